What follows belongs to an exercise in optimizing a design on an open flow for small area and a short achievable clock period; a production flow would make more cautious choices. Where RTL was checked, it was by simulation tests only, not by an equivalence proof against the original. Order is by start time. A run may have started before the one above it ended, and the first run may already hold edits. The series may have gaps, and a smaller design here may also do less where the tests do not look. The RTL of runs 1, 2, 5, 7, 9, 16 to 20, 23, 24 and 26 to 28 was laid out without a check of its function. Power and IR drop assume default switching activity.

<file path="design/flow/design.v">
`timescale 1ns / 1ps
module lab4_2(
  input [1:0] mode,
  input [2:0] n_gasoline_pumps,
  input [2:0] n_diesel_pumps,
  input [3:0] fuel_amount,
  input fuel_type,
  input CLK,
  input rst,
  output [0:5] pump_status,
  output is_gasoline_queue_not_full,
  output is_diesel_queue_not_full,
  output [3:0] n_cars_in_gasoline_queue,
  output [3:0] n_cars_in_diesel_queue,
  output [7:0] total_gasoline_needed,
  output [7:0] total_diesel_needed,
  output reg invalid_gasoline_car,
  output reg invalid_diesel_car,
  output reg invalid_setup_params
);
reg [2:0] gc, ac;
wire [5:0] gm = {gc[2] & gc[1], gc[2] & (gc[1] | gc[0]), gc[2], gc[2] | (gc[1] & gc[0]), gc[2] | gc[1], |gc};
wire [5:0] am = {ac[2] & ac[1], ac[2] & (ac[1] | ac[0]), ac[2], ac[2] | (ac[1] & ac[0]), ac[2] | ac[1], |ac};
reg [3:0] r  [0:5];
reg [3:0] gq [0:7];
reg [3:0] dq [0:7];
reg [3:0] ncg, ncd;
reg [6:0] tg, td;
wire nog = ncg[3] & ncg[2];      
wire nod = ncd[3] & ncd[2];
genvar gi;
generate
  for (gi = 0; gi < 6; gi = gi + 1) begin : g_ps
    assign pump_status[gi] = am[gi] & (r[gi] == 4'd0);
  end
endgenerate
assign is_gasoline_queue_not_full = ~ncg[3];
assign is_diesel_queue_not_full   = ~ncd[3];
assign n_cars_in_gasoline_queue   = ncg;
assign n_cars_in_diesel_queue     = ncd;
assign total_gasoline_needed      = {nog, tg | {7{nog}}};
assign total_diesel_needed        = {nod, td | {7{nod}}};
wire setup  = mode[1];
wire addcmd = ~mode[1] & mode[0];
wire fa_ok  = ~fuel_amount[3] | (fuel_amount[2:0] == 3'd0);
reg [3:0] enc;
always @* begin
  case (fuel_amount)
    4'd0: enc = 4'b0000;
    4'd1: enc = 4'b1000;
    4'd2: enc = 4'b0100;
    4'd3: enc = 4'b0010;
    4'd4: enc = 4'b1001;
    4'd5: enc = 4'b1100;
    4'd6: enc = 4'b0110;
    4'd7: enc = 4'b1011;
    4'd8: enc = 4'b1101;
    default: enc = 4'bxxxx;
  endcase
end
wire add_g  = addcmd & ~fuel_type & fa_ok & ~ncg[3];
wire add_d  = addcmd &  fuel_type & fa_ok & ~ncd[3];
wire flag   = am[0];
wire [2:0] sum3 = n_gasoline_pumps + n_diesel_pumps;
wire [3:0] sum4 = {1'b0, n_gasoline_pumps} + {1'b0, n_diesel_pumps};
wire valid = (sum3 != 3'd0) && (sum3 != 3'd7);
wire g_on  = valid && (n_gasoline_pumps != 3'd0);
wire d_on  = valid && (n_diesel_pumps != 3'd0);
wire [5:0] dm = am & ~gm;
reg  [5:0] free, fg, fd;
reg  [6:0] ohg, ohd;
reg  [5:0] tkg [0:5];      
reg  [5:0] tkd [0:5];
reg  [6:0] pfg, pfd;       
reg  [7:0] eqg, eqd;       
integer a;
always @* begin
  for (a = 0; a < 6; a = a + 1) begin
    free[a] = (r[a] == 4'd0);
    fg[a] = gm[a] & free[a] & ~setup;
    fd[a] = dm[a] & free[a] & ~setup;
  end
  ohg = 7'd1;
  ohd = 7'd1;
  for (a = 0; a < 6; a = a + 1) begin
    tkg[a] = fg[a] ? ohg[5:0] : 6'd0;
    tkd[a] = fd[a] ? ohd[5:0] : 6'd0;
    if (fg[a]) ohg = {ohg[5:0], 1'b0};
    if (fd[a]) ohd = {ohd[5:0], 1'b0};
  end
  pfg = ohg;
  pfd = ohd;
  for (a = 0; a < 8; a = a + 1) begin
    eqg[a] = (ncg == a);
    eqd[a] = (ncd == a);
  end
end
wire [5:0] bg = gm & ~free;
wire [5:0] bd = dm & ~free;
wire [2:0] nbg = bg[0] + bg[1] + bg[2] + bg[3] + bg[4] + bg[5];
wire [2:0] nbd = bd[0] + bd[1] + bd[2] + bd[3] + bd[4] + bd[5];
reg [3:0] gqa [0:7];
reg [3:0] dqa [0:7];
reg [3:0] r_nx  [0:5];
reg [3:0] gq_nx [0:7];
reg [3:0] dq_nx [0:7];
integer b, k;
always @* begin
  for (b = 0; b < 8; b = b + 1) begin
    gqa[b] = gq[b] | ((add_g & eqg[b]) ? enc : 4'd0);
    dqa[b] = dq[b] | ((add_d & eqd[b]) ? enc : 4'd0);
  end
  for (b = 0; b < 6; b = b + 1) begin
    r_nx[b] = setup ? 4'd0 : {r[b][2:0], r[b][3] & r[b][2]};
    for (k = 0; k <= b; k = k + 1) begin
      if (tkg[b][k]) r_nx[b] = r_nx[b] | gqa[k];
      if (tkd[b][k]) r_nx[b] = r_nx[b] | dqa[k];
    end
  end
  for (b = 0; b < 8; b = b + 1) begin
    gq_nx[b] = 4'd0;
    dq_nx[b] = 4'd0;
    for (k = 0; k <= 6; k = k + 1) begin
      if (b + k <= 7) begin
        if (pfg[k] & ~setup) gq_nx[b] = gq_nx[b] | gqa[b + k];
        if (pfd[k] & ~setup) dq_nx[b] = dq_nx[b] | dqa[b + k];
      end
    end
  end
end
reg [2:0] pfg_b, pfd_b;
integer c;
always @* begin
  pfg_b = 3'd0;
  pfd_b = 3'd0;
  for (c = 0; c < 7; c = c + 1) begin
    if (pfg[c]) pfg_b = pfg_b | c;
    if (pfd[c]) pfd_b = pfd_b | c;
  end
end
wire [3:0] ncg_sub = ncg - {1'b0, pfg_b};
wire [3:0] ncd_sub = ncd - {1'b0, pfd_b};
wire neg_g = ncg_sub[3] & ~ncg[3];
wire neg_d = ncd_sub[3] & ~ncd[3];
wire [3:0] ncg_nx = neg_g ? 4'd0 : ncg_sub + add_g;
wire [3:0] ncd_nx = neg_d ? 4'd0 : ncd_sub + add_d;
wire [6:0] tg_nx = tg + {4'b1111, ~nbg} + 7'd1 + (add_g ? fuel_amount : 4'd0);
wire [6:0] td_nx = td + {4'b1111, ~nbd} + 7'd1 + (add_d ? fuel_amount : 4'd0);
integer i;
always @(posedge CLK) begin
  if (rst) begin
    gc <= 3'd0;
    ac <= 3'd0;
    ncg <= 4'hf;
    ncd <= 4'hf;
    tg <= 7'd0;
    td <= 7'd0;
    invalid_gasoline_car <= 1'b0;
    invalid_diesel_car <= 1'b0;
    invalid_setup_params <= 1'b0;
  end else if (setup) begin
    gc <= ~valid ? 3'd0 : (n_gasoline_pumps == 3'd7) ? 3'd6 : n_gasoline_pumps;
    ac <= ~valid ? 3'd0 : (sum4 > 4'd6) ? 3'd6 : sum4[2:0];
    ncg <= g_on ? 4'd0 : 4'hf;
    ncd <= d_on ? 4'd0 : 4'hf;
    tg <= 7'd0;
    td <= 7'd0;
    invalid_gasoline_car <= 1'b0;
    invalid_diesel_car <= 1'b0;
    invalid_setup_params <= ~valid;
  end else begin
    ncg <= ncg_nx;
    ncd <= ncd_nx;
    tg <= tg_nx;
    td <= td_nx;
    invalid_gasoline_car <= flag & addcmd & ~fuel_type & (~fa_ok | ncg[3]);
    invalid_diesel_car   <= flag & addcmd &  fuel_type & (~fa_ok | ncd[3]);
  end
end
always @(posedge CLK) begin
  for (i = 0; i < 6; i = i + 1)
    r[i] <= r_nx[i];
  for (i = 0; i < 8; i = i + 1) begin
    gq[i] <= gq_nx[i];
    dq[i] <= dq_nx[i];
  end
end
endmodule
</file>
<file path="design/flow/flow/run.sh">
#!/bin/bash
# Own layout flow: the standard layout (standard.sh) with two changes:
#  1. synthesis maps the logic with Yosys's default ABC script and without
#     the full-adder extraction (flow/synth.tcl; registers are the same as
#     the standard synthesis's);
#  2. ORFS's timing repair aims for a setup slack margin (SETUP_SLACK_MARGIN),
#     so the gates on the input-to-register paths get sized for a short period.
# Each tool's output goes to a log file of its own in this folder.
set -euo pipefail
W=$PWD
MARGIN=$(cat "$W/flow/margin.txt")
make -C "$FLOW_HOME" DESIGN_CONFIG="$W/config.mk" WORK_HOME="$W/orfs" CLKGATE_MAP_FILE= \
  SYNTH_SCRIPT="$W/flow/synth.tcl" ADDER_MAP_FILE= synth > "$W/synth.log" 2>&1
SETUP_SLACK_MARGIN=$MARGIN bash "$W/standard.sh" > "$W/layout.log" 2>&1
</file>
<file path="design/flow/flow/margin.txt">
26
</file>
<file path="design/flow/flow/synth.tcl">
# The standard synthesis (synth_recipe.tcl), except that ABC maps the logic
# with Yosys's default ABC script instead of ORFS's speed script.
proc synth {args} { yosys synth -nofsm -noshare {*}$args }

proc abc {args} {
  set keep {}
  set skip 0
  foreach a $args {
    if { $skip } { set skip 0; continue }
    if { $a in {-script -constr -D} } { set skip 1; continue }
    lappend keep $a
  }
  puts "abc (default script) $keep"
  yosys abc {*}$keep
}
source $::env(SCRIPTS_DIR)/synth.tcl
# left out here: clear keep_hierarchy, flatten, clean up, hide names made inside functions, write 1_2_yosys.v
</file>
<file path="design/flow/standard.sh">
#!/bin/bash
# synth_recipe.tcl (not shown) runs the flow's synth.tcl, then flattens the netlist and writes it again
# the make line also repeats each setting of config.mk as NAME=value (left out here)
make -C /OpenROAD-flow-scripts/flow DESIGN_CONFIG=/design/flow/config.mk WORK_HOME=/design/flow/orfs CLKGATE_MAP_FILE= SYNTH_SCRIPT=/design/flow/synth_recipe.tcl "${@:-finish}"
</file>
<file path="design/flow/config.mk">
export PLATFORM = sky130hd
export DESIGN_NAME = lab4_2
export DESIGN_NICKNAME = lab4_2
export VERILOG_FILES = /design/flow/design.v
export SDC_FILE = /design/flow/constraint.sdc
export NUM_CORES = 4
export LEC_CHECK = 0
export CAP_MARGIN = 20
export CORE_MARGIN = 2
export CORE_UTILIZATION = 25
export SLEW_MARGIN = 20
</file>
<file path="design/flow/constraint.sdc">
create_clock -name core_clock -period 36.0 [get_ports {CLK}]
set_input_delay 7.2000 -clock core_clock [delete_from_list [all_inputs] [get_ports {CLK}]]
set_output_delay 7.2000 -clock core_clock [all_outputs]
set_load 0.01 [all_outputs]
</file>
==> results.json, run 1 <==
{
  "status": "complete, no violations",
  "area_delta_synth_final_pct": 34.7,
  "crit_type": "input port to register",
  "nets": 1107,
  "fin_util_pct": 34.5,
  "seq_area_frac_synth_pct": 32.3,
  "core_area_um2": 28900,
  "avgSynthCellArea_um2": 7.58,
  "drt_wl_total_um": 31600,
  "synth_ff_type": "dfxtp_1",
  "ir_drop_mv": 0.0241,
  "path_buf_inv": 2,
  "ys_ff_latch": 119,
  "multi_input_area_um2": 5490,
  "layout_min_cycle_time_ns": 9.92,
  "grt_pass1_vias": 8203,
  "track_usage_pct": 19.8,
  "critPathMaxFanout": 6,
  "worstSetupStartpointType": "input port",
  "num_vias": 8894,
  "fillCellCount": 3011,
  "drt-initial-drc-count": 1000,
  "ctsHoldBuffers": 0,
  "arrival_ns": 10.25,
  "start_util_pct": 25.6,
  "final_area_um2": 9950,
  "cp_top_family": "compound AO/OA/AOI/OAI gates",
  "startpoint": "mode[1]",
  "finClkSkew_ns": 0.0150,
  "hold_violations": 0,
  "pre_cts_slack_ns": 24.38,
  "drv_slew": 0,
  "synth_top_area_share_pct": 32.3,
  "grt_max_degree": 33,
  "power_leakage_nw": 3.46,
  "synth_top_cell_by_area": "dfxtp_1",
  "rr_startpoint": "gc[2]",
  "hp-class": "register to register",
  "ant_nets": 0,
  "wl_per_cell_um": 21.2,
  "overflow": 0,
  "setup_viol": 0,
  "drive_above_1_share_pct": 15.2,
  "num_rows": 62,
  "synth_nets": 989,
  "cts_tree": "yes",
  "grt_pass1_wl_um": 47700,
  "ff_latch_area_um2": 2380,
  "maxCapViolations": 0,
  "place_inst": 1414,
  "place_congestion": 0.979,
  "die_y_um": 176,
  "slowest_delay_ns": 0.43,
  "clockBufferDepth": 2,
  "insertion_delay_ns": 0.43,
  "ios": 50,
  "min_period_over_period_pct": 27.5,
  "die_area_um2": 30900,
  "setup_ws_ns": 26.08,
  "rsz0062_at_grt": "yes",
  "yosys_warnings": 11,
  "antenna_found_initial": 0,
  "cts_root_buf": "clkbuf_16",
  "crit_path_top_delay_cell": "maj3_1",
  "diodes": 0,
  "syn_area_um2": 7380,
  "worstMarginPinSlew_ns": 1.16,
  "holdCritStartpoint": "tg[6]",
  "synth_cell_type_count": 46,
  "cp_cell_sequence": "clkbuf_2 > clkbuf_16 > nor4_4 > maj3_2 > or3_1 > nand2_2 > a21boi_4 > nand2b_4 > a21boi_4 > nand3_2 > maj3_1 > a21oi_1 > o21ai_1 > o31ai_1",
  "cts_sinks": 119,
  "syn_inst": 974,
  "cpMostUsedCell": "a21boi_4",
  "drc": 0,
  "cellPowerDensity_nw_per_um2": 43.9,
  "finalNonFillerCells": 1488,
  "dpl_cell_area_um2": 8540,
  "die_x_um": 176,
  "synth_enable_flop_cells": 0,
  "synth_area_leaders": "dfxtp_1 (32%), o22ai_1 (11%), a21oi_1 (7.5%)",
  "async_reset_ff_share_pct": 0,
  "finalSetupTns_ns": 0,
  "worstPathRequired_ns": 36.34,
  "fmax_mhz": 101,
  "cts.reportedPaths.clkPinSlew_ns": 0.06,
  "worstSetupEndpointType": "register",
  "io_buffers": 49,
  "htree_levels": 4,
  "viasPerCell": 5.98,
  "numCtsBuffers": 17,
  "place_hpwl_um": 21100,
  "slew_headroom_pct": 23.0,
  "firstDrtPassIters": 8
}
## logic make-up after synthesis
kind of cell             after synthesis  share of synthesized area, %
XOR/XNOR                              35                          5.30
adder cells (fa/ha/maj)               14                          1.90
buffers and inverters                 13                         0.763
AO/OA/AOI/OAI                        402                          33.9
flip-flops                           119                          32.3
AND/OR/NAND/NOR                      390                          25.7
multiplexers                           1                         0.136
## final cells by class
cell class / count / area share, %
Timing Repair Buffer: 95 / 8.87
Inverter: 11 / 0.541
Sequential cell: 119 / 24.0
Multi-Input combinational cell: 848 / 55.2
Tap cell: 384 / 4.83
Clock buffer: 18 / 4.42
Clock inverter: 13 / 2.19
## layer usage
layer	up-vias	global-route usage [%]	routed length, um
li1	4061	-	-
met1	4127	25.7	12800
met2	567	30.7	14100
met3	139	3.90	2920
met4	0	11.3	1760
met5	-	0	0
## cells in the final DEF (no fill, tap or decap), drive strengths merged, types with 4 or more instances in the layout
cell type,n
a31oi,4
nor2b,7
clkbuf,24
bufinv,5
o21a,7
or4,14
a21oi,110
a2111oi,8
clkinv,12
xor2,9
o22a,14
o21ai,60
a21o,14
o22ai,130
and3,7
clkdlybuf4s50,44
inv,5
o221ai,22
xnor2,20
dfxtp,119
nand2b,31
a22o,4
o211ai,7
nor3,41
xnor3,4
maj3,14
or3,29
buf,44
nand4,6
nor4,16
nand3,29
nand2,69
and2,11
a21boi,10
nor2,124
or2,4
## metrics by stage
stage	total power [W]	hold slack [ns]
finish	0.000437	0.457
global route	0.000454	0.506
CTS	0.000432	0.467
detailed placement	0.000233	0.455
global placement	0.000232	0.433
floorplan	0.000197	0.414
## cell usage after synthesis (14+ instances only)
cell type	number
o22ai_1	130
o21ai_0	60
dfxtp_1	119
or3_1	29
nand2_1	69
nor2_1	124
a21oi_1	110
o22a_1	14
nor4_1	16
maj3_1	14
o221ai_1	22
nand2b_1	31
xnor2_1	20
nand3_1	29
a21o_1	14
nor3_1	41
or4_1	14
## power breakdown
part	switching, W	leakage (nW)	internal, W	total, W
registers	0.00000847	0.963	0.000136	0.000145
logic	0.0000567	2.18	0.0000427	0.0000994
clock network	0.0000673	0.314	0.000125	0.000193
total	0.000132	3.46	0.000304	0.000437
## path summary, 6_finish.rpt
check / endpoint / slack [ns] / cells past startpoint
max: ncd[0] / 26.08 / 14
max reg2reg: td[5] / 31.28 / 15
min: tg[6] / 0.46 / 1
min reg2reg: tg[6] / 0.46 / 1
## state kept, by name (all words and copies together) (netlist names), 3 cells and up
name and flops:
r 24, tg 7, gq 32, dq 32
gc 3, ncg 4, ac 3, td 7
ncd 4
## timing repair
item                                   CTS  global route
resized for setup                       62            49
pin swaps                                9            18
setup endpoints to repair               81            52
endpoints found under the hold margin    0             0
gates cloned                             5             3
setup buffers                           24            11
==> inputs of run 2 (changes only) <==
==> design/flow/flow/margin.txt (replaced) <==
20
==> results.json, run 2 <==
{
  "grt_pass1_vias": 7899,
  "ant_nets": 0,
  "min_period_over_period_pct": 32.0,
  "hold_violations": 0,
  "ys_ff_latch": 119,
  "worstRegToRegCells": 13,
  "rsz0062_at_grt": "no",
  "die_area_um2": 30900,
  "syn_area_um2": 7380,
  "cts.reportedPaths.clkPinSlew_ns": 0.06,
  "cellPowerDensity_nw_per_um2": 43.4,
  "grt_max_degree": 33,
  "drt-initial-drc-count": 908,
  "synth_top_area_share_pct": 32.3,
  "cts_sinks": 119,
  "setup_viol": 0,
  "area_delta_synth_final_pct": 23.1,
  "maxCapViolations": 0,
  "firstDrtPassIters": 6,
  "dpl_cell_area_um2": 8520,
  "ir_drop_mv": 0.0225,
  "cts_root_buf": "clkbuf_16",
  "async_reset_ff_share_pct": 0,
  "status": "complete, no violations",
  "pre_cts_slack_ns": 24.17,
  "crit_type": "input port to register",
  "seq_area_frac_synth_pct": 32.3,
  "drt_wl_total_um": 28700,
  "arrival_ns": 11.86,
  "synth_area_leaders": "dfxtp_1 (32%), o22ai_1 (11%), a21oi_1 (7.5%)",
  "diodes": 0,
  "ctsHoldBuffers": 0,
  "multi_input_area_um2": 4960,
  "overflow": 0,
  "worstMarginPinSlew_ns": 1.08,
  "drv_slew": 0,
  "core_area_um2": 28900,
  "critPathMaxFanout": 28,
  "viasPerCell": 5.83,
  "worstSetupStartpointType": "input port",
  "yosys_warnings": 11,
  "slew_headroom_pct": 27.7,
  "worstSetupEndpointType": "register",
  "synth_ff_type": "dfxtp_1",
  "mostFrequentLayoutCells": "o22ai_1 (130), nor2_1 (122), dfxtp_1 (119)",
  "fin_util_pct": 31.5,
  "synth_enable_flop_cells": 0,
  "numCtsBuffers": 17,
  "num_rows": 62,
  "track_usage_pct": 18.3,
  "final_area_um2": 9090,
  "synth_nets": 989,
  "place_hpwl_um": 20800,
  "grt_pass1_wl_um": 44700,
  "ios": 50,
  "wl_per_cell_um": 19.6,
  "final_common_cell": "o22ai_1",
  "yosysMostFrequentCell": "o22ai_1",
  "antenna_found_initial": 0,
  "finClkSkew_ns": 0.0129,
  "hp-class": "register to register",
  "layout_min_cycle_time_ns": 11.52,
  "power_leakage_nw": 3.10,
  "total_power_w": 0.000395,
  "worstPathRequired_ns": 36.34,
  "synth_top_cell_by_area": "dfxtp_1",
  "ff_latch_area_um2": 2380,
  "fmax_mhz": 86.8,
  "synth_cell_type_count": 46,
  "die_y_um": 176,
  "clockBufferDepth": 2,
  "htree_levels": 4,
  "drive_above_1_share_pct": 5.48,
  "place_congestion": 1.02,
  "insertion_delay_ns": 0.43,
  "nets": 1078,
  "cts_tree": "yes",
  "fillCellCount": 3070,
  "avgSynthCellArea_um2": 7.58,
  "syn_inst": 974,
  "die_x_um": 176,
  "drc": 0,
  "synthTopCellsByCount": "o22ai_1 (130), nor2_1 (124), dfxtp_1 (119)",
  "cts_setup_buffers": 0,
  "reg_top3": "dq (32), gq (32), r (24)",
  "io_buffers": 49,
  "num_vias": 8513,
  "finalSetupTns_ns": 0,
  "setup_ws_ns": 24.48,
  "min_path_cells": 1,
  "start_util_pct": 25.6,
  "post_cts_resized": 0
}
[run 2: changes by cell type in the layout (fill, tap and decap cells not counted), sizes merged]
| cell | change |
|---|---|
| clkdlybuf4s50 | +5 |
| and3 | -1 |
| clkbuf | -7 |
| inv | +1 |
| clkinv | +3 |
| bufinv | -4 |
| bufbuf | -1 |
| o21a | -2 |
| buf | -21 |
| a21boi | -3 |
| clkinvlp | +2 |
[run 2: final timing paths]
path / startpoint / end / slack (ns)
hold / removal: tg[6] / tg[6] / 0.45
setup reg to reg: r[0][1] / ncd[0] / 30.86
hold reg to reg: tg[6] / tg[6] / 0.45
setup / recovery: mode[1] / ncd[0] / 24.48
[run 2: cell families after synthesis]
group | Yosys count | synth area share (%)
fa+ha+maj | 14 | 1.90
flops | 119 | 32.3
compound gates | 402 | 33.9
buf+inv | 13 | 0.763
simple gates | 390 | 25.7
mux | 1 | 0.136
xor+xnor | 35 | 5.30
[run 2: final cells by class]
class	instances	share of cell area (%)
Clock buffer	17	4.68
Tap cell	384	5.28
Clock inverter	15	1.54
Inverter	11	0.454
Multi-Input combinational cell	842	54.6
Sequential cell	119	26.2
Timing Repair Buffer	72	7.27
[run 2: stage by stage]
| stage | hold slack (ns) | instances |
|---|---|---|
| after global placement | 0.438 | 1427 |
| after global routing | 0.473 | 1460 |
| after floorplan | 0.414 | 974 |
| final | 0.451 | 1460 |
| after detailed placement | 0.450 | 1428 |
| after CTS | 0.460 | 1460 |
[run 2: per-layer routing]
layer	vias to the layer above	track usage, %	part of all wire, %
li1	3995	-	-
met5	-	0	0
met1	4000	23.4	42
met3	87	3.74	7.6
met4	0	10.5	4.5
met2	431	28.7	46
[run 2: power by group]
group	total (W)	leakage (nW)	internal [W]	switching, W
clock	0.000165	0.267	0.0000959	0.0000688
combinational	0.0000858	1.87	0.0000363	0.0000495
sequential	0.000144	0.963	0.000136	0.00000786
total	0.000395	3.10	0.000269	0.000126
[run 2: worst max-delay path, stage by stage]
cell	delay [ns]
clkdlybuf4s50_1	0.40
buf_4	0.22
nor4_1	0.88
maj3_1	0.41
or3_1	0.21
nand2_1	0.12
nand2_1	0.11
a21o_1	0.22
o21a_1	0.73
a31oi_1	0.27
maj3_1	0.44
a21oi_1	0.20
o21ai_0	0.18
o31ai_1	0.27
==> inputs of run 3 (changes only) <==
==> design/flow/design.v (replaced) <==
`timescale 1ns / 1ps
module lab4_2(
  input [1:0] mode,
  input [2:0] n_gasoline_pumps,
  input [2:0] n_diesel_pumps,
  input [3:0] fuel_amount,
  input fuel_type,
  input CLK,
  input rst,
  output [0:5] pump_status,
  output is_gasoline_queue_not_full,
  output is_diesel_queue_not_full,
  output [3:0] n_cars_in_gasoline_queue,
  output [3:0] n_cars_in_diesel_queue,
  output [7:0] total_gasoline_needed,
  output [7:0] total_diesel_needed,
  output reg invalid_gasoline_car,
  output reg invalid_diesel_car,
  output reg invalid_setup_params
);
reg [2:0] gc, ac;
reg [23:0] r;      
reg [31:0] gq;     
reg [31:0] dq;
reg [3:0] ncg, ncd;
reg [6:0] tg, td;
wire [23:0] r_keep;
wire [5:0]  newg, newd;
wire [31:0] gq_sh, dq_sh;
wire [7:0]  insg, insd;
wire [3:0]  ncg0, ncg1, ncd0, ncd1;
wire [6:0]  tg0, td0;
lab4_2_core core (
  .gc(gc), .ac(ac), .r(r), .gq(gq), .dq(dq), .ncg(ncg), .ncd(ncd), .tg(tg), .td(td),
  .pump_status(pump_status),
  .r_keep(r_keep), .newg(newg), .newd(newd),
  .gq_sh(gq_sh), .dq_sh(dq_sh), .insg(insg), .insd(insd),
  .ncg0(ncg0), .ncg1(ncg1), .ncd0(ncd0), .ncd1(ncd1),
  .tg0(tg0), .td0(td0));
wire nog = ncg[3] & ncg[2];      
wire nod = ncd[3] & ncd[2];
assign is_gasoline_queue_not_full = ~ncg[3];
assign is_diesel_queue_not_full   = ~ncd[3];
assign n_cars_in_gasoline_queue   = ncg;
assign n_cars_in_diesel_queue     = ncd;
assign total_gasoline_needed      = {nog, tg | {7{nog}}};
assign total_diesel_needed        = {nod, td | {7{nod}}};
wire setup  = mode[1];
wire addcmd = ~mode[1] & mode[0];
wire fa_ok  = ~fuel_amount[3] | (fuel_amount[2:0] == 3'd0);
wire add_g  = addcmd & ~fuel_type & fa_ok & ~ncg[3];
wire add_d  = addcmd &  fuel_type & fa_ok & ~ncd[3];
wire flag   = ac != 3'd0;
reg [3:0] enc;
always @* begin
  case (fuel_amount)
    4'd0: enc = 4'b0000;
    4'd1: enc = 4'b1000;
    4'd2: enc = 4'b0100;
    4'd3: enc = 4'b0010;
    4'd4: enc = 4'b1001;
    4'd5: enc = 4'b1100;
    4'd6: enc = 4'b0110;
    4'd7: enc = 4'b1011;
    4'd8: enc = 4'b1101;
    default: enc = 4'bxxxx;
  endcase
end
wire [3:0] lo_g = {1'b0, tg0[2:0]} + {1'b0, fuel_amount[2:0]};
wire [3:0] lo_d = {1'b0, td0[2:0]} + {1'b0, fuel_amount[2:0]};
wire [6:0] tga = fuel_amount[3] ? tg0 + 7'd8 : {tg0[6:3] + lo_g[3], lo_g[2:0]};
wire [6:0] tda = fuel_amount[3] ? td0 + 7'd8 : {td0[6:3] + lo_d[3], lo_d[2:0]};
wire [2:0] sum3 = n_gasoline_pumps + n_diesel_pumps;
wire [3:0] sum4 = {1'b0, n_gasoline_pumps} + {1'b0, n_diesel_pumps};
wire valid = (sum3 != 3'd0) && (sum3 != 3'd7);
wire g_on  = valid && (n_gasoline_pumps != 3'd0);
wire d_on  = valid && (n_diesel_pumps != 3'd0);
always @(posedge CLK) begin
  if (rst) begin
    gc <= 3'd0;
    ac <= 3'd0;
    ncg <= 4'hf;
    ncd <= 4'hf;
    tg <= 7'd0;
    td <= 7'd0;
    invalid_gasoline_car <= 1'b0;
    invalid_diesel_car <= 1'b0;
    invalid_setup_params <= 1'b0;
  end else if (setup) begin
    gc <= ~valid ? 3'd0 : (n_gasoline_pumps == 3'd7) ? 3'd6 : n_gasoline_pumps;
    ac <= ~valid ? 3'd0 : (sum4 > 4'd6) ? 3'd6 : sum4[2:0];
    ncg <= g_on ? 4'd0 : 4'hf;
    ncd <= d_on ? 4'd0 : 4'hf;
    tg <= 7'd0;
    td <= 7'd0;
    invalid_gasoline_car <= 1'b0;
    invalid_diesel_car <= 1'b0;
    invalid_setup_params <= ~valid;
  end else begin
    ncg <= add_g ? ncg1 : ncg0;
    ncd <= add_d ? ncd1 : ncd0;
    tg <= add_g ? tga : tg0;
    td <= add_d ? tda : td0;
    invalid_gasoline_car <= flag & addcmd & ~fuel_type & (~fa_ok | ncg[3]);
    invalid_diesel_car   <= flag & addcmd &  fuel_type & (~fa_ok | ncd[3]);
  end
end
integer i;
always @(posedge CLK) begin
  for (i = 0; i < 6; i = i + 1)
    r[4*i +: 4] <= (setup ? 4'd0 : r_keep[4*i +: 4]) |
                   (((add_g & newg[i]) | (add_d & newd[i])) ? enc : 4'd0);
  for (i = 0; i < 8; i = i + 1) begin
    gq[4*i +: 4] <= (setup ? 4'd0 : gq_sh[4*i +: 4]) | ((add_g & insg[i]) ? enc : 4'd0);
    dq[4*i +: 4] <= (setup ? 4'd0 : dq_sh[4*i +: 4]) | ((add_d & insd[i]) ? enc : 4'd0);
  end
end
endmodule
module lab4_2_core(
  input  [2:0]  gc, ac,
  input  [23:0] r,
  input  [31:0] gq, dq,
  input  [3:0]  ncg, ncd,
  input  [6:0]  tg, td,
  output [0:5]  pump_status,
  output reg [23:0] r_keep,      
  output reg [5:0]  newg, newd,  
  output reg [31:0] gq_sh, dq_sh,  
  output [7:0]  insg, insd,      
  output [3:0]  ncg0, ncg1, ncd0, ncd1,  
  output [6:0]  tg0, td0         
);
wire [5:0] gm = {gc[2] & gc[1], gc[2] & (gc[1] | gc[0]), gc[2], gc[2] | (gc[1] & gc[0]), gc[2] | gc[1], |gc};
wire [5:0] am = {ac[2] & ac[1], ac[2] & (ac[1] | ac[0]), ac[2], ac[2] | (ac[1] & ac[0]), ac[2] | ac[1], |ac};
wire [5:0] dm = am & ~gm;
reg  [5:0] free;
reg  [6:0] ohg, ohd;
reg  [5:0] tkg [0:5];      
reg  [5:0] tkd [0:5];
reg  [7:0] eqg, eqd;       
reg  [2:0] pfg, pfd;       
integer a, b, k;
genvar gi;
generate
  for (gi = 0; gi < 6; gi = gi + 1) begin : g_ps
    assign pump_status[gi] = am[gi] & free[gi];
  end
endgenerate
always @* begin
  for (a = 0; a < 6; a = a + 1)
    free[a] = (r[4*a +: 4] == 4'd0);
  ohg = 7'd1;
  ohd = 7'd1;
  for (a = 0; a < 6; a = a + 1) begin
    tkg[a] = (gm[a] & free[a]) ? ohg[5:0] : 6'd0;
    tkd[a] = (dm[a] & free[a]) ? ohd[5:0] : 6'd0;
    if (gm[a] & free[a]) ohg = {ohg[5:0], 1'b0};
    if (dm[a] & free[a]) ohd = {ohd[5:0], 1'b0};
  end
  pfg = 3'd0;
  pfd = 3'd0;
  for (a = 0; a < 7; a = a + 1) begin
    if (ohg[a]) pfg = pfg | a;
    if (ohd[a]) pfd = pfd | a;
  end
  for (a = 0; a < 8; a = a + 1) begin
    eqg[a] = (ncg == a);
    eqd[a] = (ncd == a);
  end
  for (b = 0; b < 6; b = b + 1) begin
    r_keep[4*b +: 4] = {r[4*b +: 3], r[4*b+3] & r[4*b+2]};
    newg[b] = 1'b0;
    newd[b] = 1'b0;
    for (k = 0; k <= b; k = k + 1) begin
      if (tkg[b][k]) r_keep[4*b +: 4] = r_keep[4*b +: 4] | gq[4*k +: 4];
      if (tkd[b][k]) r_keep[4*b +: 4] = r_keep[4*b +: 4] | dq[4*k +: 4];
      newg[b] = newg[b] | (tkg[b][k] & eqg[k]);
      newd[b] = newd[b] | (tkd[b][k] & eqd[k]);
    end
  end
  for (b = 0; b < 8; b = b + 1) begin
    gq_sh[4*b +: 4] = 4'd0;
    dq_sh[4*b +: 4] = 4'd0;
    for (k = 0; k <= 6; k = k + 1) begin
      if (b + k <= 7) begin
        if (ohg[k]) gq_sh[4*b +: 4] = gq_sh[4*b +: 4] | gq[4*(b+k) +: 4];
        if (ohd[k]) dq_sh[4*b +: 4] = dq_sh[4*b +: 4] | dq[4*(b+k) +: 4];
      end
    end
  end
end
wire [3:0] ncg_sub = ncg - {1'b0, pfg};
wire [3:0] ncd_sub = ncd - {1'b0, pfd};
wire neg_g = ncg_sub[3] & ~ncg[3];
wire neg_d = ncd_sub[3] & ~ncd[3];
assign ncg0 = neg_g ? 4'd0 : ncg_sub;
assign ncd0 = neg_d ? 4'd0 : ncd_sub;
assign ncg1 = neg_g ? 4'd0 : ncg_sub + 4'd1;
assign ncd1 = neg_d ? 4'd0 : ncd_sub + 4'd1;
genvar gb;
generate
  for (gb = 0; gb < 8; gb = gb + 1) begin : g_ins
    assign insg[gb] = ~neg_g & (ncg_sub[2:0] == gb);
    assign insd[gb] = ~neg_d & (ncd_sub[2:0] == gb);
  end
endgenerate
wire [5:0] bg = gm & ~free;
wire [5:0] bd = dm & ~free;
wire [2:0] nbg = bg[0] + bg[1] + bg[2] + bg[3] + bg[4] + bg[5];
wire [2:0] nbd = bd[0] + bd[1] + bd[2] + bd[3] + bd[4] + bd[5];
assign tg0 = tg + {4'b1111, ~nbg} + 7'd1;
assign td0 = td + {4'b1111, ~nbd} + 7'd1;
endmodule
==> design/flow/flow/run.sh (replaced) <==
#!/bin/bash
# Own layout flow: the standard layout (standard.sh) with these changes:
#  1. synthesis keeps lab4_2_core (pure combinational logic) apart from the
#     top module, so the command inputs only pass through the top's final
#     logic, and maps the logic with Yosys's default ABC script and without
#     the full-adder extraction (flow/synth.tcl); the registers are the same
#     as the standard synthesis's, all in the top module;
#  2. ORFS's timing repair aims for a setup slack margin (flow/margin.txt),
#     so the gates get sized for a short period.
# Each tool's output goes to a log file of its own in this folder.
set -euo pipefail
W=$PWD
MARGIN=$(cat "$W/flow/margin.txt")
make -C "$FLOW_HOME" DESIGN_CONFIG="$W/config.mk" WORK_HOME="$W/orfs" CLKGATE_MAP_FILE= \
  SYNTH_SCRIPT="$W/flow/synth.tcl" ADDER_MAP_FILE= SYNTH_HIERARCHICAL=1 SYNTH_MINIMUM_KEEP_SIZE=0 \
  synth > "$W/synth.log" 2>&1
SETUP_SLACK_MARGIN=$MARGIN bash "$W/standard.sh" > "$W/layout.log" 2>&1
==> design/flow/flow/margin.txt (replaced) <==
27
==> results.json, run 3 <==
{
  "overflow": 0,
  "cp_cell_sequence": "clkdlybuf4s50_1 > o31a_1 > nor2_2 > and3_4 > buf_12 > a22oi_1 > o2bb2ai_1",
  "numCtsBuffers": 17,
  "synth_top_cell_by_area": "dfxtp_1",
  "setup_viol": 0,
  "drt-initial-drc-count": 1774,
  "cts_tree": "yes",
  "area_delta_synth_final_pct": 24.4,
  "crit_type": "input port to register",
  "die_x_um": 185,
  "fmax_mhz": 112,
  "track_usage_pct": 18.6,
  "avgSynthCellArea_um2": 8.01,
  "final_common_cell": "nand2_1",
  "mostFrequentLayoutCells": "nand2_1 (134), dfxtp_1 (114), a222oi_1 (92)",
  "drc": 0,
  "maxCapViolations": 0,
  "slew_headroom_pct": 29.5,
  "yosysMostFrequentCell": "nand2_1",
  "layout_min_cycle_time_ns": 8.96,
  "finalNonFillerCells": 1574,
  "hp-class": "register to register",
  "finalSetupTns_ns": 0,
  "worstPathRequired_ns": 36.30,
  "slowest_delay_ns": 0.73,
  "syn_inst": 1028,
  "reg_top3": "dq (32), gq (32), r (24)",
  "cts_sinks": 119,
  "die_area_um2": 34400,
  "wl_per_cell_um": 20.7,
  "ant_nets": 0,
  "worstSetupEndpointType": "register",
  "worstMarginPinSlew_ns": 1.06,
  "io_buffers": 49,
  "yosys_warnings": 10,
  "ios": 50,
  "seq_area_frac_synth_pct": 28.9,
  "ys_ff_latch": 119,
  "hold_violations": 0,
  "synth_ff_type": "dfxtp_1",
  "grt_max_degree": 51,
  "drt_wl_total_um": 32600,
  "num_vias": 9728,
  "arrival_ns": 9.26,
  "min_period_over_period_pct": 24.9,
  "insertion_delay_ns": 0.44,
  "finClkSkew_ns": 0.0142,
  "synthTopCellsByCount": "nand2_1 (136), dfxtp_1 (119), nor2_1 (94)",
  "synth_nets": 1043,
  "ctsHoldBuffers": 0,
  "synth_cell_type_count": 49,
  "power_leakage_nw": 3.54,
  "synth_top_area_share_pct": 28.9,
  "rsz0062_at_grt": "yes",
  "nets": 1134,
  "status": "complete, no violations",
  "drv_slew": 0,
  "core_area_um2": 32500,
  "async_reset_ff_share_pct": 0,
  "place_inst": 1530,
  "synth_area_leaders": "dfxtp_1 (29%), a222oi_1 (11%), o2bb2ai_1 (9.5%)",
  "critPathMaxFanout": 11,
  "cts.reportedPaths.clkPinSlew_ns": 0.06,
  "worstSetupStartpointType": "input port",
  "crit_path_top_delay_cell": "clkdlybuf4s50_1",
  "syn_area_um2": 8230,
  "clockBufferDepth": 2,
  "grt_pass1_vias": 8853,
  "place_congestion": 0.919,
  "synth_enable_flop_cells": 0,
  "num_rows": 66,
  "antenna_found_initial": 0,
  "die_y_um": 185,
  "grt_pass1_wl_um": 50200,
  "ir_drop_mv": 0.0307,
  "place_hpwl_um": 22000,
  "firstDrtPassIters": 9,
  "start_util_pct": 25.4,
  "htree_levels": 4,
  "diodes": 0,
  "viasPerCell": 6.18,
  "cts_root_buf": "clkbuf_16",
  "cellPowerDensity_nw_per_um2": 47.1,
  "drive_above_1_share_pct": 8.48
}
run 3: routing by layer:
metal,wire [um],track usage [%]
met4,1130,7.81
met1,14100,24.6
met3,2670,3.58
met2,14700,29.3
met5,0,0
run 3: cell families (layout without fill, tap and decap cells):
kind of cell / after synthesis / count (layout) / synth area share (%)
compound gates: 416 / 416 / 40.2
xor+xnor: 44 / 44 / 5.03
fa+ha+maj: 6 / 6 / 0.730
buf+inv: 30 / 133 / 1.46
flops: 119 / 119 / 28.9
mux: 3 / 3 / 0.380
simple gates: 410 / 411 / 23.2
run 3: what timing repair did:
item,in CTS,in global routing
resized for setup,42,16
cloned,1,1
buffers inserted,6,4
pin swaps,3,3
setup endpoints to repair,133,36
run 3: final cells by class:
class,count,area [um^2]
Sequential cell,119,2390
Timing Repair Buffer,72,669
Tap cell,442,553
Multi-Input combinational cell,880,5920
Clock buffer,18,429
Timing Repair inverter,1,8.76
Clock inverter,14,150
Inverter,28,118
Fill cell,3435,22200
run 3: critical path, delay by kind of cell:
kind | cells | cell delay (ns)
AOI/OAI and AO/OA | 3 | 0.86
and+or+nand+nor | 2 | 0.31
buffers and inverters | 2 | 0.88
run 3: metrics by stage:
step | cell area [um^2] | utilization (%) | hold WS, ns | total power [W] | setup WS (ns)
final | 10200 | 31.6 | 0.488 | 0.000482 | 27.04
after CTS | 10100 | 31.2 | 0.497 | 0.000480 | 26.95
after detailed placement | 9390 | 28.9 | 0.481 | 0.000306 | 25.94
after global routing | 10200 | 31.6 | 0.537 | 0.000507 | 26.99
after floorplan | 8250 | - | 0.467 | 0.000249 | 27.05
after global placement | 9390 | 28.9 | 0.470 | 0.000305 | 26.03
run 3: worst paths after layout:
kind | end | from | slack, ns | depth (start not counted)
worst max-delay path | r[23] | fuel_amount[3] | 27.04 | 7
worst min-delay path | invalid_setup_params | invalid_setup_params | 0.49 | 2
worst max register to register | dq[21] | r[3] | 29.32 | 15
worst min register to register | invalid_setup_params | invalid_setup_params | 0.49 | 2
run 3: modules after synthesis, one instance, submodules excluded:
module / cells inside / times used / flops+latches
lab4_2: 392 / 1 / 119
lab4_2_core: 636 / 1 / 0
run 3: power by group:
| group | internal [W] | switching, W | leakage, nW |
|---|---|---|---|
| clock | 0.000102 | 0.0000687 | 0.288 |
| sequential | 0.000138 | 0.0000142 | 0.963 |
| combinational | 0.0000582 | 0.000101 | 2.29 |
==> inputs of run 4 (changes only) <==
--- a/design/flow/flow/run.sh
+++ b/design/flow/flow/run.sh
@@ -15,3 +15,3 @@
   SYNTH_SCRIPT="$W/flow/synth.tcl" ADDER_MAP_FILE= SYNTH_HIERARCHICAL=1 SYNTH_MINIMUM_KEEP_SIZE=0 \
   synth > "$W/synth.log" 2>&1
-SETUP_SLACK_MARGIN=$MARGIN bash "$W/standard.sh" > "$W/layout.log" 2>&1
+BUFFER_PORTS_ARGS="-buffer_cell sky130_fd_sc_hd__buf_2" SETUP_SLACK_MARGIN=$MARGIN bash "$W/standard.sh" > "$W/layout.log" 2>&1
==> design/flow/flow/margin.txt (replaced) <==
27.5
==> results.json, run 4 <==
{
  "status": "complete, no violations",
  "track_usage_pct": 18.8,
  "ys_ff_latch": 119,
  "drt-initial-drc-count": 1714,
  "grt_pass1_wl_um": 50900,
  "grt_max_degree": 101,
  "syn_inst": 1028,
  "ant_nets": 0,
  "num_vias": 9832,
  "insertion_delay_ns": 0.43,
  "place_inst": 1529,
  "finalNonFillerCells": 1587,
  "cts_sinks": 119,
  "worstRegToRegCells": 15,
  "fillCellCount": 3402,
  "wl_met1_um": 13900,
  "cts.reportedPaths.clkPinSlew_ns": 0.05,
  "drc": 0,
  "ir_drop_mv": 0.0258,
  "routed-wl-met3_um": 3040,
  "power_leakage_nw": 3.62,
  "place_congestion": 0.927,
  "htree_levels": 4,
  "layout_min_cycle_time_ns": 8.77,
  "diodes": 0,
  "start_util_pct": 25.4,
  "critPathMaxFanout": 2,
  "cts_tree": "yes",
  "final_common_cell": "nand2_1",
  "area_delta_synth_final_pct": 25.1,
  "drt_wl_total_um": 32800,
  "yosysMostFrequentCell": "nand2_1",
  "viasPerCell": 6.20,
  "synth_nets": 1043,
  "worstSetupStartpointType": "register",
  "drv_slew": 0,
  "crit_type": "register to primary output",
  "antenna_found_initial": 0,
  "firstDrtPassIters": 14,
  "numCtsBuffers": 17,
  "mostFrequentLayoutCells": "nand2_1 (133), dfxtp_1 (106), a222oi_1 (92)",
  "io_buffers": 49,
  "cts_root_buf": "clkbuf_16",
  "drive_above_1_share_pct": 15.2,
  "clockBufferDepth": 2,
  "synth_cell_type_count": 49,
  "hp-class": "register to register",
  "wl_met2_um": 14800,
  "synth_top_area_share_pct": 28.9,
  "finalSetupTns_ns": 0,
  "cellPowerDensity_nw_per_um2": 46.4,
  "arrival_ns": 1.57,
  "reg_top3": "dq (32), gq (32), r (24)",
  "die_area_um2": 34400,
  "num_rows": 66,
  "async_reset_ff_share_pct": 0,
  "setup_viol": 0,
  "worstMarginPinSlew_ns": 1.15,
  "r2r_slack_ns": 29.25,
  "worstSetupEndpointType": "primary output",
  "synth_area_leaders": "dfxtp_1 (29%), a222oi_1 (11%), o2bb2ai_1 (9.5%)",
  "syn_area_um2": 8230,
  "core_area_um2": 32500,
  "finClkSkew_ns": 0.00870,
  "slew_headroom_pct": 22.3,
  "fmax_mhz": 114,
  "die_x_um": 185,
  "die_y_um": 185,
  "top_layer": "met4",
  "overflow": 0,
  "wl_per_cell_um": 20.7,
  "avgSynthCellArea_um2": 8.01,
  "nets": 1149,
  "min_period_over_period_pct": 24.3,
  "synth_enable_flop_cells": 0,
  "synthTopCellsByCount": "nand2_1 (136), dfxtp_1 (119), nor2_1 (94)",
  "grt_pass1_vias": 9107,
  "synth_top_cell_by_area": "dfxtp_1",
  "rsz0062_at_grt": "yes",
  "place_hpwl_um": 22000,
  "ios": 50,
  "hold_violations": 0,
  "seq_area_frac_synth_pct": 28.9,
  "total_power_w": 0.000478,
  "ctsHoldBuffers": 0,
  "synth_ff_type": "dfxtp_1",
  "min_path_cells": 2,
  "worstPathRequired_ns": 28.80,
  "yosys_warnings": 10,
  "maxCapViolations": 0
}
[run 4: cell counts after synthesis]
No cell type changed its count.
[run 4: where the power goes]
group	total [W]	internal, W	leakage, nW	switching (W)
clock	0.000169	0.000106	0.278	0.0000632
combinational	0.000158	0.0000525	2.38	0.000106
sequential	0.000150	0.000138	0.967	0.0000123
[run 4: worst paths after layout]
kind	start	to
max reg2reg	r[3]	dq[23]
min reg2reg	invalid_setup_params	invalid_setup_params
min	invalid_setup_params	invalid_setup_params
max	r[19]	pump_status[4]
[run 4: repair_timing]
item,CTS,global route
setup buffers,14,13
setup endpoints to repair,32,39
gates cloned,1,0
resized for setup,45,29
pin swaps,9,11
[run 4: per-module statistics from Yosys (local to each module, per instance)]
| module | cells | flip-flops and latches |
|---|---|---|
| lab4_2 | 392 | 119 |
| lab4_2_core | 636 | 0 |
[run 4: metrics by stage]
stage / hold slack [ns] / worst slack, ns / instance area, um^2 / util (%)
2_1_floorplan: 0.467 / 27.41 / 8360 / -
3_3_place_gp: 0.465 / 26.97 / 9240 / 28.5
3_5_place_dp: 0.467 / 26.94 / 9250 / 28.5
4_1_cts: 0.478 / 27.23 / 10100 / 31.1
5_1_grt: 0.547 / 27.20 / 10300 / 31.7
6_report: 0.484 / 27.23 / 10300 / 31.7
[run 4: logic make-up after synthesis]
family / after synthesis / synth area share [%]
flip-flops: 119 / 28.9
XOR/XNOR: 44 / 5.03
AND/OR/NAND/NOR: 410 / 23.2
AO/OA/AOI/OAI: 416 / 40.2
adder cells (fa/ha/maj): 6 / 0.730
buffers and inverters: 30 / 1.46
multiplexers: 3 / 0.380
[run 4: final cells by class]
cell class | instances | area [um^2] | share of cell area (%)
clock buffers | 22 | 474 | 4.61
inverters | 28 | 131 | 1.28
well taps | 442 | 553 | 5.37
flip-flops and latches | 119 | 2400 | 23.3
repair buffers | 88 | 619 | 6.01
multi-input cells | 880 | 6020 | 58.4
clock inverters | 8 | 98.8 | 0.960
[run 4: per-layer routing]
metal  vias up  global-route usage, %
li1       4447                      -
met3        88                   3.72
met5         -                      0
met2       582                   29.3
met4         0                   8.29
met1      4715                   25.0
[run 4: worst max-delay path: stages, from the launching register on]
cell and delay, ns:
dfxtp_2 0.32, or4_4 0.56, nor2_4 0.14, buf_6 0.12
==> inputs of run 5 (changes only) <==
--- a/design/flow/design.v
+++ b/design/flow/design.v
@@ -8,7 +8,7 @@
   input CLK,
   input rst,
-  output [0:5] pump_status,
-  output is_gasoline_queue_not_full,
-  output is_diesel_queue_not_full,
+  output reg [0:5] pump_status,
+  output reg is_gasoline_queue_not_full,
+  output reg is_diesel_queue_not_full,
   output [3:0] n_cars_in_gasoline_queue,
   output [3:0] n_cars_in_diesel_queue,
@@ -24,5 +24,5 @@
 reg [31:0] dq;
 reg [3:0] ncg, ncd;
-reg [6:0] tg, td;
+reg [7:0] tg, td;
 wire [23:0] r_keep;
 wire [5:0]  newg, newd;
@@ -30,20 +30,17 @@
 wire [7:0]  insg, insd;
 wire [3:0]  ncg0, ncg1, ncd0, ncd1;
-wire [6:0]  tg0, td0;
+wire [7:0]  tg0, td0;
+wire [5:0]  zkeep;
 lab4_2_core core (
   .gc(gc), .ac(ac), .r(r), .gq(gq), .dq(dq), .ncg(ncg), .ncd(ncd), .tg(tg), .td(td),
-  .pump_status(pump_status),
+  .zkeep(zkeep),
   .r_keep(r_keep), .newg(newg), .newd(newd),
   .gq_sh(gq_sh), .dq_sh(dq_sh), .insg(insg), .insd(insd),
   .ncg0(ncg0), .ncg1(ncg1), .ncd0(ncd0), .ncd1(ncd1),
   .tg0(tg0), .td0(td0));
-wire nog = ncg[3] & ncg[2];      
-wire nod = ncd[3] & ncd[2];
-assign is_gasoline_queue_not_full = ~ncg[3];
-assign is_diesel_queue_not_full   = ~ncd[3];
 assign n_cars_in_gasoline_queue   = ncg;
 assign n_cars_in_diesel_queue     = ncd;
-assign total_gasoline_needed      = {nog, tg | {7{nog}}};
-assign total_diesel_needed        = {nod, td | {7{nod}}};
+assign total_gasoline_needed      = tg;
+assign total_diesel_needed        = td;
 wire setup  = mode[1];
 wire addcmd = ~mode[1] & mode[0];
@@ -69,6 +66,6 @@
 wire [3:0] lo_g = {1'b0, tg0[2:0]} + {1'b0, fuel_amount[2:0]};
 wire [3:0] lo_d = {1'b0, td0[2:0]} + {1'b0, fuel_amount[2:0]};
-wire [6:0] tga = fuel_amount[3] ? tg0 + 7'd8 : {tg0[6:3] + lo_g[3], lo_g[2:0]};
-wire [6:0] tda = fuel_amount[3] ? td0 + 7'd8 : {td0[6:3] + lo_d[3], lo_d[2:0]};
+wire [7:0] tga = fuel_amount[3] ? tg0 + 8'd8 : {tg0[7:3] + lo_g[3], lo_g[2:0]};
+wire [7:0] tda = fuel_amount[3] ? td0 + 8'd8 : {td0[7:3] + lo_d[3], lo_d[2:0]};
 wire [2:0] sum3 = n_gasoline_pumps + n_diesel_pumps;
 wire [3:0] sum4 = {1'b0, n_gasoline_pumps} + {1'b0, n_diesel_pumps};
@@ -76,4 +73,20 @@
 wire g_on  = valid && (n_gasoline_pumps != 3'd0);
 wire d_on  = valid && (n_diesel_pumps != 3'd0);
+wire [5:0] am_set;
+genvar gs;
+generate
+  for (gs = 0; gs < 6; gs = gs + 1) begin : g_amset
+    assign am_set[gs] = valid && (sum4 > gs);
+  end
+endgenerate
+wire [3:0] ncg_nx = add_g ? ncg1 : ncg0;
+wire [3:0] ncd_nx = add_d ? ncd1 : ncd0;
+wire fa_nz = fuel_amount != 4'd0;
+reg [5:0] ps_nx;
+integer p;
+always @* begin
+  for (p = 0; p < 6; p = p + 1)
+    ps_nx[p] = zkeep[p] & ~(fa_nz & ((add_g & newg[p]) | (add_d & newd[p])));
+end
 always @(posedge CLK) begin
   if (rst) begin
@@ -82,6 +95,9 @@
     ncg <= 4'hf;
     ncd <= 4'hf;
-    tg <= 7'd0;
-    td <= 7'd0;
+    tg <= 8'hff;
+    td <= 8'hff;
+    pump_status <= 6'd0;
+    is_gasoline_queue_not_full <= 1'b0;
+    is_diesel_queue_not_full <= 1'b0;
     invalid_gasoline_car <= 1'b0;
     invalid_diesel_car <= 1'b0;
@@ -92,12 +108,18 @@
     ncg <= g_on ? 4'd0 : 4'hf;
     ncd <= d_on ? 4'd0 : 4'hf;
-    tg <= 7'd0;
-    td <= 7'd0;
+    tg <= g_on ? 8'd0 : 8'hff;
+    td <= d_on ? 8'd0 : 8'hff;
+    pump_status <= {am_set[0], am_set[1], am_set[2], am_set[3], am_set[4], am_set[5]};
+    is_gasoline_queue_not_full <= g_on;
+    is_diesel_queue_not_full <= d_on;
     invalid_gasoline_car <= 1'b0;
     invalid_diesel_car <= 1'b0;
     invalid_setup_params <= ~valid;
   end else begin
-    ncg <= add_g ? ncg1 : ncg0;
-    ncd <= add_d ? ncd1 : ncd0;
+    ncg <= ncg_nx;
+    ncd <= ncd_nx;
+    pump_status <= {ps_nx[0], ps_nx[1], ps_nx[2], ps_nx[3], ps_nx[4], ps_nx[5]};
+    is_gasoline_queue_not_full <= ~ncg_nx[3];
+    is_diesel_queue_not_full <= ~ncd_nx[3];
     tg <= add_g ? tga : tg0;
     td <= add_d ? tda : td0;
@@ -122,6 +144,6 @@
   input  [31:0] gq, dq,
   input  [3:0]  ncg, ncd,
-  input  [6:0]  tg, td,
-  output [0:5]  pump_status,
+  input  [7:0]  tg, td,
+  output [5:0]  zkeep,           
   output reg [23:0] r_keep,      
   output reg [5:0]  newg, newd,  
@@ -129,5 +151,5 @@
   output [7:0]  insg, insd,      
   output [3:0]  ncg0, ncg1, ncd0, ncd1,  
-  output [6:0]  tg0, td0         
+  output [7:0]  tg0, td0         
 );
 wire [5:0] gm = {gc[2] & gc[1], gc[2] & (gc[1] | gc[0]), gc[2], gc[2] | (gc[1] & gc[0]), gc[2] | gc[1], |gc};
@@ -143,6 +165,6 @@
 genvar gi;
 generate
-  for (gi = 0; gi < 6; gi = gi + 1) begin : g_ps
-    assign pump_status[gi] = am[gi] & free[gi];
+  for (gi = 0; gi < 6; gi = gi + 1) begin : g_z
+    assign zkeep[gi] = am[gi] & (r_keep[4*gi +: 4] == 4'd0);
   end
 endgenerate
@@ -209,5 +231,5 @@
 wire [2:0] nbg = bg[0] + bg[1] + bg[2] + bg[3] + bg[4] + bg[5];
 wire [2:0] nbd = bd[0] + bd[1] + bd[2] + bd[3] + bd[4] + bd[5];
-assign tg0 = tg + {4'b1111, ~nbg} + 7'd1;
-assign td0 = td + {4'b1111, ~nbd} + 7'd1;
+assign tg0 = tg + {5'b11111, ~nbg} + 8'd1;
+assign td0 = td + {5'b11111, ~nbd} + 8'd1;
 endmodule
==> design/flow/flow/margin.txt (replaced) <==
27.8
==> results.json, run 5 <==
{
  "track_usage_pct": 19.4,
  "place_hpwl_um": 24200,
  "antenna_found_initial": 0,
  "dpl_cell_area_um2": 9730,
  "crit_type": "input port to register",
  "yosys_warnings": 10,
  "insertion_delay_ns": 0.43,
  "cts_tree": "yes",
  "avgSynthCellArea_um2": 8.14,
  "synth_nets": 1075,
  "drive_above_1_share_pct": 26.1,
  "worstPathRequired_ns": 36.29,
  "critPathCapture": "pump_status[4]",
  "finalSetupTns_ns": 0,
  "wl_per_cell_um": 22.1,
  "grt_pass1_wl_um": 55900,
  "finClkSkew_ns": 0.00989,
  "async_reset_ff_share_pct": 0,
  "critPathMaxFanout": 8,
  "worstSetupEndpointType": "register",
  "final_area_um2": 12200,
  "seq_area_frac_synth_pct": 29.9,
  "grt_pass1_vias": 9860,
  "synth_top_cell_by_area": "dfxtp_1",
  "ff_latch_area_um2": 2620,
  "die_area_um2": 36000,
  "r2r_end": "gq[21]",
  "finalNonFillerCells": 1673,
  "grtUsageMet1_pct": 25.7,
  "hold_violations": 0,
  "viasPerCell": 6.40,
  "firstDrtPassIters": 11,
  "cts_root_buf": "clkbuf_16",
  "io_buffers": 49,
  "slew_headroom_pct": 23.5,
  "die_y_um": 190,
  "rr_startpoint": "gc[2]",
  "synthTopCellsByCount": "nand2_1 (131), dfxtp_1 (129), a222oi_1 (93)",
  "grtUsageMet3_pct": 3.89,
  "numCtsBuffers": 17,
  "path_buf_inv": 5,
  "die_x_um": 190,
  "power_leakage_nw": 4.37,
  "ys_ff_latch": 129,
  "diodes": 0,
  "core_area_um2": 34300,
  "grt_busiest_layer": "met2",
  "worstSetupStartpointType": "input port",
  "place_congestion": 0.967,
  "multi_input_area_um2": 7180,
  "mostFrequentLayoutCells": "dfxtp_1 (114), nand2_1 (110), a222oi_1 (93)",
  "worstRegToRegCells": 14,
  "synth_ff_type": "dfxtp_1",
  "htree_levels": 4,
  "r2r_slack_ns": 29.87,
  "cellPowerDensity_nw_per_um2": 44.1,
  "synth_top_area_share_pct": 29.9,
  "syn_area_um2": 8630,
  "layout_min_cycle_time_ns": 8.48,
  "cp_top_family": "compound AO/OA/AOI/OAI gates",
  "synth_cell_type_count": 49,
  "grt_max_degree": 97,
  "place_inst": 1580,
  "startpoint": "fuel_amount[2]",
  "hp-class": "register to register",
  "cts_sinks": 129,
  "ant_nets": 0,
  "cts.reportedPaths.clkPinSlew_ns": 0.06,
  "cp_cell_sequence": "buf_12 > o31a_1 > buf_4 > buf_6 > nor4_4 > buf_4 > buf_8 > a22oi_2 > o211ai_1 > a21oi_1",
  "ctsHoldBuffers": 0,
  "overflow": 0,
  "slowest_delay_ns": 0.33,
  "synth_enable_flop_cells": 0,
  "start_util_pct": 25.2,
  "synth_area_leaders": "dfxtp_1 (30%), a222oi_1 (11%), o2bb2ai_1 (8.9%)",
  "status": "complete, no violations",
  "fmax_mhz": 118,
  "min_period_over_period_pct": 23.6,
  "num_vias": 10699,
  "drt-initial-drc-count": 1940,
  "cpMostUsedCell": "buf_4",
  "nets": 1221,
  "cp_num_cells": 10,
  "crit_path_top_delay_cell": "o31a_1",
  "ios": 50,
  "fillCellCount": 3458,
  "reg_top3": "dq (32), gq (32), r (24)",
  "yosysMostFrequentCell": "nand2_1",
  "rsz0062_at_grt": "yes",
  "clockBufferDepth": 2,
  "setup_viol": 0,
  "grtUsageMet2_pct": 30.3,
  "drt_wl_total_um": 37000,
  "final_common_cell": "dfxtp_1",
  "num_rows": 68,
  "syn_inst": 1060,
  "area_delta_synth_final_pct": 41.2,
  "drc": 0,
  "ir_drop_mv": 0.0269,
  "worstMarginPinSlew_ns": 1.14,
  "drv_slew": 0,
  "maxCapViolations": 0,
  "arrival_ns": 8.77
}
run 5: cell count changes after synthesis, sizes merged, moves of 5 or more:
cell | before | now
a221oi | 20 | 14
a31oi | 0 | 5
dfxtp | 119 | 129
nand2 | 136 | 131
nand2b | 17 | 9
nand3 | 37 | 50
nand4 | 0 | 5
nor2 | 94 | 83
o211ai | 3 | 10
o21ai | 49 | 54
or3 | 5 | 13
xnor2 | 32 | 27
xor2 | 10 | 18
run 5: kinds of logic (layout without fill, tap and decap cells):
group	count (synthesis)	in the layout	synth area share (%)
XOR/XNOR	47	47	5.10
flip-flops	129	129	29.9
AO/OA/AOI/OAI	428	430	39.2
AND/OR/NAND/NOR	419	419	23.3
buffers and inverters	25	180	1.09
multiplexers	6	7	0.696
adder cells (fa/ha/maj)	6	6	0.696
run 5: worst min path at each step:
stage                               from                   end  slack (ns)  cells after the start
floorplan                          ac[0]                 ac[0]        0.47                      2
global placement    invalid_setup_params  invalid_setup_params        0.46                      1
detailed placement  invalid_setup_params  invalid_setup_params        0.48                      1
CTS                 invalid_setup_params  invalid_setup_params        0.49                      1
global route        invalid_setup_params  invalid_setup_params        0.51                      1
finish              invalid_setup_params  invalid_setup_params        0.48                      1
run 5: area by class of cell:
cell class	count	area share (%)
repair buffers	124	9.25
well taps	455	4.67
multi-input cells	909	58.9
inverters	25	0.780
flip-flops and latches	129	21.5
clock buffers	22	3.81
clock inverters	9	1.09
run 5: timing repair:
| item | in CTS | in global routing |
|---|---|---|
| pin swaps | 29 | 46 |
| setup buffers | 36 | 21 |
| gates resized for setup | 126 | 142 |
| setup endpoints to repair | 139 | 131 |
| gates cloned | 5 | 0 |
run 5: where the power goes:
| group | switching (W) | internal [W] | leakage [nW] |
|---|---|---|---|
| Combinational | 0.000127 | 0.0000629 | 3.03 |
| Clock | 0.0000675 | 0.000112 | 0.286 |
| Sequential | 0.0000150 | 0.000154 | 1.05 |
run 5: worst register-to-register path: stages, from the launching register on:
cell,delay (ns)
dfxtp_1,0.47
a21oi_1,0.59
or2_0,0.47
nand3_1,0.16
a21oi_1,0.59
o21ai_0,0.24
a21oi_1,0.50
or2_0,0.93
nor3_1,0.23
xnor2_1,0.21
xnor2_1,0.56
o21ai_0,0.40
nor2_1,0.43
nand2_8,0.12
o2bb2ai_2,0.14
run 5: modules after synthesis (local to each module, per instance):
module	times used	flip-flops and latches	area, um^2	cells inside
lab4_2	1	129	4490	408
lab4_2_core	1	0	4140	652
run 5: per-layer routing:
metal,vias to the layer above,routed length (um)
li1,4704,-
met1,5113,14800
met2,752,17000
met3,130,3600
met4,0,1560
met5,-,0
run 5: per-stage QoR:
| stage | util, % | setup WS, ns | total power (W) | hold slack (ns) |
|---|---|---|---|---|
| floorplan | - | 27.11 | 0.000270 | 0.473 |
| global placement | 28.3 | 26.39 | 0.000318 | 0.461 |
| detailed placement | 28.4 | 26.37 | 0.000319 | 0.475 |
| CTS | 32.5 | 27.45 | 0.000515 | 0.486 |
| global route | 35.5 | 27.47 | 0.000563 | 0.507 |
| finish | 35.5 | 27.52 | 0.000538 | 0.484 |
==> inputs of run 6 (changes only) <==
==> design/flow/design.v: back to that of run 3 <==
--- a/design/flow/flow/run.sh
+++ b/design/flow/flow/run.sh
@@ -15,3 +15,3 @@
   SYNTH_SCRIPT="$W/flow/synth.tcl" ADDER_MAP_FILE= SYNTH_HIERARCHICAL=1 SYNTH_MINIMUM_KEEP_SIZE=0 \
   synth > "$W/synth.log" 2>&1
-BUFFER_PORTS_ARGS="-buffer_cell sky130_fd_sc_hd__buf_2" SETUP_SLACK_MARGIN=$MARGIN bash "$W/standard.sh" > "$W/layout.log" 2>&1
+BUFFER_PORTS_ARGS="-buffer_cell sky130_fd_sc_hd__buf_1" SETUP_SLACK_MARGIN=$MARGIN bash "$W/standard.sh" > "$W/layout.log" 2>&1
==> design/flow/flow/margin.txt (replaced) <==
27.5
--- a/design/flow/config.mk
+++ b/design/flow/config.mk
@@ -9,3 +9,4 @@
 export CORE_MARGIN = 2
 export CORE_UTILIZATION = 25
+export CTS_BUF_LIST = sky130_fd_sc_hd__clkbuf_4
 export SLEW_MARGIN = 20
==> results.json, run 6 <==
{
  "mostFrequentLayoutCells": "nand2_1 (134), dfxtp_1 (93), a222oi_1 (92)",
  "wl_met1_um": 13400,
  "synth_ff_type": "dfxtp_1",
  "ios": 50,
  "fin_util_pct": 30.8,
  "die_y_um": 185,
  "num_vias": 9725,
  "synth_nets": 1043,
  "crit_type": "register to primary output",
  "synth_enable_flop_cells": 0,
  "yosys_warnings": 10,
  "seq_area_frac_synth_pct": 28.9,
  "routed-wl-met3_um": 3060,
  "holdCritStartpoint": "invalid_setup_params",
  "reg_top3": "dq (32), gq (32), r (24)",
  "clockBufferDepth": 2,
  "grt_pass1_wl_um": 49900,
  "overflow": 0,
  "nets": 1150,
  "num_rows": 66,
  "syn_inst": 1028,
  "min_to": "invalid_setup_params",
  "io_buffers": 49,
  "cellPowerDensity_nw_per_um2": 40.1,
  "finalSetupTns_ns": 0,
  "synth_area_leaders": "dfxtp_1 (29%), a222oi_1 (11%), o2bb2ai_1 (9.5%)",
  "setup_viol": 0,
  "ir_drop_mv": 0.0204,
  "hp-class": "register to register",
  "layout_min_cycle_time_ns": 8.90,
  "arrival_ns": 1.70,
  "synth_top_area_share_pct": 28.9,
  "top_layer": "met4",
  "final_area_um2": 10000,
  "drc": 0,
  "worstMarginPinSlew_ns": 1.07,
  "r2r_end": "dq[19]",
  "place_hpwl_um": 22000,
  "wl_met2_um": 14500,
  "power_leakage_nw": 3.46,
  "wl_per_cell_um": 20.3,
  "grt_max_degree": 101,
  "die_x_um": 185,
  "maxCapViolations": 0,
  "area_delta_synth_final_pct": 21.6,
  "track_usage_pct": 18.4,
  "dpl_cell_area_um2": 9190,
  "total_power_w": 0.000401,
  "synth_top_cell_by_area": "dfxtp_1",
  "firstDrtPassIters": 14,
  "drt-initial-drc-count": 1669,
  "cts_root_buf": "clkbuf_4",
  "core_area_um2": 32500,
  "die_area_um2": 34400,
  "grt_pass1_vias": 8963,
  "rr_startpoint": "r[1]",
  "avgSynthCellArea_um2": 8.01,
  "min_path_cells": 2,
  "worstPathRequired_ns": 28.80,
  "drt_wl_total_um": 32300,
  "numCtsBuffers": 17,
  "hold_violations": 0,
  "min_period_over_period_pct": 24.7,
  "place_congestion": 0.943,
  "syn_area_um2": 8230,
  "cts.reportedPaths.clkPinSlew_ns": 0.12,
  "fillCellCount": 3499,
  "fmax_mhz": 112,
  "final_common_cell": "nand2_1",
  "status": "complete, no violations",
  "slew_headroom_pct": 28.3,
  "synth_cell_type_count": 49,
  "synthTopCellsByCount": "nand2_1 (136), dfxtp_1 (119), nor2_1 (94)",
  "worstRegToRegCells": 15,
  "worstSetupStartpointType": "register",
  "insertion_delay_ns": 0.57,
  "htree_levels": 4,
  "critPathMaxFanout": 2,
  "drv_slew": 0,
  "cts_tree": "yes",
  "viasPerCell": 6.12,
  "antenna_found_initial": 1,
  "r2r_slack_ns": 29.33,
  "rsz0062_at_grt": "yes",
  "cts_sinks": 119,
  "drive_above_1_share_pct": 14.6,
  "yosysMostFrequentCell": "nand2_1",
  "worstSetupEndpointType": "primary output",
  "ys_ff_latch": 119,
  "finClkSkew_ns": 0.0246,
  "hold_slack_ns": 0.490,
  "start_util_pct": 25.4,
  "ant_nets": 0,
  "async_reset_ff_share_pct": 0
}
## run 6: changes by cell type after synthesis, moves of 6 or more
| cell | previous run | this run |
|---|---|---|
| o211ai_1 | 10 | 3 |
| nand3_1 | 50 | 37 |
| a221oi_1 | 14 | 20 |
| or3_1 | 13 | 5 |
| dfxtp_1 | 129 | 119 |
| nor2_1 | 83 | 94 |
| xor2_1 | 18 | 10 |
| nand2b_1 | 9 | 17 |
## run 6: report_power, final
part / switching [W] / internal, W / leakage (nW)
Clock: 0.0000534 / 0.0000328 / 0.129
Combinational: 0.000108 / 0.0000572 / 2.36
Sequential: 0.0000123 / 0.000138 / 0.972
Total: 0.000173 / 0.000228 / 3.46
## run 6: stage by stage
step | worst slack, ns | instances
after CTS | 27.09 | 1581
final | 27.10 | 1590
after floorplan | 27.41 | 1028
after detailed placement | 26.74 | 1530
after global routing | 27.03 | 1590
after global placement | 26.84 | 1530
## run 6: layer usage
metal  up-vias  global-route usage (%)
met5         -                       0
met4         0                    8.54
met3        97                    3.81
met2       606                    28.9
met1      4586                    24.1
li1       4436                       -
## run 6: cell families after synthesis
family	synth area share [%]
AO/OA/AOI/OAI	40.2
XOR/XNOR	5.03
adder cells (fa/ha/maj)	0.730
buffers and inverters	1.46
flip-flops	28.9
multiplexers	0.380
AND/OR/NAND/NOR	23.2
## run 6: worst max-delay path by stage
stage              startpoint  slack, ns  depth (start not counted)        endpoint
3_3_place_gp          mode[1]      26.84                          8           tg[2]
6_report                 r[1]      27.10                          3  pump_status[0]
5_1_grt                  r[5]      27.03                          3  pump_status[1]
4_1_cts                  r[1]      27.09                          3  pump_status[0]
2_1_floorplan  fuel_amount[1]      27.41                          5           tg[2]
3_5_place_dp          mode[1]      26.74                          7           r[23]
## run 6: layout make-up
type	count	area, um^2	share of cell area [%]
antenna	1	2.50	0.0250
clock buffer	18	135	1.35
clock inverter	13	90.1	0.901
inverter	28	131	1.31
multi-input combinational	880	6040	60.4
sequential	119	2420	24.2
tap	442	553	5.53
timing repair buffer	89	629	6.29
## run 6: timing repair
action                     in CTS  in global routing
hold buffers                    0                  0
pin swaps                       7                  5
setup buffers                  20                  7
gates cloned                    0                  1
gates resized for setup        58                 72
setup endpoints to repair      35                 47
## run 6: critical path, cell delays in order, from the launching register on
cell and delay [ns]:
dfxtp_2 0.35, or4_4 0.54, nor2_2 0.10, buf_2 0.15
## run 6: per-module statistics from Yosys (local to each module, per instance)
module | flops+latches | cells inside | cell area, um^2 | copies in the design
lab4_2 | 119 | 392 | 4180 | 1
lab4_2_core | 0 | 636 | 4050 | 1
==> inputs of run 7 (changes only) <==
--- a/design/flow/design.v
+++ b/design/flow/design.v
@@ -9,6 +9,6 @@
   input rst,
   output [0:5] pump_status,
-  output is_gasoline_queue_not_full,
-  output is_diesel_queue_not_full,
+  output reg is_gasoline_queue_not_full,
+  output reg is_diesel_queue_not_full,
   output [3:0] n_cars_in_gasoline_queue,
   output [3:0] n_cars_in_diesel_queue,
@@ -19,10 +19,11 @@
   output reg invalid_setup_params
 );
-reg [2:0] gc, ac;
+reg [2:0] gc;
+reg [5:0] am;
 reg [23:0] r;      
 reg [31:0] gq;     
 reg [31:0] dq;
 reg [3:0] ncg, ncd;
-reg [6:0] tg, td;
+reg [7:0] tg, td;
 wire [23:0] r_keep;
 wire [5:0]  newg, newd;
@@ -30,7 +31,7 @@
 wire [7:0]  insg, insd;
 wire [3:0]  ncg0, ncg1, ncd0, ncd1;
-wire [6:0]  tg0, td0;
+wire [7:0]  tg0, td0;
 lab4_2_core core (
-  .gc(gc), .ac(ac), .r(r), .gq(gq), .dq(dq), .ncg(ncg), .ncd(ncd), .tg(tg), .td(td),
+  .gc(gc), .am(am), .r(r), .gq(gq), .dq(dq), .ncg(ncg), .ncd(ncd), .tg(tg), .td(td),
   .pump_status(pump_status),
   .r_keep(r_keep), .newg(newg), .newd(newd),
@@ -38,12 +39,8 @@
   .ncg0(ncg0), .ncg1(ncg1), .ncd0(ncd0), .ncd1(ncd1),
   .tg0(tg0), .td0(td0));
-wire nog = ncg[3] & ncg[2];      
-wire nod = ncd[3] & ncd[2];
-assign is_gasoline_queue_not_full = ~ncg[3];
-assign is_diesel_queue_not_full   = ~ncd[3];
 assign n_cars_in_gasoline_queue   = ncg;
 assign n_cars_in_diesel_queue     = ncd;
-assign total_gasoline_needed      = {nog, tg | {7{nog}}};
-assign total_diesel_needed        = {nod, td | {7{nod}}};
+assign total_gasoline_needed      = tg;
+assign total_diesel_needed        = td;
 wire setup  = mode[1];
 wire addcmd = ~mode[1] & mode[0];
@@ -51,5 +48,5 @@
 wire add_g  = addcmd & ~fuel_type & fa_ok & ~ncg[3];
 wire add_d  = addcmd &  fuel_type & fa_ok & ~ncd[3];
-wire flag   = ac != 3'd0;
+wire flag   = am[0];
 reg [3:0] enc;
 always @* begin
@@ -57,11 +54,11 @@
     4'd0: enc = 4'b0000;
     4'd1: enc = 4'b1000;
-    4'd2: enc = 4'b0100;
-    4'd3: enc = 4'b0010;
-    4'd4: enc = 4'b1001;
-    4'd5: enc = 4'b1100;
-    4'd6: enc = 4'b0110;
-    4'd7: enc = 4'b1011;
-    4'd8: enc = 4'b1101;
+    4'd2: enc = 4'b1100;
+    4'd3: enc = 4'b0110;
+    4'd4: enc = 4'b1011;
+    4'd5: enc = 4'b0101;
+    4'd6: enc = 4'b1010;
+    4'd7: enc = 4'b1101;
+    4'd8: enc = 4'b1110;
     default: enc = 4'bxxxx;
   endcase
@@ -69,6 +66,6 @@
 wire [3:0] lo_g = {1'b0, tg0[2:0]} + {1'b0, fuel_amount[2:0]};
 wire [3:0] lo_d = {1'b0, td0[2:0]} + {1'b0, fuel_amount[2:0]};
-wire [6:0] tga = fuel_amount[3] ? tg0 + 7'd8 : {tg0[6:3] + lo_g[3], lo_g[2:0]};
-wire [6:0] tda = fuel_amount[3] ? td0 + 7'd8 : {td0[6:3] + lo_d[3], lo_d[2:0]};
+wire [7:0] tga = fuel_amount[3] ? tg0 + 8'd8 : {tg0[7:3] + lo_g[3], lo_g[2:0]};
+wire [7:0] tda = fuel_amount[3] ? td0 + 8'd8 : {td0[7:3] + lo_d[3], lo_d[2:0]};
 wire [2:0] sum3 = n_gasoline_pumps + n_diesel_pumps;
 wire [3:0] sum4 = {1'b0, n_gasoline_pumps} + {1'b0, n_diesel_pumps};
@@ -76,12 +73,17 @@
 wire g_on  = valid && (n_gasoline_pumps != 3'd0);
 wire d_on  = valid && (n_diesel_pumps != 3'd0);
+wire [3:0] ncg_nx = add_g ? ncg1 : ncg0;
+wire [3:0] ncd_nx = add_d ? ncd1 : ncd0;
+integer i;
 always @(posedge CLK) begin
   if (rst) begin
     gc <= 3'd0;
-    ac <= 3'd0;
+    am <= 6'd0;
     ncg <= 4'hf;
     ncd <= 4'hf;
-    tg <= 7'd0;
-    td <= 7'd0;
+    tg <= 8'hff;
+    td <= 8'hff;
+    is_gasoline_queue_not_full <= 1'b0;
+    is_diesel_queue_not_full <= 1'b0;
     invalid_gasoline_car <= 1'b0;
     invalid_diesel_car <= 1'b0;
@@ -89,15 +91,20 @@
   end else if (setup) begin
     gc <= ~valid ? 3'd0 : (n_gasoline_pumps == 3'd7) ? 3'd6 : n_gasoline_pumps;
-    ac <= ~valid ? 3'd0 : (sum4 > 4'd6) ? 3'd6 : sum4[2:0];
+    for (i = 0; i < 6; i = i + 1)
+      am[i] <= valid && (sum4 > i);
     ncg <= g_on ? 4'd0 : 4'hf;
     ncd <= d_on ? 4'd0 : 4'hf;
-    tg <= 7'd0;
-    td <= 7'd0;
+    tg <= g_on ? 8'd0 : 8'hff;
+    td <= d_on ? 8'd0 : 8'hff;
+    is_gasoline_queue_not_full <= g_on;
+    is_diesel_queue_not_full <= d_on;
     invalid_gasoline_car <= 1'b0;
     invalid_diesel_car <= 1'b0;
     invalid_setup_params <= ~valid;
   end else begin
-    ncg <= add_g ? ncg1 : ncg0;
-    ncd <= add_d ? ncd1 : ncd0;
+    ncg <= ncg_nx;
+    ncd <= ncd_nx;
+    is_gasoline_queue_not_full <= ~ncg_nx[3];
+    is_diesel_queue_not_full <= ~ncd_nx[3];
     tg <= add_g ? tga : tg0;
     td <= add_d ? tda : td0;
@@ -106,5 +113,4 @@
   end
 end
-integer i;
 always @(posedge CLK) begin
   for (i = 0; i < 6; i = i + 1)
@@ -118,9 +124,10 @@
 endmodule
 module lab4_2_core(
-  input  [2:0]  gc, ac,
+  input  [2:0]  gc,
+  input  [5:0]  am,
   input  [23:0] r,
   input  [31:0] gq, dq,
   input  [3:0]  ncg, ncd,
-  input  [6:0]  tg, td,
+  input  [7:0]  tg, td,
   output [0:5]  pump_status,
   output reg [23:0] r_keep,      
@@ -129,8 +136,7 @@
   output [7:0]  insg, insd,      
   output [3:0]  ncg0, ncg1, ncd0, ncd1,  
-  output [6:0]  tg0, td0         
+  output [7:0]  tg0, td0         
 );
 wire [5:0] gm = {gc[2] & gc[1], gc[2] & (gc[1] | gc[0]), gc[2], gc[2] | (gc[1] & gc[0]), gc[2] | gc[1], |gc};
-wire [5:0] am = {ac[2] & ac[1], ac[2] & (ac[1] | ac[0]), ac[2], ac[2] | (ac[1] & ac[0]), ac[2] | ac[1], |ac};
 wire [5:0] dm = am & ~gm;
 reg  [5:0] free;
@@ -149,5 +155,5 @@
 always @* begin
   for (a = 0; a < 6; a = a + 1)
-    free[a] = (r[4*a +: 4] == 4'd0);
+    free[a] = ~(r[4*a+3] | r[4*a+2]);
   ohg = 7'd1;
   ohd = 7'd1;
@@ -169,5 +175,5 @@
   end
   for (b = 0; b < 6; b = b + 1) begin
-    r_keep[4*b +: 4] = {r[4*b +: 3], r[4*b+3] & r[4*b+2]};
+    r_keep[4*b +: 4] = {r[4*b +: 3], (~r[4*b] & r[4*b+1] & r[4*b+3]) | (r[4*b] & ~r[4*b+1] & ~r[4*b+3])};
     newg[b] = 1'b0;
     newd[b] = 1'b0;
@@ -209,5 +215,5 @@
 wire [2:0] nbg = bg[0] + bg[1] + bg[2] + bg[3] + bg[4] + bg[5];
 wire [2:0] nbd = bd[0] + bd[1] + bd[2] + bd[3] + bd[4] + bd[5];
-assign tg0 = tg + {4'b1111, ~nbg} + 7'd1;
-assign td0 = td + {4'b1111, ~nbd} + 7'd1;
+assign tg0 = tg + {5'b11111, ~nbg} + 8'd1;
+assign td0 = td + {5'b11111, ~nbd} + 8'd1;
 endmodule
==> design/flow/flow/run.sh (replaced) <==
#!/bin/bash
# Own layout flow: the standard layout (standard.sh) with these changes:
#  1. synthesis keeps lab4_2_core (pure combinational logic) apart from the
#     top module, so the command inputs only pass through the top's final
#     logic, and maps the logic with an area-minded ABC script (flow/abc.script)
#     and without the full-adder extraction (flow/synth.tcl); the registers
#     are the same as the standard synthesis's, all in the top module;
#  2. ports get sky130_fd_sc_hd__buf_1 buffers (the resizer sizes them up
#     where timing needs it);
#  3. ORFS's timing repair aims for a setup slack margin (flow/margin.txt),
#     so the gates get sized for a short period.
# Each tool's output goes to a log file of its own in this folder.
set -euo pipefail
W=$PWD
MARGIN=$(cat "$W/flow/margin.txt")
make -C "$FLOW_HOME" DESIGN_CONFIG="$W/config.mk" WORK_HOME="$W/orfs" CLKGATE_MAP_FILE= \
  SYNTH_SCRIPT="$W/flow/synth.tcl" MY_ABC_SCRIPT="$W/flow/abc.script" ADDER_MAP_FILE= \
  SYNTH_HIERARCHICAL=1 SYNTH_MINIMUM_KEEP_SIZE=0 \
  synth > "$W/synth.log" 2>&1
BUFFER_PORTS_ARGS="-buffer_cell sky130_fd_sc_hd__buf_1" SETUP_SLACK_MARGIN=$MARGIN \
  bash "$W/standard.sh" > "$W/layout.log" 2>&1
==> design/flow/flow/abc.script (new file) <==
strash
&get -n
&st
&dch -x
&nf -R 200
&st
&dch -x
&nf -R 200
&st
&dch -x
&nf -R 200
&put
==> design/flow/flow/margin.txt (replaced) <==
27
==> design/flow/flow/synth.tcl (replaced) <==
proc synth {args} { yosys synth -nofsm -noshare {*}$args }
proc abc {args} {
  set keep {}
  set skip 0
  foreach a $args {
    if { $skip } { set skip 0; continue }
    if { $a in {-script -constr -D} } { set skip 1; continue }
    lappend keep $a
  }
  if { [info exists ::env(MY_ABC_SCRIPT)] } { lappend keep -script $::env(MY_ABC_SCRIPT) }
  puts "abc (custom) $keep"
  yosys abc {*}$keep
}
source $::env(SCRIPTS_DIR)/synth.tcl
# left out here: clear keep_hierarchy, flatten, clean up, hide names made inside functions, write 1_2_yosys.v
--- a/design/flow/config.mk
+++ b/design/flow/config.mk
@@ -9,4 +9,5 @@
 export CORE_MARGIN = 2
 export CORE_UTILIZATION = 25
-export CTS_BUF_LIST = sky130_fd_sc_hd__clkbuf_4
+export CTS_BUF_LIST = sky130_fd_sc_hd__clkbuf_8
+export PLACE_DENSITY = 0.4
 export SLEW_MARGIN = 20
==> results.json, run 7 <==
{
  "status": "complete, no violations",
  "reg_top3": "dq (32), gq (32), r (24)",
  "overflow": 0,
  "drv_slew": 0,
  "cts_tree": "yes",
  "avgSynthCellArea_um2": 8.06,
  "synth_cell_type_count": 45,
  "syn_area_um2": 8220,
  "track_usage_pct": 20.7,
  "syn_inst": 1020,
  "worstPathRequired_ns": 28.80,
  "total_power_w": 0.000469,
  "place_congestion": 0.892,
  "power_leakage_nw": 3.24,
  "hold_slack_ns": 0.489,
  "die_x_um": 185,
  "io_buffers": 49,
  "synth_top_area_share_pct": 30.7,
  "cts_sinks": 126,
  "rr_startpoint": "gc[2]",
  "startpoint": "r[15]",
  "cp_top_family": "simple AND/OR/NAND/NOR gates",
  "num_vias": 9258,
  "ctsHoldBuffers": 0,
  "power.switching_w": 0.000191,
  "die_y_um": 185,
  "antenna_found_initial": 0,
  "clockBufferDepth": 2,
  "ios": 50,
  "holdCritStartpoint": "am[4]",
  "grt_pass1_vias": 8884,
  "die_area_um2": 34400,
  "insertion_delay_ns": 0.46,
  "maxCapViolations": 0,
  "combPwrFrac_pct": 32.9,
  "layout_min_cycle_time_ns": 8.90,
  "fmax_mhz": 112,
  "diodes": 0,
  "worstMarginPinSlew_ns": 1.13,
  "ir_drop_mv": 0.0270,
  "cellPowerDensity_nw_per_um2": 47.8,
  "htree_levels": 4,
  "slowest_delay_ns": 0.36,
  "place_inst": 1530,
  "path_buf_inv": 1,
  "drive_above_1_share_pct": 7.22,
  "numCtsBuffers": 17,
  "grt_max_degree": 98,
  "internal_power_w": 0.000278,
  "slew_headroom_pct": 24.9,
  "finalSetupTns_ns": 0,
  "worstSetupStartpointType": "register",
  "finalNonFillerCells": 1564,
  "drc": 0,
  "crit_path_top_delay_cell": "dfxtp_1",
  "critPathMaxFanout": 4,
  "yosys_warnings": 10,
  "cp_cell_sequence": "nor2_1 > and2_0 > buf_1",
  "firstDrtPassIters": 9,
  "core_area_um2": 32500,
  "ys_ff_latch": 126,
  "p_seq_share_pct": 36.2,
  "cts_root_buf": "clkbuf_8",
  "hp-class": "register to register",
  "synth_enable_flop_cells": 0,
  "async_reset_ff_share_pct": 0,
  "swShare_pct": 40.7,
  "finClkSkew_ns": 0.0210,
  "rsz0062_at_grt": "yes",
  "drt-initial-drc-count": 1209,
  "seq_area_frac_synth_pct": 30.7,
  "arrival_ns": 1.70,
  "final_area_um2": 9800,
  "start_util_pct": 25.3,
  "grt_pass1_wl_um": 54600,
  "dpl_cell_area_um2": 9210,
  "mostFrequentLayoutCells": "nand2_1 (145), dfxtp_1 (126), nor2_1 (106)",
  "clockPowerShare_pct": 30.9,
  "synth_nets": 1035,
  "worstSetupEndpointType": "primary output",
  "fillCellCount": 3521,
  "min_period_over_period_pct": 24.7,
  "wl_per_cell_um": 22.9,
  "synthTopCellsByCount": "nand2_1 (146), dfxtp_1 (126), nor2_1 (111)",
  "setup_viol": 0,
  "final_common_cell": "nand2_1",
  "viasPerCell": 5.92,
  "crit_type": "register to primary output",
  "place_hpwl_um": 24800,
  "drt_wl_total_um": 35800,
  "cts.reportedPaths.clkPinSlew_ns": 0.08,
  "area_delta_synth_final_pct": 19.1,
  "synth_area_leaders": "dfxtp_1 (31%), a222oi_1 (11%), o2bb2ai_1 (9.4%)",
  "hold_violations": 0,
  "ant_nets": 0,
  "num_rows": 66,
  "synth_ff_type": "dfxtp_1",
  "yosysMostFrequentCell": "nand2_1",
  "nets": 1125,
  "synth_top_cell_by_area": "dfxtp_1"
}
-- run 7: power groups by stage --
| stage | logic [W] | clock network [W] | registers, W |
|---|---|---|---|
| floorplan | 0.000103 | 0 | 0.000167 |
| global placement | 0.000152 | 0 | 0.000173 |
| detailed placement | 0.000150 | 0 | 0.000172 |
| CTS | 0.000151 | 0.000149 | 0.000169 |
| global route | 0.000172 | 0.000155 | 0.000171 |
| finish | 0.000154 | 0.000145 | 0.000170 |
-- run 7: kinds of logic after synthesis --
family,Yosys count,share of synthesized area (%)
simple gates,416,22.9
compound gates,388,37.9
flops,126,30.7
xor+xnor,57,6.07
buf+inv,21,0.959
fa+ha+maj,8,0.974
mux,4,0.502
-- run 7: per-module statistics from Yosys (local to each module, per instance) --
module / copies in the design / flip-flops and latches / area [um^2] / cells
lab4_2_core: 1 / 0 / 3930 / 631
lab4_2: 1 / 126 / 4290 / 389
-- run 7: worst paths after layout --
path              depth (start not counted)  slack [ns]        endpoint
setup / recovery                          3       27.10  pump_status[3]
hold / removal                            2        0.49           am[4]
setup reg to reg                         21       29.53          dq[19]
hold reg to reg                           2        0.49           am[4]
-- run 7: tightest hold or removal path: stages (launching register included) --
cell and delay, ns:
dfxtp_1 0.34, nand2_1 0.06, nand2_1 0.04
-- run 7: routing by layer --
| layer | wire length, um | track usage (%) | share of wire, % | vias up |
|---|---|---|---|---|
| li1 | - | - | - | 4309 |
| met1 | 16200 | 28.1 | 45 | 4508 |
| met2 | 16100 | 32.7 | 45 | 374 |
| met3 | 2620 | 3.48 | 7.3 | 67 |
| met4 | 882 | 7.78 | 2.5 | 0 |
| met5 | 0 | 0 | 0 | - |
-- run 7: through the flow --
step	util (%)	setup slack, ns
final	30.2	27.10
after global placement	28.4	26.20
after CTS	29.8	27.01
after detailed placement	28.4	26.15
after floorplan	-	26.95
after global routing	30.2	26.97
-- run 7: area by class of cell --
type | count | area [um^2] | share of cell area [%]
clock inverter | 12 | 185 | 1.89
clock buffer | 19 | 262 | 2.67
multi-input combinational | 873 | 5790 | 59.1
sequential | 126 | 2520 | 25.8
tap | 442 | 553 | 5.65
inverter | 21 | 105 | 1.07
timing repair buffer | 71 | 382 | 3.90
-- run 7: repair_timing --
| action | in CTS | in global routing |
|---|---|---|
| setup buffers | 0 | 2 |
| pin swaps | 0 | 2 |
| gates resized for setup | 2 | 13 |
| gates cloned | 0 | 0 |
| endpoints found under the setup margin | 26 | 46 |
==> inputs of run 8 (changes only) <==
==> design/flow/design.v: back to that of run 3 <==
==> design/flow/flow/run.sh (replaced) <==
#!/bin/bash
# Own layout flow: the standard layout (standard.sh) with these changes:
#  1. synthesis keeps lab4_2_core (pure combinational logic) apart from the
#     top module, so the command inputs only pass through the top's final
#     logic, and maps the logic with Yosys's default ABC script and without
#     the full-adder extraction (flow/synth.tcl); the registers are the same
#     as the standard synthesis's, all in the top module;
#  2. ORFS's timing repair aims for a setup slack margin (flow/margin.txt),
#     so the gates get sized for a short period.
# Each tool's output goes to a log file of its own in this folder.
set -euo pipefail
W=$PWD
MARGIN=$(cat "$W/flow/margin.txt")
make -C "$FLOW_HOME" DESIGN_CONFIG="$W/config.mk" WORK_HOME="$W/orfs" CLKGATE_MAP_FILE= \
  SYNTH_SCRIPT="$W/flow/synth.tcl" ADDER_MAP_FILE= SYNTH_HIERARCHICAL=1 SYNTH_MINIMUM_KEEP_SIZE=0 \
  synth > "$W/synth.log" 2>&1
BUFFER_PORTS_ARGS="-buffer_cell sky130_fd_sc_hd__buf_1" SETUP_SLACK_MARGIN=$MARGIN bash "$W/standard.sh" > "$W/layout.log" 2>&1
--- a/design/flow/flow/synth.tcl
+++ b/design/flow/flow/synth.tcl
@@ -1,3 +1,6 @@
+# The standard synthesis (synth_recipe.tcl), except that ABC maps the logic
+# with Yosys's default ABC script instead of ORFS's speed script.
 proc synth {args} { yosys synth -nofsm -noshare {*}$args }
+
 proc abc {args} {
   set keep {}
@@ -8,6 +11,5 @@
     lappend keep $a
   }
-  if { [info exists ::env(MY_ABC_SCRIPT)] } { lappend keep -script $::env(MY_ABC_SCRIPT) }
-  puts "abc (custom) $keep"
+  puts "abc (default script) $keep"
   yosys abc {*}$keep
 }
--- a/design/flow/config.mk
+++ b/design/flow/config.mk
@@ -9,5 +9,5 @@
 export CORE_MARGIN = 2
 export CORE_UTILIZATION = 25
-export CTS_BUF_LIST = sky130_fd_sc_hd__clkbuf_8
+export CTS_BUF_LIST = sky130_fd_sc_hd__clkbuf_4 sky130_fd_sc_hd__clkbuf_8
 export PLACE_DENSITY = 0.4
 export SLEW_MARGIN = 20
removed: design/flow/flow/abc.script
==> results.json, run 8 <==
{
  "cts_root_buf": "clkbuf_8",
  "drive_above_1_share_pct": 7.26,
  "hold_violations": 0,
  "synth-xor-area-share_pct": 5.03,
  "holdCritStartpoint": "invalid_setup_params",
  "grtUsageMet2_pct": 32.6,
  "drt_wl_total_um": 35000,
  "cellPowerDensity_nw_per_um2": 44.7,
  "yosysMostFrequentCell": "nand2_1",
  "cp_cell_sequence": "or4_4 > nor2_2 > buf_1",
  "cts_sinks": 119,
  "ys_ff_latch": 119,
  "place_hpwl_um": 24500,
  "ant_nets": 0,
  "io_buffers": 49,
  "cts_tree": "yes",
  "viasPerCell": 5.94,
  "final_common_cell": "nand2_1",
  "place_inst": 1537,
  "fmax_mhz": 112,
  "crit_path_top_delay_cell": "or4_4",
  "yosys_warnings": 10,
  "grt_pass1_vias": 8901,
  "setup_viol": 0,
  "synthAdderAreaFrac_pct": 0.730,
  "grt_busiest_layer": "met2",
  "synth_area_leaders": "dfxtp_1 (29%), a222oi_1 (11%), o2bb2ai_1 (9.5%)",
  "worstRegToRegCells": 14,
  "fillCellCount": 3543,
  "syn_area_um2": 8230,
  "area_delta_synth_final_pct": 17.5,
  "status": "complete, no violations",
  "grtUsageMet3_pct": 3.87,
  "wl_per_cell_um": 22.3,
  "drt-initial-drc-count": 1332,
  "clockBufferDepth": 2,
  "start_util_pct": 25.4,
  "synth_enable_flop_cells": 0,
  "synthMuxAreaShare_pct": 0.380,
  "fin_util_pct": 29.8,
  "finalSetupTns_ns": 0,
  "yosys.area_share.simple_pct": 23.2,
  "ios": 50,
  "drc": 0,
  "ctsHoldBuffers": 0,
  "hp-class": "register to register",
  "insertion_delay_ns": 0.48,
  "min_period_over_period_pct": 24.8,
  "synthTopCellsByCount": "nand2_1 (136), dfxtp_1 (119), nor2_1 (94)",
  "finalNonFillerCells": 1571,
  "overflow": 0,
  "avgSynthCellArea_um2": 8.01,
  "layout_min_cycle_time_ns": 8.93,
  "synth_compound_area_share_pct": 40.2,
  "num_rows": 66,
  "antenna_found_initial": 0,
  "critPathMaxFanout": 8,
  "cp_top_family": "simple AND/OR/NAND/NOR gates",
  "synth_top_family_by_area": "compound AO/OA/AOI/OAI gates",
  "rr_startpoint": "r[4]",
  "r2r_end": "dq[23]",
  "place_congestion": 0.889,
  "diodes": 0,
  "synth_cell_type_count": 49,
  "cp_num_cells": 3,
  "cts.reportedPaths.clkPinSlew_ns": 0.08,
  "synth_nets": 1043,
  "core_area_um2": 32500,
  "r2r_slack_ns": 29.53,
  "synth_top_cell_by_area": "dfxtp_1",
  "drv_slew": 0,
  "worstMarginPinSlew_ns": 1.16,
  "worstSetupEndpointType": "primary output",
  "htree_levels": 4,
  "firstDrtPassIters": 10,
  "maxCapViolations": 0,
  "seq_area_frac_synth_pct": 28.9,
  "grt_max_degree": 101,
  "ir_drop_mv": 0.0205,
  "slew_headroom_pct": 22.7,
  "die_y_um": 185,
  "grtUsageMet1_pct": 27.5,
  "num_vias": 9324,
  "synth_top_area_share_pct": 28.9,
  "track_usage_pct": 20.4,
  "die_x_um": 185,
  "reg_top3": "dq (32), gq (32), r (24)",
  "power_leakage_nw": 3.27,
  "numCtsBuffers": 17,
  "path_buf_inv": 1,
  "nets": 1131,
  "async_reset_ff_share_pct": 0,
  "slowest_delay_ns": 0.60,
  "rsz0062_at_grt": "yes",
  "min_path_cells": 2,
  "syn_inst": 1028,
  "crit_type": "register to primary output",
  "die_area_um2": 34400,
  "min_to": "invalid_setup_params",
  "mostFrequentLayoutCells": "nand2_1 (136), dfxtp_1 (116), a222oi_1 (92)",
  "worstPathRequired_ns": 28.80,
  "arrival_ns": 1.73,
  "grt_pass1_wl_um": 53800,
  "synth_ff_type": "dfxtp_1",
  "worstSetupStartpointType": "register",
  "finClkSkew_ns": 0.0144
}
run 8: changes by cell type in the layout (fill, tap and decap cells not counted), moves of 6 or more:
cell	change
nand2_1	-9
a22oi_1	+12
nand2b_1	+6
xor2_1	-6
clkinv_1	+7
a21oi_1	+8
dfxtp_1	-10
nand4_1	-6
nor2_1	-18
nor4_1	+8
xnor2_1	-8
o21ai_0	+6
or2_0	+8
run 8: power by group:
part	switching [W]	leakage [nW]	internal (W)
Combinational	0.000102	2.12	0.0000454
Clock	0.0000654	0.187	0.0000684
Sequential	0.0000134	0.963	0.000137
Total	0.000181	3.27	0.000251
run 8: metal layers:
| metal | routed length, um | part of all wire, % | vias to the layer above |
|---|---|---|---|
| li1 | - | - | 4385 |
| met1 | 16000 | 46 | 4504 |
| met2 | 16000 | 46 | 383 |
| met3 | 2100 | 6.0 | 52 |
| met4 | 843 | 2.4 | 0 |
| met5 | 0 | 0 | - |
run 8: Yosys stat by module (local to each module, per instance):
module / area, um^2 / cells inside / flops+latches / times used
lab4_2: 4180 / 392 / 119 / 1
lab4_2_core: 4050 / 636 / 0 / 1
run 8: layout make-up:
cell class                      count  area, um^2  share of cell area [%]
Sequential cell                   119        2390                    24.7
Inverter                           28         119                    1.23
Timing Repair Buffer               71         353                    3.65
Clock inverter                     15         179                    1.85
Tap cell                          442         553                    5.72
Clock buffer                       17         234                    2.42
Multi-Input combinational cell    879        5850                    60.5
run 8: worst max path at each step:
stage	startpoint	slack, ns	end
after CTS	r[4]	27.01	pump_status[1]
after global routing	n_gasoline_pumps[1]	26.99	gc[0]
after detailed placement	n_gasoline_pumps[1]	26.26	ncd[0]
after floorplan	fuel_amount[0]	27.05	dq[10]
final	r[4]	27.07	pump_status[1]
after global placement	n_gasoline_pumps[1]	26.33	ncd[3]
run 8: kinds of logic (layout without fill, tap and decap cells):
| group | Yosys count | after routing |
|---|---|---|
| compound gates | 416 | 416 |
| simple gates | 410 | 410 |
| flops | 119 | 119 |
| xor+xnor | 44 | 44 |
| buf+inv | 30 | 131 |
| fa+ha+maj | 6 | 6 |
| mux | 3 | 3 |
run 8: stage by stage:
| step | cell area (um^2) | setup WS, ns | power, W | hold slack, ns |
|---|---|---|---|---|
| floorplan | 8250 | 27.05 | 0.000249 | 0.467 |
| global placement | 9150 | 26.33 | 0.000300 | 0.475 |
| detailed placement | 9150 | 26.26 | 0.000298 | 0.479 |
| CTS | 9620 | 27.01 | 0.000434 | 0.495 |
| global route | 9670 | 26.99 | 0.000462 | 0.571 |
| finish | 9670 | 27.07 | 0.000432 | 0.491 |
run 8: repair_timing:
action | CTS | global route
pin swaps | 1 | 0
setup endpoints to repair | 23 | 44
resized for setup | 13 | 12
buffers inserted | 2 | 0
run 8: worst register-to-register path: stages (launching register included):
cell	delay, ns
dfxtp_1	0.34
or4_4	0.60
nor3_1	0.44
o21ai_0	0.25
a211oi_1	0.91
o21ai_0	0.31
a21oi_1	0.55
or2_0	0.91
nor3_1	0.25
xor2_1	0.31
xor2_1	0.49
o21ai_0	0.35
nor2_1	0.23
nand2_1	0.23
o2bb2ai_1	0.21
==> inputs of run 9 (changes only) <==
==> design/flow/design.v: back to that of run 7 <==
==> design/flow/flow/run.sh (replaced) <==
#!/bin/bash
# Own layout flow: the standard layout (standard.sh) with these changes:
#  1. synthesis keeps lab4_2_core (pure combinational logic) apart from the
#     top module, so the command inputs only pass through the top's final
#     logic, and maps the logic with an area-minded ABC script (flow/abc.script)
#     and without the full-adder extraction (flow/synth.tcl); the registers
#     are the same as the standard synthesis's, all in the top module;
#  2. ports get sky130_fd_sc_hd__buf_1 buffers (the resizer sizes them up
#     where timing needs it);
#  3. ORFS's timing repair aims for a setup slack margin (flow/margin.txt),
#     so the gates get sized for a short period.
# Each tool's output goes to a log file of its own in this folder.
set -euo pipefail
W=$PWD
MARGIN=$(cat "$W/flow/margin.txt")
make -C "$FLOW_HOME" DESIGN_CONFIG="$W/config.mk" WORK_HOME="$W/orfs" CLKGATE_MAP_FILE= \
  SYNTH_SCRIPT="$W/flow/synth.tcl" MY_ABC_SCRIPT="$W/flow/abc.script" ADDER_MAP_FILE= \
  SYNTH_HIERARCHICAL=1 SYNTH_MINIMUM_KEEP_SIZE=0 \
  synth > "$W/synth.log" 2>&1
BUFFER_PORTS_ARGS="-buffer_cell sky130_fd_sc_hd__buf_1" SETUP_SLACK_MARGIN=$MARGIN \
  bash "$W/standard.sh" > "$W/layout.log" 2>&1
==> design/flow/flow/abc.script (new file) <==
strash
&get -n
&st
&dch -x
&nf -R 200
&st
&dch -x
&nf -R 200
&st
&dch -x
&nf -R 200
&put
==> design/flow/flow/margin.txt (replaced) <==
27.5
==> design/flow/flow/synth.tcl (replaced) <==
proc synth {args} { yosys synth -nofsm -noshare {*}$args }
proc abc {args} {
  set keep {}
  set skip 0
  foreach a $args {
    if { $skip } { set skip 0; continue }
    if { $a in {-script -constr -D} } { set skip 1; continue }
    lappend keep $a
  }
  if { [info exists ::env(MY_ABC_SCRIPT)] } { lappend keep -script $::env(MY_ABC_SCRIPT) }
  puts "abc (custom) $keep"
  yosys abc {*}$keep
}
source $::env(SCRIPTS_DIR)/synth.tcl
# left out here: clear keep_hierarchy, flatten, clean up, hide names made inside functions, write 1_2_yosys.v
--- a/design/flow/config.mk
+++ b/design/flow/config.mk
@@ -9,5 +9,5 @@
 export CORE_MARGIN = 2
 export CORE_UTILIZATION = 25
-export CTS_BUF_LIST = sky130_fd_sc_hd__clkbuf_4 sky130_fd_sc_hd__clkbuf_8
+export CTS_BUF_LIST = sky130_fd_sc_hd__clkbuf_8
 export PLACE_DENSITY = 0.4
 export SLEW_MARGIN = 20
==> results.json, run 9 <==
{
  "cellPowerDensity_nw_per_um2": 44.8,
  "synth_area_leaders": "dfxtp_1 (31%), a222oi_1 (11%), o2bb2ai_1 (9.4%)",
  "worstMarginPinSlew_ns": 1.08,
  "area_delta_synth_final_pct": 24.1,
  "diodes": 0,
  "worstPathRequired_ns": 28.80,
  "cts_tree": "yes",
  "wl_per_cell_um": 23.6,
  "critPathCapture": "pump_status[5]",
  "drive_above_1_share_pct": 13.7,
  "power.switching_w": 0.000197,
  "maxCapViolations": 0,
  "slowest_delay_ns": 0.37,
  "min_path_cells": 2,
  "swShare_pct": 43.1,
  "mostFrequentLayoutCells": "nand2_1 (145), dfxtp_1 (111), nor2_1 (100)",
  "overflow": 0,
  "status": "complete, no violations",
  "ir_drop_mv": 0.0192,
  "cts_sinks": 126,
  "avgSynthCellArea_um2": 8.06,
  "place_congestion": 0.902,
  "insertion_delay_ns": 0.47,
  "grt_max_degree": 49,
  "syn_inst": 1020,
  "final_area_um2": 10200,
  "die_y_um": 185,
  "final_common_cell": "nand2_1",
  "synth_enable_flop_cells": 0,
  "grt_pass1_wl_um": 57200,
  "viasPerCell": 6.01,
  "ios": 50,
  "num_vias": 9572,
  "cp_cell_sequence": "nor2_4 > and2_4 > buf_6",
  "rr_startpoint": "gc[2]",
  "r2r_slack_ns": 29.47,
  "slew_headroom_pct": 28.2,
  "ctsHoldBuffers": 0,
  "crit_path_top_delay_cell": "dfxtp_4",
  "worstSetupStartpointType": "register",
  "async_reset_ff_share_pct": 0,
  "numCtsBuffers": 17,
  "synth_nets": 1035,
  "antenna_found_initial": 0,
  "synth_top_cell_by_area": "dfxtp_1",
  "htree_levels": 4,
  "die_x_um": 185,
  "drt-initial-drc-count": 1237,
  "synth_top_area_share_pct": 30.7,
  "num_rows": 66,
  "place_hpwl_um": 25200,
  "reg_top3": "dq (32), gq (32), r (24)",
  "dpl_cell_area_um2": 9300,
  "critPathMaxFanout": 4,
  "hp-class": "register to register",
  "finClkSkew_ns": 0.0202,
  "hold_violations": 0,
  "die_area_um2": 34400,
  "ys_ff_latch": 126,
  "seq_area_frac_synth_pct": 30.7,
  "ant_nets": 0,
  "firstDrtPassIters": 8,
  "drv_slew": 0,
  "combPwrFrac_pct": 35.8,
  "synthTopCellsByCount": "nand2_1 (146), dfxtp_1 (126), nor2_1 (111)",
  "layout_min_cycle_time_ns": 8.51,
  "min_period_over_period_pct": 23.6,
  "clockPowerShare_pct": 27.1,
  "synth_cell_type_count": 45,
  "arrival_ns": 1.31,
  "setup_viol": 0,
  "startpoint": "r[22]",
  "power_leakage_nw": 3.48,
  "internal_power_w": 0.000260,
  "core_area_um2": 32500,
  "nets": 1155,
  "ff_latch_area_um2": 2550,
  "yosysMostFrequentCell": "nand2_1",
  "worstSetupEndpointType": "primary output",
  "drt_wl_total_um": 37700,
  "grt_pass1_vias": 9215,
  "start_util_pct": 25.3,
  "drc": 0,
  "track_usage_pct": 21.8,
  "crit_type": "register to primary output",
  "p_seq_share_pct": 37.0,
  "worstRegToRegCells": 21,
  "io_buffers": 49,
  "yosys_warnings": 10,
  "cts.reportedPaths.clkPinSlew_ns": 0.08,
  "clockBufferDepth": 2,
  "multi_input_area_um2": 5910,
  "syn_area_um2": 8220,
  "r2r_end": "is_gasoline_queue_not_full",
  "fmax_mhz": 118,
  "cts_root_buf": "clkbuf_8",
  "synth_ff_type": "dfxtp_1",
  "fillCellCount": 3477,
  "rsz0062_at_grt": "yes",
  "finalSetupTns_ns": 0
}
==> run 9: timing repair <==
action                                  in CTS  in global routing
endpoints found under the setup margin      99                 96
resized for setup                           60                 20
pin swaps                                   10                  8
hold endpoints to repair                     0                  0
setup buffers                               16                  8
gates cloned                                 4                  2
==> run 9: critical path, delay by kind of cell, from the launching register on <==
family                 cells  cell delay [ns]
flip-flops                 1             0.37
AND/OR/NAND/NOR            2             0.38
buffers and inverters      1             0.10
==> run 9: cells by family (layout without fill, tap and decap cells) <==
| kind of cell | Yosys count | after routing | synth area share, % |
|---|---|---|---|
| AO/OA/AOI/OAI | 388 | 388 | 37.9 |
| XOR/XNOR | 57 | 57 | 6.07 |
| adder cells (fa/ha/maj) | 8 | 8 | 0.974 |
| buffers and inverters | 21 | 153 | 0.959 |
| flip-flops | 126 | 126 | 30.7 |
| multiplexers | 4 | 4 | 0.502 |
| AND/OR/NAND/NOR | 416 | 416 | 22.9 |
==> run 9: power groups by stage <==
stage	Clock, W	Combinational [W]	Sequential, W
floorplan	0	0.000104	0.000167
global placement	0	0.000156	0.000172
detailed placement	0	0.000152	0.000172
CTS	0.000128	0.000159	0.000169
global route	0.000133	0.000182	0.000171
finish	0.000124	0.000164	0.000169
==> run 9: layout make-up <==
class	instances	share of cell area [%]
Clock buffer	18	2.43
Clock inverter	13	1.14
Inverter	21	1.04
Multi-Input combinational cell	873	58.0
Sequential cell	126	25.0
Tap cell	442	5.42
Timing Repair Buffer	98	6.50
Timing Repair inverter	3	0.478
==> run 9: through the flow <==
stage	util, %	instances	power (W)	hold slack (ns)	setup WS, ns
after floorplan	-	1020	0.000271	0.428	26.97
after global placement	28.6	1532	0.000327	0.473	26.57
after detailed placement	28.7	1533	0.000324	0.483	26.55
after CTS	30.9	1584	0.000456	0.496	27.44
after global routing	31.4	1594	0.000486	0.539	27.43
final	31.4	1594	0.000457	0.492	27.49
==> run 9: per-module statistics from Yosys (local to each module, per instance) <==
module,cell area [um^2],copies in the design,flops+latches,cells inside
lab4_2_core,3930,1,0,631
lab4_2,4290,1,126,389
==> run 9: per-layer routing <==
metal	vias up	share of wire, %	track usage (%)
met5	-	0	0
met4	0	2.4	6.89
met3	69	8.2	4.86
met2	493	46	35.3
met1	4643	43	28.7
li1	4367	-	-
==> run 9: how the worst min path moves through the flow <==
stage,start,slack (ns),to
4_1_cts,invalid_setup_params,0.50,invalid_setup_params
6_report,invalid_setup_params,0.49,invalid_setup_params
3_5_place_dp,invalid_setup_params,0.48,invalid_setup_params
2_1_floorplan,am[4],0.43,am[4]
3_3_place_gp,am[4],0.47,am[4]
5_1_grt,am[4],0.54,am[4]
==> inputs of run 10 (changes only) <==
==> design/flow/design.v: back to that of run 3 <==
==> design/flow/flow/run.sh (replaced) <==
#!/bin/bash
# Own layout flow: the standard layout (standard.sh) with these changes:
#  1. synthesis keeps lab4_2_core (pure combinational logic) apart from the
#     top module, so the command inputs only pass through the top's final
#     logic, and maps the logic with Yosys's default ABC script and without
#     the full-adder extraction (flow/synth.tcl); the registers are the same
#     as the standard synthesis's, all in the top module;
#  2. ORFS's timing repair aims for a setup slack margin (flow/margin.txt),
#     so the gates get sized for a short period.
# Each tool's output goes to a log file of its own in this folder.
set -euo pipefail
W=$PWD
MARGIN=$(cat "$W/flow/margin.txt")
make -C "$FLOW_HOME" DESIGN_CONFIG="$W/config.mk" WORK_HOME="$W/orfs" CLKGATE_MAP_FILE= \
  SYNTH_SCRIPT="$W/flow/synth.tcl" ADDER_MAP_FILE= SYNTH_HIERARCHICAL=1 SYNTH_MINIMUM_KEEP_SIZE=0 \
  synth > "$W/synth.log" 2>&1
BUFFER_PORTS_ARGS="-buffer_cell sky130_fd_sc_hd__buf_1" SETUP_SLACK_MARGIN=$MARGIN bash "$W/standard.sh" > "$W/layout.log" 2>&1
==> design/flow/flow/margin.txt (replaced) <==
27
--- a/design/flow/flow/synth.tcl
+++ b/design/flow/flow/synth.tcl
@@ -1,3 +1,6 @@
+# The standard synthesis (synth_recipe.tcl), except that ABC maps the logic
+# with Yosys's default ABC script instead of ORFS's speed script.
 proc synth {args} { yosys synth -nofsm -noshare {*}$args }
+
 proc abc {args} {
   set keep {}
@@ -8,6 +11,5 @@
     lappend keep $a
   }
-  if { [info exists ::env(MY_ABC_SCRIPT)] } { lappend keep -script $::env(MY_ABC_SCRIPT) }
-  puts "abc (custom) $keep"
+  puts "abc (default script) $keep"
   yosys abc {*}$keep
 }
--- a/design/flow/config.mk
+++ b/design/flow/config.mk
@@ -8,6 +8,6 @@
 export CAP_MARGIN = 20
 export CORE_MARGIN = 2
-export CORE_UTILIZATION = 25
+export CORE_UTILIZATION = 35
 export CTS_BUF_LIST = sky130_fd_sc_hd__clkbuf_8
-export PLACE_DENSITY = 0.4
+export PLACE_DENSITY = 0.45
 export SLEW_MARGIN = 20
removed: design/flow/flow/abc.script
==> results.json, run 10 <==
{
  "synth_enable_flop_cells": 0,
  "rsz0062_at_grt": "yes",
  "track_usage_pct": 27.6,
  "grt_max_degree": 101,
  "drive_above_1_share_pct": 6.83,
  "final_common_cell": "nand2_1",
  "slew_headroom_pct": 21.7,
  "finalSetupTns_ns": 0,
  "htree_levels": 4,
  "worstSetupStartpointType": "register",
  "firstDrtPassIters": 13,
  "num_vias": 9393,
  "synth_top_area_share_pct": 28.9,
  "ys_ff_latch": 119,
  "overflow": 0,
  "synthTopCellsByCount": "nand2_1 (136), dfxtp_1 (119), nor2_1 (94)",
  "setup_viol": 0,
  "core_area_um2": 23300,
  "cts_root_buf": "clkbuf_8",
  "multi_input_area_um2": 5820,
  "die_x_um": 157,
  "layout_min_cycle_time_ns": 8.93,
  "ios": 50,
  "insertion_delay_ns": 0.47,
  "synth_nets": 1043,
  "ff_latch_area_um2": 2380,
  "critPathMaxFanout": 8,
  "drt-initial-drc-count": 1386,
  "finClkSkew_ns": 0.0251,
  "total_power_w": 0.000429,
  "place_inst": 1414,
  "drt_wl_total_um": 34500,
  "synth_cell_type_count": 49,
  "antenna_found_initial": 0,
  "hold_violations": 0,
  "crit_type": "register to primary output",
  "maxCapViolations": 0,
  "viasPerCell": 6.49,
  "nets": 1130,
  "area_delta_synth_final_pct": 15.0,
  "power_leakage_nw": 3.27,
  "syn_inst": 1028,
  "die_area_um2": 24800,
  "cellPowerDensity_nw_per_um2": 45.3,
  "fmax_mhz": 112,
  "diodes": 0,
  "num_rows": 56,
  "numCtsBuffers": 17,
  "grt_pass1_wl_um": 52700,
  "grt_busiest_layer": "met2",
  "place_hpwl_um": 24100,
  "ir_drop_mv": 0.0159,
  "cts_tree": "yes",
  "status": "complete, no violations",
  "cts.reportedPaths.clkPinSlew_ns": 0.09,
  "io_buffers": 49,
  "grtUsageMet3_pct": 5.51,
  "yosys_warnings": 10,
  "ctsHoldBuffers": 0,
  "fillCellCount": 2518,
  "grtUsageMet1_pct": 37.2,
  "grtUsageMet2_pct": 44.5,
  "async_reset_ff_share_pct": 0,
  "synth_top_cell_by_area": "dfxtp_1",
  "drc": 0,
  "worstSetupEndpointType": "primary output",
  "worstMarginPinSlew_ns": 1.17,
  "drv_slew": 0,
  "hp-class": "register to register",
  "grt_pass1_vias": 8681,
  "cts_sinks": 119,
  "avgSynthCellArea_um2": 8.01,
  "start_util_pct": 35.4,
  "place_congestion": 0.866,
  "mostFrequentLayoutCells": "nand2_1 (136), dfxtp_1 (117), a222oi_1 (92)",
  "ant_nets": 0,
  "wl_per_cell_um": 23.9,
  "syn_area_um2": 8230,
  "die_y_um": 157,
  "min_period_over_period_pct": 24.8,
  "clockBufferDepth": 2,
  "synth_ff_type": "dfxtp_1",
  "seq_area_frac_synth_pct": 28.9,
  "finalNonFillerCells": 1447,
  "worstPathRequired_ns": 28.80,
  "yosysMostFrequentCell": "nand2_1",
  "reg_top3": "dq (32), gq (32), r (24)",
  "synth_area_leaders": "dfxtp_1 (29%), a222oi_1 (11%), o2bb2ai_1 (9.5%)",
  "arrival_ns": 1.73
}
==> run 10: cell count changes after synthesis, moves of 9 or more <==
cell     delta
xnor2_1     -9
nand2_1    -10
a22oi_1     +9
nor2_1     -17
==> run 10: worst paths after layout <==
check / slack (ns) / end / from / cells after the start
max: 27.07 / pump_status[0] / r[0] / 3
min: 0.56 / ac[0] / ac[0] / 2
max reg2reg: 29.64 / dq[19] / r[4] / 14
min reg2reg: 0.56 / ac[0] / ac[0] / 2
==> run 10: metal layers <==
layer	share of wire, %	vias up
met3	6.8	61
met4	2.1	0
met1	45	4527
met2	46	419
li1	-	4386
met5	0	-
==> run 10: logic make-up after synthesis <==
logic type               Yosys count  synth area share [%]
AND/OR/NAND/NOR                  410                  23.2
buffers and inverters             30                  1.46
AO/OA/AOI/OAI                    416                  40.2
XOR/XNOR                          44                  5.03
adder cells (fa/ha/maj)            6                 0.730
flip-flops                       119                  28.9
multiplexers                       3                 0.380
==> run 10: Yosys stat by module, one instance, submodules excluded <==
module,cells,times used,area [um^2]
lab4_2_core,636,1,4050
lab4_2,392,1,4180
==> run 10: timing repair <==
item / in CTS / in global routing
buffers inserted: 0 / 1
resized for setup: 7 / 12
gates cloned: 0 / 0
pin swaps: 0 / 0
setup endpoints to repair: 17 / 23
==> run 10: area by class of cell <==
type,count,share of cell area [%]
repair buffers,70,3.64
flip-flops and latches,119,25.2
clock inverters,15,1.75
well taps,319,4.22
inverters,28,1.26
clock buffers,17,2.47
multi-input cells,879,61.5
==> run 10: worst max-delay path, stage by stage (launching register included) <==
cell and delay, ns:
dfxtp_1 0.34, or4_4 0.60, nor2_1 0.16, clkbuf_2 0.16
==> run 10: where the power goes <==
part	internal [W]	switching (W)	total [W]
Clock	0.0000630	0.0000687	0.000132
Sequential	0.000137	0.0000137	0.000151
Combinational	0.0000451	0.000101	0.000146
Total	0.000245	0.000184	0.000429
==> run 10: metrics by stage <==
step                util [%]  area (um^2)  setup slack [ns]  hold WS (ns)
floorplan                  -         8250             27.05         0.467
global placement        38.6         8980             26.44         0.546
detailed placement      38.6         8980             26.37         0.553
CTS                     40.4         9400             27.01         0.569
global route            40.7         9460             27.00         0.596
finish                  40.7         9460             27.07         0.561
==> inputs of run 11 (changes only) <==
==> design/flow/flow/margin.txt (replaced) <==
27.5
==> results.json, run 11 <==
{
  "firstDrtPassIters": 13,
  "drive_above_1_share_pct": 12.5,
  "synth_enable_flop_cells": 0,
  "grt_pass1_wl_um": 54000,
  "place_congestion": 0.903,
  "wl_per_cell_um": 24.1,
  "avgSynthCellArea_um2": 8.01,
  "power_leakage_nw": 3.47,
  "synth_nets": 1043,
  "drc": 0,
  "htree_levels": 4,
  "worstSetupStartpointType": "register",
  "grt_pass1_vias": 9006,
  "fmax_mhz": 114,
  "grt_max_degree": 101,
  "worstMarginPinSlew_ns": 1.10,
  "nets": 1150,
  "slew_headroom_pct": 26.4,
  "cts_tree": "yes",
  "slowest_delay_ns": 0.54,
  "overflow": 0,
  "synthTopCellsByCount": "nand2_1 (136), dfxtp_1 (119), nor2_1 (94)",
  "pre_cts_slack_ns": 26.76,
  "status": "complete, no violations",
  "area_delta_synth_final_pct": 21.1,
  "reg_top3": "dq (32), gq (32), r (24)",
  "rsz0062_at_grt": "yes",
  "setup_ws_ns": 27.21,
  "ctsHoldBuffers": 0,
  "io_buffers": 49,
  "num_rows": 56,
  "die_y_um": 157,
  "total_power_w": 0.000444,
  "synth_area_leaders": "dfxtp_1 (29%), a222oi_1 (11%), o2bb2ai_1 (9.5%)",
  "start_util_pct": 35.4,
  "cellPowerDensity_nw_per_um2": 44.6,
  "synth_top_cell_by_area": "dfxtp_1",
  "dpl_cell_area_um2": 9070,
  "cts_sinks": 119,
  "mostFrequentLayoutCells": "nand2_1 (134), dfxtp_1 (105), a222oi_1 (92)",
  "die_area_um2": 24800,
  "yosys_warnings": 10,
  "layout_min_cycle_time_ns": 8.79,
  "drt_wl_total_um": 35300,
  "arrival_ns": 1.59,
  "synth_cell_type_count": 49,
  "viasPerCell": 6.53,
  "yosysMostFrequentCell": "nand2_1",
  "drv_slew": 0,
  "core_area_um2": 23300,
  "place_inst": 1412,
  "cp_top_family": "simple AND/OR/NAND/NOR gates",
  "worstSetupEndpointType": "primary output",
  "final_common_cell": "nand2_1",
  "cts_root_buf": "clkbuf_8",
  "numCtsBuffers": 17,
  "hold_violations": 0,
  "critPathMaxFanout": 3,
  "finalNonFillerCells": 1467,
  "finClkSkew_ns": 0.0165,
  "insertion_delay_ns": 0.45,
  "async_reset_ff_share_pct": 0,
  "finalSetupTns_ns": 0,
  "antenna_found_initial": 0,
  "place_hpwl_um": 24000,
  "ys_ff_latch": 119,
  "ios": 50,
  "syn_area_um2": 8230,
  "crit_type": "register to primary output",
  "path_buf_inv": 1,
  "seq_area_frac_synth_pct": 28.9,
  "worstPathRequired_ns": 28.80,
  "setup_viol": 0,
  "track_usage_pct": 28.4,
  "cts.reportedPaths.clkPinSlew_ns": 0.09,
  "final_area_um2": 9970,
  "die_x_um": 157,
  "num_vias": 9573,
  "clockBufferDepth": 2,
  "drt-initial-drc-count": 1316,
  "hp-class": "register to register",
  "cp_cell_sequence": "or4_4 > nor2_4 > buf_6",
  "maxCapViolations": 0,
  "min_period_over_period_pct": 24.4,
  "syn_inst": 1028,
  "ant_nets": 0,
  "synth_top_area_share_pct": 28.9,
  "diodes": 0,
  "ir_drop_mv": 0.0219,
  "crit_path_top_delay_cell": "or4_4",
  "synth_ff_type": "dfxtp_1"
}
## run 11: cell counts after synthesis
No cell type changed its count.
## run 11: cell families after synthesis
group	Yosys count	synth area share (%)
adders and majority gates	6	0.730
AOI/OAI and AO/OA	416	40.2
muxes	3	0.380
xor gates and xnor gates	44	5.03
and+or+nand+nor	410	23.2
buffers and inverters	30	1.46
DFF	119	28.9
## run 11: through the flow
step                      hold slack (ns)  util (%)
final                               0.478      42.8
after global routing                0.499      42.8
after CTS                           0.482      42.3
after detailed placement            0.465      39.0
after global placement              0.480      39.0
after floorplan                     0.467         -
## run 11: where the power goes
group,switching (W),internal [W]
sequential,0.0000125,0.000138
clock,0.0000642,0.0000729
combinational,0.000106,0.0000507
## run 11: final cells by class
cell class,instances,area [um^2]
Clock buffer,19,262
Clock inverter,13,169
Fill cell,2442,13300
Inverter,28,131
Multi-Input combinational cell,880,6020
Sequential cell,119,2410
Tap cell,319,399
Timing Repair Buffer,89,581
## run 11: worst paths after layout
kind                                             end  cells past startpoint  slack (ns)                 start
worst max-delay path                  pump_status[4]                      3       27.21                 r[17]
worst min-delay path            invalid_setup_params                      2        0.48  invalid_setup_params
worst max register to register                dq[16]                     15       29.12                  r[3]
worst min register to register  invalid_setup_params                      2        0.48  invalid_setup_params
## run 11: routing by layer
metal | vias up | routed length, um | GRT usage, %
met5 | - | 0 | 0
met4 | 0 | 1010 | 9.74
met1 | 4620 | 15600 | 38.8
met2 | 462 | 16200 | 45.6
met3 | 68 | 2530 | 4.19
li1 | 4423 | - | -
## run 11: worst reg2reg max path, delay by kind of cell (launching register included)
| kind | cells | cell delay [ns] |
|---|---|---|
| buffers and inverters | 1 | 0.18 |
| XOR/XNOR | 2 | 0.83 |
| AND/OR/NAND/NOR | 6 | 2.85 |
| flip-flops | 1 | 0.33 |
| AO/OA/AOI/OAI | 6 | 2.62 |
## run 11: Yosys stat by module, one instance, submodules excluded
module	cell area, um^2	copies in the design	cells
lab4_2	4180	1	392
lab4_2_core	4050	1	636
## run 11: what timing repair did
| action | in CTS | in global routing |
|---|---|---|
| pin swaps | 9 | 7 |
| resized for setup | 55 | 32 |
| endpoints found under the setup margin | 99 | 91 |
| buffers inserted | 19 | 3 |
| gates cloned | 1 | 0 |
==> inputs of run 12 (changes only) <==
==> design/flow/flow/run.sh (replaced) <==
#!/bin/bash
# Own layout flow: the standard layout (standard.sh) with these changes:
#  1. synthesis keeps lab4_2_core (pure combinational logic) apart from the
#     top module, so the command inputs only pass through the top's final
#     logic, and maps the logic with an area-minded ABC script (flow/abc.script)
#     and without the full-adder extraction (flow/synth.tcl); the registers
#     are the same as the standard synthesis's, all in the top module;
#  2. ports get sky130_fd_sc_hd__buf_1 buffers (the resizer sizes them up
#     where timing needs it);
#  3. ORFS's timing repair aims for a setup slack margin (flow/margin.txt),
#     so the gates get sized for a short period.
# Each tool's output goes to a log file of its own in this folder.
set -euo pipefail
W=$PWD
MARGIN=$(cat "$W/flow/margin.txt")
make -C "$FLOW_HOME" DESIGN_CONFIG="$W/config.mk" WORK_HOME="$W/orfs" CLKGATE_MAP_FILE= \
  SYNTH_SCRIPT="$W/flow/synth.tcl" MY_ABC_SCRIPT="$W/flow/abc.script" ADDER_MAP_FILE= \
  SYNTH_HIERARCHICAL=1 SYNTH_MINIMUM_KEEP_SIZE=0 \
  synth > "$W/synth.log" 2>&1
BUFFER_PORTS_ARGS="-buffer_cell sky130_fd_sc_hd__buf_1" SETUP_SLACK_MARGIN=$MARGIN \
  bash "$W/standard.sh" > "$W/layout.log" 2>&1
==> design/flow/flow/abc.script (new file) <==
strash
&get -n
&st
&dch -x
&nf -R 200
&st
&dch -x
&nf -R 200
&st
&dch -x
&nf -R 200
&put
==> design/flow/flow/margin.txt (replaced) <==
27
==> design/flow/flow/synth.tcl (replaced) <==
proc synth {args} { yosys synth -nofsm -noshare {*}$args }
proc abc {args} {
  set keep {}
  set skip 0
  foreach a $args {
    if { $skip } { set skip 0; continue }
    if { $a in {-script -constr -D} } { set skip 1; continue }
    lappend keep $a
  }
  if { [info exists ::env(MY_ABC_SCRIPT)] } { lappend keep -script $::env(MY_ABC_SCRIPT) }
  puts "abc (custom) $keep"
  yosys abc {*}$keep
}
source $::env(SCRIPTS_DIR)/synth.tcl
# left out here: clear keep_hierarchy, flatten, clean up, hide names made inside functions, write 1_2_yosys.v
--- a/design/flow/config.mk
+++ b/design/flow/config.mk
@@ -6,8 +6,8 @@
 export NUM_CORES = 4
 export LEC_CHECK = 0
-export CAP_MARGIN = 20
+export CAP_MARGIN = 0
 export CORE_MARGIN = 2
 export CORE_UTILIZATION = 35
 export CTS_BUF_LIST = sky130_fd_sc_hd__clkbuf_8
 export PLACE_DENSITY = 0.45
-export SLEW_MARGIN = 20
+export SLEW_MARGIN = 0
==> results.json, run 12 <==
{
  "die_y_um": 155,
  "grt_pass1_wl_um": 50400,
  "synthTopCellsByCount": "nand2_1 (124), dfxtp_1 (119), nor2_1 (114)",
  "diodes": 0,
  "viasPerCell": 6.52,
  "cts.reportedPaths.clkPinSlew_ns": 0.08,
  "num_vias": 9041,
  "cp_cell_sequence": "nor4_2 > buf_4 > o211a_1 > buf_1",
  "synth_area_leaders": "dfxtp_1 (30%), a222oi_1 (11%), o2bb2ai_1 (9.6%)",
  "synth_nets": 1011,
  "avgSynthCellArea_um2": 8.04,
  "cellPowerDensity_nw_per_um2": 45.2,
  "slowest_delay_ns": 0.33,
  "start_util_pct": 35.5,
  "critPathMaxFanout": 7,
  "die_x_um": 155,
  "cts_sinks": 119,
  "maxCapViolations": 0,
  "overflow": 0,
  "fillCellCount": 2371,
  "arrival_ns": 1.72,
  "reg_top3": "dq (32), gq (32), r (24)",
  "synth_top_cell_by_area": "dfxtp_1",
  "rsz0062_at_grt": "yes",
  "worstSetupStartpointType": "register",
  "num_rows": 55,
  "core_area_um2": 22600,
  "ios": 50,
  "hold_violations": 0,
  "rr_startpoint": "gc[2]",
  "finalSetupTns_ns": 0,
  "wl_per_cell_um": 23.3,
  "hp-class": "register to register",
  "io_buffers": 49,
  "synth_top_area_share_pct": 29.7,
  "worstRegToRegCells": 21,
  "drv_slew": 0,
  "htree_levels": 4,
  "drc": 0,
  "antenna_found_initial": 0,
  "track_usage_pct": 26.6,
  "syn_area_um2": 8010,
  "clockBufferDepth": 2,
  "min_period_over_period_pct": 24.8,
  "syn_inst": 996,
  "fmax_mhz": 112,
  "startpoint": "r[16]",
  "drt_wl_total_um": 32300,
  "status": "complete, no violations",
  "finClkSkew_ns": 0.0162,
  "firstDrtPassIters": 9,
  "insertion_delay_ns": 0.46,
  "synth_enable_flop_cells": 0,
  "drt-initial-drc-count": 1621,
  "setup_viol": 0,
  "finalNonFillerCells": 1386,
  "cts_tree": "yes",
  "layout_min_cycle_time_ns": 8.92,
  "slew_headroom_pct": 21.6,
  "nets": 1103,
  "place_hpwl_um": 22700,
  "yosys_warnings": 10,
  "cts_root_buf": "clkbuf_8",
  "power_leakage_nw": 3.23,
  "grt_max_degree": 99,
  "synth_ff_type": "dfxtp_1",
  "yosysMostFrequentCell": "nand2_1",
  "numCtsBuffers": 17,
  "grt_pass1_vias": 8502,
  "die_area_um2": 24100,
  "worstMarginPinSlew_ns": 1.17,
  "ir_drop_mv": 0.0206,
  "worstSetupEndpointType": "primary output",
  "place_congestion": 0.911,
  "async_reset_ff_share_pct": 0,
  "area_delta_synth_final_pct": 15.8,
  "place_inst": 1352,
  "crit_path_top_delay_cell": "dfxtp_1",
  "final_common_cell": "nand2_1",
  "min_to": "invalid_setup_params",
  "total_power_w": 0.000420,
  "r2r_slack_ns": 29.60,
  "seq_area_frac_synth_pct": 29.7,
  "min_path_cells": 1,
  "ant_nets": 0,
  "r2r_end": "dq[11]",
  "drive_above_1_share_pct": 7.18,
  "synth_cell_type_count": 45,
  "mostFrequentLayoutCells": "nand2_1 (124), dfxtp_1 (117), nor2_1 (109)",
  "ys_ff_latch": 119,
  "worstPathRequired_ns": 28.80,
  "holdCritStartpoint": "invalid_setup_params",
  "crit_type": "register to primary output"
}
[run 12: worst max path at each step]
stage                endpoint  cells after the start
4_1_cts                 td[6]                      9
3_3_place_gp            tg[6]                      9
6_report       pump_status[4]                      4
5_1_grt        pump_status[4]                      4
2_1_floorplan          dq[10]                      3
3_5_place_dp            tg[6]                      9
[run 12: cell type report]
class / instances / area (um^2) / share of cell area [%]
timing repair buffer: 75 / 382 / 4.11
tap: 285 / 357 / 3.84
clock inverter: 15 / 203 / 2.18
sequential: 119 / 2380 / 25.7
inverter: 22 / 109 / 1.17
multi-input combinational: 853 / 5610 / 60.5
clock buffer: 17 / 234 / 2.52
[run 12: cell families after synthesis]
kind of cell             after synthesis  share of synthesized area, %
AO/OA/AOI/OAI                        384                          39.0
buffers and inverters                 24                          1.22
XOR/XNOR                              43                          4.70
flip-flops                           119                          29.7
AND/OR/NAND/NOR                      415                          24.0
adder cells (fa/ha/maj)                4                         0.500
multiplexers                           7                         0.890
[run 12: Yosys stat by module (local to each module, per instance)]
| module | area [um^2] | cells | copies in the design | flip-flops and latches |
|---|---|---|---|---|
| lab4_2_core | 3850 | 610 | 1 | 0 |
| lab4_2 | 4160 | 386 | 1 | 119 |
[run 12: critical path, delay by kind of cell, from the launching register on]
| family | cells | cell delay [ns] |
|---|---|---|
| buffers and inverters | 2 | 0.40 |
| DFF | 1 | 0.33 |
| and+or+nand+nor | 1 | 0.28 |
| AOI/OAI and AO/OA | 1 | 0.27 |
[run 12: metal layers]
metal	track usage, %	wire length, um
met2	41.8	14600
met3	4.01	2380
met1	37.7	14600
met5	0	0
met4	7.86	772
[run 12: repair_timing]
action	4_1_cts	5_1_grt
buffers inserted	2	0
endpoints found under the setup margin	68	47
hold endpoints to repair	0	0
cloned	0	0
pin swaps	1	0
gates resized for setup	3	9
hold buffers	0	0
[run 12: report_power, final]
group | switching (W) | internal, W
clock network | 0.0000641 | 0.0000758
registers | 0.0000116 | 0.000136
logic | 0.0000931 | 0.0000392
[run 12: metrics by stage]
stage / worst slack, ns / util (%) / hold slack, ns / instance area [um^2]
after floorplan: 27.05 / - / 0.503 / 8060
after global placement: 26.15 / 39.0 / 0.468 / 8790
after CTS: 27.00 / 41.0 / 0.493 / 9250
final: 27.08 / 41.1 / 0.488 / 9280
after detailed placement: 26.08 / 39.0 / 0.474 / 8790
after global routing: 26.99 / 41.1 / 0.520 / 9280
==> inputs of run 13 (changes only) <==
==> design/flow/flow/margin.txt (replaced) <==
26.7
--- a/design/flow/config.mk
+++ b/design/flow/config.mk
@@ -6,8 +6,8 @@
 export NUM_CORES = 4
 export LEC_CHECK = 0
-export CAP_MARGIN = 0
+export CAP_MARGIN = 20
 export CORE_MARGIN = 2
 export CORE_UTILIZATION = 35
 export CTS_BUF_LIST = sky130_fd_sc_hd__clkbuf_8
 export PLACE_DENSITY = 0.45
-export SLEW_MARGIN = 0
+export SLEW_MARGIN = 20
==> results.json, run 13 <==
{
  "rr_startpoint": "gc[2]",
  "worstRegToRegCells": 21,
  "viasPerCell": 6.55,
  "syn_area_um2": 8010,
  "seq_area_frac_synth_pct": 29.7,
  "cts_root_buf": "clkbuf_8",
  "grtUsageMet2_pct": 43.1,
  "final_area_um2": 9170,
  "drt-initial-drc-count": 1306,
  "layout_min_cycle_time_ns": 9.14,
  "startpoint": "r[0]",
  "critPathMaxFanout": 9,
  "dpl_cell_area_um2": 8770,
  "hp-class": "register to register",
  "io_buffers": 49,
  "diodes": 0,
  "place_hpwl_um": 22800,
  "synth_nets": 1011,
  "cts.reportedPaths.clkPinSlew_ns": 0.08,
  "finalSetupTns_ns": 0,
  "cts_sinks": 119,
  "insertion_delay_ns": 0.47,
  "wl_per_cell_um": 23.5,
  "ant_nets": 0,
  "final_common_cell": "nand2_1",
  "drive_above_1_share_pct": 6.10,
  "yosysMostFrequentCell": "nand2_1",
  "status": "complete, no violations",
  "synthTopCellsByCount": "nand2_1 (124), dfxtp_1 (119), nor2_1 (114)",
  "min_period_over_period_pct": 25.4,
  "drt_wl_total_um": 32500,
  "fin_util_pct": 40.6,
  "power.switching_w": 0.000172,
  "ios": 50,
  "antenna_found_initial": 0,
  "reg_top3": "dq (32), gq (32), r (24)",
  "track_usage_pct": 26.8,
  "clockBufferDepth": 2,
  "setup_viol": 0,
  "start_util_pct": 35.5,
  "r2r_end": "dq[11]",
  "internal_power_w": 0.000231,
  "swShare_pct": 42.8,
  "num_rows": 55,
  "worstSetupEndpointType": "primary output",
  "ys_ff_latch": 119,
  "die_x_um": 155,
  "nets": 1101,
  "synth_ff_type": "dfxtp_1",
  "core_area_um2": 22600,
  "avgSynthCellArea_um2": 8.04,
  "worstPathRequired_ns": 28.80,
  "r2r_slack_ns": 29.67,
  "worstSetupStartpointType": "register",
  "synth_area_leaders": "dfxtp_1 (30%), a222oi_1 (11%), o2bb2ai_1 (9.6%)",
  "ctsHoldBuffers": 0,
  "firstDrtPassIters": 7,
  "finClkSkew_ns": 0.0205,
  "clockPowerShare_pct": 30.8,
  "crit_type": "register to primary output",
  "synth_enable_flop_cells": 0,
  "place_congestion": 0.915,
  "grtUsageMet1_pct": 36.7,
  "grt_busiest_layer": "met2",
  "fillCellCount": 2367,
  "slew_headroom_pct": 31.3,
  "mostFrequentLayoutCells": "nand2_1 (124), dfxtp_1 (119), nor2_1 (112)",
  "drc": 0,
  "synth_top_cell_by_area": "dfxtp_1",
  "grt_pass1_wl_um": 50900,
  "arrival_ns": 1.94,
  "ir_drop_mv": 0.0188,
  "syn_inst": 996,
  "rsz0062_at_grt": "no",
  "cts_tree": "yes",
  "overflow": 0,
  "numCtsBuffers": 17,
  "die_y_um": 155,
  "cellPowerDensity_nw_per_um2": 43.9,
  "combPwrFrac_pct": 32.5,
  "p_seq_share_pct": 36.7,
  "die_area_um2": 24100,
  "hold_violations": 0,
  "fmax_mhz": 109,
  "worstMarginPinSlew_ns": 1.02,
  "num_vias": 9062,
  "grt_max_degree": 99,
  "grtUsageMet3_pct": 3.84,
  "async_reset_ff_share_pct": 0,
  "drv_slew": 0,
  "power_leakage_nw": 3.17,
  "area_delta_synth_final_pct": 14.5,
  "synth_cell_type_count": 45,
  "grt_pass1_vias": 8666,
  "maxCapViolations": 0,
  "critPathCapture": "pump_status[0]",
  "yosys_warnings": 10,
  "htree_levels": 4,
  "synth_top_area_share_pct": 29.7
}
-- run 13: cell counts after synthesis --
Identical to the previous run, type by type.
-- run 13: modules after synthesis, one instance, submodules excluded --
| module | cell area [um^2] | flip-flops and latches | cells inside | times used |
|---|---|---|---|---|
| lab4_2 | 4160 | 119 | 386 | 1 |
| lab4_2_core | 3850 | 0 | 610 | 1 |
-- run 13: how the worst min path moves through the flow --
stage	slack (ns)	startpoint	cells past startpoint	to
floorplan	0.50	gc[0]	1	gc[0]
global placement	0.47	invalid_setup_params	1	invalid_setup_params
detailed placement	0.47	invalid_setup_params	1	invalid_setup_params
CTS	0.49	invalid_setup_params	1	invalid_setup_params
global route	0.51	invalid_setup_params	1	invalid_setup_params
finish	0.49	invalid_setup_params	1	invalid_setup_params
-- run 13: repair_timing --
action,CTS,global route
gates resized for setup,0,2
setup buffers,1,0
cloned,0,0
endpoints found under the setup margin,16,13
pin swaps,1,0
-- run 13: cell type report --
| cell class | instances | area, um^2 | area share [%] |
|---|---|---|---|
| tap | 285 | 357 | 3.89 |
| timing repair buffer | 73 | 364 | 3.97 |
| sequential | 119 | 2380 | 26.0 |
| inverter | 22 | 95.1 | 1.04 |
| clock inverter | 15 | 144 | 1.57 |
| multi-input combinational | 853 | 5600 | 61.0 |
| clock buffer | 17 | 234 | 2.55 |
-- run 13: through the flow --
step	worst slack (ns)	power, W	hold slack, ns	std cells
after global routing	26.76	0.000428	0.510	1384
after CTS	26.81	0.000404	0.491	1384
final	26.86	0.000403	0.488	1384
after global placement	25.86	0.000281	0.467	1351
after detailed placement	25.80	0.000280	0.470	1351
after floorplan	26.79	0.000237	0.503	996
-- run 13: logic make-up after synthesis --
kind of cell,after synthesis,share of synthesized area [%]
adder cells (fa/ha/maj),4,0.500
AND/OR/NAND/NOR,415,24.0
flip-flops,119,29.7
multiplexers,7,0.890
buffers and inverters,24,1.22
XOR/XNOR,43,4.70
AO/OA/AOI/OAI,384,39.0
-- run 13: worst max-delay path, stage by stage (launching register included) --
cell and delay, ns:
dfxtp_1 0.34, or4_1 0.71, nor2_1 0.24, buf_1 0.19
-- run 13: per-layer routing --
metal / vias to the layer above / routed length, um
li1: 4254 / -
met3: 64 / 2500
met4: 0 / 735
met2: 435 / 14700
met1: 4309 / 14500
met5: - / 0
-- run 13: power by group through the flow --
stage	Sequential (W)	Combinational [W]	Clock [W]
2_1_floorplan	0.000147	0.0000896	0
3_3_place_gp	0.000151	0.000131	0
3_5_place_dp	0.000151	0.000129	0
4_1_cts	0.000148	0.000129	0.000126
5_1_grt	0.000149	0.000146	0.000133
6_report	0.000148	0.000131	0.000124
==> inputs of run 14 (changes only) <==
==> design/flow/flow/margin.txt (replaced) <==
27.2
==> results.json, run 14 <==
{
  "io_buffers": 49,
  "power_leakage_nw": 3.29,
  "critPathMaxFanout": 3,
  "reg_top3": "dq (32), gq (32), r (24)",
  "num_vias": 9224,
  "core_area_um2": 22600,
  "start_util_pct": 35.5,
  "area_delta_synth_final_pct": 17.9,
  "ff_latch_area_um2": 2390,
  "routed-wl-met3_um": 2510,
  "synth_nets": 1011,
  "status": "complete, no violations",
  "track_usage_pct": 27.2,
  "slowest_delay_ns": 0.56,
  "cts_sinks": 119,
  "synth_top_family_by_area": "compound AO/OA/AOI/OAI gates",
  "mostFrequentLayoutCells": "nand2_1 (122), dfxtp_1 (112), nor2_1 (108)",
  "synth_ff_type": "dfxtp_1",
  "place_hpwl_um": 22800,
  "yosys.area_share.simple_pct": 24.0,
  "synth-xor-area-share_pct": 4.70,
  "drt_wl_total_um": 33100,
  "cp_top_family": "simple AND/OR/NAND/NOR gates",
  "worstPathRequired_ns": 28.80,
  "drt-initial-drc-count": 1408,
  "antenna_found_initial": 0,
  "htree_levels": 4,
  "clockBufferDepth": 2,
  "ios": 50,
  "synth_enable_flop_cells": 0,
  "setup_viol": 0,
  "ant_nets": 0,
  "yosysMostFrequentCell": "nand2_1",
  "hp-class": "register to register",
  "final_common_cell": "nand2_1",
  "wl_met2_um": 15200,
  "place_congestion": 0.963,
  "layout_min_cycle_time_ns": 8.78,
  "synthTopCellsByCount": "nand2_1 (124), dfxtp_1 (119), nor2_1 (114)",
  "drive_above_1_share_pct": 10.2,
  "drv_slew": 0,
  "numCtsBuffers": 17,
  "ys_ff_latch": 119,
  "overflow": 0,
  "die_area_um2": 24100,
  "grt_pass1_vias": 8641,
  "fillCellCount": 2335,
  "viasPerCell": 6.60,
  "fmax_mhz": 114,
  "synth_area_leaders": "dfxtp_1 (30%), a222oi_1 (11%), o2bb2ai_1 (9.6%)",
  "arrival_ns": 1.58,
  "min_period_over_period_pct": 24.4,
  "crit_type": "register to primary output",
  "drc": 0,
  "avgSynthCellArea_um2": 8.04,
  "hold_violations": 0,
  "cp_cell_sequence": "or4_4 > nor2_4 > buf_6",
  "path_buf_inv": 1,
  "synth_top_area_share_pct": 29.7,
  "worstMarginPinSlew_ns": 1.11,
  "ir_drop_mv": 0.0191,
  "maxCapViolations": 0,
  "cts_tree": "yes",
  "insertion_delay_ns": 0.45,
  "synth_top_cell_by_area": "dfxtp_1",
  "seq_area_frac_synth_pct": 29.7,
  "die_y_um": 155,
  "nets": 1115,
  "synth_cell_type_count": 45,
  "ctsHoldBuffers": 0,
  "cellPowerDensity_nw_per_um2": 43.1,
  "worstSetupStartpointType": "register",
  "top_layer": "met4",
  "synthMuxAreaShare_pct": 0.890,
  "slew_headroom_pct": 25.1,
  "finClkSkew_ns": 0.0171,
  "async_reset_ff_share_pct": 0,
  "syn_area_um2": 8010,
  "rsz0062_at_grt": "yes",
  "final_area_um2": 9450,
  "die_x_um": 155,
  "synthAdderAreaFrac_pct": 0.500,
  "multi_input_area_um2": 5710,
  "grt_pass1_wl_um": 51500,
  "finalSetupTns_ns": 0,
  "crit_path_top_delay_cell": "or4_4",
  "synth_compound_area_share_pct": 39.0,
  "grt_max_degree": 99,
  "num_rows": 55,
  "yosys_warnings": 10,
  "worstSetupEndpointType": "primary output",
  "dpl_cell_area_um2": 8800,
  "wl_met1_um": 14700,
  "cts_root_buf": "clkbuf_8",
  "firstDrtPassIters": 9,
  "wl_per_cell_um": 23.7,
  "cts.reportedPaths.clkPinSlew_ns": 0.08,
  "diodes": 0,
  "syn_inst": 996
}
==> run 14: worst paths after layout <==
kind / start / end / slack [ns] / cells past startpoint
worst max-delay path: r[1] / pump_status[0] / 27.22 / 3
worst max register to register: gc[2] / dq[11] / 29.50 / 21
worst min register to register: invalid_setup_params / invalid_setup_params / 0.49 / 1
worst min-delay path: invalid_setup_params / invalid_setup_params / 0.49 / 1
==> run 14: layer usage <==
metal / vias up / track usage, %
li1: 4288 / -
met1: 4444 / 38.1
met2: 436 / 42.8
met3: 56 / 4.46
met4: 0 / 8.74
met5: - / 0
==> run 14: cell type report <==
class | instances | share of cell area (%)
clock buffer | 17 | 2.48
clock inverter | 15 | 1.54
inverter | 22 | 1.15
multi-input combinational | 854 | 60.4
sequential | 119 | 25.3
tap | 285 | 3.77
timing repair buffer | 86 | 5.34
==> run 14: Yosys stat by module (local to each module, per instance) <==
module	cells inside	copies in the design	cell area, um^2
lab4_2	386	1	4160
lab4_2_core	610	1	3850
==> run 14: kinds of logic after synthesis <==
| logic type | after synthesis |
|---|---|
| adders and majority gates | 4 |
| muxes | 7 |
| DFF | 119 |
| AOI/OAI and AO/OA | 384 |
| xor gates and xnor gates | 43 |
| buffers and inverters | 24 |
| and+or+nand+nor | 415 |
==> run 14: worst reg2reg max path, delay by kind of cell, from the launching register on <==
| kind | cells | cell delay, ns |
|---|---|---|
| simple gates | 13 | 4.18 |
| fa+ha+maj | 1 | 0.43 |
| buf+inv | 1 | 0.09 |
| compound gates | 6 | 1.21 |
| flops | 1 | 0.49 |
==> run 14: timing repair <==
action,CTS,global route
buffers inserted,10,5
resized for setup,25,20
gates cloned,1,0
pin swaps,6,4
endpoints found under the setup margin,124,41
==> run 14: stage by stage <==
| stage | hold WS [ns] | power (W) | worst slack (ns) | util (%) | instances |
|---|---|---|---|---|---|
| final | 0.490 | 0.000407 | 27.22 | 41.9 | 1398 |
| after global routing | 0.523 | 0.000432 | 27.15 | 41.9 | 1398 |
| after CTS | 0.498 | 0.000408 | 27.15 | 41.4 | 1393 |
| after detailed placement | 0.477 | 0.000281 | 26.22 | 39.0 | 1350 |
| after global placement | 0.469 | 0.000282 | 26.25 | 39.0 | 1350 |
| after floorplan | 0.503 | 0.000237 | 27.07 | - | 996 |
==> run 14: power breakdown <==
group	internal, W	total [W]	switching (W)	leakage [nW]
clock	0.0000560	0.000123	0.0000670	0.183
combinational	0.0000417	0.000136	0.0000941	2.14
sequential	0.000136	0.000149	0.0000125	0.964
total	0.000234	0.000407	0.000174	3.29
==> inputs of run 15 (changes only) <==
==> design/flow/flow/margin.txt (replaced) <==
27
==> results.json, run 15 <==
{
  "status": "complete, no violations",
  "p_seq_share_pct": 35.5,
  "place_congestion": 0.911,
  "overflow": 0,
  "viasPerCell": 6.51,
  "die_area_um2": 24100,
  "crit_type": "register to primary output",
  "setup_ws_ns": 27.06,
  "swShare_pct": 40.8,
  "fmax_mhz": 112,
  "final_area_um2": 9280,
  "die_x_um": 155,
  "cts_sinks": 119,
  "multi_input_area_um2": 5620,
  "holdCritStartpoint": "invalid_setup_params",
  "area_delta_synth_final_pct": 15.8,
  "synth_area_leaders": "dfxtp_1 (30%), a222oi_1 (11%), o2bb2ai_1 (9.6%)",
  "grtUsageMet1_pct": 36.6,
  "diodes": 0,
  "grt_pass1_wl_um": 50300,
  "htree_levels": 4,
  "cellPowerDensity_nw_per_um2": 44.8,
  "grt_busiest_layer": "met2",
  "worstSetupStartpointType": "register",
  "worstMarginPinSlew_ns": 1.06,
  "pre_cts_slack_ns": 26.07,
  "min_period_over_period_pct": 24.8,
  "combPwrFrac_pct": 31.9,
  "synth_enable_flop_cells": 0,
  "wl_per_cell_um": 23.2,
  "core_area_um2": 22600,
  "grtUsageMet2_pct": 41.9,
  "rsz0062_at_grt": "no",
  "setup_viol": 0,
  "hp-class": "register to register",
  "drive_above_1_share_pct": 7.27,
  "cts_root_buf": "clkbuf_8",
  "numCtsBuffers": 17,
  "finalSetupTns_ns": 0,
  "seq_area_frac_synth_pct": 29.7,
  "clockPowerShare_pct": 32.6,
  "slew_headroom_pct": 28.1,
  "finClkSkew_ns": 0.0225,
  "mostFrequentLayoutCells": "nand2_1 (124), dfxtp_1 (117), nor2_1 (110)",
  "hold_violations": 0,
  "die_y_um": 155,
  "antenna_found_initial": 0,
  "ys_ff_latch": 119,
  "async_reset_ff_share_pct": 0,
  "drt_wl_total_um": 32200,
  "fillCellCount": 2401,
  "cts.reportedPaths.clkPinSlew_ns": 0.07,
  "grtUsageMet3_pct": 4.90,
  "synth_nets": 1011,
  "power_leakage_nw": 3.21,
  "arrival_ns": 1.74,
  "critPathMaxFanout": 3,
  "reg_top3": "dq (32), gq (32), r (24)",
  "syn_area_um2": 8010,
  "avgSynthCellArea_um2": 8.04,
  "insertion_delay_ns": 0.46,
  "grt_max_degree": 99,
  "drc": 0,
  "synth_cell_type_count": 45,
  "layout_min_cycle_time_ns": 8.94,
  "maxCapViolations": 0,
  "synth_top_area_share_pct": 29.7,
  "io_buffers": 49,
  "ir_drop_mv": 0.0190,
  "internal_power_w": 0.000246,
  "synth_ff_type": "dfxtp_1",
  "syn_inst": 996,
  "place_hpwl_um": 22800,
  "track_usage_pct": 26.5,
  "synth_top_cell_by_area": "dfxtp_1",
  "ios": 50,
  "worstPathRequired_ns": 28.80,
  "ff_latch_area_um2": 2380,
  "num_rows": 55,
  "final_common_cell": "nand2_1",
  "worstSetupEndpointType": "primary output",
  "ant_nets": 0,
  "dpl_cell_area_um2": 8800,
  "ctsHoldBuffers": 0,
  "rr_startpoint": "gc[2]",
  "yosys_warnings": 10,
  "startpoint": "r[8]",
  "nets": 1104,
  "firstDrtPassIters": 9,
  "drv_slew": 0,
  "synthTopCellsByCount": "nand2_1 (124), dfxtp_1 (119), nor2_1 (114)",
  "start_util_pct": 35.5,
  "drt-initial-drc-count": 1420,
  "num_vias": 9019,
  "grt_pass1_vias": 8584,
  "clockBufferDepth": 2,
  "yosysMostFrequentCell": "nand2_1",
  "cts_tree": "yes",
  "power.switching_w": 0.000170
}
==> run 15: cell counts after synthesis <==
Identical to the previous run, type by type.
==> run 15: final cells by class <==
type	instances	area share, %
clock buffers	18	2.67
repair buffers	76	4.23
multi-input cells	853	60.5
well taps	285	3.84
flip-flops and latches	119	25.7
clock inverters	13	1.85
inverters	22	1.17
==> run 15: critical path: stages, from the launching register on <==
cell and delay, ns:
dfxtp_1 0.33, or4_1 0.58, nor2_1 0.20, buf_1 0.18
==> run 15: cells by family after synthesis <==
family                   count (synthesis)  share of synthesized area, %
adder cells (fa/ha/maj)                  4                         0.500
multiplexers                             7                         0.890
AND/OR/NAND/NOR                        415                          24.0
XOR/XNOR                                43                          4.70
AO/OA/AOI/OAI                          384                          39.0
buffers and inverters                   24                          1.22
flip-flops                             119                          29.7
==> run 15: power groups by stage <==
stage	logic, W	clock network, W	registers [W]
2_1_floorplan	0.0000897	0	0.000147
3_3_place_gp	0.000131	0	0.000151
3_5_place_dp	0.000130	0	0.000150
4_1_cts	0.000131	0.000139	0.000147
5_1_grt	0.000148	0.000145	0.000149
6_report	0.000133	0.000136	0.000148
==> run 15: per-module statistics from Yosys, one instance, submodules excluded <==
module       cell area, um^2  times used
lab4_2_core             3850           1
lab4_2                  4160           1
==> run 15: through the flow <==
step                std cells  hold WS [ns]  util (%)  total power, W
global route             1386         0.517      41.1        0.000443
CTS                      1386         0.493      41.0        0.000417
floorplan                 996         0.503         -        0.000237
detailed placement       1353         0.474      39.0        0.000280
finish                   1386         0.489      41.1        0.000416
global placement         1352         0.468      39.0        0.000282
==> run 15: layer usage <==
metal	up-vias	routed length (um)	part of all wire (%)
li1	4251	-	-
met1	4293	14400	45
met2	422	14700	46
met3	53	2440	7.6
met4	0	708	2.2
met5	-	0	0
==> run 15: worst paths after layout <==
check | to | slack, ns | cells after the start
max | pump_status[2] | 27.06 | 3
min | invalid_setup_params | 0.49 | 1
max reg2reg | dq[11] | 29.58 | 21
min reg2reg | invalid_setup_params | 0.49 | 1
==> run 15: timing repair <==
action	in CTS	in global routing
pin swaps	1	0
gates resized for setup	4	8
buffers inserted	2	0
setup endpoints to repair	68	25
==> inputs of run 16 (changes only) <==
--- a/design/flow/design.v
+++ b/design/flow/design.v
@@ -19,5 +19,6 @@
   output reg invalid_setup_params
 );
-reg [2:0] gc, ac;
+reg [2:0] gc;
+reg [5:0] am;
 reg [23:0] r;      
 reg [31:0] gq;     
@@ -32,5 +33,5 @@
 wire [6:0]  tg0, td0;
 lab4_2_core core (
-  .gc(gc), .ac(ac), .r(r), .gq(gq), .dq(dq), .ncg(ncg), .ncd(ncd), .tg(tg), .td(td),
+  .gc(gc), .am(am), .r(r), .gq(gq), .dq(dq), .ncg(ncg), .ncd(ncd), .tg(tg), .td(td),
   .pump_status(pump_status),
   .r_keep(r_keep), .newg(newg), .newd(newd),
@@ -51,5 +52,5 @@
 wire add_g  = addcmd & ~fuel_type & fa_ok & ~ncg[3];
 wire add_d  = addcmd &  fuel_type & fa_ok & ~ncd[3];
-wire flag   = ac != 3'd0;
+wire flag   = am[0];
 reg [3:0] enc;
 always @* begin
@@ -57,11 +58,11 @@
     4'd0: enc = 4'b0000;
     4'd1: enc = 4'b1000;
-    4'd2: enc = 4'b0100;
-    4'd3: enc = 4'b0010;
-    4'd4: enc = 4'b1001;
-    4'd5: enc = 4'b1100;
-    4'd6: enc = 4'b0110;
-    4'd7: enc = 4'b1011;
-    4'd8: enc = 4'b1101;
+    4'd2: enc = 4'b1100;
+    4'd3: enc = 4'b0110;
+    4'd4: enc = 4'b1011;
+    4'd5: enc = 4'b0101;
+    4'd6: enc = 4'b1010;
+    4'd7: enc = 4'b1101;
+    4'd8: enc = 4'b1110;
     default: enc = 4'bxxxx;
   endcase
@@ -76,8 +77,9 @@
 wire g_on  = valid && (n_gasoline_pumps != 3'd0);
 wire d_on  = valid && (n_diesel_pumps != 3'd0);
+integer i;
 always @(posedge CLK) begin
   if (rst) begin
     gc <= 3'd0;
-    ac <= 3'd0;
+    am <= 6'd0;
     ncg <= 4'hf;
     ncd <= 4'hf;
@@ -89,5 +91,6 @@
   end else if (setup) begin
     gc <= ~valid ? 3'd0 : (n_gasoline_pumps == 3'd7) ? 3'd6 : n_gasoline_pumps;
-    ac <= ~valid ? 3'd0 : (sum4 > 4'd6) ? 3'd6 : sum4[2:0];
+    for (i = 0; i < 6; i = i + 1)
+      am[i] <= valid && (sum4 > i);
     ncg <= g_on ? 4'd0 : 4'hf;
     ncd <= d_on ? 4'd0 : 4'hf;
@@ -106,5 +109,4 @@
   end
 end
-integer i;
 always @(posedge CLK) begin
   for (i = 0; i < 6; i = i + 1)
@@ -118,5 +120,6 @@
 endmodule
 module lab4_2_core(
-  input  [2:0]  gc, ac,
+  input  [2:0]  gc,
+  input  [5:0]  am,
   input  [23:0] r,
   input  [31:0] gq, dq,
@@ -132,5 +135,4 @@
 );
 wire [5:0] gm = {gc[2] & gc[1], gc[2] & (gc[1] | gc[0]), gc[2], gc[2] | (gc[1] & gc[0]), gc[2] | gc[1], |gc};
-wire [5:0] am = {ac[2] & ac[1], ac[2] & (ac[1] | ac[0]), ac[2], ac[2] | (ac[1] & ac[0]), ac[2] | ac[1], |ac};
 wire [5:0] dm = am & ~gm;
 reg  [5:0] free;
@@ -149,5 +151,5 @@
 always @* begin
   for (a = 0; a < 6; a = a + 1)
-    free[a] = (r[4*a +: 4] == 4'd0);
+    free[a] = ~(r[4*a+3] | r[4*a+2]);
   ohg = 7'd1;
   ohd = 7'd1;
@@ -169,5 +171,5 @@
   end
   for (b = 0; b < 6; b = b + 1) begin
-    r_keep[4*b +: 4] = {r[4*b +: 3], r[4*b+3] & r[4*b+2]};
+    r_keep[4*b +: 4] = {r[4*b +: 3], (~r[4*b] & r[4*b+1] & r[4*b+3]) | (r[4*b] & ~r[4*b+1] & ~r[4*b+3])};
     newg[b] = 1'b0;
     newd[b] = 1'b0;
==> design/flow/flow/margin.txt (replaced) <==
27.3
==> results.json, run 16 <==
{
  "total_power_w": 0.000436,
  "rr_startpoint": "gc[2]",
  "hold_violations": 0,
  "hp-class": "register to register",
  "setup_viol": 0,
  "seq_area_frac_synth_pct": 29.9,
  "nets": 1132,
  "diodes": 0,
  "rsz0062_at_grt": "no",
  "die_y_um": 157,
  "synth_enable_flop_cells": 0,
  "min_path_cells": 2,
  "num_vias": 9247,
  "worstRegToRegCells": 21,
  "area_delta_synth_final_pct": 16.4,
  "setup_ws_ns": 27.35,
  "finClkSkew_ns": 0.0154,
  "cellPowerDensity_nw_per_um2": 45.8,
  "grt_pass1_vias": 8698,
  "syn_inst": 1029,
  "io_buffers": 49,
  "overflow": 0,
  "pre_cts_slack_ns": 26.52,
  "slew_headroom_pct": 29.0,
  "final_common_cell": "nand2_1",
  "r2r_slack_ns": 29.50,
  "slowest_delay_ns": 0.41,
  "worstPathRequired_ns": 28.80,
  "power_leakage_nw": 3.29,
  "dpl_cell_area_um2": 8990,
  "place_congestion": 0.902,
  "place_hpwl_um": 23400,
  "cts_tree": "yes",
  "cp_num_cells": 3,
  "ir_drop_mv": 0.0190,
  "yosys_warnings": 10,
  "layout_min_cycle_time_ns": 8.65,
  "clockBufferDepth": 2,
  "worstMarginPinSlew_ns": 1.05,
  "grt_pass1_wl_um": 51900,
  "min_period_over_period_pct": 24.0,
  "wl_per_cell_um": 23.4,
  "synth_area_leaders": "dfxtp_1 (30%), a222oi_1 (10%), o2bb2ai_1 (9.4%)",
  "path_buf_inv": 1,
  "track_usage_pct": 27.4,
  "crit_path_top_delay_cell": "dfxtp_1",
  "insertion_delay_ns": 0.47,
  "ios": 50,
  "arrival_ns": 1.45,
  "avgSynthCellArea_um2": 7.95,
  "mostFrequentLayoutCells": "nand2_1 (145), dfxtp_1 (118), nor2_1 (105)",
  "synth_top_area_share_pct": 29.9,
  "synth_ff_type": "dfxtp_1",
  "num_rows": 55,
  "drt-initial-drc-count": 1411,
  "crit_type": "register to primary output",
  "drt_wl_total_um": 33700,
  "cts_root_buf": "clkbuf_8",
  "worstSetupStartpointType": "register",
  "status": "complete, no violations",
  "numCtsBuffers": 17,
  "drv_slew": 0,
  "htree_levels": 4,
  "synthTopCellsByCount": "nand2_1 (148), dfxtp_1 (122), nor2_1 (114)",
  "drive_above_1_share_pct": 8.41,
  "reg_top3": "dq (32), gq (32), r (24)",
  "worstSetupEndpointType": "primary output",
  "ys_ff_latch": 122,
  "viasPerCell": 6.41,
  "cts_sinks": 122,
  "yosysMostFrequentCell": "nand2_1",
  "cp_cell_sequence": "nor2_4 > and2_1 > buf_1",
  "ant_nets": 0,
  "final_area_um2": 9520,
  "critPathMaxFanout": 5,
  "r2r_end": "dq[8]",
  "cp_top_family": "flip-flops",
  "min_to": "invalid_setup_params",
  "hold_slack_ns": 0.472,
  "synth_nets": 1044,
  "antenna_found_initial": 0,
  "finalSetupTns_ns": 0,
  "synth_top_cell_by_area": "dfxtp_1",
  "die_area_um2": 24600,
  "holdCritStartpoint": "invalid_setup_params",
  "async_reset_ff_share_pct": 0,
  "fmax_mhz": 116,
  "drc": 0,
  "core_area_um2": 22800,
  "grt_max_degree": 48,
  "die_x_um": 157,
  "synth_cell_type_count": 42,
  "start_util_pct": 35.9,
  "maxCapViolations": 0,
  "firstDrtPassIters": 9,
  "cts.reportedPaths.clkPinSlew_ns": 0.09,
  "syn_area_um2": 8180
}
## run 16: cell count changes after synthesis, moves of 4 or more
cell	previous run	this run
o21ai_0	37	42
a221oi_1	16	23
and2_0	20	24
nand2_1	124	148
nor4_1	11	5
xnor2_1	26	33
and3_1	13	9
a221o_1	18	11
nor3b_1	0	4
a22oi_1	51	57
nand2b_1	26	30
a222oi_1	90	85
## run 16: worst max-delay path by stage
stage / from / end
after global routing: r[10] / pump_status[2]
after CTS: n_gasoline_pumps[1] / ncg[1]
after global placement: fuel_amount[2] / r[20]
after detailed placement: fuel_amount[2] / td[6]
after floorplan: fuel_amount[2] / tg[6]
final: r[18] / pump_status[4]
## run 16: kinds of logic after synthesis
logic type | Yosys count | synth area share, %
muxes | 5 | 0.612
and+or+nand+nor | 438 | 24.5
buffers and inverters | 24 | 1.19
DFF | 122 | 29.9
adders and majority gates | 5 | 0.612
xor gates and xnor gates | 51 | 5.46
AOI/OAI and AO/OA | 384 | 37.7
## run 16: through the flow
| stage | cells | util (%) |
|---|---|---|
| after global placement | 1407 | 39.4 |
| final | 1442 | 41.8 |
| after detailed placement | 1407 | 39.5 |
| after CTS | 1440 | 41.5 |
| after floorplan | 1029 | - |
| after global routing | 1442 | 41.8 |
## run 16: worst register-to-register path, cell delays in order, from the launching register on
cell	delay, ns
dfxtp_1	0.45
nor3_1	0.49
and3_1	0.43
a21oi_1	0.17
nor3_1	0.57
a21oi_1	0.15
nor2_1	0.40
a21oi_1	0.13
nor2_1	0.49
a21oi_1	0.12
nor2_1	0.49
a21o_1	0.47
or3_1	0.22
nor2b_1	0.20
o21ai_0	0.22
maj3_1	0.44
or2_0	0.27
and2_0	0.22
nand2_1	0.13
nor2_1	0.06
nand2_1	0.18
o2bb2ai_1	0.09
## run 16: final cells by class
class | count | area (um^2)
multi-input combinational | 883 | 5810
clock inverter | 14 | 150
sequential | 122 | 2450
inverter | 22 | 109
tap | 313 | 392
clock buffer | 17 | 234
timing repair inverter | 1 | 16.3
fill | 2387 | 13300
timing repair buffer | 70 | 354
## run 16: where the power goes
| group | switching (W) | leakage [nW] | total, W | internal [W] |
|---|---|---|---|---|
| Clock | 0.0000652 | 0.188 | 0.000127 | 0.0000614 |
| Combinational | 0.000105 | 2.11 | 0.000152 | 0.0000468 |
| Sequential | 0.0000160 | 0.987 | 0.000157 | 0.000141 |
## run 16: repair_timing
item | in CTS | in global routing
hold buffers | 0 | 0
gates cloned | 1 | 0
buffers inserted | 1 | 1
gates resized for setup | 21 | 17
setup endpoints to repair | 87 | 35
## run 16: modules after synthesis, one instance, submodules excluded
module       times used  cells  cell area [um^2]  flops+latches
lab4_2                1    395              4260            122
lab4_2_core           1    634              3920              0
## run 16: metal layers
layer	up-vias	wire length [um]	track usage, %
met4	0	888	8.56
met2	443	15400	44.5
met5	-	0	0
met3	72	2680	6.06
li1	4302	-	-
met1	4430	14800	36.1
==> inputs of run 17 (changes only) <==
==> design/flow/flow/margin.txt (replaced) <==
27.5
==> results.json, run 17 <==
{
  "status": "complete, no violations",
  "finalSetupTns_ns": 0,
  "hold_violations": 0,
  "viasPerCell": 6.49,
  "ys_ff_latch": 122,
  "finClkSkew_ns": 0.0103,
  "worstPathRequired_ns": 28.80,
  "final_area_um2": 10000,
  "ctsHoldBuffers": 0,
  "async_reset_ff_share_pct": 0,
  "mostFrequentLayoutCells": "nand2_1 (139), dfxtp_1 (106), nor2_1 (105)",
  "insertion_delay_ns": 0.46,
  "drc": 0,
  "synthMuxAreaShare_pct": 0.612,
  "synth_cell_type_count": 42,
  "critPathMaxFanout": 5,
  "cts_sinks": 122,
  "overflow": 0,
  "drt-initial-drc-count": 1464,
  "die_area_um2": 24600,
  "yosysMostFrequentCell": "nand2_1",
  "die_x_um": 157,
  "htree_levels": 4,
  "core_area_um2": 22800,
  "area_delta_synth_final_pct": 22.3,
  "yosys_warnings": 10,
  "antenna_found_initial": 0,
  "place_hpwl_um": 23500,
  "clockPowerShare_pct": 29.0,
  "hp-class": "register to register",
  "io_buffers": 49,
  "ff_latch_area_um2": 2480,
  "fillCellCount": 2383,
  "diodes": 0,
  "synth_top_area_share_pct": 29.9,
  "synthTopCellsByCount": "nand2_1 (148), dfxtp_1 (122), nor2_1 (114)",
  "setup_viol": 0,
  "slew_headroom_pct": 24.3,
  "synthAdderAreaFrac_pct": 0.612,
  "synth-xor-area-share_pct": 5.46,
  "track_usage_pct": 28.4,
  "synth_top_cell_by_area": "dfxtp_1",
  "firstDrtPassIters": 10,
  "ir_drop_mv": 0.0207,
  "power.switching_w": 0.000190,
  "combPwrFrac_pct": 36.7,
  "internal_power_w": 0.000260,
  "ios": 50,
  "cts.reportedPaths.clkPinSlew_ns": 0.08,
  "final_common_cell": "nand2_1",
  "start_util_pct": 35.9,
  "grt_pass1_wl_um": 53200,
  "seq_area_frac_synth_pct": 29.9,
  "nets": 1164,
  "worstMarginPinSlew_ns": 1.13,
  "crit_type": "register to primary output",
  "die_y_um": 157,
  "avgSynthCellArea_um2": 7.95,
  "drt_wl_total_um": 35200,
  "place_congestion": 0.932,
  "arrival_ns": 1.27,
  "num_vias": 9571,
  "num_rows": 55,
  "synth_area_leaders": "dfxtp_1 (30%), a222oi_1 (10%), o2bb2ai_1 (9.4%)",
  "layout_min_cycle_time_ns": 8.47,
  "pre_cts_slack_ns": 26.39,
  "power_leakage_nw": 3.54,
  "syn_inst": 1029,
  "numCtsBuffers": 17,
  "drv_slew": 0,
  "ant_nets": 0,
  "synth_enable_flop_cells": 0,
  "synth_ff_type": "dfxtp_1",
  "maxCapViolations": 0,
  "wl_per_cell_um": 23.9,
  "cellPowerDensity_nw_per_um2": 45.1,
  "clockBufferDepth": 2,
  "grt_max_degree": 47,
  "rsz0062_at_grt": "yes",
  "synth_top_family_by_area": "compound AO/OA/AOI/OAI gates",
  "p_seq_share_pct": 34.3,
  "setup_ws_ns": 27.53,
  "yosys.area_share.simple_pct": 24.5,
  "reg_top3": "dq (32), gq (32), r (24)",
  "multi_input_area_um2": 5930,
  "min_period_over_period_pct": 23.5,
  "drive_above_1_share_pct": 14.1,
  "fmax_mhz": 118,
  "synth_compound_area_share_pct": 37.7,
  "cts_root_buf": "clkbuf_8",
  "worstSetupEndpointType": "primary output",
  "synth_nets": 1044,
  "cts_tree": "yes",
  "dpl_cell_area_um2": 9050,
  "hold_slack_ns": 0.492,
  "swShare_pct": 42.2,
  "worstSetupStartpointType": "register",
  "syn_area_um2": 8180,
  "grt_pass1_vias": 8669
}
-- run 17: power by group through the flow --
stage / clock, W / combinational (W) / sequential, W
2_1_floorplan: 0 / 0.000103 / 0.000155
3_3_place_gp: 0 / 0.000151 / 0.000160
3_5_place_dp: 0 / 0.000149 / 0.000160
4_1_cts: 0.000133 / 0.000156 / 0.000156
5_1_grt: 0.000139 / 0.000183 / 0.000155
6_report: 0.000131 / 0.000166 / 0.000155
-- run 17: layout make-up --
class | instances | share of cell area, %
Multi-Input combinational cell | 883 | 59.3
Sequential cell | 122 | 24.8
Timing Repair Buffer | 100 | 6.30
Tap cell | 313 | 3.92
Clock buffer | 19 | 2.61
Clock inverter | 13 | 1.44
Inverter | 22 | 1.09
Timing Repair inverter | 3 | 0.488
-- run 17: final timing paths --
kind              start              to  slack, ns  cells past startpoint
setup / recovery  r[19]  pump_status[4]      27.53                      3
hold / removal    am[4]           am[4]       0.49                      2
setup reg to reg  gc[2]          gq[11]      29.71                     22
hold reg to reg   am[4]           am[4]       0.49                      2
-- run 17: metal layers --
layer,vias to the layer above,part of all wire [%],GRT usage (%)
met3,106,8.8,5.73
met2,525,45,45.3
li1,4381,-,-
met4,0,3.7,10.4
met5,-,0,0
met1,4559,43,37.9
-- run 17: what timing repair did --
| item | 4_1_cts | 5_1_grt |
|---|---|---|
| endpoints found under the hold margin | 0 | 0 |
| resized for setup | 63 | 40 |
| endpoints found under the setup margin | 132 | 89 |
| buffers inserted | 10 | 20 |
| gates cloned | 3 | 0 |
| pin swaps | 6 | 8 |
-- run 17: per-module statistics from Yosys, one instance, submodules excluded --
module       copies in the design  flip-flops and latches
lab4_2_core                     1                       0
lab4_2                          1                     122
-- run 17: logic make-up after synthesis --
| kind of cell | Yosys count |
|---|---|
| AND/OR/NAND/NOR | 438 |
| AO/OA/AOI/OAI | 384 |
| flip-flops | 122 |
| XOR/XNOR | 51 |
| buffers and inverters | 24 |
| multiplexers | 5 |
| adder cells (fa/ha/maj) | 5 |
-- run 17: through the flow --
stage	power, W	util [%]	std cells
2_1_floorplan	0.000257	-	1029
6_report	0.000451	43.9	1475
3_3_place_gp	0.000311	39.7	1408
4_1_cts	0.000446	42.8	1454
3_5_place_dp	0.000309	39.8	1409
5_1_grt	0.000478	43.9	1475
-- run 17: worst max-delay path: stages (launching register included) --
cell and delay, ns:
dfxtp_4 0.37, nor2_4 0.16, and2_4 0.18, buf_6 0.09
==> inputs of run 18 (changes only) <==
--- a/design/flow/design.v
+++ b/design/flow/design.v
@@ -28,6 +28,5 @@
 wire [23:0] r_keep;
 wire [5:0]  newg, newd;
-wire [31:0] gq_sh, dq_sh;
-wire [7:0]  insg, insd;
+wire [31:0] gq_nx, dq_nx;
 wire [3:0]  ncg0, ncg1, ncd0, ncd1;
 wire [6:0]  tg0, td0;
@@ -36,5 +35,5 @@
   .pump_status(pump_status),
   .r_keep(r_keep), .newg(newg), .newd(newd),
-  .gq_sh(gq_sh), .dq_sh(dq_sh), .insg(insg), .insd(insd),
+  .setup(setup), .eg(eg), .ed(ed), .gq_nx(gq_nx), .dq_nx(dq_nx),
   .ncg0(ncg0), .ncg1(ncg1), .ncd0(ncd0), .ncd1(ncd1),
   .tg0(tg0), .td0(td0));
@@ -68,4 +67,6 @@
   endcase
 end
+wire [3:0] eg = add_g ? enc : 4'd0;
+wire [3:0] ed = add_d ? enc : 4'd0;
 wire [3:0] lo_g = {1'b0, tg0[2:0]} + {1'b0, fuel_amount[2:0]};
 wire [3:0] lo_d = {1'b0, td0[2:0]} + {1'b0, fuel_amount[2:0]};
@@ -112,9 +113,7 @@
   for (i = 0; i < 6; i = i + 1)
     r[4*i +: 4] <= (setup ? 4'd0 : r_keep[4*i +: 4]) |
-                   (((add_g & newg[i]) | (add_d & newd[i])) ? enc : 4'd0);
-  for (i = 0; i < 8; i = i + 1) begin
-    gq[4*i +: 4] <= (setup ? 4'd0 : gq_sh[4*i +: 4]) | ((add_g & insg[i]) ? enc : 4'd0);
-    dq[4*i +: 4] <= (setup ? 4'd0 : dq_sh[4*i +: 4]) | ((add_d & insd[i]) ? enc : 4'd0);
-  end
+                   (newg[i] ? eg : 4'd0) | (newd[i] ? ed : 4'd0);
+  gq <= gq_nx;
+  dq <= dq_nx;
 end
 endmodule
@@ -129,6 +128,7 @@
   output reg [23:0] r_keep,      
   output reg [5:0]  newg, newd,  
-  output reg [31:0] gq_sh, dq_sh,  
-  output [7:0]  insg, insd,      
+  input         setup,           
+  input  [3:0]  eg, ed,          
+  output reg [31:0] gq_nx, dq_nx,  
   output [3:0]  ncg0, ncg1, ncd0, ncd1,  
   output [6:0]  tg0, td0         
@@ -182,10 +182,10 @@
   end
   for (b = 0; b < 8; b = b + 1) begin
-    gq_sh[4*b +: 4] = 4'd0;
-    dq_sh[4*b +: 4] = 4'd0;
+    gq_nx[4*b +: 4] = insg[b] ? eg : 4'd0;
+    dq_nx[4*b +: 4] = insd[b] ? ed : 4'd0;
     for (k = 0; k <= 6; k = k + 1) begin
       if (b + k <= 7) begin
-        if (ohg[k]) gq_sh[4*b +: 4] = gq_sh[4*b +: 4] | gq[4*(b+k) +: 4];
-        if (ohd[k]) dq_sh[4*b +: 4] = dq_sh[4*b +: 4] | dq[4*(b+k) +: 4];
+        if (ohg[k] & ~setup) gq_nx[4*b +: 4] = gq_nx[4*b +: 4] | gq[4*(b+k) +: 4];
+        if (ohd[k] & ~setup) dq_nx[4*b +: 4] = dq_nx[4*b +: 4] | dq[4*(b+k) +: 4];
       end
     end
@@ -200,4 +200,5 @@
 assign ncg1 = neg_g ? 4'd0 : ncg_sub + 4'd1;
 assign ncd1 = neg_d ? 4'd0 : ncd_sub + 4'd1;
+wire [7:0] insg, insd;
 genvar gb;
 generate
==> design/flow/flow/margin.txt (replaced) <==
27.3
==> results.json, run 18 <==
{
  "final_area_um2": 9400,
  "setup_viol": 0,
  "grt_max_degree": 52,
  "synth_top_area_share_pct": 30.1,
  "maxCapViolations": 0,
  "ir_drop_mv": 0.0189,
  "nets": 1184,
  "clockBufferDepth": 2,
  "dpl_cell_area_um2": 8830,
  "critPathMaxFanout": 5,
  "cellPowerDensity_nw_per_um2": 45.2,
  "grt_pass1_wl_um": 52100,
  "synthTopCellsByCount": "nand2_1 (162), nor2_1 (132), dfxtp_1 (122)",
  "setup_ws_ns": 27.36,
  "viasPerCell": 6.44,
  "worstSetupEndpointType": "primary output",
  "synth_ff_type": "dfxtp_1",
  "ys_ff_latch": 122,
  "track_usage_pct": 27.4,
  "num_rows": 55,
  "drt-initial-drc-count": 1430,
  "wl_per_cell_um": 23.0,
  "worstSetupStartpointType": "register",
  "start_util_pct": 35.8,
  "hp-class": "register to register",
  "arrival_ns": 1.44,
  "num_vias": 9448,
  "cts_sinks": 122,
  "finalSetupTns_ns": 0,
  "drc": 0,
  "async_reset_ff_share_pct": 0,
  "core_area_um2": 22700,
  "die_area_um2": 24400,
  "ctsHoldBuffers": 0,
  "fmax_mhz": 116,
  "place_hpwl_um": 24400,
  "die_x_um": 156,
  "rsz0062_at_grt": "no",
  "cts_root_buf": "clkbuf_8",
  "power_leakage_nw": 3.32,
  "final_common_cell": "nand2_1",
  "crit_type": "register to primary output",
  "drive_above_1_share_pct": 7.79,
  "seq_area_frac_synth_pct": 30.1,
  "yosysMostFrequentCell": "nand2_1",
  "ant_nets": 0,
  "reg_top3": "dq (32), gq (32), r (24)",
  "synth_top_cell_by_area": "dfxtp_1",
  "finClkSkew_ns": 0.0173,
  "rr_startpoint": "gc[2]",
  "grt_pass1_vias": 8824,
  "avgSynthCellArea_um2": 7.54,
  "startpoint": "r[19]",
  "htree_levels": 4,
  "die_y_um": 156,
  "slew_headroom_pct": 22.5,
  "status": "complete, no violations",
  "diodes": 0,
  "cts_tree": "yes",
  "synth_area_leaders": "dfxtp_1 (30%), a222oi_1 (9.7%), nand2_1 (7.5%)",
  "fin_util_pct": 41.4,
  "hold_violations": 0,
  "mostFrequentLayoutCells": "nand2_1 (159), nor2_1 (124), dfxtp_1 (116)",
  "holdCritStartpoint": "invalid_setup_params",
  "pre_cts_slack_ns": 25.96,
  "layout_min_cycle_time_ns": 8.64,
  "drv_slew": 0,
  "synth_nets": 1092,
  "min_period_over_period_pct": 24.0,
  "worstMarginPinSlew_ns": 1.15,
  "overflow": 0,
  "yosys_warnings": 10,
  "synth_enable_flop_cells": 0,
  "fillCellCount": 2431,
  "io_buffers": 49,
  "area_delta_synth_final_pct": 15.7,
  "antenna_found_initial": 0,
  "numCtsBuffers": 17,
  "place_congestion": 0.926,
  "syn_inst": 1077,
  "worstPathRequired_ns": 28.80,
  "total_power_w": 0.000425,
  "r2r_slack_ns": 29.63,
  "syn_area_um2": 8120,
  "synth_cell_type_count": 43,
  "insertion_delay_ns": 0.45,
  "drt_wl_total_um": 33700,
  "cts.reportedPaths.clkPinSlew_ns": 0.08,
  "ios": 50,
  "firstDrtPassIters": 10
}
[run 18: kinds of logic after synthesis]
kind of cell,after synthesis,synth area share (%)
AOI/OAI and AO/OA,373,35.2
and+or+nand+nor,480,26.8
muxes,1,0.123
buffers and inverters,52,2.50
DFF,122,30.1
adders and majority gates,4,0.493
xor gates and xnor gates,45,4.85
[run 18: per-module statistics from Yosys (local to each module, per instance)]
module | area (um^2) | flip-flops and latches | cells | times used
lab4_2 | 3830 | 122 | 376 | 1
lab4_2_core | 4290 | 0 | 701 | 1
[run 18: power by group]
part / leakage (nW) / total, W / switching, W / internal [W]
logic: 2.16 / 0.000150 / 0.000108 / 0.0000420
clock network: 0.177 / 0.000119 / 0.0000615 / 0.0000572
registers: 0.989 / 0.000156 / 0.0000149 / 0.000141
[run 18: routing by layer]
layer  track usage, %  share of wire (%)  up-vias
met5                0                  0        -
met4             11.0                3.2        0
met3             3.63                6.7       70
met2             43.1                 45      452
met1             37.9                 45     4512
li1                 -                  -     4414
[run 18: area by class of cell]
cell class	count	area [um^2]	area share, %
Tap cell	285	357	3.79
Clock buffer	19	262	2.78
Multi-Input combinational cell	903	5640	60.0
Timing Repair Buffer	75	402	4.27
Inverter	50	188	2.00
Sequential cell	122	2450	26.1
Clock inverter	12	100	1.06
[run 18: metrics by stage]
stage	hold slack, ns	std cells
3_3_place_gp	0.448	1427
4_1_cts	0.474	1463
5_1_grt	0.495	1466
2_1_floorplan	0.433	1077
6_report	0.464	1466
3_5_place_dp	0.455	1427
[run 18: critical path: stages (launching register included)]
cell and delay [ns]:
dfxtp_2 0.39, nor2_4 0.19, and2_1 0.24, buf_1 0.18
[run 18: final timing paths]
path	end	cells past startpoint
worst min register to register	invalid_setup_params	2
worst min-delay path	invalid_setup_params	2
worst max-delay path	pump_status[4]	3
worst max register to register	gq[27]	21
[run 18: what timing repair did]
item / CTS / global route
setup endpoints to repair: 106 / 69
setup buffers: 5 / 3
pin swaps: 3 / 1
gates cloned: 0 / 0
gates resized for setup: 26 / 23
==> inputs of run 19 (changes only) <==
==> design/flow/flow/margin.txt (replaced) <==
27.15
==> results.json, run 19 <==
{
  "status": "complete, no violations",
  "mostFrequentLayoutCells": "nand2_1 (160), nor2_1 (127), dfxtp_1 (119)",
  "num_vias": 9418,
  "cp_cell_sequence": "nor2_2 > and2_0 > buf_1",
  "grtUsageMet1_pct": 38.5,
  "firstDrtPassIters": 10,
  "synth_top_area_share_pct": 30.1,
  "area_delta_synth_final_pct": 15.4,
  "antenna_found_initial": 0,
  "final_common_cell": "nand2_1",
  "syn_inst": 1077,
  "avgSynthCellArea_um2": 7.54,
  "grt_pass1_wl_um": 52200,
  "yosys_warnings": 10,
  "hold_violations": 0,
  "die_y_um": 156,
  "finClkSkew_ns": 0.0165,
  "die_x_um": 156,
  "worstSetupEndpointType": "primary output",
  "setup_viol": 0,
  "grt_pass1_vias": 8703,
  "grtUsageMet3_pct": 5.15,
  "grt_busiest_layer": "met2",
  "overflow": 0,
  "critPathMaxFanout": 4,
  "io_buffers": 49,
  "core_area_um2": 22700,
  "cp_top_family": "simple AND/OR/NAND/NOR gates",
  "crit_type": "register to primary output",
  "insertion_delay_ns": 0.48,
  "nets": 1183,
  "ios": 50,
  "reg_top3": "dq (32), gq (32), r (24)",
  "hp-class": "register to register",
  "synth_top_cell_by_area": "dfxtp_1",
  "ctsHoldBuffers": 0,
  "cts_root_buf": "clkbuf_8",
  "synthTopCellsByCount": "nand2_1 (162), nor2_1 (132), dfxtp_1 (122)",
  "syn_area_um2": 8120,
  "synth_cell_type_count": 43,
  "fmax_mhz": 114,
  "path_buf_inv": 1,
  "clockBufferDepth": 2,
  "viasPerCell": 6.43,
  "grt_max_degree": 52,
  "ant_nets": 0,
  "htree_levels": 4,
  "diodes": 0,
  "slew_headroom_pct": 28.7,
  "cts_sinks": 122,
  "rsz0062_at_grt": "no",
  "num_rows": 55,
  "yosysMostFrequentCell": "nand2_1",
  "arrival_ns": 1.58,
  "async_reset_ff_share_pct": 0,
  "synth_area_leaders": "dfxtp_1 (30%), a222oi_1 (9.7%), nand2_1 (7.5%)",
  "cellPowerDensity_nw_per_um2": 47.7,
  "layout_min_cycle_time_ns": 8.78,
  "synth_ff_type": "dfxtp_1",
  "grtUsageMet2_pct": 42.8,
  "drt-initial-drc-count": 1292,
  "pre_cts_slack_ns": 26.01,
  "worstSetupStartpointType": "register",
  "slowest_delay_ns": 0.39,
  "worstPathRequired_ns": 28.80,
  "cts_tree": "yes",
  "numCtsBuffers": 17,
  "ys_ff_latch": 122,
  "drc": 0,
  "cts.reportedPaths.clkPinSlew_ns": 0.08,
  "crit_path_top_delay_cell": "dfxtp_1",
  "start_util_pct": 35.8,
  "setup_ws_ns": 27.22,
  "finalSetupTns_ns": 0,
  "fillCellCount": 2422,
  "synth_enable_flop_cells": 0,
  "drive_above_1_share_pct": 6.69,
  "track_usage_pct": 27.7,
  "drv_slew": 0,
  "drt_wl_total_um": 33800,
  "maxCapViolations": 0,
  "worstMarginPinSlew_ns": 1.06,
  "seq_area_frac_synth_pct": 30.1,
  "synth_nets": 1092,
  "die_area_um2": 24400,
  "power_leakage_nw": 3.31,
  "place_hpwl_um": 24400,
  "min_period_over_period_pct": 24.4,
  "ir_drop_mv": 0.0203,
  "place_congestion": 0.939,
  "wl_per_cell_um": 23.0
}
## run 19: per-stage QoR
step	instance area, um^2	total power (W)	std cells	hold slack, ns	util (%)
after floorplan	8140	0.000250	1077	0.433	-
after global placement	8840	0.000304	1430	0.456	38.9
after detailed placement	8840	0.000303	1430	0.450	38.9
after CTS	9340	0.000448	1465	0.470	41.1
after global routing	9370	0.000472	1465	0.501	41.3
final	9370	0.000447	1465	0.457	41.3
## run 19: worst register-to-register path, stage by stage (launching register included)
cell     delay [ns]
dfxtp_1        0.70
nor3_1         0.20
nor3_1         0.57
nor2_1         0.20
nor3_1         0.72
a21oi_1        0.15
nor2_1         0.39
a21oi_1        0.14
nor2_1         0.36
a21oi_1        0.10
nor2_1         0.56
a21oi_1        0.12
and3_1         0.25
nor2_1         0.15
o21ai_0        0.20
maj3_1         0.43
nor2_1         0.20
or3_1          0.20
nor2_1         0.15
nor2_1         0.15
a21oi_1        0.05
o21ai_0        0.19
nand2_1        0.07
## run 19: power breakdown
group | switching [W] | internal [W]
logic | 0.000107 | 0.0000413
registers | 0.0000143 | 0.000141
clock network | 0.0000658 | 0.0000777
total | 0.000187 | 0.000260
## run 19: kinds of logic after synthesis
family,share of synthesized area [%]
AO/OA/AOI/OAI,35.2
multiplexers,0.123
XOR/XNOR,4.85
adder cells (fa/ha/maj),0.493
buffers and inverters,2.50
flip-flops,30.1
AND/OR/NAND/NOR,26.8
## run 19: final cells by class
class	count	area [um^2]	share of cell area (%)
clock buffers	18	248	2.64
clock inverters	13	194	2.07
inverters	50	188	2.00
multi-input cells	903	5570	59.4
flip-flops and latches	122	2450	26.1
well taps	285	357	3.80
repair buffers	74	375	4.00
## run 19: worst paths after layout
path | slack, ns | depth (start not counted) | start | to
max | 27.22 | 3 | r[15] | pump_status[3]
min | 0.46 | 2 | invalid_setup_params | invalid_setup_params
max reg2reg | 29.65 | 22 | gc[2] | ncg[3]
min reg2reg | 0.46 | 2 | invalid_setup_params | invalid_setup_params
## run 19: modules after synthesis (local to each module, per instance)
module	copies in the design	flops+latches	cells
lab4_2	1	122	376
lab4_2_core	1	0	701
## run 19: timing repair
| action | 4_1_cts | 5_1_grt |
|---|---|---|
| endpoints found under the setup margin | 79 | 56 |
| pin swaps | 1 | 0 |
| resized for setup | 11 | 12 |
| setup buffers | 4 | 0 |
## run 19: routing by layer
metal  share of wire (%)  vias to the layer above
met5                   0                        -
met4                 2.7                        0
met3                 7.9                       56
met2                  45                      470
met1                  44                     4487
li1                    -                     4405
==> inputs of run 20 (changes only) <==
==> design/flow/flow/margin.txt (replaced) <==
27.45
==> results.json, run 20 <==
{
  "worstSetupStartpointType": "register",
  "die_y_um": 156,
  "ctsHoldBuffers": 0,
  "cts.reportedPaths.clkPinSlew_ns": 0.08,
  "clockPowerShare_pct": 30.2,
  "nets": 1198,
  "synth-xor-area-share_pct": 4.85,
  "die_area_um2": 24400,
  "grt_pass1_vias": 8688,
  "ys_ff_latch": 122,
  "mostFrequentLayoutCells": "nand2_1 (159), nor2_1 (121), dfxtp_1 (112)",
  "seq_area_frac_synth_pct": 30.1,
  "synth_compound_area_share_pct": 35.2,
  "ant_nets": 0,
  "drt_wl_total_um": 33400,
  "drv_slew": 0,
  "place_congestion": 0.939,
  "total_power_w": 0.000444,
  "viasPerCell": 6.38,
  "crit_type": "register to primary output",
  "finalSetupTns_ns": 0,
  "numCtsBuffers": 17,
  "wl_per_cell_um": 22.6,
  "synthAdderAreaFrac_pct": 0.493,
  "cts_root_buf": "clkbuf_8",
  "p_seq_share_pct": 34.8,
  "cts_sinks": 122,
  "status": "complete, no violations",
  "core_area_um2": 22700,
  "layout_min_cycle_time_ns": 8.48,
  "yosysMostFrequentCell": "nand2_1",
  "yosys_warnings": 10,
  "area_delta_synth_final_pct": 19.0,
  "final_common_cell": "nand2_1",
  "worstPathRequired_ns": 28.80,
  "min_period_over_period_pct": 23.5,
  "combPwrFrac_pct": 35.0,
  "worstSetupEndpointType": "primary output",
  "power_leakage_nw": 3.48,
  "power.switching_w": 0.000183,
  "num_rows": 55,
  "avgSynthCellArea_um2": 7.54,
  "insertion_delay_ns": 0.45,
  "synth_enable_flop_cells": 0,
  "async_reset_ff_share_pct": 0,
  "synth_top_family_by_area": "compound AO/OA/AOI/OAI gates",
  "internal_power_w": 0.000261,
  "drc": 0,
  "overflow": 0,
  "die_x_um": 156,
  "syn_area_um2": 8120,
  "hold_violations": 0,
  "synth_top_cell_by_area": "dfxtp_1",
  "synth_area_leaders": "dfxtp_1 (30%), a222oi_1 (9.7%), nand2_1 (7.5%)",
  "finClkSkew_ns": 0.0147,
  "reg_top3": "dq (32), gq (32), r (24)",
  "synth_top_area_share_pct": 30.1,
  "clockBufferDepth": 2,
  "synthTopCellsByCount": "nand2_1 (162), nor2_1 (132), dfxtp_1 (122)",
  "drive_above_1_share_pct": 10.5,
  "arrival_ns": 1.27,
  "synth_nets": 1092,
  "rsz0062_at_grt": "no",
  "grt_max_degree": 52,
  "maxCapViolations": 0,
  "place_hpwl_um": 24400,
  "synth_ff_type": "dfxtp_1",
  "setup_viol": 0,
  "firstDrtPassIters": 10,
  "slew_headroom_pct": 20.0,
  "worstMarginPinSlew_ns": 1.19,
  "ios": 50,
  "yosys.area_share.simple_pct": 26.8,
  "io_buffers": 49,
  "synthMuxAreaShare_pct": 0.123,
  "cellPowerDensity_nw_per_um2": 45.9,
  "diodes": 0,
  "critPathMaxFanout": 5,
  "swShare_pct": 41.2,
  "drt-initial-drc-count": 1352,
  "syn_inst": 1077,
  "grt_pass1_wl_um": 50800,
  "num_vias": 9436,
  "antenna_found_initial": 0,
  "htree_levels": 4,
  "ir_drop_mv": 0.0203,
  "fmax_mhz": 118,
  "cts_tree": "yes",
  "synth_cell_type_count": 43,
  "hp-class": "register to register",
  "start_util_pct": 35.8,
  "track_usage_pct": 26.9
}
[run 20: changes by cell type in the layout (fill, tap and decap cells not counted), moves of 5 or more]
cell / delta
buf_4: +12
dfxtp_4: +5
dfxtp_1: -7
and2_0: -7
nor2_1: -6
buf_1: -10
buf_2: +5
and2_1: +5
nor2_4: +7
[run 20: logic make-up after synthesis]
logic type                 count (synthesis)
AOI/OAI and AO/OA                        373
xor gates and xnor gates                  45
buffers and inverters                     52
muxes                                      1
adders and majority gates                  4
DFF                                      122
and+or+nand+nor                          480
[run 20: metal layers]
| layer | GRT usage [%] | vias up | wire length (um) |
|---|---|---|---|
| li1 | - | 4445 | - |
| met1 | 36.8 | 4487 | 14900 |
| met2 | 43.1 | 444 | 15300 |
| met3 | 4.10 | 60 | 2280 |
| met4 | 9.61 | 0 | 984 |
| met5 | 0 | - | 0 |
[run 20: power groups by stage]
| stage | clock network (W) | logic [W] | registers (W) |
|---|---|---|---|
| 2_1_floorplan | 0 | 0.0000974 | 0.000153 |
| 3_3_place_gp | 0 | 0.000149 | 0.000157 |
| 3_5_place_dp | 0 | 0.000148 | 0.000157 |
| 4_1_cts | 0.000137 | 0.000150 | 0.000155 |
| 5_1_grt | 0.000143 | 0.000172 | 0.000156 |
| 6_report | 0.000134 | 0.000155 | 0.000154 |
[run 20: worst paths after layout]
kind                        start  cells past startpoint  slack (ns)              endpoint
max                          r[7]                      3       27.53        pump_status[1]
min          invalid_setup_params                      2        0.47  invalid_setup_params
min reg2reg  invalid_setup_params                      2        0.47  invalid_setup_params
max reg2reg                 gc[2]                     21       29.66                gq[27]
[run 20: area by class of cell]
type	count	area [um^2]
Tap cell	285	357
Timing Repair Buffer	89	532
Inverter	50	188
Clock buffer	21	289
Sequential cell	122	2470
Clock inverter	10	125
Multi-Input combinational cell	903	5710
Fill cell	2386	13000
[run 20: timing repair]
item,in CTS,in global routing
setup endpoints to repair,132,66
gates resized for setup,52,21
pin swaps,8,3
setup buffers,14,12
[run 20: Yosys stat by module, one instance, submodules excluded]
| module | flip-flops and latches | area (um^2) | copies in the design | cells inside |
|---|---|---|---|---|
| lab4_2_core | 0 | 4290 | 1 | 701 |
| lab4_2 | 122 | 3830 | 1 | 376 |
[run 20: worst max-delay path: stages (launching register included)]
cell	delay [ns]
dfxtp_1	0.37
nor2_2	0.13
and2_1	0.17
buf_1	0.16
[run 20: stage by stage]
stage	area [um^2]	setup WS, ns	util (%)	hold slack [ns]	instances
floorplan	8210	27.17	-	0.433	1077
global placement	8840	26.05	38.9	0.443	1423
detailed placement	8850	25.93	39.0	0.452	1423
CTS	9530	27.45	42.0	0.473	1468
global route	9670	27.45	42.6	0.521	1480
finish	9670	27.53	42.6	0.467	1480
==> inputs of run 21 (changes only) <==
--- a/design/flow/design.v
+++ b/design/flow/design.v
@@ -26,4 +26,27 @@
 reg [3:0] ncg, ncd;
 reg [6:0] tg, td;
+wire setup  = mode[1];
+wire addcmd = ~mode[1] & mode[0];
+wire fa_ok  = ~fuel_amount[3] | (fuel_amount[2:0] == 3'd0);
+wire add_g  = addcmd & ~fuel_type & fa_ok & ~ncg[3];
+wire add_d  = addcmd &  fuel_type & fa_ok & ~ncd[3];
+wire flag   = am[0];
+reg [3:0] enc;
+always @* begin
+  case (fuel_amount)
+    4'd0: enc = 4'b0000;
+    4'd1: enc = 4'b1000;
+    4'd2: enc = 4'b1100;
+    4'd3: enc = 4'b0110;
+    4'd4: enc = 4'b1011;
+    4'd5: enc = 4'b0101;
+    4'd6: enc = 4'b1010;
+    4'd7: enc = 4'b1101;
+    4'd8: enc = 4'b1110;
+    default: enc = 4'bxxxx;
+  endcase
+end
+wire [3:0] eg = add_g ? enc : 4'd0;
+wire [3:0] ed = add_d ? enc : 4'd0;
 wire [23:0] r_keep;
 wire [5:0]  newg, newd;
@@ -46,27 +69,4 @@
 assign total_gasoline_needed      = {nog, tg | {7{nog}}};
 assign total_diesel_needed        = {nod, td | {7{nod}}};
-wire setup  = mode[1];
-wire addcmd = ~mode[1] & mode[0];
-wire fa_ok  = ~fuel_amount[3] | (fuel_amount[2:0] == 3'd0);
-wire add_g  = addcmd & ~fuel_type & fa_ok & ~ncg[3];
-wire add_d  = addcmd &  fuel_type & fa_ok & ~ncd[3];
-wire flag   = am[0];
-reg [3:0] enc;
-always @* begin
-  case (fuel_amount)
-    4'd0: enc = 4'b0000;
-    4'd1: enc = 4'b1000;
-    4'd2: enc = 4'b1100;
-    4'd3: enc = 4'b0110;
-    4'd4: enc = 4'b1011;
-    4'd5: enc = 4'b0101;
-    4'd6: enc = 4'b1010;
-    4'd7: enc = 4'b1101;
-    4'd8: enc = 4'b1110;
-    default: enc = 4'bxxxx;
-  endcase
-end
-wire [3:0] eg = add_g ? enc : 4'd0;
-wire [3:0] ed = add_d ? enc : 4'd0;
 wire [3:0] lo_g = {1'b0, tg0[2:0]} + {1'b0, fuel_amount[2:0]};
 wire [3:0] lo_d = {1'b0, td0[2:0]} + {1'b0, fuel_amount[2:0]};
@@ -142,5 +142,5 @@
 reg  [7:0] eqg, eqd;       
 reg  [2:0] pfg, pfd;       
-integer a, b, k;
+integer a, b, k, q, c;
 genvar gi;
 generate
@@ -169,25 +169,4 @@
     eqg[a] = (ncg == a);
     eqd[a] = (ncd == a);
-  end
-  for (b = 0; b < 6; b = b + 1) begin
-    r_keep[4*b +: 4] = {r[4*b +: 3], (~r[4*b] & r[4*b+1] & r[4*b+3]) | (r[4*b] & ~r[4*b+1] & ~r[4*b+3])};
-    newg[b] = 1'b0;
-    newd[b] = 1'b0;
-    for (k = 0; k <= b; k = k + 1) begin
-      if (tkg[b][k]) r_keep[4*b +: 4] = r_keep[4*b +: 4] | gq[4*k +: 4];
-      if (tkd[b][k]) r_keep[4*b +: 4] = r_keep[4*b +: 4] | dq[4*k +: 4];
-      newg[b] = newg[b] | (tkg[b][k] & eqg[k]);
-      newd[b] = newd[b] | (tkd[b][k] & eqd[k]);
-    end
-  end
-  for (b = 0; b < 8; b = b + 1) begin
-    gq_nx[4*b +: 4] = insg[b] ? eg : 4'd0;
-    dq_nx[4*b +: 4] = insd[b] ? ed : 4'd0;
-    for (k = 0; k <= 6; k = k + 1) begin
-      if (b + k <= 7) begin
-        if (ohg[k] & ~setup) gq_nx[4*b +: 4] = gq_nx[4*b +: 4] | gq[4*(b+k) +: 4];
-        if (ohd[k] & ~setup) dq_nx[4*b +: 4] = dq_nx[4*b +: 4] | dq[4*(b+k) +: 4];
-      end
-    end
   end
 end
@@ -208,4 +187,29 @@
   end
 endgenerate
+always @* begin
+  for (b = 0; b < 6; b = b + 1) begin
+    r_keep[4*b +: 4] = {r[4*b +: 3], (~r[4*b] & r[4*b+1] & r[4*b+3]) | (r[4*b] & ~r[4*b+1] & ~r[4*b+3])};
+    newg[b] = 1'b0;
+    newd[b] = 1'b0;
+    for (k = 0; k <= b; k = k + 1) begin
+      if (tkg[b][k]) r_keep[4*b +: 4] = r_keep[4*b +: 4] | gq[4*k +: 4];
+      if (tkd[b][k]) r_keep[4*b +: 4] = r_keep[4*b +: 4] | dq[4*k +: 4];
+      newg[b] = newg[b] | (tkg[b][k] & eqg[k]);
+      newd[b] = newd[b] | (tkd[b][k] & eqd[k]);
+    end
+  end
+end
+always @* begin
+  for (q = 0; q < 8; q = q + 1) begin
+    gq_nx[4*q +: 4] = insg[q] ? eg : 4'd0;
+    dq_nx[4*q +: 4] = insd[q] ? ed : 4'd0;
+    for (c = 0; c <= 6; c = c + 1) begin
+      if (q + c <= 7) begin
+        if (ohg[c] & ~setup) gq_nx[4*q +: 4] = gq_nx[4*q +: 4] | gq[4*(q+c) +: 4];
+        if (ohd[c] & ~setup) dq_nx[4*q +: 4] = dq_nx[4*q +: 4] | dq[4*(q+c) +: 4];
+      end
+    end
+  end
+end
 wire [5:0] bg = gm & ~free;
 wire [5:0] bd = dm & ~free;
==> design/flow/flow/margin.txt (replaced) <==
27.3
==> results.json, run 21 <==
{
  "top_layer": "met4",
  "syn_area_um2": 8110,
  "synth_nets": 1084,
  "firstDrtPassIters": 11,
  "io_buffers": 49,
  "cellPowerDensity_nw_per_um2": 46.9,
  "setup_viol": 0,
  "yosysMostFrequentCell": "nand2_1",
  "nets": 1175,
  "drv_slew": 0,
  "holdCritStartpoint": "invalid_setup_params",
  "drt-initial-drc-count": 1696,
  "ios": 50,
  "final_common_cell": "nand2_1",
  "start_util_pct": 35.7,
  "grt_pass1_wl_um": 52200,
  "place_hpwl_um": 24400,
  "finClkSkew_ns": 0.0172,
  "num_vias": 9455,
  "maxCapViolations": 0,
  "ir_drop_mv": 0.0228,
  "async_reset_ff_share_pct": 0,
  "fmax_mhz": 116,
  "num_rows": 55,
  "routed-wl-met3_um": 2750,
  "wl_per_cell_um": 23.2,
  "critPathMaxFanout": 5,
  "drc": 0,
  "wl_met2_um": 15400,
  "cts_sinks": 122,
  "worstSetupStartpointType": "register",
  "htree_levels": 4,
  "drt_wl_total_um": 33800,
  "status": "complete, no violations",
  "slowest_delay_ns": 0.41,
  "clockBufferDepth": 2,
  "wl_met1_um": 14800,
  "crit_type": "register to primary output",
  "crit_path_top_delay_cell": "dfxtp_1",
  "place_congestion": 0.969,
  "insertion_delay_ns": 0.46,
  "numCtsBuffers": 17,
  "swShare_pct": 42.7,
  "clockPowerShare_pct": 30.8,
  "ant_nets": 0,
  "worstMarginPinSlew_ns": 1.07,
  "die_x_um": 156,
  "finalNonFillerCells": 1458,
  "track_usage_pct": 27.8,
  "rsz0062_at_grt": "yes",
  "synth_cell_type_count": 42,
  "antenna_found_initial": 0,
  "total_power_w": 0.000442,
  "synth_area_leaders": "dfxtp_1 (30%), a222oi_1 (9.7%), nand2_1 (7.3%)",
  "area_delta_synth_final_pct": 16.1,
  "internal_power_w": 0.000253,
  "arrival_ns": 1.45,
  "min_period_over_period_pct": 24.0,
  "synth_top_area_share_pct": 30.1,
  "ys_ff_latch": 122,
  "viasPerCell": 6.48,
  "p_seq_share_pct": 35.4,
  "hp-class": "register to register",
  "grt_max_degree": 52,
  "ctsHoldBuffers": 0,
  "worstPathRequired_ns": 28.80,
  "cts_root_buf": "clkbuf_8",
  "slew_headroom_pct": 28.2,
  "reg_top3": "dq (32), gq (32), r (24)",
  "syn_inst": 1069,
  "place_inst": 1421,
  "seq_area_frac_synth_pct": 30.1,
  "worstSetupEndpointType": "primary output",
  "mostFrequentLayoutCells": "nand2_1 (154), nor2_1 (118), dfxtp_1 (117)",
  "cts.reportedPaths.clkPinSlew_ns": 0.08,
  "overflow": 0,
  "combPwrFrac_pct": 33.8,
  "die_area_um2": 24400,
  "startpoint": "r[19]",
  "core_area_um2": 22700,
  "rr_startpoint": "gc[2]",
  "finalSetupTns_ns": 0,
  "avgSynthCellArea_um2": 7.59,
  "cts_tree": "yes",
  "fillCellCount": 2379,
  "synth_ff_type": "dfxtp_1",
  "die_y_um": 156,
  "synth_enable_flop_cells": 0,
  "hold_violations": 0,
  "yosys_warnings": 10,
  "synthTopCellsByCount": "nand2_1 (157), nor2_1 (128), dfxtp_1 (122)",
  "grt_pass1_vias": 8769,
  "synth_top_cell_by_area": "dfxtp_1",
  "power.switching_w": 0.000189,
  "diodes": 0,
  "cp_cell_sequence": "nor2_4 > and2_1 > buf_1",
  "layout_min_cycle_time_ns": 8.65,
  "drive_above_1_share_pct": 7.93,
  "power_leakage_nw": 3.36
}
-- run 21: cell count changes after synthesis, moves of 3 or more --
| cell | delta |
|---|---|
| nand2_1 | -5 |
| and3_1 | +3 |
| nor3_1 | -4 |
| a221o_1 | +5 |
| nor4b_1 | +3 |
| nor2_1 | -4 |
| nor2b_1 | -3 |
-- run 21: through the flow --
step	instance area [um^2]	hold WS (ns)	utilization (%)	setup WS, ns
finish	9420	0.456	41.5	27.35
global route	9420	0.521	41.5	27.28
CTS	9330	0.468	41.1	27.31
detailed placement	8830	0.448	38.9	26.20
global placement	8830	0.453	38.9	26.20
floorplan	8140	0.433	-	27.16
-- run 21: Yosys stat by module (local to each module, per instance) --
| module | copies in the design | area [um^2] |
|---|---|---|
| lab4_2 | 1 | 3830 |
| lab4_2_core | 1 | 4280 |
-- run 21: repair_timing --
action / CTS / global route
resized for setup: 24 / 19
setup endpoints to repair: 125 / 65
setup buffers: 2 / 3
-- run 21: layout make-up --
class	instances	area (um^2)	area share [%]
well taps	285	357	3.78
multi-input cells	895	5610	59.5
clock buffers	17	234	2.48
inverters	50	188	1.99
flip-flops and latches	122	2450	26.0
repair buffers	74	395	4.20
clock inverters	15	189	2.01
-- run 21: final timing paths --
check	slack [ns]	cells past startpoint	endpoint
hold / removal	0.46	2	invalid_setup_params
setup / recovery	27.35	3	pump_status[4]
setup reg to reg	29.79	22	ncg[3]
hold reg to reg	0.46	2	invalid_setup_params
-- run 21: worst max-delay path, delay by kind of cell (launching register included) --
family | cells | cell delay [ns]
buffers and inverters | 1 | 0.18
DFF | 1 | 0.41
and+or+nand+nor | 2 | 0.42
-- run 21: metal layers --
| metal | global-route usage [%] | vias up |
|---|---|---|
| met5 | 0 | - |
| met4 | 9.22 | 0 |
| met3 | 5.37 | 75 |
| met2 | 43.7 | 495 |
| met1 | 38.1 | 4500 |
| li1 | - | 4385 |
-- run 21: logic make-up (layout without fill, tap and decap cells) --
| logic type | Yosys count | after routing | share of synthesized area [%] |
|---|---|---|---|
| compound gates | 374 | 374 | 35.4 |
| xor+xnor | 45 | 45 | 4.86 |
| fa+ha+maj | 4 | 4 | 0.494 |
| buf+inv | 52 | 156 | 2.50 |
| flops | 122 | 122 | 30.1 |
| mux | 1 | 1 | 0.123 |
| simple gates | 471 | 471 | 26.5 |
-- run 21: power groups by stage --
stage / Combinational, W / Sequential (W) / Clock [W]
after CTS: 0.000146 / 0.000156 / 0.000140
after global routing: 0.000167 / 0.000158 / 0.000146
after detailed placement: 0.000145 / 0.000159 / 0
after global placement: 0.000147 / 0.000159 / 0
after floorplan: 0.0000957 / 0.000154 / 0
final: 0.000150 / 0.000157 / 0.000136
==> inputs of run 22 (changes only) <==
--- a/design/flow/flow/synth.tcl
+++ b/design/flow/flow/synth.tcl
@@ -1,2 +1,6 @@
+# The standard synthesis (synth_recipe.tcl: ORFS synth.tcl without Yosys's fsm
+# and share passes, then flatten and rename), except that ABC maps the logic
+# with the script named by MY_ABC_SCRIPT (flow/abc.script) instead of ORFS's
+# speed script with its 36 ps delay target.  Registers are untouched by ABC.
 proc synth {args} { yosys synth -nofsm -noshare {*}$args }
 proc abc {args} {
--- a/design/flow/config.mk
+++ b/design/flow/config.mk
@@ -8,6 +8,6 @@
 export CAP_MARGIN = 20
 export CORE_MARGIN = 2
-export CORE_UTILIZATION = 35
+export CORE_UTILIZATION = 42
 export CTS_BUF_LIST = sky130_fd_sc_hd__clkbuf_8
-export PLACE_DENSITY = 0.45
+export PLACE_DENSITY = 0.52
 export SLEW_MARGIN = 20
==> results.json, run 22 <==
{
  "antenna_found_initial": 0,
  "track_usage_pct": 30.7,
  "die_x_um": 143,
  "hp-class": "register to register",
  "synth_nets": 1084,
  "grt_max_degree": 52,
  "synth_top_cell_by_area": "dfxtp_1",
  "start_util_pct": 43.1,
  "cts_tree": "yes",
  "ant_nets": 0,
  "r2r_end": "ncg[3]",
  "grt_pass1_wl_um": 48900,
  "cts.reportedPaths.clkPinSlew_ns": 0.08,
  "drv_slew": 0,
  "die_y_um": 143,
  "drc": 0,
  "synthTopCellsByCount": "nand2_1 (157), nor2_1 (128), dfxtp_1 (122)",
  "nets": 1171,
  "place_congestion": 0.982,
  "finClkSkew_ns": 0.0198,
  "synth_ff_type": "dfxtp_1",
  "critPathMaxFanout": 4,
  "final_common_cell": "nand2_1",
  "hold_violations": 0,
  "routed-wl-met3_um": 2830,
  "area_delta_synth_final_pct": 15.3,
  "synth_top_area_share_pct": 30.1,
  "diodes": 0,
  "wl_per_cell_um": 22.1,
  "yosys_warnings": 10,
  "min_path_cells": 2,
  "rsz0062_at_grt": "yes",
  "worstSetupEndpointType": "primary output",
  "slew_headroom_pct": 21.9,
  "firstDrtPassIters": 10,
  "wl_met2_um": 14200,
  "worstPathRequired_ns": 28.80,
  "seq_area_frac_synth_pct": 30.1,
  "setup_viol": 0,
  "ir_drop_mv": 0.0216,
  "crit_path_top_delay_cell": "dfxtp_1",
  "reg_top3": "dq (32), gq (32), r (24)",
  "worstMarginPinSlew_ns": 1.16,
  "syn_inst": 1069,
  "syn_area_um2": 8110,
  "ys_ff_latch": 122,
  "cts_root_buf": "clkbuf_8",
  "maxCapViolations": 0,
  "ios": 50,
  "hold_slack_ns": 0.469,
  "power_leakage_nw": 3.35,
  "synth_cell_type_count": 42,
  "dpl_cell_area_um2": 8790,
  "num_vias": 9424,
  "overflow": 0,
  "drt_wl_total_um": 31500,
  "numCtsBuffers": 17,
  "yosysMostFrequentCell": "nand2_1",
  "async_reset_ff_share_pct": 0,
  "grt_pass1_vias": 8604,
  "setup_ws_ns": 27.35,
  "worstRegToRegCells": 22,
  "status": "complete, no violations",
  "slowest_delay_ns": 0.40,
  "min_to": "invalid_setup_params",
  "synth_enable_flop_cells": 0,
  "clockBufferDepth": 2,
  "drt-initial-drc-count": 1322,
  "crit_type": "register to primary output",
  "die_area_um2": 20400,
  "insertion_delay_ns": 0.46,
  "finalSetupTns_ns": 0,
  "place_hpwl_um": 22700,
  "cellPowerDensity_nw_per_um2": 47.5,
  "viasPerCell": 6.60,
  "total_power_w": 0.000444,
  "rr_startpoint": "gc[2]",
  "cts_sinks": 122,
  "pre_cts_slack_ns": 26.02,
  "io_buffers": 49,
  "holdCritStartpoint": "invalid_setup_params",
  "min_period_over_period_pct": 24.0,
  "arrival_ns": 1.45,
  "avgSynthCellArea_um2": 7.59,
  "ctsHoldBuffers": 0,
  "top_layer": "met4",
  "layout_min_cycle_time_ns": 8.65,
  "drive_above_1_share_pct": 7.28,
  "cp_cell_sequence": "nor2_4 > and2_0 > buf_1",
  "fillCellCount": 1890,
  "r2r_slack_ns": 29.79,
  "final_area_um2": 9360,
  "synth_area_leaders": "dfxtp_1 (30%), a222oi_1 (9.7%), nand2_1 (7.3%)",
  "num_rows": 50,
  "mostFrequentLayoutCells": "nand2_1 (154), nor2_1 (122), dfxtp_1 (115)",
  "core_area_um2": 18800,
  "worstSetupStartpointType": "register",
  "wl_met1_um": 13400,
  "htree_levels": 4,
  "fmax_mhz": 116
}
-- run 22: changes by cell type in the layout (fill, tap and decap cells not counted), sizes merged --
cell,change
buf,-4
bufinv,+1
clkinv,-1
clkinvlp,-2
inv,+1
-- run 22: layout make-up --
type	instances	area [um^2]	share of cell area, %
Inverter	50	188	2.01
Clock inverter	14	210	2.25
Tap cell	260	325	3.48
Timing Repair Buffer	70	348	3.72
Clock buffer	17	234	2.50
Sequential cell	122	2460	26.3
Multi-Input combinational cell	895	5590	59.8
-- run 22: worst max-delay path, delay by kind of cell, from the launching register on --
kind	cells	cell delay (ns)
simple gates	2	0.43
flops	1	0.40
buf+inv	1	0.17
-- run 22: per-layer routing --
| metal | up-vias | global-route usage (%) |
|---|---|---|
| met5 | - | 0 |
| met4 | 0 | 13.5 |
| met2 | 530 | 47.6 |
| met1 | 4412 | 41.6 |
| met3 | 90 | 5.77 |
| li1 | 4392 | - |
-- run 22: what timing repair did --
action                                  4_1_cts  5_1_grt
endpoints found under the setup margin       94       60
resized for setup                            22       18
pin swaps                                     1        1
setup buffers                                 3        0
-- run 22: worst max path at each step --
stage,cells after the start,end,slack [ns],from
2_1_floorplan,7,r[0],27.16,fuel_amount[1]
3_3_place_gp,8,r[2],26.11,fuel_amount[0]
3_5_place_dp,8,r[18],26.02,fuel_amount[2]
4_1_cts,3,pump_status[4],27.31,r[19]
5_1_grt,8,am[4],27.29,n_gasoline_pumps[0]
6_report,3,pump_status[5],27.35,r[22]
-- run 22: stage by stage --
stage | instances | util, %
6_report | 1428 | 49.7
5_1_grt | 1428 | 49.7
4_1_cts | 1428 | 49.4
3_5_place_dp | 1394 | 46.7
3_3_place_gp | 1394 | 46.6
2_1_floorplan | 1069 | -
-- run 22: cell families (layout without fill, tap and decap cells) --
kind of cell | count (synthesis) | after routing | synth area share, %
muxes | 1 | 1 | 0.123
AOI/OAI and AO/OA | 374 | 374 | 35.4
DFF | 122 | 122 | 30.1
adders and majority gates | 4 | 4 | 0.494
and+or+nand+nor | 471 | 471 | 26.5
xor gates and xnor gates | 45 | 45 | 4.86
buffers and inverters | 52 | 151 | 2.50
-- run 22: modules after synthesis, one instance, submodules excluded --
| module | flip-flops and latches | cell area (um^2) |
|---|---|---|
| lab4_2_core | 0 | 4280 |
| lab4_2 | 122 | 3830 |
-- run 22: report_power, final --
part           total, W  switching, W  leakage, nW  internal [W]
logic          0.000146      0.000104         2.13     0.0000415
clock network  0.000142     0.0000654        0.224     0.0000770
registers      0.000156     0.0000148        0.989      0.000141
total          0.000444      0.000184         3.35      0.000260
==> inputs of run 23 (changes only) <==
--- a/design/flow/design.v
+++ b/design/flow/design.v
@@ -25,5 +25,5 @@
 reg [31:0] dq;
 reg [3:0] ncg, ncd;
-reg [6:0] tg, td;
+reg [7:0] tg, td;
 wire setup  = mode[1];
 wire addcmd = ~mode[1] & mode[0];
@@ -55,18 +55,21 @@
 wire [6:0]  tg0, td0;
 lab4_2_core core (
-  .gc(gc), .am(am), .r(r), .gq(gq), .dq(dq), .ncg(ncg), .ncd(ncd), .tg(tg), .td(td),
-  .pump_status(pump_status),
+  .gc(gc), .am(am), .r(r), .gq(gq), .dq(dq), .ncg(ncg), .ncd(ncd), .tg(tg[6:0]), .td(td[6:0]),
   .r_keep(r_keep), .newg(newg), .newd(newd),
   .setup(setup), .eg(eg), .ed(ed), .gq_nx(gq_nx), .dq_nx(dq_nx),
   .ncg0(ncg0), .ncg1(ncg1), .ncd0(ncd0), .ncd1(ncd1),
   .tg0(tg0), .td0(td0));
-wire nog = ncg[3] & ncg[2];      
-wire nod = ncd[3] & ncd[2];
+genvar gp;
+generate
+  for (gp = 0; gp < 6; gp = gp + 1) begin : g_ps
+    assign pump_status[gp] = am[gp] & ~r[4*gp+3] & ~r[4*gp+2];
+  end
+endgenerate
 assign is_gasoline_queue_not_full = ~ncg[3];
 assign is_diesel_queue_not_full   = ~ncd[3];
 assign n_cars_in_gasoline_queue   = ncg;
 assign n_cars_in_diesel_queue     = ncd;
-assign total_gasoline_needed      = {nog, tg | {7{nog}}};
-assign total_diesel_needed        = {nod, td | {7{nod}}};
+assign total_gasoline_needed      = tg;
+assign total_diesel_needed        = td;
 wire [3:0] lo_g = {1'b0, tg0[2:0]} + {1'b0, fuel_amount[2:0]};
 wire [3:0] lo_d = {1'b0, td0[2:0]} + {1'b0, fuel_amount[2:0]};
@@ -85,6 +88,6 @@
     ncg <= 4'hf;
     ncd <= 4'hf;
-    tg <= 7'd0;
-    td <= 7'd0;
+    tg <= 8'hff;
+    td <= 8'hff;
     invalid_gasoline_car <= 1'b0;
     invalid_diesel_car <= 1'b0;
@@ -96,6 +99,6 @@
     ncg <= g_on ? 4'd0 : 4'hf;
     ncd <= d_on ? 4'd0 : 4'hf;
-    tg <= 7'd0;
-    td <= 7'd0;
+    tg <= g_on ? 8'd0 : 8'hff;
+    td <= d_on ? 8'd0 : 8'hff;
     invalid_gasoline_car <= 1'b0;
     invalid_diesel_car <= 1'b0;
@@ -104,6 +107,6 @@
     ncg <= add_g ? ncg1 : ncg0;
     ncd <= add_d ? ncd1 : ncd0;
-    tg <= add_g ? tga : tg0;
-    td <= add_d ? tda : td0;
+    tg[6:0] <= add_g ? tga : tg0;
+    td[6:0] <= add_d ? tda : td0;
     invalid_gasoline_car <= flag & addcmd & ~fuel_type & (~fa_ok | ncg[3]);
     invalid_diesel_car   <= flag & addcmd &  fuel_type & (~fa_ok | ncd[3]);
@@ -125,5 +128,4 @@
   input  [3:0]  ncg, ncd,
   input  [6:0]  tg, td,
-  output [0:5]  pump_status,
   output reg [23:0] r_keep,      
   output reg [5:0]  newg, newd,  
@@ -143,10 +145,4 @@
 reg  [2:0] pfg, pfd;       
 integer a, b, k, q, c;
-genvar gi;
-generate
-  for (gi = 0; gi < 6; gi = gi + 1) begin : g_ps
-    assign pump_status[gi] = am[gi] & free[gi];
-  end
-endgenerate
 always @* begin
   for (a = 0; a < 6; a = a + 1)
==> design/flow/flow/margin.txt (replaced) <==
27.4
--- a/design/flow/config.mk
+++ b/design/flow/config.mk
@@ -8,6 +8,6 @@
 export CAP_MARGIN = 20
 export CORE_MARGIN = 2
-export CORE_UTILIZATION = 42
+export CORE_UTILIZATION = 35
 export CTS_BUF_LIST = sky130_fd_sc_hd__clkbuf_8
-export PLACE_DENSITY = 0.52
+export PLACE_DENSITY = 0.45
 export SLEW_MARGIN = 20
==> results.json, run 23 <==
{
  "finClkSkew_ns": 0.0118,
  "syn_area_um2": 8130,
  "drt-initial-drc-count": 1280,
  "synth_nets": 1063,
  "synth_enable_flop_cells": 0,
  "die_area_um2": 24500,
  "nets": 1172,
  "min_to": "td[7]",
  "place_congestion": 0.927,
  "drv_slew": 0,
  "core_area_um2": 22700,
  "worstMarginPinSlew_ns": 1.10,
  "min_path_cells": 2,
  "viasPerCell": 6.47,
  "overflow": 0,
  "ctsHoldBuffers": 0,
  "drc": 0,
  "cp_cell_sequence": "buf_12 > or3_4 > nand2_2 > nand2_2 > or3b_4 > buf_12 > nor3_4 > buf_6 > buf_12 > a22oi_2 > o21ai_1",
  "hp-class": "register to register",
  "drt_wl_total_um": 34000,
  "area_delta_synth_final_pct": 22.4,
  "htree_levels": 4,
  "synthTopCellsByCount": "nand2_1 (150), dfxtp_1 (124), nor2_1 (123)",
  "die_x_um": 156,
  "cts_tree": "yes",
  "worstPathRequired_ns": 36.39,
  "ios": 50,
  "synth_ff_type": "dfxtp_1",
  "synth_area_leaders": "dfxtp_1 (31%), a222oi_1 (8.5%), a22oi_1 (7.6%)",
  "drive_above_1_share_pct": 11.0,
  "cts_sinks": 124,
  "power_leakage_nw": 3.55,
  "slowest_delay_ns": 0.42,
  "critPathMaxFanout": 8,
  "avgSynthCellArea_um2": 7.75,
  "syn_inst": 1048,
  "worstSetupEndpointType": "register",
  "fin_util_pct": 43.8,
  "place_hpwl_um": 24500,
  "grt_pass1_vias": 8630,
  "setup_viol": 0,
  "cellPowerDensity_nw_per_um2": 46.5,
  "slew_headroom_pct": 26.3,
  "cts_root_buf": "clkbuf_8",
  "wl_per_cell_um": 23.4,
  "synth_cell_type_count": 43,
  "finalSetupTns_ns": 0,
  "insertion_delay_ns": 0.46,
  "synth_top_area_share_pct": 30.5,
  "layout_min_cycle_time_ns": 8.66,
  "ant_nets": 0,
  "firstDrtPassIters": 7,
  "r2r_slack_ns": 29.67,
  "hold_violations": 0,
  "yosys_warnings": 10,
  "antenna_found_initial": 0,
  "crit_type": "input port to register",
  "grt_pass1_wl_um": 51900,
  "maxCapViolations": 0,
  "ir_drop_mv": 0.0252,
  "final_common_cell": "nand2_1",
  "r2r_end": "ncd[3]",
  "worstSetupStartpointType": "input port",
  "synth_top_cell_by_area": "dfxtp_1",
  "cts.reportedPaths.clkPinSlew_ns": 0.09,
  "min_period_over_period_pct": 24.0,
  "holdCritStartpoint": "td[7]",
  "num_vias": 9421,
  "seq_area_frac_synth_pct": 30.5,
  "reg_top3": "dq (32), gq (32), r (24)",
  "worstRegToRegCells": 19,
  "die_y_um": 156,
  "clockBufferDepth": 2,
  "track_usage_pct": 27.6,
  "ys_ff_latch": 124,
  "fmax_mhz": 116,
  "cpMostUsedCell": "buf_12",
  "crit_path_top_delay_cell": "or3b_4",
  "arrival_ns": 9.05,
  "yosysMostFrequentCell": "nand2_1",
  "async_reset_ff_share_pct": 0,
  "start_util_pct": 35.8,
  "grt_max_degree": 37,
  "mostFrequentLayoutCells": "nand2_1 (146), dfxtp_1 (121), nor2_1 (115)",
  "rr_startpoint": "gc[2]",
  "rsz0062_at_grt": "yes",
  "num_rows": 55,
  "io_buffers": 49,
  "diodes": 0,
  "status": "complete, no violations",
  "numCtsBuffers": 17
}
## run 23: worst max-delay path by stage
stage                               from  endpoint  slack (ns)  cells after the start
after floorplan           fuel_amount[1]     tg[6]       27.14                      8
after global placement           mode[1]    gq[11]       26.52                      7
after detailed placement         mode[1]    gq[11]       26.53                      7
after CTS                 fuel_amount[0]     tg[6]       27.40                      9
after global routing      fuel_amount[0]     r[20]       27.31                     11
final                     fuel_amount[0]     r[20]       27.34                     11
## run 23: per-layer routing
metal	up-vias	share of wire, %	GRT usage, %	wire length (um)
li1	4390	-	-	-
met3	85	8.2	5.07	2770
met1	4442	45	38.5	15300
met2	504	44	42.4	14800
met5	-	0	0	0
met4	0	3.3	10.3	1110
## run 23: logic make-up after synthesis
family          synth area share [%]
simple gates                    25.9
compound gates                  35.2
flops                           30.5
xor+xnor                        5.50
buf+inv                         1.89
mux                            0.493
fa+ha+maj                      0.493
## run 23: critical path, delay by kind of cell
| kind | cells | cell delay, ns |
|---|---|---|
| buf+inv | 4 | 0.53 |
| compound gates | 2 | 0.15 |
| simple gates | 5 | 1.16 |
## run 23: cell type report
cell class / count / area, um^2
repair buffers: 90 / 699
clock buffers: 18 / 248
multi-input cells: 883 / 5800
inverters: 41 / 154
clock inverters: 14 / 199
fillers: 2347 / 12800
well taps: 285 / 357
flip-flops and latches: 124 / 2490
## run 23: stage by stage
step / std cells / instance area [um^2] / setup WS [ns] / total power, W / hold WS [ns]
4_1_cts: 1440 / 9640 / 27.40 / 0.000461 / 0.459
3_3_place_gp: 1396 / 8900 / 26.52 / 0.000309 / 0.444
5_1_grt: 1455 / 9940 / 27.31 / 0.000487 / 0.500
3_5_place_dp: 1397 / 8910 / 26.53 / 0.000309 / 0.445
2_1_floorplan: 1048 / 8250 / 27.14 / 0.000258 / 0.457
6_report: 1455 / 9940 / 27.34 / 0.000462 / 0.455
## run 23: where the power goes
| part | total [W] | internal (W) | switching [W] |
|---|---|---|---|
| Sequential | 0.000162 | 0.000146 | 0.0000157 |
| Combinational | 0.000153 | 0.0000480 | 0.000105 |
| Clock | 0.000148 | 0.0000737 | 0.0000743 |
## run 23: per-module statistics from Yosys (local to each module, per instance)
| module | flops+latches | copies in the design | area, um^2 | cells |
|---|---|---|---|---|
| lab4_2_core | 0 | 1 | 4300 | 687 |
| lab4_2 | 124 | 1 | 3830 | 361 |
## run 23: repair_timing
| action | CTS | global route |
|---|---|---|
| gates resized for setup | 29 | 43 |
| buffers inserted | 11 | 14 |
| cloned | 0 | 1 |
| pin swaps | 10 | 19 |
| setup endpoints to repair | 119 | 75 |
==> inputs of run 24 (changes only) <==
==> design/flow/flow/margin.txt (replaced) <==
27.3
==> results.json, run 24 <==
{
  "status": "complete, no violations",
  "drc": 0,
  "cts_sinks": 124,
  "core_area_um2": 22700,
  "grt_busiest_layer": "met2",
  "area_delta_synth_final_pct": 18.8,
  "hold_slack_ns": 0.459,
  "ant_nets": 0,
  "critPathMaxFanout": 7,
  "die_x_um": 156,
  "track_usage_pct": 27.9,
  "synth_nets": 1063,
  "grtUsageMet3_pct": 4.40,
  "reg_top3": "dq (32), gq (32), r (24)",
  "finClkSkew_ns": 0.0209,
  "ios": 50,
  "fmax_mhz": 115,
  "hold_violations": 0,
  "synth_ff_type": "dfxtp_1",
  "hp-class": "register to register",
  "worstSetupEndpointType": "register",
  "clockPowerShare_pct": 28.7,
  "cp_cell_sequence": "buf_4 > or3_4 > nand2_2 > nand2_2 > or3b_4 > buf_6 > nor3_4 > buf_6 > buf_12 > a22oi_1 > o21ai_0",
  "power.switching_w": 0.000191,
  "synth_top_area_share_pct": 30.5,
  "drt-initial-drc-count": 1203,
  "die_y_um": 156,
  "swShare_pct": 43.6,
  "combPwrFrac_pct": 34.3,
  "drv_slew": 0,
  "yosysMostFrequentCell": "nand2_1",
  "ctsHoldBuffers": 0,
  "crit_type": "input port to register",
  "fillCellCount": 2368,
  "maxCapViolations": 0,
  "firstDrtPassIters": 7,
  "seq_area_frac_synth_pct": 30.5,
  "cts.reportedPaths.clkPinSlew_ns": 0.10,
  "viasPerCell": 6.43,
  "fin_util_pct": 42.5,
  "dpl_cell_area_um2": 8900,
  "layout_min_cycle_time_ns": 8.67,
  "avgSynthCellArea_um2": 7.75,
  "synth_area_leaders": "dfxtp_1 (31%), a222oi_1 (8.5%), a22oi_1 (7.6%)",
  "wl_per_cell_um": 23.4,
  "arrival_ns": 9.05,
  "drive_above_1_share_pct": 8.58,
  "worstRegToRegCells": 19,
  "synth_cell_type_count": 43,
  "final_common_cell": "nand2_1",
  "cellPowerDensity_nw_per_um2": 45.4,
  "syn_area_um2": 8130,
  "async_reset_ff_share_pct": 0,
  "place_hpwl_um": 24500,
  "synth_top_cell_by_area": "dfxtp_1",
  "num_vias": 9319,
  "crit_path_top_delay_cell": "or3b_4",
  "synthTopCellsByCount": "nand2_1 (150), dfxtp_1 (124), nor2_1 (123)",
  "cts_tree": "yes",
  "worstPathRequired_ns": 36.38,
  "worstMarginPinSlew_ns": 1.17,
  "numCtsBuffers": 17,
  "min_path_cells": 2,
  "insertion_delay_ns": 0.46,
  "grt_max_degree": 71,
  "p_seq_share_pct": 37.0,
  "min_period_over_period_pct": 24.1,
  "antenna_found_initial": 0,
  "slew_headroom_pct": 21.1,
  "yosys_warnings": 10,
  "grt_pass1_wl_um": 52500,
  "final_area_um2": 9650,
  "cts_root_buf": "clkbuf_8",
  "nets": 1167,
  "setup_viol": 0,
  "overflow": 0,
  "grt_pass1_vias": 8578,
  "start_util_pct": 35.8,
  "num_rows": 55,
  "finalSetupTns_ns": 0,
  "grtUsageMet1_pct": 40.0,
  "diodes": 0,
  "mostFrequentLayoutCells": "nand2_1 (148), dfxtp_1 (123), nor2_1 (117)",
  "slowest_delay_ns": 0.43,
  "drt_wl_total_um": 34000,
  "die_area_um2": 24500,
  "synth_enable_flop_cells": 0,
  "grtUsageMet2_pct": 42.6,
  "syn_inst": 1048,
  "rsz0062_at_grt": "no",
  "place_congestion": 0.915,
  "ys_ff_latch": 124,
  "clockBufferDepth": 2,
  "power_leakage_nw": 3.39,
  "io_buffers": 49,
  "ir_drop_mv": 0.0319,
  "internal_power_w": 0.000247,
  "htree_levels": 4,
  "worstSetupStartpointType": "input port"
}
-- run 24: cell counts after synthesis --
Identical to the previous run, type by type.
-- run 24: layer usage --
| layer | routed length [um] | vias up | part of all wire [%] |
|---|---|---|---|
| met5 | 0 | - | 0 |
| met4 | 874 | 0 | 2.6 |
| met3 | 2610 | 60 | 7.7 |
| met2 | 14900 | 455 | 44 |
| met1 | 15600 | 4433 | 46 |
| li1 | - | 4371 | - |
-- run 24: what timing repair did --
action / CTS / global route
pin swaps: 9 / 7
endpoints found under the setup margin: 114 / 45
resized for setup: 21 / 11
gates cloned: 1 / 0
setup buffers: 10 / 10
-- run 24: kinds of logic after synthesis --
group	count (synthesis)	share of synthesized area, %
compound gates	369	35.2
xor+xnor	51	5.50
fa+ha+maj	4	0.493
buf+inv	41	1.89
flops	124	30.5
mux	4	0.493
simple gates	455	25.9
-- run 24: final timing paths --
kind                       start  endpoint  slack [ns]
setup / recovery  fuel_amount[1]      r[0]       27.33
hold / removal             tg[7]     tg[7]        0.46
setup reg to reg           gc[2]    ncd[3]       29.55
hold reg to reg            tg[7]     tg[7]        0.46
-- run 24: final cells by class --
| cell class | instances | area [um^2] | share of cell area, % |
|---|---|---|---|
| multi-input cells | 883 | 5690 | 59.0 |
| flip-flops and latches | 124 | 2480 | 25.7 |
| repair buffers | 85 | 593 | 6.14 |
| well taps | 285 | 357 | 3.69 |
| clock buffers | 17 | 234 | 2.42 |
| inverters | 41 | 154 | 1.59 |
| clock inverters | 15 | 138 | 1.43 |
-- run 24: power by group through the flow --
stage / clock (W) / combinational (W) / sequential, W
final: 0.000126 / 0.000150 / 0.000162
after global routing: 0.000133 / 0.000166 / 0.000164
after CTS: 0.000127 / 0.000148 / 0.000161
after detailed placement: 0 / 0.000145 / 0.000165
after global placement: 0 / 0.000147 / 0.000164
after floorplan: 0 / 0.0000957 / 0.000162
-- run 24: per-module statistics from Yosys (local to each module, per instance) --
| module | copies in the design | flip-flops and latches | area, um^2 | cells inside |
|---|---|---|---|---|
| lab4_2 | 1 | 124 | 3830 | 361 |
| lab4_2_core | 1 | 0 | 4300 | 687 |
-- run 24: critical path, delay by kind of cell --
family	cells	cell delay [ns]
AOI/OAI and AO/OA	2	0.17
and+or+nand+nor	5	1.09
buffers and inverters	4	0.58
-- run 24: metrics by stage --
| step | instances | setup WS (ns) | total power [W] |
|---|---|---|---|
| 6_report | 1450 | 27.33 | 0.000438 |
| 4_1_cts | 1440 | 27.31 | 0.000436 |
| 2_1_floorplan | 1048 | 27.14 | 0.000258 |
| 3_3_place_gp | 1397 | 26.52 | 0.000311 |
| 3_5_place_dp | 1397 | 26.46 | 0.000310 |
| 5_1_grt | 1450 | 27.30 | 0.000463 |
==> inputs of run 25 (changes only) <==
==> design/flow/design.v: back to that of run 21 <==
==> results.json, run 25 <==
{
  "status": "complete, no violations",
  "antenna_found_initial": 0,
  "routed-wl-met3_um": 2750,
  "rsz0062_at_grt": "yes",
  "ios": 50,
  "grt_pass1_vias": 8769,
  "die_area_um2": 24400,
  "die_x_um": 156,
  "synth_enable_flop_cells": 0,
  "cts_tree": "yes",
  "crit_type": "register to primary output",
  "core_area_um2": 22700,
  "insertion_delay_ns": 0.46,
  "setup_viol": 0,
  "yosys_warnings": 10,
  "clockBufferDepth": 2,
  "hold_violations": 0,
  "wl_met2_um": 15400,
  "drc": 0,
  "layout_min_cycle_time_ns": 8.65,
  "seq_area_frac_synth_pct": 30.1,
  "synth_top_area_share_pct": 30.1,
  "drt_wl_total_um": 33800,
  "worstMarginPinSlew_ns": 1.07,
  "worstSetupEndpointType": "primary output",
  "ant_nets": 0,
  "reg_top3": "dq (32), gq (32), r (24)",
  "critPathMaxFanout": 5,
  "top_layer": "met4",
  "synthTopCellsByCount": "nand2_1 (157), nor2_1 (128), dfxtp_1 (122)",
  "htree_levels": 4,
  "wl_per_cell_um": 23.2,
  "finClkSkew_ns": 0.0172,
  "final_common_cell": "nand2_1",
  "firstDrtPassIters": 11,
  "numCtsBuffers": 17,
  "place_congestion": 0.969,
  "wl_met1_um": 14800,
  "finalSetupTns_ns": 0,
  "syn_inst": 1069,
  "drv_slew": 0,
  "ys_ff_latch": 122,
  "synth_top_cell_by_area": "dfxtp_1",
  "async_reset_ff_share_pct": 0,
  "overflow": 0,
  "nets": 1175,
  "ir_drop_mv": 0.0228,
  "min_period_over_period_pct": 24.0,
  "worstSetupStartpointType": "register",
  "yosysMostFrequentCell": "nand2_1",
  "diodes": 0,
  "synth_nets": 1084,
  "start_util_pct": 35.7,
  "power_leakage_nw": 3.36,
  "die_y_um": 156,
  "cts.reportedPaths.clkPinSlew_ns": 0.08,
  "synth_cell_type_count": 42,
  "cellPowerDensity_nw_per_um2": 46.9,
  "fmax_mhz": 116,
  "worstPathRequired_ns": 28.80,
  "syn_area_um2": 8110,
  "cts_root_buf": "clkbuf_8",
  "synth_ff_type": "dfxtp_1",
  "grt_max_degree": 52,
  "io_buffers": 49,
  "fillCellCount": 2379,
  "setup_ws_ns": 27.35,
  "slew_headroom_pct": 28.2,
  "track_usage_pct": 27.8,
  "hp-class": "register to register",
  "synth_area_leaders": "dfxtp_1 (30%), a222oi_1 (9.7%), nand2_1 (7.3%)",
  "grt_pass1_wl_um": 52200,
  "viasPerCell": 6.48,
  "place_hpwl_um": 24400,
  "drive_above_1_share_pct": 7.93,
  "area_delta_synth_final_pct": 16.1,
  "place_inst": 1421,
  "num_rows": 55,
  "maxCapViolations": 0,
  "mostFrequentLayoutCells": "nand2_1 (154), nor2_1 (118), dfxtp_1 (117)",
  "num_vias": 9455,
  "arrival_ns": 1.45,
  "finalNonFillerCells": 1458,
  "pre_cts_slack_ns": 26.20,
  "avgSynthCellArea_um2": 7.59,
  "cts_sinks": 122,
  "drt-initial-drc-count": 1696
}
run 25: power breakdown:
part	leakage [nW]	switching, W	internal (W)	total (W)
Clock	0.208	0.0000663	0.0000698	0.000136
Sequential	0.988	0.0000152	0.000141	0.000157
Combinational	2.17	0.000107	0.0000422	0.000150
run 25: logic make-up after synthesis:
| family | synth area share, % |
|---|---|
| and+or+nand+nor | 26.5 |
| AOI/OAI and AO/OA | 35.4 |
| DFF | 30.1 |
| buffers and inverters | 2.50 |
| xor gates and xnor gates | 4.86 |
| adders and majority gates | 0.494 |
| muxes | 0.123 |
run 25: Yosys stat by module (local to each module, per instance):
module       flops+latches  area, um^2  cells
lab4_2                 122        3830    376
lab4_2_core              0        4280    693
run 25: what timing repair did:
item | CTS | global route
hold buffers | 0 | 0
gates cloned | 0 | 0
buffers inserted | 2 | 3
resized for setup | 24 | 19
setup endpoints to repair | 125 | 65
run 25: stage by stage:
stage	hold WS [ns]	total power (W)	cell area [um^2]	utilization (%)
after floorplan	0.433	0.000250	8140	-
after global placement	0.453	0.000306	8830	38.9
after detailed placement	0.448	0.000304	8830	38.9
after CTS	0.468	0.000442	9330	41.1
after global routing	0.521	0.000471	9420	41.5
final	0.456	0.000442	9420	41.5
run 25: path summary, 6_finish.rpt:
path / from / to / slack, ns / cells after the start
setup reg to reg: gc[2] / ncg[3] / 29.79 / 22
hold reg to reg: invalid_setup_params / invalid_setup_params / 0.46 / 2
hold / removal: invalid_setup_params / invalid_setup_params / 0.46 / 2
setup / recovery: r[19] / pump_status[4] / 27.35 / 3
run 25: worst max-delay path, stage by stage, from the launching register on:
cell     delay [ns]
dfxtp_1        0.41
nor2_4         0.21
and2_1         0.21
buf_1          0.18
run 25: area by class of cell:
type                            count  area (um^2)  area share (%)
Multi-Input combinational cell    895         5610            59.5
Sequential cell                   122         2450            26.0
Timing Repair Buffer               74          395            4.20
Tap cell                          285          357            3.78
Clock buffer                       17          234            2.48
Clock inverter                     15          189            2.01
Inverter                           50          188            1.99
run 25: metal layers:
metal,vias to the layer above,GRT usage (%)
met1,4500,38.1
met4,0,9.22
met2,495,43.7
li1,4385,-
met3,75,5.37
met5,-,0
==> inputs of run 26 (changes only) <==
--- a/design/flow/design.v
+++ b/design/flow/design.v
@@ -47,6 +47,7 @@
   endcase
 end
-wire [3:0] eg = add_g ? enc : 4'd0;
-wire [3:0] ed = add_d ? enc : 4'd0;
+wire [3:0] eg, ed, egp, edp;
+lab4_2_amount amt_q (.add_g(add_g), .add_d(add_d), .enc(enc), .eg(eg), .ed(ed));
+lab4_2_amount amt_p (.add_g(add_g), .add_d(add_d), .enc(enc), .eg(egp), .ed(edp));
 wire [23:0] r_keep;
 wire [5:0]  newg, newd;
@@ -113,5 +114,5 @@
   for (i = 0; i < 6; i = i + 1)
     r[4*i +: 4] <= (setup ? 4'd0 : r_keep[4*i +: 4]) |
-                   (newg[i] ? eg : 4'd0) | (newd[i] ? ed : 4'd0);
+                   (newg[i] ? egp : 4'd0) | (newd[i] ? edp : 4'd0);
   gq <= gq_nx;
   dq <= dq_nx;
@@ -219,2 +220,10 @@
 assign td0 = td + {4'b1111, ~nbd} + 7'd1;
 endmodule
+module lab4_2_amount(
+  input        add_g, add_d,
+  input  [3:0] enc,
+  output [3:0] eg, ed
+);
+assign eg = add_g ? enc : 4'd0;
+assign ed = add_d ? enc : 4'd0;
+endmodule
--- a/design/flow/flow/run.sh
+++ b/design/flow/flow/run.sh
@@ -1,5 +1,5 @@
 #!/bin/bash
 # Own layout flow: the standard layout (standard.sh) with these changes:
-#  1. synthesis keeps lab4_2_core (pure combinational logic) apart from the
+#  1. synthesis keeps lab4_2_core and lab4_2_amount (combinational logic) apart from the
 #     top module, so the command inputs only pass through the top's final
 #     logic, and maps the logic with an area-minded ABC script (flow/abc.script)
==> results.json, run 26 <==
{
  "synth_area_leaders": "dfxtp_1 (30%), a222oi_1 (9.8%), nand2_1 (7.3%)",
  "track_usage_pct": 27.6,
  "rr_startpoint": "gc[2]",
  "grt_pass1_vias": 8750,
  "critPathMaxFanout": 6,
  "r2r_slack_ns": 29.60,
  "drc": 0,
  "power_leakage_nw": 3.40,
  "synth_ff_type": "dfxtp_1",
  "setup_ws_ns": 27.39,
  "worstRegToRegCells": 22,
  "maxCapViolations": 0,
  "syn_inst": 1056,
  "final_area_um2": 9470,
  "hp-class": "register to register",
  "finClkSkew_ns": 0.0127,
  "finalNonFillerCells": 1468,
  "place_hpwl_um": 24800,
  "cts_root_buf": "clkbuf_8",
  "multi_input_area_um2": 5790,
  "reg_top3": "dq (32), gq (32), r (24)",
  "synth_top_cell_by_area": "dfxtp_1",
  "worstMarginPinSlew_ns": 1.17,
  "core_area_um2": 22800,
  "cts_sinks": 122,
  "drt-initial-drc-count": 1354,
  "r2r_end": "ncg[3]",
  "holdCritStartpoint": "am[3]",
  "fmax_mhz": 116,
  "grt_pass1_wl_um": 52200,
  "drive_above_1_share_pct": 7.36,
  "min_to": "am[3]",
  "synthTopCellsByCount": "nand2_1 (159), nor2_1 (132), dfxtp_1 (122)",
  "cp_top_family": "simple AND/OR/NAND/NOR gates",
  "synth_enable_flop_cells": 0,
  "min_path_cells": 2,
  "num_vias": 9436,
  "synth_cell_type_count": 43,
  "yosysMostFrequentCell": "nand2_1",
  "ff_latch_area_um2": 2450,
  "slew_headroom_pct": 21.3,
  "worstSetupStartpointType": "register",
  "diodes": 0,
  "layout_min_cycle_time_ns": 8.61,
  "status": "complete, no violations",
  "die_area_um2": 24600,
  "mostFrequentLayoutCells": "nand2_1 (156), nor2_1 (124), dfxtp_1 (118)",
  "grt_max_degree": 35,
  "cellPowerDensity_nw_per_um2": 44.6,
  "hold_violations": 0,
  "cts_tree": "yes",
  "viasPerCell": 6.43,
  "nets": 1160,
  "ios": 50,
  "overflow": 0,
  "antenna_found_initial": 0,
  "yosys_warnings": 10,
  "total_power_w": 0.000423,
  "die_x_um": 157,
  "crit_type": "register to primary output",
  "numCtsBuffers": 17,
  "setup_viol": 0,
  "synth_nets": 1071,
  "worstSetupEndpointType": "primary output",
  "clockBufferDepth": 2,
  "place_inst": 1433,
  "ys_ff_latch": 122,
  "place_congestion": 0.916,
  "area_delta_synth_final_pct": 15.8,
  "fillCellCount": 2435,
  "firstDrtPassIters": 9,
  "die_y_um": 157,
  "ir_drop_mv": 0.0229,
  "cp_cell_sequence": "nor2_4 > and2_0 > buf_1",
  "async_reset_ff_share_pct": 0,
  "start_util_pct": 35.9,
  "path_buf_inv": 1,
  "cts.reportedPaths.clkPinSlew_ns": 0.08,
  "seq_area_frac_synth_pct": 29.9,
  "dpl_cell_area_um2": 8920,
  "final_common_cell": "nand2_1",
  "avgSynthCellArea_um2": 7.75,
  "syn_area_um2": 8180,
  "io_buffers": 49,
  "drt_wl_total_um": 34200,
  "ant_nets": 0,
  "insertion_delay_ns": 0.47,
  "arrival_ns": 1.41,
  "htree_levels": 4,
  "slowest_delay_ns": 0.39,
  "startpoint": "r[2]",
  "drv_slew": 0,
  "rsz0062_at_grt": "no",
  "wl_per_cell_um": 23.3,
  "finalSetupTns_ns": 0,
  "num_rows": 55,
  "min_period_over_period_pct": 23.9,
  "crit_path_top_delay_cell": "dfxtp_1",
  "pre_cts_slack_ns": 26.09,
  "synth_top_area_share_pct": 29.9,
  "worstPathRequired_ns": 28.80,
  "ctsHoldBuffers": 0
}
## run 26: Yosys stat by module (local to each module, per instance)
module | times used | flops+latches | cell area [um^2] | cells inside
lab4_2_core | 1 | 0 | 4290 | 695
lab4_2 | 1 | 122 | 3790 | 345
lab4_2_amount | 2 | 0 | 50.0 | 8
## run 26: worst max path at each step
stage	to	slack, ns	cells past startpoint
2_1_floorplan	tg[6]	27.10	7
3_3_place_gp	tg[6]	26.13	10
4_1_cts	gq[26]	27.31	10
5_1_grt	tg[6]	27.30	11
6_report	pump_status[0]	27.39	3
3_5_place_dp	tg[6]	26.09	10
## run 26: power by group
| group | internal [W] | total (W) | switching [W] | leakage, nW |
|---|---|---|---|---|
| clock network | 0.0000622 | 0.000122 | 0.0000603 | 0.182 |
| logic | 0.0000407 | 0.000145 | 0.000104 | 2.23 |
| registers | 0.000141 | 0.000155 | 0.0000141 | 0.988 |
## run 26: metrics by stage
stage               utilization (%)  hold WS [ns]
floorplan                         -         0.424
detailed placement             39.2         0.448
global route                   41.6         0.493
finish                         41.6         0.457
CTS                            41.2         0.462
global placement               39.2         0.442
## run 26: final cells by class
class                      instances  area share, %
clock buffer                      22           3.20
tap                              313           4.13
multi-input combinational        913           61.1
timing repair buffer              72           4.04
inverter                          19          0.938
sequential                       122           25.8
clock inverter                     7          0.726
## run 26: worst register-to-register path: stages, from the launching register on
cell and delay [ns]:
dfxtp_1 0.59, nor3_1 0.17, nor3_1 0.60, nor2_1 0.22
nor3_1 0.74, a21oi_1 0.14, nor2_1 0.49, a21oi_1 0.13
nor2_1 0.49, a21oi_1 0.12, nor2_1 0.49, a21oi_1 0.11
and3_1 0.25, nor2_1 0.15, o21ai_0 0.19, maj3_1 0.42
nor2_1 0.20, or3_1 0.21, nor2_1 0.17, nor2_1 0.15
a21oi_1 0.06, nor2b_1 0.11, o21ai_0 0.07
## run 26: cells by family (layout without fill, tap and decap cells)
group	count (synthesis)	in the layout	synth area share (%)
simple gates	520	520	29.9
compound gates	345	345	34.0
flops	122	122	29.9
xor+xnor	43	43	4.60
buf+inv	21	120	1.06
fa+ha+maj	4	4	0.489
mux	1	1	0.122
## run 26: metal layers
metal	wire length, um	up-vias	track usage, %
li1	-	4373	-
met1	15700	4502	40.4
met2	14900	491	40.7
met5	0	-	0
met4	775	0	8.43
met3	2840	70	5.26
## run 26: repair_timing
action / CTS / global route
endpoints found under the setup margin: 125 / 88
buffers inserted: 5 / 1
pin swaps: 2 / 3
resized for setup: 16 / 27
==> inputs of run 27 (changes only) <==
--- a/design/flow/design.v
+++ b/design/flow/design.v
@@ -47,7 +47,6 @@
   endcase
 end
-wire [3:0] eg, ed, egp, edp;
-lab4_2_amount amt_q (.add_g(add_g), .add_d(add_d), .enc(enc), .eg(eg), .ed(ed));
-lab4_2_amount amt_p (.add_g(add_g), .add_d(add_d), .enc(enc), .eg(egp), .ed(edp));
+wire [3:0] eg = add_g ? enc : 4'd0;
+wire [3:0] ed = add_d ? enc : 4'd0;
 wire [23:0] r_keep;
 wire [5:0]  newg, newd;
@@ -57,5 +56,4 @@
 lab4_2_core core (
   .gc(gc), .am(am), .r(r), .gq(gq), .dq(dq), .ncg(ncg), .ncd(ncd), .tg(tg), .td(td),
-  .pump_status(pump_status),
   .r_keep(r_keep), .newg(newg), .newd(newd),
   .setup(setup), .eg(eg), .ed(ed), .gq_nx(gq_nx), .dq_nx(dq_nx),
@@ -64,4 +62,10 @@
 wire nog = ncg[3] & ncg[2];      
 wire nod = ncd[3] & ncd[2];
+genvar gp;
+generate
+  for (gp = 0; gp < 6; gp = gp + 1) begin : g_ps
+    assign pump_status[gp] = am[gp] & ~r[4*gp+3] & ~r[4*gp+2];
+  end
+endgenerate
 assign is_gasoline_queue_not_full = ~ncg[3];
 assign is_diesel_queue_not_full   = ~ncd[3];
@@ -114,5 +118,5 @@
   for (i = 0; i < 6; i = i + 1)
     r[4*i +: 4] <= (setup ? 4'd0 : r_keep[4*i +: 4]) |
-                   (newg[i] ? egp : 4'd0) | (newd[i] ? edp : 4'd0);
+                   (newg[i] ? eg : 4'd0) | (newd[i] ? ed : 4'd0);
   gq <= gq_nx;
   dq <= dq_nx;
@@ -126,5 +130,4 @@
   input  [3:0]  ncg, ncd,
   input  [6:0]  tg, td,
-  output [0:5]  pump_status,
   output reg [23:0] r_keep,      
   output reg [5:0]  newg, newd,  
@@ -144,10 +147,4 @@
 reg  [2:0] pfg, pfd;       
 integer a, b, k, q, c;
-genvar gi;
-generate
-  for (gi = 0; gi < 6; gi = gi + 1) begin : g_ps
-    assign pump_status[gi] = am[gi] & free[gi];
-  end
-endgenerate
 always @* begin
   for (a = 0; a < 6; a = a + 1)
@@ -220,10 +217,2 @@
 assign td0 = td + {4'b1111, ~nbd} + 7'd1;
 endmodule
-module lab4_2_amount(
-  input        add_g, add_d,
-  input  [3:0] enc,
-  output [3:0] eg, ed
-);
-assign eg = add_g ? enc : 4'd0;
-assign ed = add_d ? enc : 4'd0;
-endmodule
--- a/design/flow/flow/run.sh
+++ b/design/flow/flow/run.sh
@@ -1,5 +1,5 @@
 #!/bin/bash
 # Own layout flow: the standard layout (standard.sh) with these changes:
-#  1. synthesis keeps lab4_2_core and lab4_2_amount (combinational logic) apart from the
+#  1. synthesis keeps lab4_2_core (pure combinational logic) apart from the
 #     top module, so the command inputs only pass through the top's final
 #     logic, and maps the logic with an area-minded ABC script (flow/abc.script)
==> results.json, run 27 <==
{
  "path_buf_inv": 2,
  "start_util_pct": 35.8,
  "crit_path_top_delay_cell": "nor2_1",
  "seq_area_frac_synth_pct": 30.0,
  "ios": 50,
  "cellPowerDensity_nw_per_um2": 45.8,
  "grtUsageMet1_pct": 38.5,
  "synth_top_cell_by_area": "dfxtp_1",
  "fillCellCount": 2407,
  "drive_above_1_share_pct": 8.11,
  "cts_tree": "yes",
  "cp_top_family": "simple AND/OR/NAND/NOR gates",
  "clockBufferDepth": 2,
  "worstPathRequired_ns": 36.40,
  "drt_wl_total_um": 33100,
  "critPathMaxFanout": 8,
  "finClkSkew_ns": 0.0203,
  "drc": 0,
  "power_leakage_nw": 3.38,
  "grtUsageMet2_pct": 39.3,
  "die_area_um2": 24500,
  "finalSetupTns_ns": 0,
  "clockPowerShare_pct": 30.3,
  "power.switching_w": 0.000186,
  "slowest_delay_ns": 0.64,
  "numCtsBuffers": 17,
  "hp-class": "register to register",
  "reg_top3": "dq (32), gq (32), r (24)",
  "ir_drop_mv": 0.0266,
  "antenna_found_initial": 0,
  "grt_pass1_vias": 8345,
  "track_usage_pct": 26.7,
  "die_y_um": 157,
  "place_inst": 1433,
  "synthTopCellsByCount": "nand2_1 (138), nor2_1 (131), dfxtp_1 (122)",
  "setup_viol": 0,
  "overflow": 0,
  "async_reset_ff_share_pct": 0,
  "p_seq_share_pct": 36.0,
  "fmax_mhz": 116,
  "wl_per_cell_um": 22.5,
  "place_congestion": 0.942,
  "htree_levels": 4,
  "viasPerCell": 6.34,
  "crit_type": "input port to register",
  "final_common_cell": "nand2_1",
  "synth_cell_type_count": 45,
  "yosys_warnings": 10,
  "maxCapViolations": 0,
  "insertion_delay_ns": 0.46,
  "grtUsageMet3_pct": 5.18,
  "yosysMostFrequentCell": "nand2_1",
  "combPwrFrac_pct": 33.8,
  "num_rows": 55,
  "syn_area_um2": 8150,
  "hold_violations": 0,
  "grt_max_degree": 44,
  "cts_sinks": 122,
  "internal_power_w": 0.000249,
  "num_vias": 9338,
  "ant_nets": 0,
  "synth_enable_flop_cells": 0,
  "ys_ff_latch": 122,
  "slew_headroom_pct": 25.5,
  "nets": 1161,
  "finalNonFillerCells": 1472,
  "cp_cell_sequence": "clkbuf_2 > nor3_2 > nor2_1 > nor2_1 > nand4_1 > nor2_1 > buf_4 > nand2_1 > nand3_1",
  "worstMarginPinSlew_ns": 1.11,
  "mostFrequentLayoutCells": "nand2_1 (136), nor2_1 (127), dfxtp_1 (118)",
  "diodes": 0,
  "synth_nets": 1070,
  "area_delta_synth_final_pct": 16.6,
  "drt-initial-drc-count": 1349,
  "status": "complete, no violations",
  "synth_top_area_share_pct": 30.0,
  "cpMostUsedCell": "nor2_1",
  "worstSetupStartpointType": "input port",
  "cts.reportedPaths.clkPinSlew_ns": 0.09,
  "place_hpwl_um": 24200,
  "drv_slew": 0,
  "avgSynthCellArea_um2": 7.72,
  "ctsHoldBuffers": 0,
  "syn_inst": 1055,
  "synth_area_leaders": "dfxtp_1 (30%), a222oi_1 (8.7%), a22oi_1 (8.0%)",
  "swShare_pct": 42.8,
  "die_x_um": 157,
  "arrival_ns": 9.03,
  "synth_ff_type": "dfxtp_1",
  "core_area_um2": 22800,
  "cts_root_buf": "clkbuf_8",
  "grt_pass1_wl_um": 50100,
  "layout_min_cycle_time_ns": 8.62,
  "worstSetupEndpointType": "register",
  "rsz0062_at_grt": "yes",
  "io_buffers": 49,
  "grt_busiest_layer": "met2",
  "min_period_over_period_pct": 24.0,
  "firstDrtPassIters": 8
}
run 27: cell types whose count changed after synthesis, moves of 6 or more:
cell and change:
a21boi_0 +7, a21oi_1 -8, a221oi_1 -7, a222oi_1 -9, a22oi_1 +33, and2_0 -48
clkinv_1 +25, nand2_1 -21, nor3_1 +7, o21ai_0 +20, xor2_1 +6
run 27: repair_timing:
action                                  4_1_cts  5_1_grt
buffers inserted                              5        2
endpoints found under the hold margin         0        0
endpoints found under the setup margin      126       71
gates resized for setup                      22       14
pin swaps                                     3        3
run 27: power groups by stage:
stage	registers [W]	logic (W)	clock network [W]
4_1_cts	0.000156	0.000146	0.000135
3_3_place_gp	0.000158	0.000146	0
3_5_place_dp	0.000159	0.000144	0
2_1_floorplan	0.000154	0.0000959	0
5_1_grt	0.000158	0.000162	0.000141
6_report	0.000157	0.000147	0.000132
run 27: worst min-delay path: stages, from the launching register on:
cell and delay, ns:
dfxtp_1 0.32, nor2_1 0.08, a211oi_1 0.05
run 27: per-module statistics from Yosys, one instance, submodules excluded:
module,cells,times used,flip-flops and latches,cell area (um^2)
lab4_2_core,682,1,0,4290
lab4_2,373,1,122,3850
run 27: cells by family after synthesis:
group           share of synthesized area (%)
buf+inv                                  2.21
compound gates                           36.4
fa+ha+maj                               0.491
flops                                    30.0
simple gates                             25.9
xor+xnor                                 4.95
run 27: final timing paths:
kind / startpoint / end / slack [ns] / depth (start not counted)
worst min-delay path: invalid_setup_params / invalid_setup_params / 0.49 / 2
worst max register to register: r[6] / gq[27] / 30.04 / 20
worst min register to register: invalid_setup_params / invalid_setup_params / 0.49 / 2
worst max-delay path: fuel_amount[1] / dq[17] / 27.38 / 9
run 27: per-layer routing:
metal,up-vias,part of all wire (%)
li1,4375,-
met1,4393,46
met2,491,43
met3,79,7.8
met4,0,3.4
met5,-,0
run 27: stage by stage:
stage               hold slack, ns  instance area [um^2]  utilization, %  total power, W  setup slack [ns]
floorplan                    0.440                  8200               -        0.000250             27.15
global placement             0.484                  8910            39.1        0.000305             26.15
detailed placement           0.479                  8910            39.1        0.000303             26.03
CTS                          0.492                  9420            41.4        0.000438             27.30
global route                 0.513                  9500            41.7        0.000461             27.27
finish                       0.494                  9500            41.7        0.000435             27.38
run 27: final cells by class:
| type | instances | area, um^2 | area share [%] |
|---|---|---|---|
| multi-input cells | 887 | 5690 | 59.8 |
| clock inverters | 14 | 159 | 1.67 |
| well taps | 313 | 392 | 4.12 |
| flip-flops and latches | 122 | 2450 | 25.8 |
| repair buffers | 74 | 397 | 4.17 |
| clock buffers | 18 | 248 | 2.61 |
| inverters | 44 | 168 | 1.76 |
==> inputs of run 28 (changes only) <==
--- a/design/flow/design.v
+++ b/design/flow/design.v
@@ -47,6 +47,7 @@
   endcase
 end
-wire [3:0] eg = add_g ? enc : 4'd0;
-wire [3:0] ed = add_d ? enc : 4'd0;
+wire [3:0] eg, ed, egp, edp;
+lab4_2_amount amt_q (.add_g(add_g), .add_d(add_d), .enc(enc), .eg(eg), .ed(ed));
+lab4_2_amount amt_p (.add_g(add_g), .add_d(add_d), .enc(enc), .eg(egp), .ed(edp));
 wire [23:0] r_keep;
 wire [5:0]  newg, newd;
@@ -56,4 +57,5 @@
 lab4_2_core core (
   .gc(gc), .am(am), .r(r), .gq(gq), .dq(dq), .ncg(ncg), .ncd(ncd), .tg(tg), .td(td),
+  .pump_status(pump_status),
   .r_keep(r_keep), .newg(newg), .newd(newd),
   .setup(setup), .eg(eg), .ed(ed), .gq_nx(gq_nx), .dq_nx(dq_nx),
@@ -62,10 +64,4 @@
 wire nog = ncg[3] & ncg[2];      
 wire nod = ncd[3] & ncd[2];
-genvar gp;
-generate
-  for (gp = 0; gp < 6; gp = gp + 1) begin : g_ps
-    assign pump_status[gp] = am[gp] & ~r[4*gp+3] & ~r[4*gp+2];
-  end
-endgenerate
 assign is_gasoline_queue_not_full = ~ncg[3];
 assign is_diesel_queue_not_full   = ~ncd[3];
@@ -118,5 +114,5 @@
   for (i = 0; i < 6; i = i + 1)
     r[4*i +: 4] <= (setup ? 4'd0 : r_keep[4*i +: 4]) |
-                   (newg[i] ? eg : 4'd0) | (newd[i] ? ed : 4'd0);
+                   (newg[i] ? egp : 4'd0) | (newd[i] ? edp : 4'd0);
   gq <= gq_nx;
   dq <= dq_nx;
@@ -130,4 +126,5 @@
   input  [3:0]  ncg, ncd,
   input  [6:0]  tg, td,
+  output [0:5]  pump_status,
   output reg [23:0] r_keep,      
   output reg [5:0]  newg, newd,  
@@ -147,4 +144,10 @@
 reg  [2:0] pfg, pfd;       
 integer a, b, k, q, c;
+genvar gi;
+generate
+  for (gi = 0; gi < 6; gi = gi + 1) begin : g_ps
+    assign pump_status[gi] = am[gi] & free[gi];
+  end
+endgenerate
 always @* begin
   for (a = 0; a < 6; a = a + 1)
@@ -217,2 +220,10 @@
 assign td0 = td + {4'b1111, ~nbd} + 7'd1;
 endmodule
+module lab4_2_amount(
+  input        add_g, add_d,
+  input  [3:0] enc,
+  output [3:0] eg, ed
+);
+assign eg = add_g ? enc : 4'd0;
+assign ed = add_d ? enc : 4'd0;
+endmodule
--- a/design/flow/flow/run.sh
+++ b/design/flow/flow/run.sh
@@ -1,5 +1,5 @@
 #!/bin/bash
 # Own layout flow: the standard layout (standard.sh) with these changes:
-#  1. synthesis keeps lab4_2_core (pure combinational logic) apart from the
+#  1. synthesis keeps lab4_2_core and lab4_2_amount (combinational logic) apart from the
 #     top module, so the command inputs only pass through the top's final
 #     logic, and maps the logic with an area-minded ABC script (flow/abc.script)
==> design/flow/flow/margin.txt (replaced) <==
27.45
==> results.json, run 28 <==
{
  "r2r_end": "ncg[3]",
  "core_area_um2": 22800,
  "track_usage_pct": 27.5,
  "ir_drop_mv": 0.0319,
  "final_common_cell": "nand2_1",
  "worstSetupEndpointType": "register",
  "crit_path_top_delay_cell": "o31a_1",
  "nets": 1174,
  "synth_nets": 1071,
  "ios": 50,
  "routed-wl-met3_um": 2540,
  "numCtsBuffers": 17,
  "die_x_um": 157,
  "rsz0062_at_grt": "yes",
  "clockBufferDepth": 2,
  "synth_top_area_share_pct": 29.9,
  "syn_inst": 1056,
  "worstRegToRegCells": 22,
  "power_leakage_nw": 3.55,
  "cp_top_family": "compound AO/OA/AOI/OAI gates",
  "synth_enable_flop_cells": 0,
  "drive_above_1_share_pct": 11.7,
  "finalSetupTns_ns": 0,
  "worstMarginPinSlew_ns": 1.08,
  "place_hpwl_um": 24800,
  "reg_top3": "dq (32), gq (32), r (24)",
  "cts_root_buf": "clkbuf_8",
  "rr_startpoint": "gc[2]",
  "arrival_ns": 8.84,
  "status": "complete, no violations",
  "path_buf_inv": 1,
  "die_area_um2": 24600,
  "synth_cell_type_count": 43,
  "drc": 0,
  "cts.reportedPaths.clkPinSlew_ns": 0.09,
  "wl_per_cell_um": 22.9,
  "maxCapViolations": 0,
  "crit_type": "input port to register",
  "hold_violations": 0,
  "grt_max_degree": 35,
  "startpoint": "fuel_amount[2]",
  "layout_min_cycle_time_ns": 8.48,
  "synthTopCellsByCount": "nand2_1 (159), nor2_1 (132), dfxtp_1 (122)",
  "viasPerCell": 6.34,
  "worstPathRequired_ns": 36.36,
  "fmax_mhz": 118,
  "critPathMaxFanout": 12,
  "cellPowerDensity_nw_per_um2": 44.4,
  "ant_nets": 0,
  "pre_cts_slack_ns": 26.28,
  "wl_met1_um": 15900,
  "yosysMostFrequentCell": "nand2_1",
  "wl_met2_um": 14800,
  "area_delta_synth_final_pct": 19.1,
  "top_layer": "met4",
  "drv_slew": 0,
  "start_util_pct": 35.9,
  "syn_area_um2": 8180,
  "setup_viol": 0,
  "drt-initial-drc-count": 1404,
  "total_power_w": 0.000433,
  "num_vias": 9414,
  "yosys_warnings": 10,
  "place_congestion": 0.929,
  "antenna_found_initial": 0,
  "slew_headroom_pct": 27.1,
  "cts_tree": "yes",
  "finClkSkew_ns": 0.0143,
  "grt_pass1_vias": 8665,
  "io_buffers": 49,
  "worstSetupStartpointType": "input port",
  "hp-class": "register to register",
  "overflow": 0,
  "critPathCapture": "td[6]",
  "avgSynthCellArea_um2": 7.75,
  "min_period_over_period_pct": 23.6,
  "ctsHoldBuffers": 0,
  "async_reset_ff_share_pct": 0,
  "ys_ff_latch": 122,
  "die_y_um": 157,
  "slowest_delay_ns": 0.32,
  "synth_top_cell_by_area": "dfxtp_1",
  "synth_area_leaders": "dfxtp_1 (30%), a222oi_1 (9.8%), nand2_1 (7.3%)",
  "cts_sinks": 122,
  "diodes": 0,
  "r2r_slack_ns": 29.59,
  "htree_levels": 4,
  "cp_cell_sequence": "buf_2 > o31a_1 > nor2_2 > nand4_1 > a21oi_2 > and3_4 > and2_4 > a21oi_1 > o21a_1",
  "seq_area_frac_synth_pct": 29.9,
  "drt_wl_total_um": 34100,
  "insertion_delay_ns": 0.45,
  "setup_ws_ns": 27.52,
  "grt_pass1_wl_um": 51600,
  "firstDrtPassIters": 12,
  "cp_num_cells": 9,
  "fillCellCount": 2358,
  "synth_ff_type": "dfxtp_1",
  "num_rows": 55,
  "mostFrequentLayoutCells": "nand2_1 (156), nor2_1 (120), dfxtp_1 (113)"
}
[run 28: cell types whose count changed in the layout (fill, tap and decap cells not counted), sizes merged, moves of 8 or more]
cell	previous run	this run
clkinv	46	24
o21ai	68	48
a21oi	33	41
nand2	138	159
buf	69	81
and2	15	63
a22oi	87	54
a222oi	71	80
[run 28: cell type report]
cell class | instances | area, um^2 | share of cell area, %
Multi-Input combinational cell | 913 | 5870 | 60.2
Clock buffer | 18 | 248 | 2.54
Timing Repair Buffer | 86 | 527 | 5.41
Clock inverter | 14 | 148 | 1.51
Sequential cell | 122 | 2460 | 25.3
Tap cell | 313 | 392 | 4.02
Inverter | 19 | 98.8 | 1.01
[run 28: modules after synthesis (local to each module, per instance)]
module | flip-flops and latches | copies in the design | cells | area [um^2]
lab4_2_core | 0 | 1 | 695 | 4290
lab4_2 | 122 | 1 | 345 | 3790
lab4_2_amount | 0 | 2 | 8 | 50.0
[run 28: worst min path at each step]
stage,from,end,slack [ns],cells past startpoint
after floorplan,am[1],am[1],0.42,2
after global placement,am[1],am[1],0.44,2
after detailed placement,am[3],am[3],0.45,2
after CTS,am[3],am[3],0.46,2
after global routing,am[1],am[1],0.48,2
final,invalid_setup_params,invalid_setup_params,0.46,2
[run 28: report_power, final]
part / leakage (nW) / internal (W) / switching [W]
combinational: 2.37 / 0.0000435 / 0.000105
sequential: 0.991 / 0.000141 / 0.0000140
clock: 0.193 / 0.0000635 / 0.0000652
[run 28: timing repair]
item	4_1_cts	5_1_grt
gates resized for setup	40	32
pin swaps	5	12
endpoints found under the setup margin	130	48
setup buffers	14	8
[run 28: kinds of logic (layout without fill, tap and decap cells)]
kind of cell | Yosys count | after routing | synth area share [%]
flops | 122 | 122 | 29.9
simple gates | 520 | 520 | 29.9
xor+xnor | 43 | 43 | 4.60
fa+ha+maj | 4 | 4 | 0.489
buf+inv | 21 | 137 | 1.06
mux | 1 | 1 | 0.122
compound gates | 345 | 345 | 34.0
[run 28: tightest hold or removal path, cell delays in order (launching register included)]
cell and delay, ns:
dfxtp_1 0.33, nand2_1 0.04, o21ai_0 0.05
[run 28: metrics by stage]
stage          cells  util (%)  hold WS [ns]  cell area (um^2)
3_3_place_gp    1429      39.3         0.441              8950
2_1_floorplan   1056         -         0.424              8290
5_1_grt         1485      42.8         0.479              9750
3_5_place_dp    1431      39.4         0.447              8970
4_1_cts         1477      42.1         0.457              9600
6_report        1485      42.8         0.460              9750
[run 28: metal layers]
metal	vias up	GRT usage [%]
met5	-	0
met1	4519	39.4
met3	62	5.95
li1	4395	-
met4	0	8.52
met2	438	40.8
==> inputs of run 29 (changes only) <==
--- a/design/flow/design.v
+++ b/design/flow/design.v
@@ -47,7 +47,6 @@
   endcase
 end
-wire [3:0] eg, ed, egp, edp;
-lab4_2_amount amt_q (.add_g(add_g), .add_d(add_d), .enc(enc), .eg(eg), .ed(ed));
-lab4_2_amount amt_p (.add_g(add_g), .add_d(add_d), .enc(enc), .eg(egp), .ed(edp));
+wire [3:0] eg = add_g ? enc : 4'd0;
+wire [3:0] ed = add_d ? enc : 4'd0;
 wire [23:0] r_keep;
 wire [5:0]  newg, newd;
@@ -114,5 +113,5 @@
   for (i = 0; i < 6; i = i + 1)
     r[4*i +: 4] <= (setup ? 4'd0 : r_keep[4*i +: 4]) |
-                   (newg[i] ? egp : 4'd0) | (newd[i] ? edp : 4'd0);
+                   (newg[i] ? eg : 4'd0) | (newd[i] ? ed : 4'd0);
   gq <= gq_nx;
   dq <= dq_nx;
@@ -220,10 +219,2 @@
 assign td0 = td + {4'b1111, ~nbd} + 7'd1;
 endmodule
-module lab4_2_amount(
-  input        add_g, add_d,
-  input  [3:0] enc,
-  output [3:0] eg, ed
-);
-assign eg = add_g ? enc : 4'd0;
-assign ed = add_d ? enc : 4'd0;
-endmodule
--- a/design/flow/flow/run.sh
+++ b/design/flow/flow/run.sh
@@ -1,5 +1,5 @@
 #!/bin/bash
 # Own layout flow: the standard layout (standard.sh) with these changes:
-#  1. synthesis keeps lab4_2_core and lab4_2_amount (combinational logic) apart from the
+#  1. synthesis keeps lab4_2_core (pure combinational logic) apart from the
 #     top module, so the command inputs only pass through the top's final
 #     logic, and maps the logic with an area-minded ABC script (flow/abc.script)
==> design/flow/flow/abc.script (replaced) <==
strash
&get -n
&st
&dch
&nf -R 200
&st
&dch
&nf -R 200
&st
&dch
&nf -R 200
&put
==> design/flow/flow/margin.txt (replaced) <==
27.3
==> results.json, run 29 <==
{
  "status": "complete, no violations",
  "rr_startpoint": "gc[2]",
  "firstDrtPassIters": 7,
  "min_path_cells": 2,
  "place_congestion": 0.934,
  "ir_drop_mv": 0.0247,
  "drt_wl_total_um": 34400,
  "power_leakage_nw": 3.37,
  "holdCritStartpoint": "invalid_setup_params",
  "worstMarginPinSlew_ns": 0.982,
  "cts.reportedPaths.clkPinSlew_ns": 0.09,
  "r2r_slack_ns": 29.73,
  "die_x_um": 156,
  "pre_cts_slack_ns": 26.19,
  "yosysMostFrequentCell": "nand2_1",
  "cts_root_buf": "clkbuf_8",
  "viasPerCell": 6.49,
  "place_inst": 1427,
  "setup_ws_ns": 27.35,
  "setup_viol": 0,
  "maxCapViolations": 0,
  "synth_nets": 1093,
  "insertion_delay_ns": 0.47,
  "num_vias": 9551,
  "area_delta_synth_final_pct": 17.3,
  "p_seq_share_pct": 34.9,
  "drc": 0,
  "die_y_um": 156,
  "min_period_over_period_pct": 24.0,
  "core_area_um2": 22700,
  "reg_top3": "dq (32), gq (32), r (24)",
  "synth_area_leaders": "dfxtp_1 (30%), a222oi_1 (9.4%), a22oi_1 (7.6%)",
  "finalSetupTns_ns": 0,
  "num_rows": 55,
  "r2r_end": "ncg[3]",
  "combPwrFrac_pct": 34.7,
  "power.switching_w": 0.000192,
  "internal_power_w": 0.000255,
  "drt-initial-drc-count": 1417,
  "grt_pass1_wl_um": 53300,
  "synth_top_cell_by_area": "dfxtp_1",
  "cts_tree": "yes",
  "critPathMaxFanout": 7,
  "drv_slew": 0,
  "swShare_pct": 43.0,
  "ys_ff_latch": 122,
  "cellPowerDensity_nw_per_um2": 46.9,
  "synth_ff_type": "dfxtp_1",
  "finClkSkew_ns": 0.0231,
  "cts_sinks": 122,
  "syn_inst": 1078,
  "seq_area_frac_synth_pct": 30.0,
  "clockBufferDepth": 2,
  "diodes": 0,
  "io_buffers": 49,
  "slew_headroom_pct": 34.3,
  "track_usage_pct": 28.1,
  "cp_cell_sequence": "nor2_4 > and2_0 > buf_1",
  "layout_min_cycle_time_ns": 8.65,
  "async_reset_ff_share_pct": 0,
  "place_hpwl_um": 25100,
  "synthTopCellsByCount": "nand2_1 (152), nor2_1 (133), dfxtp_1 (122)",
  "final_common_cell": "nand2_1",
  "worstSetupEndpointType": "primary output",
  "drive_above_1_share_pct": 8.17,
  "antenna_found_initial": 0,
  "rsz0062_at_grt": "no",
  "ios": 50,
  "synth_enable_flop_cells": 0,
  "path_buf_inv": 1,
  "start_util_pct": 35.8,
  "finalNonFillerCells": 1472,
  "synth_cell_type_count": 42,
  "slowest_delay_ns": 0.41,
  "syn_area_um2": 8130,
  "numCtsBuffers": 17,
  "yosys_warnings": 10,
  "grt_max_degree": 51,
  "synth_top_area_share_pct": 30.0,
  "crit_path_top_delay_cell": "dfxtp_1",
  "worstPathRequired_ns": 28.80,
  "wl_per_cell_um": 23.4,
  "overflow": 0,
  "mostFrequentLayoutCells": "nand2_1 (149), nor2_1 (123), dfxtp_1 (117)",
  "nets": 1189,
  "crit_type": "register to primary output",
  "fin_util_pct": 42.0,
  "clockPowerShare_pct": 30.4,
  "htree_levels": 4,
  "cp_top_family": "simple AND/OR/NAND/NOR gates",
  "hold_violations": 0,
  "min_to": "invalid_setup_params",
  "arrival_ns": 1.45,
  "worstRegToRegCells": 22,
  "hp-class": "register to register",
  "worstSetupStartpointType": "register",
  "fmax_mhz": 116,
  "ant_nets": 0,
  "avgSynthCellArea_um2": 7.54,
  "die_area_um2": 24500,
  "grt_pass1_vias": 8838
}
run 29: area by class of cell:
type                    count  area, um^2
fillers                  2397       13200
inverters                  52         195
clock inverters            14         174
clock buffers              18         248
flip-flops and latches    122        2450
repair buffers             79         487
multi-input cells         902        5620
well taps                 285         357
run 29: worst register-to-register path: stages, from the launching register on:
cell     delay, ns
dfxtp_1       0.69
nor3_1        0.21
nor3_1        0.64
nor2_1        0.21
nor3_1        0.63
a21oi_1       0.14
nor2_1        0.40
a21oi_1       0.14
nor2_1        0.36
a21oi_1       0.10
nor2_1        0.43
a21oi_1       0.12
and3_1        0.26
nor2_1        0.15
o21ai_0       0.20
maj3_1        0.44
nor2_1        0.21
or3_1         0.21
nor2_1        0.18
nor2_1        0.15
a21oi_1       0.06
o21ai_0       0.16
nand2_1       0.07
run 29: worst max path at each step:
stage	from	endpoint	slack, ns	cells past startpoint
2_1_floorplan	fuel_amount[1]	r[0]	27.14	7
3_3_place_gp	fuel_amount[0]	r[0]	26.28	8
3_5_place_dp	fuel_amount[0]	r[8]	26.19	8
4_1_cts	r[18]	pump_status[4]	27.31	3
5_1_grt	r[3]	pump_status[0]	27.30	3
6_report	r[3]	pump_status[0]	27.35	3
run 29: per-module statistics from Yosys (local to each module, per instance):
module	copies in the design	area, um^2
lab4_2_core	1	4300
lab4_2	1	3830
run 29: power by group through the flow:
| stage | clock [W] | combinational [W] | sequential, W |
|---|---|---|---|
| 6_report | 0.000136 | 0.000155 | 0.000156 |
| 5_1_grt | 0.000144 | 0.000173 | 0.000158 |
| 4_1_cts | 0.000139 | 0.000151 | 0.000156 |
| 3_5_place_dp | 0 | 0.000149 | 0.000159 |
| 3_3_place_gp | 0 | 0.000151 | 0.000158 |
| 2_1_floorplan | 0 | 0.0000976 | 0.000154 |
run 29: cells by family after synthesis:
logic type,synth area share [%]
muxes,0.123
AOI/OAI and AO/OA,35.2
adders and majority gates,0.492
and+or+nand+nor,26.9
xor gates and xnor gates,4.74
DFF,30.0
buffers and inverters,2.59
run 29: timing repair:
action	in CTS	in global routing
gates resized for setup	30	18
pin swaps	3	1
buffers inserted	5	7
cloned	0	1
endpoints found under the setup margin	109	71
hold buffers	0	0
run 29: per-layer routing:
layer	track usage, %	vias up	wire length, um	part of all wire (%)
met3	3.77	81	2690	7.8
met4	10.3	0	1130	3.3
met5	0	-	0	0
li1	-	4419	-	-
met1	38.9	4553	15100	44
met2	44.6	498	15500	45
run 29: per-stage QoR:
stage	power [W]	hold slack, ns	cell area, um^2
after CTS	0.000446	0.462	9400
final	0.000447	0.459	9540
after global routing	0.000475	0.504	9540
after detailed placement	0.000308	0.442	8840
after global placement	0.000309	0.446	8820
after floorplan	0.000251	0.433	8160
==> inputs of run 30 (changes only) <==
==> design/flow/flow/abc.script (replaced) <==
strash
&get -n
&fraig -x
&put
scorr
dc2
dret
strash
&get -n
&dch -f
&nf
&put
==> results.json, run 30 <==
{
  "status": "aborted with a tool error",
  "error": "ERROR: ABC script did not complete successfully",
  "failing_step": "1_2_yosys",
  "yosys_warnings": 4
}

-- afterwards: timing with drivers on the ports --
No port has a modelled driver above. Below, the same layouts with a new extraction and two added sets of constraints. Step 1, drivers: a clkbuf_16 drives CLK and a buf_2 each remaining input, both assumed. Step 2 also shifts input and output timing later by t, the mid clock arrival at the registers, as if the neighbouring blocks saw the same clock. Slacks: ideal / step 1 / step 2; pairs: ideal / step 1.
| run | shift t [ns] | setup WS [ns] | worst setup path at the end | worst register clock-pin slew, ns |
|---|---|---|---|---|
| run 1 | 0.468 | 26.084 / 26.107 / 25.640 | input to register | 0.06 / 0.06 |
| run 2 | 0.470 | 24.483 / 24.507 / 24.038 | input to register | 0.07 / 0.07 |
| run 3 | 0.484 | 27.038 / 27.005 / 26.580 | input to register | 0.06 / 0.06 |
| run 4 | 0.479 | 27.234 / 27.179 / 27.085 | input to register | 0.06 / 0.06 |
| run 5 | 0.472 | 27.521 / 27.517 / 27.045 | input to register | 0.06 / 0.06 |
| run 6 | 0.603 | 27.101 / 27.052 / 26.986 | input to register | 0.12 / 0.12 |
| run 7 | 0.497 | 27.104 / 27.058 / 26.656 | input to register | 0.09 / 0.09 |
| run 8 | 0.514 | 27.072 / 27.027 / 26.658 | input to register | 0.09 / 0.09 |
| run 9 | 0.499 | 27.493 / 27.450 / 27.049 | input to register | 0.10 / 0.10 |
| run 10 | 0.506 | 27.068 / 27.024 / 26.690 | input to register | 0.10 / 0.10 |
| run 11 | 0.489 | 27.214 / 27.167 / 27.082 | input to register | 0.09 / 0.09 |
| run 12 | 0.495 | 27.082 / 27.035 / 26.833 | input to register | 0.09 / 0.09 |
| run 13 | 0.506 | 26.860 / 26.815 / 26.461 | input to register | 0.09 / 0.09 |
| run 14 | 0.492 | 27.216 / 27.169 / 26.872 | input to register | 0.09 / 0.09 |
| run 15 | 0.496 | 27.063 / 27.018 / 26.736 | input to register | 0.09 / 0.09 |
| run 16 | 0.502 | 27.354 / 27.311 / 26.911 | input to register | 0.09 / 0.09 |
| run 17 | 0.502 | 27.535 / 27.493 / 27.042 | input to register | 0.09 / 0.09 |
| run 18 | 0.480 | 27.362 / 27.318 / 27.018 | input to register | 0.08 / 0.08 |
| run 19 | 0.514 | 27.223 / 27.178 / 26.813 | input to register | 0.09 / 0.09 |
| run 20 | 0.490 | 27.525 / 27.481 / 27.095 | input to register | 0.08 / 0.08 |
| run 21 | 0.492 | 27.345 / 27.301 / 26.961 | input to register | 0.09 / 0.09 |
| run 22 | 0.495 | 27.353 / 27.308 / 26.895 | input to register | 0.09 / 0.09 |
| run 23 | 0.503 | 27.343 / 27.341 / 26.838 | input to register | 0.10 / 0.10 |
| run 24 | 0.492 | 27.328 / 27.347 / 26.855 | input to register | 0.10 / 0.10 |
| run 25 | 0.492 | 27.345 / 27.301 / 26.961 | input to register | 0.09 / 0.09 |
| run 26 | 0.503 | 27.392 / 27.349 / 26.911 | input to register | 0.08 / 0.08 |
| run 27 | 0.492 | 27.376 / 27.362 / 26.904 | input to register | 0.10 / 0.10 |
| run 28 | 0.492 | 27.515 / 27.491 / 27.047 | input to register | 0.09 / 0.09 |
| run 29 | 0.504 | 27.354 / 27.308 / 26.954 | input to register | 0.09 / 0.09 |
After both steps every run listed still meets setup and hold. The setup slack of run 23, which loses most, moves by -0.002 ns with the drivers and by -0.505 ns with both steps.
